What follows belongs to an exercise in optimizing a design on an open flow for small area; a production flow would make more cautious choices.
In this exercise RTL edits were held to simulation tests only and were not proved equivalent to the original.
Order is by start time. A run may have started before the one above it ended, and the first run may already hold edits.
The series may have gaps, and a smaller design here may also do less where the tests do not look.
No driver is modelled on the clock port, so clocking that relies on it looks cheaper here than on a real chip.

--- design.v ---
module Processing_Element (clk, reset, inA, inB, outA, outB, out);
input [7:0] inA, inB;
input clk, reset;
output reg [7:0]outA, outB;
output reg [15:0] out;
reg [15:0] mulAB;
always @ (posedge clk)
begin
if (reset)
	begin
	out <= 0;
	outA <= 0;
	outB <= 0;
	end
 else
	begin
	outA<= inA;
	outB <= inB;
	mulAB= inA*inB;
	out<= out + mulAB;
	end
end
endmodule
module systolic_array # (parameter N= 8)  (clk, reset, inA, inB, out);
input [N*8-1:0]inA,inB;
input clk, reset;
output [(N**2)*16-1:0]out;
wire [N*8-1:0]stageA[N:0]; 
wire [N*8-1:0]stageB[N:0]; 
wire [N*16-1:0]out_reg[N-1:0]; 
assign stageA[0]=inA;
assign stageB[0]=inB;
genvar i,j;
	generate 
		for (i=0; i<N; i=i+1)
		begin
		for (j=0; j<N; j=j+1)
		begin
			 Processing_Element PE1 (clk, reset, stageA[j][i*8+7:i*8], stageB[i][j*8+7:j*8], stageA[j+1][i*8+7:i*8], stageB[i+1][j*8+7:j*8], out_reg[i][((j+1)*16)-1:j*16]);
		end
		end
		for (i=0;i<N;i=i+1)
		begin
		  assign  out[((i+1)*(N*16)-1): (i*N*16)] = out_reg[i];
		end
	endgenerate
endmodule
--- run.sh ---
#!/bin/bash
# synth_recipe.tcl (not shown) runs the flow's synth.tcl, then flattens the netlist and writes it again
# the make line also repeats each setting of config.mk as NAME=value (left out here)
make -C /OpenROAD-flow-scripts/flow DESIGN_CONFIG=/design/flow/config.mk WORK_HOME=/design/flow/orfs CLKGATE_MAP_FILE= SYNTH_SCRIPT=/design/flow/synth_recipe.tcl finish
--- config.mk ---
export PLATFORM = sky130hd
export DESIGN_NAME = systolic_array
export DESIGN_NICKNAME = systolic_array
export VERILOG_FILES = /design/flow/design.v
export SDC_FILE = /design/flow/constraint.sdc
export NUM_CORES = 4
export LEC_CHECK = 0
export CAP_MARGIN = 20
export CORE_MARGIN = 2
export CORE_UTILIZATION = 40
export SLEW_MARGIN = 20
--- constraint.sdc ---
create_clock -name core_clock -period 6.0 [get_ports {clk}]
set_input_delay 1.2000 -clock core_clock [delete_from_list [all_inputs] [get_ports {clk}]]
set_output_delay 1.2000 -clock core_clock [all_outputs]
set_load 0.01 [all_outputs]
==> flow_metrics.env, run 1 <==
export IMPL_grt_max_degree=180
export IMPL_hold_end="genblk1[4].genblk1[3].PE1.outA[3]$_SDFF_PP0_"
export IMPL_post_cts_setup_buffer_count=0
export IMPL_max_freq_ghz=0.197
export IMPL_vias=151000
export IMPL_post_dp_hpwl_um=506000
export IMPL_start_util_pct=40.1
export IMPL_gp_congestion=0.919
export IMPL_synth_edf_count=0
export IMPL_viasPerCell=4.77
export IMPL_max_slew_margin_pct=31.2
export IMPL_synth_area_top_cells="fa_1, dfxtp_1, ha_1, inv_1, and2_1"
export IMPL_synthMuxAreaShare_pct=0.221
export IMPL_reg2reg_depth=17
export IMPL_fin_skew_ns=0.0638
export IMPL_post_synth_top_area_fraction_pct=30.7
export IMPL_timing_rr_start="genblk1[5].genblk1[1].PE1.outB[0]$_SDFF_PP0_"
export IMPL_ys_top_cells_by_count="inv_1, fa_1, nand2_1"
export IMPL_synthXorXnorAreaFrac_pct=2.48
export IMPL_drv_cap=0
export IMPL_async_reset_ff_share_pct=0
export IMPL_syn_to_final_growth_pct=14.0
export IMPL_hp_class="reg -> reg"
export IMPL_io_buffers=1153
export IMPL_synth_cell_types=71
export IMPL_worstMarginPinSlew_ns=1.03
export IMPL_hold_violations=0
export IMPL_post_route_min_period_ns=5.07
export IMPL_slew_violations=0
export IMPL_placed_area_um2=228000
export IMPL_syn_avg_cell_area_um2=8.92
export IMPL_outcome="no timing/DRC/antenna violations"
export IMPL_yosys_warnings=2
export IMPL_synth_area_um2=209000
export IMPL_synthAdderAreaFrac_pct=44.2
export IMPL_rows=265
export IMPL_drc=0
export IMPL_final_antenna_net_count=0
export IMPL_synth_top_area_cell="fa_1"
export IMPL_grt_pass1_wl_um=952000
export IMPL_synth_compound_area_share_pct=5.44
export IMPL_crit_arrival_ns=5.88
export IMPL_track_usage_pct=23.3
export IMPL_rsz0062_at_grt="no"
export IMPL_cts_repair_resized=0
export IMPL_crit_path_end_kind="register"
export IMPL_wirelength_um=606000
export IMPL_pin_count=1154
export IMPL_synth_simple_area_share_pct=17.3
export IMPL_yosysSeqAreaShare_pct=18.4
export IMPL_die_area_um2=527000
export IMPL_final_area_um2=238000
export IMPL_hold_depth=1
export IMPL_hold_ws_ns=0.585
export IMPL_grt_pass1_vias=160000
export IMPL_synth_most_common_cell="inv_1"
export IMPL_fin_tns_setup_ns=0
export IMPL_r2r_slack_ns=1.00
export IMPL_synth_top_family_by_area="adder cells"
export IMPL_clockBufferDepth=4
export IMPL_cts_hold_buffers=0
export IMPL_cp_max_fo=6
export IMPL_setup_violations=0
export IMPL_first_iter_violations=7081
export IMPL_clock_latency_ns=0.98
export IMPL_worst_setup_path_start_kind="input port"
export IMPL_drive_gt1_share_pct=2.63
export IMPL_cts_buffers=270
export IMPL_holdCritStartpoint="genblk1[4].genblk1[2].PE1.outA[3]$_SDFF_PP0_"
export IMPL_h_tree_depth=5
export IMPL_root_buffer="clkbuf_16"
export IMPL_antenna_found_initial=34
export IMPL_r2r_end="genblk1[6].genblk1[1].PE1.out[13]$_SDFF_PP0_"
export IMPL_clk_pin_slew_worst_paths_ns=0.06
export IMPL_syn_inst=23400
export IMPL_die_x_um=726
export IMPL_grt_remaining_overflow=0
export IMPL_synth_ff_type="dfxtp_1"
export IMPL_cts_sinks=1920
export IMPL_yosys_register_bits=1920
export IMPL_core_area_um2=520000
export IMPL_critPathRequiredTime_ns=6.81
export IMPL_largest_register_ffs=1024
export IMPL_period_share_pct=84.5
export IMPL_fp_dieH_um=726
export IMPL_layout_nets=30100
export IMPL_wl_per_cell_um=19.1
export IMPL_cts_tree="built"
export IMPL_first_pass_iters=6
export IMPL_critical_path_class="in -> reg"
## metrics by stage
stage          std cells  setup slack (ns)  utilization (%)
2_1_floorplan      23400             0.659                -
3_3_place_gp       31200            0.0436             43.9
3_5_place_dp       31200            0.0323             43.9
4_1_cts            31600              1.06             45.7
5_1_grt            31700             0.696             45.7
6_report           31700             0.930             45.7
## cell usage in the layout, fill, tap and decap left out, types with 280 or more instances in the layout
cell             netlist  final
nor2b_1             1332   1332
dfxtp_1             1920   1920
a21oi_1              280    280
fa_1                3200   3200
and2_1              2057   2057
nor2_1               867    867
clkdlybuf4s50_1        0   1152
nand2_1             2282   2282
o21ai_0              394    394
xnor2_1              334    334
inv_1               6165   6165
ha_1                2240   2240
## critical path, stage by stage
cell and delay (ns):
clkdlybuf4s50_1 0.58, buf_4 0.23, and2_1 0.16, fa_1 0.59, fa_1 0.45, fa_1 0.50
inv_1 0.06, fa_1 0.50, inv_1 0.05, ha_1 0.22, or3_1 0.36, o22ai_1 0.27
nor2b_1 0.09, o32ai_1 0.25, mux2_2 0.37
## worst max path at each step
stage                                                       from                                            to  slack, ns  cells past startpoint
floorplan                                                 inB[8]  genblk1[0].genblk1[1].PE1.out[14]$_SDFF_PP0_       0.66                     15
global placement                                         inA[28]  genblk1[3].genblk1[0].PE1.out[14]$_SDFF_PP0_       0.04                     15
detailed placement                                       inA[28]  genblk1[3].genblk1[0].PE1.out[14]$_SDFF_PP0_       0.03                     15
CTS                 genblk1[5].genblk1[1].PE1.outB[0]$_SDFF_PP0_  genblk1[6].genblk1[1].PE1.out[13]$_SDFF_PP0_       1.06                     17
global route        genblk1[5].genblk1[1].PE1.outB[0]$_SDFF_PP0_  genblk1[6].genblk1[1].PE1.out[13]$_SDFF_PP0_       0.70                     17
finish                                                   inA[28]  genblk1[3].genblk1[0].PE1.out[14]$_SDFF_PP0_       0.93                     15
## kinds of logic (layout without fill, tap and decap cells)
| group | after synthesis | after routing |
|---|---|---|
| flip-flops | 1920 | 1920 |
| other | 0 | 24 |
| buffers and inverters | 6604 | 7921 |
| multiplexers | 41 | 41 |
| AO/OA/AOI/OAI | 1714 | 1714 |
| AND/OR/NAND/NOR | 7078 | 7078 |
| adder cells (fa/ha/maj) | 5440 | 5440 |
| XOR/XNOR | 590 | 590 |
## area by class of cell
cell class | instances | area, µm²
Fill cell | 50700 | 282000
Multi-Input combinational cell | 14900 | 145000
Antenna cell | 24 | 60.1
Sequential cell | 1920 | 38400
Timing Repair Buffer | 1268 | 12600
Clock inverter | 128 | 1980
Inverter | 6165 | 23100
Clock buffer | 360 | 7670
Tap cell | 6942 | 8690
## routing by layer
metal	part of all wire [%]	track usage [%]	up-vias	wire length (µm)
met1	43	30.1	75400	262000
met5	0.020	0	-	119
met3	6.0	4.70	869	36600
met4	5.2	9.94	18	31300
li1	-	-	71700	-
met2	45	37.8	3040	276000
Power of run 1 is not shown: the default activity estimate is doubtful for this run.
==> inputs of run 2 (changes only) <==
==> design.v (replaced) <==
module Processing_Element (clk, reset, enn, inA, inB, outA, outB, out);
input [7:0] inA, inB;
input clk, reset, enn;
output reg [7:0] outA, outB;
output reg [15:0] out;
always @(posedge clk) begin
  outA <= inA;
  outB <= inB;
end
wire [7:0] xgn;                           
wire [63:0] p;                            
genvar i, j;
generate for (i = 0; i < 8; i = i + 1) begin : g_i
  OR2 u_g (inA[i], enn, xgn[i]);
  for (j = 0; j < 8; j = j + 1) begin : g_j
    NOR2 u_p (xgn[i], inB[j], p[8*i+j]);
  end
end endgenerate
  wire n1, n2;
  HA u_n1 (out[5], p[5], n1, n2);
  wire n3, n4;
  FA u_n3 (out[6], p[6], p[13], n3, n4);
  wire n5, n6;
  HA u_n5 (p[20], p[27], n5, n6);
  wire n7, n8;
  FA u_n7 (out[7], p[7], p[14], n7, n8);
  wire n9, n10;
  FA u_n9 (p[21], p[28], p[35], n9, n10);
  wire n11, n12;
  HA u_n11 (p[42], p[49], n11, n12);
  wire n13, n14;
  FA u_n13 (out[8], p[15], p[22], n13, n14);
  wire n15, n16;
  FA u_n15 (p[29], p[36], p[43], n15, n16);
  wire n17, n18;
  HA u_n17 (p[50], p[57], n17, n18);
  wire n19, n20;
  FA u_n19 (out[9], p[23], p[30], n19, n20);
  wire n21, n22;
  FA u_n21 (p[37], p[44], p[51], n21, n22);
  wire n23, n24;
  FA u_n23 (out[10], p[31], p[38], n23, n24);
  wire n25, n26;
  HA u_n25 (out[3], p[3], n25, n26);
  wire n27, n28;
  FA u_n27 (out[4], p[4], p[11], n27, n28);
  wire n29, n30;
  HA u_n29 (p[18], p[25], n29, n30);
  wire n31, n32;
  FA u_n31 (p[12], p[19], p[26], n31, n32);
  wire n33, n34;
  FA u_n33 (p[33], p[40], n1, n33, n34);
  wire n35, n36;
  FA u_n35 (p[34], p[41], p[48], n35, n36);
  wire n37, n38;
  FA u_n37 (n2, n5, n3, n37, n38);
  wire n39, n40;
  FA u_n39 (p[56], n6, n11, n39, n40);
  wire n41, n42;
  FA u_n41 (n4, n7, n9, n41, n42);
  wire n43, n44;
  FA u_n43 (n12, n17, n8, n43, n44);
  wire n45, n46;
  FA u_n45 (n10, n13, n15, n45, n46);
  wire n47, n48;
  FA u_n47 (p[58], n18, n14, n47, n48);
  wire n49, n50;
  FA u_n49 (n16, n19, n21, n49, n50);
  wire n51, n52;
  FA u_n51 (p[45], p[52], p[59], n51, n52);
  wire n53, n54;
  FA u_n53 (n20, n22, n23, n53, n54);
  wire n55, n56;
  FA u_n55 (out[11], p[39], p[46], n55, n56);
  wire n57, n58;
  FA u_n57 (p[53], p[60], n24, n57, n58);
  wire n59, n60;
  FA u_n59 (out[12], p[47], p[54], n59, n60);
  wire n61, n62;
  HA u_n61 (out[2], p[2], n61, n62);
  wire n63, n64;
  FA u_n63 (p[10], p[17], p[24], n63, n64);
  wire n65, n66;
  FA u_n65 (p[32], n26, n29, n65, n66);
  wire n67, n68;
  FA u_n67 (n30, n28, n31, n67, n68);
  wire n69, n70;
  FA u_n69 (n32, n35, n34, n69, n70);
  wire n71, n72;
  FA u_n71 (n36, n39, n38, n71, n72);
  wire n73, n74;
  FA u_n73 (n40, n43, n42, n73, n74);
  wire n75, n76;
  FA u_n75 (n44, n47, n46, n75, n76);
  wire n77, n78;
  FA u_n77 (n51, n48, n50, n77, n78);
  wire n79, n80;
  FA u_n79 (n52, n55, n54, n79, n80);
  wire n81, n82;
  FA u_n81 (p[61], n56, n59, n81, n82);
  wire n83, n84;
  FA u_n83 (out[13], p[55], p[62], n83, n84);
  wire n85, n86;
  HA u_n85 (out[1], p[1], n85, n86);
  wire n87, n88;
  FA u_n87 (p[9], p[16], n61, n87, n88);
  wire n89, n90;
  FA u_n89 (n62, n25, n63, n89, n90);
  wire n91, n92;
  FA u_n91 (n64, n27, n65, n91, n92);
  wire n93, n94;
  FA u_n93 (n66, n33, n67, n93, n94);
  wire n95, n96;
  FA u_n95 (n68, n37, n69, n95, n96);
  wire n97, n98;
  FA u_n97 (n41, n70, n71, n97, n98);
  wire n99, n100;
  FA u_n99 (n45, n72, n73, n99, n100);
  wire n101, n102;
  FA u_n101 (n49, n74, n75, n101, n102);
  wire n103, n104;
  FA u_n103 (n53, n76, n77, n103, n104);
  wire n105, n106;
  FA u_n105 (n57, n78, n79, n105, n106);
  wire n107, n108;
  FA u_n107 (n58, n81, n80, n107, n108);
  wire n109, n110;
  FA u_n109 (n60, n83, n82, n109, n110);
  wire n111, n112;
  FA u_n111 (out[14], p[63], n84, n111, n112);
  wire n113, n114;
  HA u_n113 (out[0], p[0], n113, n114);
  wire n115, n116;
  FA u_n115 (p[8], n114, n85, n115, n116);
  wire n117, n118;
  FA u_n117 (n86, n116, n87, n117, n118);
  wire n119, n120;
  FA u_n119 (n88, n89, n118, n119, n120);
  wire n121, n122;
  FA u_n121 (n90, n91, n120, n121, n122);
  wire n123, n124;
  FA u_n123 (n92, n93, n122, n123, n124);
  wire n125, n126;
  FA u_n125 (n94, n95, n124, n125, n126);
  wire n127, n128;
  HA u_n127 (n96, n97, n127, n128);
  wire n129;
  XNOR2 u_n129 (n127, n126, n129);
  wire n130;
  AOI21 u_n130 (n127, n126, n128, n130);
  wire n131;
  XNOR2 u_n131 (n98, n99, n131);
  wire n132;
  NAND2 u_n132 (n98, n99, n132);
  wire n133;
  XNOR2 u_n133 (n131, n130, n133);
  wire n134;
  OAI21 u_n134 (n131, n130, n132, n134);
  wire n135, n136;
  HA u_n135 (n100, n101, n135, n136);
  wire n137;
  XNOR2 u_n137 (n135, n134, n137);
  wire n138;
  AOI21 u_n138 (n135, n134, n136, n138);
  wire n139;
  XNOR2 u_n139 (n102, n103, n139);
  wire n140;
  NAND2 u_n140 (n102, n103, n140);
  wire n141;
  XNOR2 u_n141 (n139, n138, n141);
  wire n142;
  OAI21 u_n142 (n139, n138, n140, n142);
  wire n143, n144;
  HA u_n143 (n104, n105, n143, n144);
  wire n145;
  XNOR2 u_n145 (n143, n142, n145);
  wire n146;
  AOI21 u_n146 (n143, n142, n144, n146);
  wire n147;
  XNOR2 u_n147 (n106, n107, n147);
  wire n148;
  NAND2 u_n148 (n106, n107, n148);
  wire n149;
  XNOR2 u_n149 (n147, n146, n149);
  wire n150;
  OAI21 u_n150 (n147, n146, n148, n150);
  wire n151, n152;
  HA u_n151 (n108, n109, n151, n152);
  wire n153;
  XNOR2 u_n153 (n151, n150, n153);
  wire n154;
  AOI21 u_n154 (n151, n150, n152, n154);
  wire n155;
  XNOR2 u_n155 (n110, n111, n155);
  wire n156;
  NAND2 u_n156 (n110, n111, n156);
  wire n157;
  XNOR2 u_n157 (n155, n154, n157);
  wire n158;
  OAI21 u_n158 (n155, n154, n156, n158);
  wire n159;
  XOR2 u_n159 (out[15], n112, n159);
  wire n160;
  XNOR2 u_n160 (n159, n158, n160);
wire [15:0] d;
  RSTG u_d0 (reset, n113, d[0]);
  RSTG u_d1 (reset, n115, d[1]);
  RSTG u_d2 (reset, n117, d[2]);
  RSTG u_d3 (reset, n119, d[3]);
  RSTG u_d4 (reset, n121, d[4]);
  RSTG u_d5 (reset, n123, d[5]);
  RSTG u_d6 (reset, n125, d[6]);
  NOR2 u_d7 (n129, reset, d[7]);
  NOR2 u_d8 (n133, reset, d[8]);
  NOR2 u_d9 (n137, reset, d[9]);
  NOR2 u_d10 (n141, reset, d[10]);
  NOR2 u_d11 (n145, reset, d[11]);
  NOR2 u_d12 (n149, reset, d[12]);
  NOR2 u_d13 (n153, reset, d[13]);
  NOR2 u_d14 (n157, reset, d[14]);
  NOR2 u_d15 (n160, reset, d[15]);
always @(posedge clk) out <= d;
endmodule
module FA (a, b, c, s, co);
input a, b, c;
output s, co;
assign s = a ^ b ^ c;
assign co = (a & b) | (c & (a ^ b));
endmodule
module HA (a, b, s, co);
input a, b;
output s, co;
assign s = a ^ b;
assign co = a & b;
endmodule
module NOR2 (a, b, y);
input a, b;
output y;
assign y = ~(a | b);
endmodule
module OR2 (a, b, y);
input a, b;
output y;
assign y = a | b;
endmodule
module NAND2 (a, b, y);
input a, b;
output y;
assign y = ~(a & b);
endmodule
module XOR2 (a, b, y);
input a, b;
output y;
assign y = a ^ b;
endmodule
module XNOR2 (a, b, y);
input a, b;
output y;
assign y = ~(a ^ b);
endmodule
module RSTG (r, a, y);
input r, a;
output y;
assign y = ~r & a;
endmodule
module AOI21 (a1, a2, b1, y);
input a1, a2, b1;
output y;
assign y = ~((a1 & a2) | b1);
endmodule
module OAI21 (a1, a2, b1, y);
input a1, a2, b1;
output y;
assign y = ~((a1 | a2) & b1);
endmodule
module systolic_array # (parameter N = 8) (clk, reset, inA, inB, out);
input [N*8-1:0] inA, inB;
input clk, reset;
output [(N**2)*16-1:0] out;
wire [N*8-1:0] stageA [N:0];
wire [N*8-1:0] stageB [N:0];
assign stageA[0] = ~inA;
assign stageB[0] = ~inB;
reg [N-1:1] v;
always @(posedge clk) begin
  if (reset) v <= 0;
  else v <= {v[N-2:1], 1'b1};
end
wire [N-1:0] validn = ~{v, 1'b1};
genvar i, j;
generate
  for (i = 0; i < N; i = i + 1) begin : row
    for (j = 0; j < N; j = j + 1) begin : col
      Processing_Element PE1 (clk, reset, validn[(i > j) ? i : j],
        stageA[j][i*8+7:i*8], stageB[i][j*8+7:j*8],
        stageA[j+1][i*8+7:i*8], stageB[i+1][j*8+7:j*8],
        out[16*(N*i+j)+15 : 16*(N*i+j)]);
    end
  end
endgenerate
endmodule
--- a/config.mk
+++ b/config.mk
@@ -8,4 +8,6 @@
 export CAP_MARGIN = 20
 export CORE_MARGIN = 2
-export CORE_UTILIZATION = 40
+export CORE_UTILIZATION = 50
 export SLEW_MARGIN = 20
+export SYNTH_HIERARCHICAL = 1
+export SYNTH_MINIMUM_KEEP_SIZE = 0
==> run 2 against run 1 <==
Net effect:
- still clean on timing, DRC and antenna
- sequential cell count grew 7
- first-iteration DRC count is 12% lower
- hold slack lost 0.25 ns
- synthesized cell count down 42%
- clock-buffer cell count fell by 52
- sequential share of layout area up 4.6 points
==> flow_metrics.env, run 2 <==
export IMPL_fin_tns_setup_ns=0
export IMPL_outcome="no timing/DRC/antenna violations"
export IMPL_place_inst=19400
export IMPL_final_cell_mix="nor2_1, fa_1, dfxtp_1"
export IMPL_max_slew_margin_pct=30.7
export IMPL_syn_inst=13700
export IMPL_h_tree_depth=4
export IMPL_reg2reg_depth=21
export IMPL_viasPerCell=5.31
export IMPL_grt_pass1_wl_um=730000
export IMPL_wirelength_um=467000
export IMPL_first_pass_iters=5
export IMPL_track_usage_pct=29.8
export IMPL_start_util_pct=50.2
export IMPL_fin_skew_ns=0.0420
export IMPL_hp_class="reg -> reg"
export IMPL_final_antenna_net_count=0
export IMPL_syn_to_final_growth_pct=17.9
export IMPL_clockBufferDepth=4
export IMPL_layout_nets=19900
export IMPL_antenna_found_initial=17
export IMPL_yosys_warnings=8
export IMPL_io_buffers=1153
export IMPL_rows=206
export IMPL_die_x_um=566
export IMPL_synth_area_um2=158000
export IMPL_grt_remaining_overflow=0
export IMPL_pin_count=1154
export IMPL_gp_congestion=0.942
export IMPL_final_common_cell="nor2_1"
export IMPL_top_register="row.col.PE1.out"
export IMPL_setup_violations=0
export IMPL_largestRegisters="row.col.PE1.out (1024), row.col.PE1.outA (448), row.col.PE1.outB (448)"
export IMPL_syn_avg_cell_area_um2=11.6
export IMPL_die_area_um2=320000
export IMPL_cts_tree="built"
export IMPL_fp_dieH_um=566
export IMPL_slew_violations=0
export IMPL_placed_area_um2=178000
export IMPL_period_share_pct=95.9
export IMPL_critPathLaunch="v[1]$_DFF_P_"
export IMPL_grt_pass1_vias=119000
export IMPL_wl_per_cell_um=23.6
export IMPL_cts_buffers=235
export IMPL_grt_max_degree=105
export IMPL_first_iter_violations=6236
export IMPL_post_dp_hpwl_um=388000
export IMPL_multi_input_area_um2=119000
export IMPL_nFillCells=26100
export IMPL_critPathRequiredTime_ns=6.78
export IMPL_clk_pin_slew_worst_paths_ns=0.07
export IMPL_hold_violations=0
export IMPL_vias=105000
export IMPL_post_route_min_period_ns=5.75
export IMPL_core_area_um2=315000
export IMPL_cts_hold_buffers=0
export IMPL_cts_sinks=1927
export IMPL_root_buffer="clkbuf_16"
export IMPL_drive_gt1_share_pct=9.62
export IMPL_clock_latency_ns=0.94
export IMPL_crit_arrival_ns=6.53
export IMPL_final_cells=19800
export IMPL_worstMarginPinSlew_ns=1.04
export IMPL_worst_setup_path_start_kind="register"
export IMPL_r2r_slack_ns=0.25
export IMPL_final_area_um2=186000
export IMPL_holdCritStartpoint="row[1].col[2].PE1.outA[7]$_DFF_P_"
export IMPL_max_freq_ghz=0.174
export IMPL_crit_path_end_kind="register"
export IMPL_timing_rr_start="v[1]$_DFF_P_"
export IMPL_fin_util_pct=59.2
export IMPL_drc=0
export IMPL_drv_cap=0
export IMPL_critical_path_class="reg -> reg"
export IMPL_largest_register_ffs=1024
export IMPL_hold_depth=0
export IMPL_cp_max_fo=16
export IMPL_seq_area_um2=38600
-- run 2: path summary, 6_finish.rpt --
| check | to |
|---|---|
| min reg2reg | row[1].col[3].PE1.outA[7]$_DFF_P_ |
| max | row[0].col[1].PE1.out[15]$_DFF_P_ |
| max reg2reg | row[0].col[1].PE1.out[15]$_DFF_P_ |
| min | row[1].col[3].PE1.outA[7]$_DFF_P_ |
-- run 2: critical path: stages, from the launching register on --
cell and delay (ns):
dfxtp_1 0.33, inv_1 0.44, buf_4 0.28, or2_1 0.34, nor2_1 0.08, ha_1 0.30
fa_1 0.46, fa_1 0.39, fa_1 0.41, fa_1 0.42, fa_1 0.40, fa_1 0.41
a21oi_2 0.16, o21ai_1 0.12, a21oi_2 0.16, o21ai_1 0.12, a21oi_2 0.16, o21ai_1 0.12
a21oi_2 0.17, o21ai_1 0.10, xnor2_1 0.18, nor2_1 0.06
-- run 2: layout make-up --
type | instances | area share [%]
sequential | 1927 | 20.7
inverter | 136 | 0.278
antenna | 4 | 0.00538
clock buffer | 308 | 3.61
tap | 4160 | 2.80
clock inverter | 121 | 0.874
multi-input combinational | 11600 | 63.9
timing repair buffer | 1534 | 7.85
-- run 2: layer usage --
| metal | part of all wire (%) | wire length (µm) | global-route usage, % | vias to the layer above |
|---|---|---|---|---|
| met5 | 0.0045 | 21 | 0 | - |
| met4 | 5.9 | 27700 | 14.7 | 4 |
| met3 | 8.2 | 38100 | 8.32 | 746 |
| met2 | 46 | 215000 | 46.9 | 3364 |
| met1 | 40 | 186000 | 38.0 | 54700 |
| li1 | - | - | - | 46200 |
-- run 2: stage by stage --
step	setup slack (ns)	hold WS [ns]
2_1_floorplan	0.209	0.324
3_3_place_gp	-0.472	0.333
3_5_place_dp	-0.495	0.329
4_1_cts	0.125	0.345
5_1_grt	-0.0000377	0.353
6_report	0.246	0.334
-- run 2: what timing repair did --
item                                    4_1_cts  5_1_grt
endpoints found under the setup margin        0       19
setup buffers                                 0        1
resized for setup                             0        9
Power of run 2 is not shown: the default activity estimate is doubtful for this run.
==> inputs of run 3 (changes only) <==
==> flow/run.sh (new file) <==
#!/bin/bash
set -euo pipefail
bash standard.sh \
  "BUFFER_PORTS_ARGS=-buffer_cell sky130_fd_sc_hd__buf_1" \
  RECOVER_POWER=100 \
  "CTS_ARGS=-sink_clustering_enable -repair_clock_nets -dont_use_dummy_load" \
  finish > make_finish.log 2>&1
==> standard.sh (new file) <==
#!/bin/bash
# synth_recipe.tcl (not shown) runs the flow's synth.tcl, then flattens the netlist and writes it again
# the make line also repeats each setting of config.mk as NAME=value (left out here)
make -C /OpenROAD-flow-scripts/flow DESIGN_CONFIG=/design/flow/config.mk WORK_HOME=/design/flow/orfs CLKGATE_MAP_FILE= SYNTH_SCRIPT=/design/flow/synth_recipe.tcl "${@:-finish}"
removed: run.sh
==> run 3 against run 2 <==
Net effect:
- now fails the layout checks on capacitance limit, slew limit
- hold slack got worse by 0.052 ns
- register-to-register slack improved by 0.02 ns
- clock-buffer cell count decreased by 77
- sequential share of layout area increased by 1.5 points
- critical path depth unchanged
- non-clock buffer count decreased by 147
- global-route usage decreased by 1.2 points
- utilization decreased by 3.9 points
- clock skew increased by 0.084 ns
- design area decreased by 6.7%
- worst setup slack improved by 0.021 ns
==> flow_metrics.env, run 3 <==
export IMPL_outcome="complete, but fails checks"
export IMPL_violations="capacitance limit, slew limit"
export IMPL_critical_path_class="reg -> reg"
export IMPL_core_area_um2=315000
export IMPL_largest_register_ffs=1024
export IMPL_wl_per_cell_um=23.0
export IMPL_max_freq_ghz=0.174
export IMPL_viasPerCell=5.30
export IMPL_clockBufferDepth=4
export IMPL_clock_latency_ns=0.99
export IMPL_syn_inst=13700
export IMPL_syn_avg_cell_area_um2=11.6
export IMPL_layout_nets=19700
export IMPL_syn_to_final_growth_pct=10.0
export IMPL_h_tree_depth=4
export IMPL_grt_pass1_wl_um=699000
export IMPL_rows=206
export IMPL_wirelength_um=448000
export IMPL_drive_gt1_share_pct=6.66
export IMPL_post_dp_hpwl_um=371000
export IMPL_worst_setup_path_start_kind="register"
export IMPL_cp_top_family="adder cells"
export IMPL_final_cell_mix="nor2_1, fa_1, dfxtp_1"
export IMPL_grt_remaining_overflow=0
export IMPL_grt_max_degree=104
export IMPL_cpPeakStageDelay_ns=0.47
export IMPL_first_pass_iters=6
export IMPL_largestRegisters="row.col.PE1.out (1024), row.col.PE1.outA (448), row.col.PE1.outB (448)"
export IMPL_worst_path_max_delay_cell="fa_1"
export IMPL_die_x_um=566
export IMPL_gp_congestion=0.955
export IMPL_nFillCells=27800
export IMPL_clk_pin_slew_worst_paths_ns=0.06
export IMPL_path_cells="inv_2 > buf_12 > or2_0 > nor2_1 > ha_1 > fa_1 > fa_1 > fa_1 > fa_1 > fa_1 > fa_1 > a21oi_2 > o21ai_1 > a21oi_2 > o21ai_1 > a21oi_2 > o21ai_1 > a21oi_2 > o21ai_1 > xnor2_1 > nor2_1"
export IMPL_cts_buffers=231
export IMPL_pre_cts_slack_ns=-0.0969
export IMPL_fin_skew_ns=0.126
export IMPL_final_antenna_net_count=0
export IMPL_post_cts_setup_buffer_count=0
export IMPL_fp_dieH_um=566
export IMPL_top_register="row.col.PE1.out"
export IMPL_start_util_pct=50.2
export IMPL_crit_path_end_kind="register"
export IMPL_worstMarginPinSlew_ns=3.02
export IMPL_track_usage_pct=28.6
export IMPL_cts_tree="built"
export IMPL_drv_cap=9
export IMPL_crit_arrival_ns=6.54
export IMPL_period_share_pct=95.6
export IMPL_yosys_warnings=8
export IMPL_hp_class="reg -> reg"
export IMPL_worst_path_most_repeated_cell="fa_1"
export IMPL_critPathRequiredTime_ns=6.81
export IMPL_max_slew_margin_pct=-101
export IMPL_die_area_um2=320000
export IMPL_grt_pass1_vias=113000
export IMPL_root_buffer="clkbuf_16"
export IMPL_hold_violations=0
export IMPL_drc=0
export IMPL_cp_max_fo=24
export IMPL_slew_violations=358
export IMPL_final_common_cell="nor2_1"
export IMPL_pin_count=1154
export IMPL_first_iter_violations=6235
export IMPL_vias=103000
export IMPL_antenna_found_initial=12
export IMPL_setup_violations=0
export IMPL_path_buf_inv=2
export IMPL_post_route_min_period_ns=5.73
export IMPL_rsz0062_at_grt="no"
export IMPL_fin_ws_ns=0.267
export IMPL_cts_sinks=1927
export IMPL_synth_area_um2=158000
export IMPL_io_buffers=1153
## run 3: cell type report
type	instances	area (µm²)	share of cell area (%)
Multi-Input combinational cell	11600	118000	67.7
Sequential cell	1927	38600	22.2
Timing Repair Buffer	1387	6030	3.47
Clock buffer	231	5780	3.33
Tap cell	4160	5200	3.00
Inverter	136	515	0.297
Antenna cell	15	37.5	0.0216
## run 3: final timing paths
kind | start | slack, ns | end | cells after the start
hold / removal | row[5].col[0].PE1.outA[5]$_DFF_P_ | 0.28 | row[5].col[1].PE1.outA[5]$_DFF_P_ | 0
setup reg to reg | v[3]$_SDFF_PP0_ | 0.27 | row[3].col[1].PE1.out[15]$_DFF_P_ | 21
hold reg to reg | row[5].col[0].PE1.outA[5]$_DFF_P_ | 0.28 | row[5].col[1].PE1.outA[5]$_DFF_P_ | 0
setup / recovery | v[3]$_SDFF_PP0_ | 0.27 | row[3].col[1].PE1.out[15]$_DFF_P_ | 21
## run 3: timing repair
item | in CTS | in global routing
hold buffers | 0 | 0
setup endpoints to repair | 0 | 20
endpoints found under the hold margin | 0 | 0
resized for setup | 0 | 1
## run 3: through the flow
step	util, %	instances	hold WS, ns	setup TNS, ns	instance area, µm²
3_5_place_dp	53.9	19200	0.328	-0.209	170000
5_1_grt	55.2	19400	0.295	0	174000
2_1_floorplan	-	13700	0.324	0	158000
4_1_cts	55.7	19400	0.274	0	175000
6_report	55.2	19500	0.282	0	174000
3_3_place_gp	53.9	19200	0.327	-0.154	170000
## run 3: metal layers
metal  vias to the layer above  global-route usage [%]  wire length (µm)
met5                         -                       0                13
met4                         2                    14.0             27900
met3                       769                    7.53             36300
met2                      3086                    44.2            203000
met1                     53400                    37.6            181000
li1                      45800                       -                 -
Power of run 3 is not shown: the default activity estimate is doubtful for this run.
==> inputs of run 4 (changes only) <==
--- a/design.v
+++ b/design.v
@@ -1,5 +1,5 @@
-module Processing_Element (clk, reset, enn, inA, inB, outA, outB, out);
+module Processing_Element (clk, reset, rn, enn, inA, inB, outA, outB, out);
 input [7:0] inA, inB;
-input clk, reset, enn;
+input clk, reset, rn, enn;    
 output reg [7:0] outA, outB;
 output reg [15:0] out;
@@ -204,11 +204,11 @@
   XNOR2 u_n160 (n159, n158, n160);
 wire [15:0] d;
-  RSTG u_d0 (reset, n113, d[0]);
-  RSTG u_d1 (reset, n115, d[1]);
-  RSTG u_d2 (reset, n117, d[2]);
-  RSTG u_d3 (reset, n119, d[3]);
-  RSTG u_d4 (reset, n121, d[4]);
-  RSTG u_d5 (reset, n123, d[5]);
-  RSTG u_d6 (reset, n125, d[6]);
+  AND2 u_d0 (n113, rn, d[0]);
+  AND2 u_d1 (n115, rn, d[1]);
+  AND2 u_d2 (n117, rn, d[2]);
+  AND2 u_d3 (n119, rn, d[3]);
+  AND2 u_d4 (n121, rn, d[4]);
+  AND2 u_d5 (n123, rn, d[5]);
+  AND2 u_d6 (n125, rn, d[6]);
   NOR2 u_d7 (n129, reset, d[7]);
   NOR2 u_d8 (n133, reset, d[8]);
@@ -259,8 +259,8 @@
 assign y = ~(a ^ b);
 endmodule
-module RSTG (r, a, y);
-input r, a;
+module AND2 (a, b, y);
+input a, b;
 output y;
-assign y = ~r & a;
+assign y = a & b;
 endmodule
 module AOI21 (a1, a2, b1, y);
@@ -288,9 +288,10 @@
 end
 wire [N-1:0] validn = ~{v, 1'b1};
+wire resetn = ~reset;
 genvar i, j;
 generate
   for (i = 0; i < N; i = i + 1) begin : row
     for (j = 0; j < N; j = j + 1) begin : col
-      Processing_Element PE1 (clk, reset, validn[(i > j) ? i : j],
+      Processing_Element PE1 (clk, reset, resetn, validn[(i > j) ? i : j],
         stageA[j][i*8+7:i*8], stageB[i][j*8+7:j*8],
         stageA[j+1][i*8+7:i*8], stageB[i+1][j*8+7:j*8],
==> flow/run.sh (replaced) <==
#!/bin/bash
set -euo pipefail
bash standard.sh \
  "BUFFER_PORTS_ARGS=-buffer_cell sky130_fd_sc_hd__buf_1" \
  "CTS_ARGS=-sink_clustering_enable -repair_clock_nets -dont_use_dummy_load" \
  "POST_CTS_TCL=$PWD/flow/post_cts.tcl" \
  finish > make_finish.log 2>&1
==> flow/post_cts.tcl (new file) <==
# Downsize gates on paths with slack to spare, then repair slew and
# capacitance and legalize again.
estimate_parasitics -placement
repair_timing -recover_power 100 -slack_margin 0.2 -verbose
repair_design -cap_margin 20 -slew_margin 20 -verbose
detailed_placement
check_placement -verbose
==> run 4 against run 3 <==
Net effect:
- now clean on timing, DRC and antenna
- die area down 2.1%
- clock skew down 0.030 ns
- wire length down 1.6%
- register-to-register slack better by 0.02 ns
- global-route usage up 0.17 points
- hold slack better by 0.0022 ns
- sequential share of layout area up 0.33 points
- critical path depth unchanged
- via count down 0.52%
- largest cell class unchanged
- highest routed layer unchanged
==> flow_metrics.env, run 4 <==
export IMPL_first_pass_iters=8
export IMPL_post_dp_hpwl_um=363000
export IMPL_layout_nets=19700
export IMPL_wl_per_cell_um=22.8
export IMPL_crit_path_end_kind="register"
export IMPL_setup_violations=0
export IMPL_top_register="row.col.PE1.out"
export IMPL_syn_to_final_growth_pct=10.8
export IMPL_cp_top_family="adder cells"
export IMPL_largest_register_ffs=1024
export IMPL_cp_max_fo=64
export IMPL_grtUsageMet2_pct=44.0
export IMPL_io_buffers=1153
export IMPL_die_x_um=560
export IMPL_path_buf_inv=2
export IMPL_antenna_found_initial=15
export IMPL_die_area_um2=314000
export IMPL_slew_violations=0
export IMPL_track_usage_pct=28.8
export IMPL_final_area_um2=171000
export IMPL_critical_path_class="reg -> reg"
export IMPL_outcome="no timing/DRC/antenna violations"
export IMPL_fin_skew_ns=0.0960
export IMPL_grt_max_degree=114
export IMPL_grt_pass1_wl_um=689000
export IMPL_critPathRequiredTime_ns=6.77
export IMPL_fp_dieH_um=560
export IMPL_vias=102000
export IMPL_hold_violations=0
export IMPL_yosys_warnings=8
export IMPL_placed_area_um2=166000
export IMPL_core_area_um2=308000
export IMPL_rows=204
export IMPL_period_share_pct=95.3
export IMPL_wirelength_um=441000
export IMPL_worst_path_max_delay_cell="fa_1"
export IMPL_syn_inst=13700
export IMPL_grt_pass1_vias=113000
export IMPL_final_antenna_net_count=0
export IMPL_largestRegisters="row.col.PE1.out (1024), row.col.PE1.outA (448), row.col.PE1.outB (448)"
export IMPL_drc=0
export IMPL_max_freq_ghz=0.175
export IMPL_final_common_cell="nor2_1"
export IMPL_path_cells="clkinv_2 > buf_12 > or2_4 > nor2_1 > ha_1 > fa_1 > fa_1 > fa_1 > fa_1 > fa_1 > fa_1 > a21oi_1 > o21ai_0 > a21oi_2 > o21ai_0 > a21oi_2 > o21ai_1 > a21oi_2 > o21ai_1 > xnor2_1 > nor2_1"
export IMPL_met1_usage_pct=37.7
export IMPL_hp_class="reg -> reg"
export IMPL_crit_arrival_ns=6.49
export IMPL_drive_gt1_share_pct=3.90
export IMPL_viasPerCell=5.29
export IMPL_worst_setup_path_start_kind="register"
export IMPL_synth_area_um2=155000
export IMPL_clock_latency_ns=0.92
export IMPL_final_cell_mix="nor2_1, fa_1, dfxtp_1"
export IMPL_fin_util_pct=55.5
export IMPL_post_route_min_period_ns=5.72
export IMPL_worstMarginPinSlew_ns=0.966
export IMPL_first_iter_violations=5838
export IMPL_fin_tns_setup_ns=0
export IMPL_use_met3_pct=8.88
export IMPL_gp_congestion=0.933
export IMPL_drv_cap=0
export IMPL_worst_path_most_repeated_cell="fa_1"
export IMPL_cpPeakStageDelay_ns=0.46
export IMPL_cts_tree="built"
export IMPL_clk_pin_slew_worst_paths_ns=0.06
export IMPL_hold_ws_ns=0.284
export IMPL_start_util_pct=50.1
export IMPL_cts_sinks=1927
export IMPL_grt_remaining_overflow=0
export IMPL_syn_avg_cell_area_um2=11.3
export IMPL_rsz0062_at_grt="yes"
export IMPL_max_slew_margin_pct=35.6
export IMPL_busiest_layer="met2"
export IMPL_pin_count=1154
[run 4: through the flow]
stage	setup WS, ns	instances
2_1_floorplan	0.209	13700
3_3_place_gp	0.0267	19100
3_5_place_dp	-0.0564	19100
5_1_grt	-0.00868	19400
6_report	0.284	19400
[run 4: per-layer routing]
layer / part of all wire [%] / vias up
met3: 9.1 / 665
li1: - / 45700
met4: 5.4 / 2
met5: 0.0027 / -
met2: 45 / 3130
met1: 41 / 53000
[run 4: final timing paths]
check / startpoint / to / slack, ns / cells past startpoint
worst max-delay path: v[5]$_SDFF_PP0_ / row[1].col[5].PE1.out[15]$_DFF_P_ / 0.28 / 21
worst min-delay path: row[2].col[5].PE1.outA[3]$_DFF_P_ / row[2].col[6].PE1.outA[3]$_DFF_P_ / 0.28 / 0
worst max register to register: v[5]$_SDFF_PP0_ / row[1].col[5].PE1.out[15]$_DFF_P_ / 0.28 / 21
worst min register to register: row[2].col[5].PE1.outA[3]$_DFF_P_ / row[2].col[6].PE1.outA[3]$_DFF_P_ / 0.28 / 0
[run 4: layout make-up]
cell class,instances,area [µm²]
flip-flops and latches,1927,38600
multi-input cells,11600,115000
well taps,4120,5150
fillers,27300,137000
clock buffers,229,5730
diodes,10,25.0
repair buffers,1358,5830
inverters,136,524
Power of run 4 is not shown: the default activity estimate is doubtful for this run.
==> inputs of run 5 (changes only) <==
--- a/design.v
+++ b/design.v
@@ -1,5 +1,5 @@
-module Processing_Element (clk, reset, rn, enn, inA, inB, outA, outB, out);
+module Processing_Element (clk, g, gn, inA, inB, outA, outB, out);
 input [7:0] inA, inB;
-input clk, reset, rn, enn;    
+input clk, g, gn;
 output reg [7:0] outA, outB;
 output reg [15:0] out;
@@ -8,11 +8,9 @@
   outB <= inB;
 end
-wire [7:0] xgn;                           
 wire [63:0] p;                            
 genvar i, j;
 generate for (i = 0; i < 8; i = i + 1) begin : g_i
-  OR2 u_g (inA[i], enn, xgn[i]);
   for (j = 0; j < 8; j = j + 1) begin : g_j
-    NOR2 u_p (xgn[i], inB[j], p[8*i+j]);
+    NOR2 u_p (inA[i], inB[j], p[8*i+j]);
   end
 end endgenerate
@@ -144,19 +142,13 @@
   FA u_n125 (n94, n95, n124, n125, n126);
   wire n127, n128;
-  HA u_n127 (n96, n97, n127, n128);
-  wire n129;
-  XNOR2 u_n129 (n127, n126, n129);
-  wire n130;
-  AOI21 u_n130 (n127, n126, n128, n130);
-  wire n131;
-  XNOR2 u_n131 (n98, n99, n131);
-  wire n132;
-  NAND2 u_n132 (n98, n99, n132);
-  wire n133;
-  XNOR2 u_n133 (n131, n130, n133);
-  wire n134;
-  OAI21 u_n134 (n131, n130, n132, n134);
+  FA u_n127 (n96, n97, n126, n127, n128);
+  wire n129, n130;
+  FA u_n129 (n98, n99, n128, n129, n130);
+  wire n131, n132;
+  FA u_n131 (n100, n101, n130, n131, n132);
+  wire n133, n134;
+  FA u_n133 (n102, n103, n132, n133, n134);
   wire n135, n136;
-  HA u_n135 (n100, n101, n135, n136);
+  HA u_n135 (n104, n105, n135, n136);
   wire n137;
   XNOR2 u_n137 (n135, n134, n137);
@@ -164,7 +156,7 @@
   AOI21 u_n138 (n135, n134, n136, n138);
   wire n139;
-  XNOR2 u_n139 (n102, n103, n139);
+  XNOR2 u_n139 (n106, n107, n139);
   wire n140;
-  NAND2 u_n140 (n102, n103, n140);
+  NAND2 u_n140 (n106, n107, n140);
   wire n141;
   XNOR2 u_n141 (n139, n138, n141);
@@ -172,5 +164,5 @@
   OAI21 u_n142 (n139, n138, n140, n142);
   wire n143, n144;
-  HA u_n143 (n104, n105, n143, n144);
+  HA u_n143 (n108, n109, n143, n144);
   wire n145;
   XNOR2 u_n145 (n143, n142, n145);
@@ -178,46 +170,32 @@
   AOI21 u_n146 (n143, n142, n144, n146);
   wire n147;
-  XNOR2 u_n147 (n106, n107, n147);
+  XNOR2 u_n147 (n110, n111, n147);
   wire n148;
-  NAND2 u_n148 (n106, n107, n148);
+  NAND2 u_n148 (n110, n111, n148);
   wire n149;
   XNOR2 u_n149 (n147, n146, n149);
   wire n150;
   OAI21 u_n150 (n147, n146, n148, n150);
-  wire n151, n152;
-  HA u_n151 (n108, n109, n151, n152);
-  wire n153;
-  XNOR2 u_n153 (n151, n150, n153);
-  wire n154;
-  AOI21 u_n154 (n151, n150, n152, n154);
-  wire n155;
-  XNOR2 u_n155 (n110, n111, n155);
-  wire n156;
-  NAND2 u_n156 (n110, n111, n156);
-  wire n157;
-  XNOR2 u_n157 (n155, n154, n157);
-  wire n158;
-  OAI21 u_n158 (n155, n154, n156, n158);
-  wire n159;
-  XOR2 u_n159 (out[15], n112, n159);
-  wire n160;
-  XNOR2 u_n160 (n159, n158, n160);
+  wire n151;
+  XOR2 u_n151 (out[15], n112, n151);
+  wire n152;
+  XNOR2 u_n152 (n151, n150, n152);
 wire [15:0] d;
-  AND2 u_d0 (n113, rn, d[0]);
-  AND2 u_d1 (n115, rn, d[1]);
-  AND2 u_d2 (n117, rn, d[2]);
-  AND2 u_d3 (n119, rn, d[3]);
-  AND2 u_d4 (n121, rn, d[4]);
-  AND2 u_d5 (n123, rn, d[5]);
-  AND2 u_d6 (n125, rn, d[6]);
-  NOR2 u_d7 (n129, reset, d[7]);
-  NOR2 u_d8 (n133, reset, d[8]);
-  NOR2 u_d9 (n137, reset, d[9]);
-  NOR2 u_d10 (n141, reset, d[10]);
-  NOR2 u_d11 (n145, reset, d[11]);
-  NOR2 u_d12 (n149, reset, d[12]);
-  NOR2 u_d13 (n153, reset, d[13]);
-  NOR2 u_d14 (n157, reset, d[14]);
-  NOR2 u_d15 (n160, reset, d[15]);
+  AND2 u_d0 (n113, g, d[0]);
+  AND2 u_d1 (n115, g, d[1]);
+  AND2 u_d2 (n117, g, d[2]);
+  AND2 u_d3 (n119, g, d[3]);
+  AND2 u_d4 (n121, g, d[4]);
+  AND2 u_d5 (n123, g, d[5]);
+  AND2 u_d6 (n125, g, d[6]);
+  AND2 u_d7 (n127, g, d[7]);
+  AND2 u_d8 (n129, g, d[8]);
+  AND2 u_d9 (n131, g, d[9]);
+  AND2 u_d10 (n133, g, d[10]);
+  NOR2 u_d11 (n137, gn, d[11]);
+  NOR2 u_d12 (n141, gn, d[12]);
+  NOR2 u_d13 (n145, gn, d[13]);
+  NOR2 u_d14 (n149, gn, d[14]);
+  NOR2 u_d15 (n152, gn, d[15]);
 always @(posedge clk) out <= d;
 endmodule
@@ -238,9 +216,4 @@
 output y;
 assign y = ~(a | b);
-endmodule
-module OR2 (a, b, y);
-input a, b;
-output y;
-assign y = a | b;
 endmodule
 module NAND2 (a, b, y);
@@ -287,11 +260,11 @@
   else v <= {v[N-2:1], 1'b1};
 end
-wire [N-1:0] validn = ~{v, 1'b1};
-wire resetn = ~reset;
+wire [N-1:0] g = {v, 1'b1} & {N{~reset}};
+wire [N-1:0] gn = ~g;
 genvar i, j;
 generate
   for (i = 0; i < N; i = i + 1) begin : row
     for (j = 0; j < N; j = j + 1) begin : col
-      Processing_Element PE1 (clk, reset, resetn, validn[(i > j) ? i : j],
+      Processing_Element PE1 (clk, g[(i > j) ? i : j], gn[(i > j) ? i : j],
         stageA[j][i*8+7:i*8], stageB[i][j*8+7:j*8],
         stageA[j+1][i*8+7:i*8], stageB[i+1][j*8+7:j*8],
==> flow/run.sh (replaced) <==
#!/bin/bash
set -euo pipefail
bash standard.sh \
  "BUFFER_PORTS_ARGS=-buffer_cell sky130_fd_sc_hd__buf_1" \
  "CTS_ARGS=-sink_clustering_enable -repair_clock_nets -dont_use_dummy_load -buf_list {sky130_fd_sc_hd__clkbuf_4 sky130_fd_sc_hd__clkbuf_8}" \
  "POST_CTS_TCL=$PWD/flow/post_cts.tcl" \
  finish > make_finish.log 2>&1
--- a/config.mk
+++ b/config.mk
@@ -8,5 +8,5 @@
 export CAP_MARGIN = 20
 export CORE_MARGIN = 2
-export CORE_UTILIZATION = 50
+export CORE_UTILIZATION = 60
 export SLEW_MARGIN = 20
 export SYNTH_HIERARCHICAL = 1
==> run 5 against run 4 <==
Net effect:
- design area is 0.83% lower
- global-route usage is 7.7 points higher
- via count is 0.43% lower
- sequential cell count stayed put
- register-to-register slack worse by 0.12 ns
- synthesized area is 3.0% lower
- final cell count is 5.6% lower
- sequential share of layout area is 0.34 points higher
- clock-buffer cell count is 129 higher
- first-iteration DRC count is 6.3% higher
- utilization is 13 points higher
==> flow_metrics.env, run 5 <==
export IMPL_hp_class="reg -> reg"
export IMPL_met3_length_um=44200
export IMPL_crit_path_end_kind="register"
export IMPL_largest_register_ffs=1024
export IMPL_grt_pass1_vias=117000
export IMPL_pin_count=1154
export IMPL_max_freq_ghz=0.170
export IMPL_cp_max_fo=5
export IMPL_layout_nets=19500
export IMPL_grt_pass1_wl_um=702000
export IMPL_first_pass_iters=6
export IMPL_io_buffers=1153
export IMPL_synth_area_um2=150000
export IMPL_hold_violations=0
export IMPL_outcome="no timing/DRC/antenna violations"
export IMPL_wirelength_um=448000
export IMPL_fin_tns_setup_ns=0
export IMPL_clk_pin_slew_worst_paths_ns=0.07
export IMPL_top_layer_used="met5"
export IMPL_start_util_pct=60.3
export IMPL_holdCritStartpoint="row[4].col[7].PE1.outB[2]$_DFF_P_"
export IMPL_timing_rr_start="row[4].col[6].PE1.outA[0]$_DFF_P_"
export IMPL_nFillCells=19400
export IMPL_final_common_cell="nor2_1"
export IMPL_post_dp_hpwl_um=375000
export IMPL_rows=183
export IMPL_fp_dieH_um=504
export IMPL_worstMarginPinSlew_ns=1.00
export IMPL_critical_path_class="in -> reg"
export IMPL_clock_latency_ns=0.98
export IMPL_post_route_min_period_ns=5.87
export IMPL_syn_to_final_growth_pct=13.2
export IMPL_drv_cap=0
export IMPL_drive_gt1_share_pct=9.22
export IMPL_cts_sinks=1927
export IMPL_met1_length_um=168000
export IMPL_period_share_pct=97.9
export IMPL_wl_per_cell_um=24.5
export IMPL_crit_arrival_ns=6.71
export IMPL_die_area_um2=254000
export IMPL_fin_skew_ns=0.0880
export IMPL_viasPerCell=5.58
export IMPL_worst_setup_path_start_kind="input port"
export IMPL_antenna_found_initial=21
export IMPL_cts_tree="built"
export IMPL_setup_violations=0
export IMPL_critPathLaunch="inB[17]"
export IMPL_grt_max_degree=93
export IMPL_vias=102000
export IMPL_final_cell_mix="nor2_1, fa_1, dfxtp_1"
export IMPL_yosys_warnings=8
export IMPL_hold_ws_ns=0.325
export IMPL_largestRegisters="row.col.PE1.out (1024), row.col.PE1.outA (448), row.col.PE1.outB (448)"
export IMPL_critPathRequiredTime_ns=6.84
export IMPL_core_area_um2=249000
export IMPL_final_area_um2=170000
export IMPL_gp_congestion=0.973
export IMPL_met2_length_um=205000
export IMPL_drc=0
export IMPL_slew_violations=0
export IMPL_first_iter_violations=6203
export IMPL_syn_avg_cell_area_um2=12.0
export IMPL_die_x_um=504
export IMPL_max_slew_margin_pct=33.2
export IMPL_final_antenna_net_count=0
export IMPL_top_register="row.col.PE1.out"
export IMPL_syn_inst=12500
export IMPL_grt_remaining_overflow=0
export IMPL_track_usage_pct=36.5
export IMPL_placed_area_um2=166000
[run 5: cell types whose count changed in the layout (fill, tap and decap cells not counted), moves of 152 or more]
cell / previous run / this run
dfxtp_2: 0 / 152
clkbuf_8: 1 / 358
and2_1: 441 / 660
clkbuf_16: 229 / 0
dfxtp_1: 1927 / 1757
clkbuf_1: 429 / 729
xnor2_1: 832 / 448
fa_1: 3456 / 3624
or2_1: 474 / 0
buf_4: 107 / 422
nor2_1: 4672 / 4414
[run 5: worst max-delay path: stages]
cell and delay, ns:
clkbuf_2 0.13, clkbuf_2 0.14, clkinvlp_4 0.14, buf_4 0.17, nor2_1 0.19, fa_1 0.46
fa_1 0.40, fa_1 0.39, fa_1 0.39, fa_2 0.35, fa_1 0.40, fa_1 0.41
fa_2 0.35, fa_1 0.39, fa_1 0.44, a21oi_2 0.18, o21ai_2 0.09, a21oi_2 0.17
o21ai_1 0.11, xnor2_1 0.15, nor2_1 0.05
[run 5: metrics by stage]
| step | instances | worst slack [ns] | utilization (%) |
|---|---|---|---|
| after floorplan | 12500 | -0.125 | - |
| after global placement | 17900 | -0.545 | 66.7 |
| after detailed placement | 17900 | -0.597 | 66.7 |
| after global routing | 18300 | -0.0166 | 68.3 |
| final | 18300 | 0.128 | 68.3 |
[run 5: metal layers]
metal / vias to the layer above / global-route usage, %
li1: 43500 / -
met1: 53400 / 46.1
met2: 4171 / 56.0
met3: 1035 / 11.8
met4: 12 / 20.5
met5: - / 0
[run 5: area by class of cell]
| type | instances | area [µm²] | area share (%) |
|---|---|---|---|
| inverter | 129 | 556 | 0.327 |
| antenna | 9 | 22.5 | 0.0133 |
| tap | 3330 | 4170 | 2.45 |
| multi-input combinational | 10500 | 111000 | 65.6 |
| timing repair buffer | 2085 | 9980 | 5.88 |
| sequential | 1927 | 38800 | 22.9 |
| clock buffer | 358 | 4930 | 2.90 |
[run 5: final timing paths]
check                                            to  slack, ns  cells past startpoint
hold / removal    row[5].col[7].PE1.outB[2]$_DFF_P_       0.33                      0
hold reg to reg   row[5].col[7].PE1.outB[2]$_DFF_P_       0.33                      0
setup reg to reg  row[4].col[7].PE1.out[15]$_DFF_P_       0.16                     19
setup / recovery  row[0].col[2].PE1.out[15]$_DFF_P_       0.13                     21
Power of run 5 is not shown: the default activity estimate is doubtful for this run.
==> inputs of run 6 (changes only) <==
--- a/design.v
+++ b/design.v
@@ -146,39 +146,49 @@
   FA u_n129 (n98, n99, n128, n129, n130);
   wire n131, n132;
-  FA u_n131 (n100, n101, n130, n131, n132);
-  wire n133, n134;
-  FA u_n133 (n102, n103, n132, n133, n134);
-  wire n135, n136;
-  HA u_n135 (n104, n105, n135, n136);
+  HA u_n131 (n100, n101, n131, n132);
+  wire n133;
+  XNOR2 u_n133 (n131, n130, n133);
+  wire n134;
+  AOI21 u_n134 (n131, n130, n132, n134);
+  wire n135;
+  XNOR2 u_n135 (n102, n103, n135);
+  wire n136;
+  NAND2 u_n136 (n102, n103, n136);
   wire n137;
   XNOR2 u_n137 (n135, n134, n137);
   wire n138;
-  AOI21 u_n138 (n135, n134, n136, n138);
-  wire n139;
-  XNOR2 u_n139 (n106, n107, n139);
-  wire n140;
-  NAND2 u_n140 (n106, n107, n140);
+  OAI21 u_n138 (n135, n134, n136, n138);
+  wire n139, n140;
+  HA u_n139 (n104, n105, n139, n140);
   wire n141;
   XNOR2 u_n141 (n139, n138, n141);
   wire n142;
-  OAI21 u_n142 (n139, n138, n140, n142);
-  wire n143, n144;
-  HA u_n143 (n108, n109, n143, n144);
+  AOI21 u_n142 (n139, n138, n140, n142);
+  wire n143;
+  XNOR2 u_n143 (n106, n107, n143);
+  wire n144;
+  NAND2 u_n144 (n106, n107, n144);
   wire n145;
   XNOR2 u_n145 (n143, n142, n145);
   wire n146;
-  AOI21 u_n146 (n143, n142, n144, n146);
-  wire n147;
-  XNOR2 u_n147 (n110, n111, n147);
-  wire n148;
-  NAND2 u_n148 (n110, n111, n148);
+  OAI21 u_n146 (n143, n142, n144, n146);
+  wire n147, n148;
+  HA u_n147 (n108, n109, n147, n148);
   wire n149;
   XNOR2 u_n149 (n147, n146, n149);
   wire n150;
-  OAI21 u_n150 (n147, n146, n148, n150);
+  AOI21 u_n150 (n147, n146, n148, n150);
   wire n151;
-  XOR2 u_n151 (out[15], n112, n151);
+  XNOR2 u_n151 (n110, n111, n151);
   wire n152;
-  XNOR2 u_n152 (n151, n150, n152);
+  NAND2 u_n152 (n110, n111, n152);
+  wire n153;
+  XNOR2 u_n153 (n151, n150, n153);
+  wire n154;
+  OAI21 u_n154 (n151, n150, n152, n154);
+  wire n155;
+  XOR2 u_n155 (out[15], n112, n155);
+  wire n156;
+  XNOR2 u_n156 (n155, n154, n156);
 wire [15:0] d;
   AND2 u_d0 (n113, g, d[0]);
@@ -191,11 +201,11 @@
   AND2 u_d7 (n127, g, d[7]);
   AND2 u_d8 (n129, g, d[8]);
-  AND2 u_d9 (n131, g, d[9]);
-  AND2 u_d10 (n133, g, d[10]);
-  NOR2 u_d11 (n137, gn, d[11]);
-  NOR2 u_d12 (n141, gn, d[12]);
-  NOR2 u_d13 (n145, gn, d[13]);
-  NOR2 u_d14 (n149, gn, d[14]);
-  NOR2 u_d15 (n152, gn, d[15]);
+  NOR2 u_d9 (n133, gn, d[9]);
+  NOR2 u_d10 (n137, gn, d[10]);
+  NOR2 u_d11 (n141, gn, d[11]);
+  NOR2 u_d12 (n145, gn, d[12]);
+  NOR2 u_d13 (n149, gn, d[13]);
+  NOR2 u_d14 (n153, gn, d[14]);
+  NOR2 u_d15 (n156, gn, d[15]);
 always @(posedge clk) out <= d;
 endmodule
==> flow/run.sh (replaced) <==
#!/bin/bash
set -euo pipefail
bash standard.sh \
  "BUFFER_PORTS_ARGS=-buffer_cell sky130_fd_sc_hd__buf_1" \
  "CTS_ARGS=-sink_clustering_enable -repair_clock_nets -dont_use_dummy_load" \
  "POST_CTS_TCL=$PWD/flow/post_cts.tcl" \
  finish > make_finish.log 2>&1
==> run 6 against run 5 <==
Net effect:
- clock skew fell by 0.026 ns
- sequential cell count did not move
- critical path depth fell by 3
- clock-buffer cell count fell by 138
- global-route usage fell by 1.9 points
- hold slack improved by 0.084 ns
- critical path type is now reg -> reg
- synthesized area rose by 0.48%
- still clean on timing, DRC and antenna
- largest cell class unchanged
- utilization fell by 1.5 points
- sequential share of layout area rose by 0.23 points
- die area rose by 0.48%
==> flow_metrics.env, run 6 <==
export IMPL_outcome="no timing/DRC/antenna violations"
export IMPL_final_cell_mix="nor2_1, fa_1, dfxtp_1"
export IMPL_io_buffers=1153
export IMPL_viasPerCell=5.58
export IMPL_die_area_um2=255000
export IMPL_max_freq_ghz=0.172
export IMPL_core_area_um2=251000
export IMPL_path_cells="clkbuf_2 > nor2_1 > fa_1 > fa_1 > fa_1 > fa_1 > fa_1 > fa_1 > fa_1 > fa_1 > a21oi_1 > o21ai_0 > a21oi_1 > o21ai_0 > a21oi_2 > o21ai_1 > xnor2_1 > nor2_1"
export IMPL_drv_cap=0
export IMPL_critical_path_class="reg -> reg"
export IMPL_syn_to_final_growth_pct=11.0
export IMPL_cpPeakStageDelay_ns=0.57
export IMPL_start_util_pct=60.1
export IMPL_placed_area_um2=163000
export IMPL_rows=184
export IMPL_cp_max_fo=8
export IMPL_max_slew_margin_pct=29.4
export IMPL_syn_inst=12800
export IMPL_first_pass_iters=6
export IMPL_clk_pin_slew_worst_paths_ns=0.06
export IMPL_worst_path_most_repeated_cell="fa_1"
export IMPL_worst_path_max_delay_cell="fa_1"
export IMPL_clock_latency_ns=0.88
export IMPL_critPathRequiredTime_ns=6.76
export IMPL_grt_pass1_vias=115000
export IMPL_grt_remaining_overflow=0
export IMPL_post_dp_hpwl_um=352000
export IMPL_final_common_cell="nor2_1"
export IMPL_drive_gt1_share_pct=4.55
export IMPL_worst_setup_path_start_kind="register"
export IMPL_post_route_min_period_ns=5.82
export IMPL_synth_area_um2=151000
export IMPL_period_share_pct=97.0
export IMPL_fp_dieH_um=505
export IMPL_wl_per_cell_um=23.6
export IMPL_multi_input_area_um2=111000
export IMPL_critPathLaunch="row[0].col[2].PE1.outB[2]$_DFF_P_"
export IMPL_cts_sinks=1927
export IMPL_largestRegisters="row.col.PE1.out (1024), row.col.PE1.outA (448), row.col.PE1.outB (448)"
export IMPL_largest_register_ffs=1024
export IMPL_drc=0
export IMPL_wirelength_um=426000
export IMPL_gp_congestion=0.971
export IMPL_slew_violations=0
export IMPL_hp_class="reg -> reg"
export IMPL_r2r_slack_ns=0.18
export IMPL_seq_area_um2=38700
export IMPL_timing_rr_start="row[0].col[2].PE1.outB[2]$_DFF_P_"
export IMPL_top_register="row.col.PE1.out"
export IMPL_nFillCells=19800
export IMPL_first_iter_violations=6011
export IMPL_vias=101000
export IMPL_track_usage_pct=34.6
export IMPL_cts_tree="built"
export IMPL_setup_violations=0
export IMPL_syn_avg_cell_area_um2=11.8
export IMPL_fin_skew_ns=0.0620
export IMPL_final_antenna_net_count=0
export IMPL_crit_path_end="row[1].col[2].PE1.out[15]$_DFF_P_"
export IMPL_r2r_end="row[1].col[2].PE1.out[15]$_DFF_P_"
export IMPL_pin_count=1154
export IMPL_path_buf_inv=1
export IMPL_cp_top_family="adder cells"
export IMPL_die_x_um=505
export IMPL_layout_nets=19200
export IMPL_worstMarginPinSlew_ns=1.06
export IMPL_crit_path_end_kind="register"
export IMPL_hold_ws_ns=0.410
export IMPL_rsz0062_at_grt="no"
export IMPL_hold_violations=0
export IMPL_yosys_warnings=8
export IMPL_final_area_um2=167000
export IMPL_crit_arrival_ns=6.58
export IMPL_grt_pass1_wl_um=674000
export IMPL_cp_depth=18
export IMPL_grt_max_degree=72
export IMPL_antenna_found_initial=10
export IMPL_fin_util_pct=66.8
export IMPL_reg2reg_depth=18
-- run 6: stage by stage --
step	std cells	setup TNS, ns	setup slack, ns
final	18000	0	0.182
after floorplan	12800	-0.0187	-0.0187
after global placement	17800	-4.85	-0.345
after detailed placement	17800	-9.15	-0.439
after global routing	18000	0	0.000354
-- run 6: worst min-delay path by stage --
stage	startpoint	endpoint	slack, ns	depth (start not counted)
after global routing	row[1].col[5].PE1.outA[3]$_DFF_P_	row[1].col[6].PE1.outA[3]$_DFF_P_	0.41	0
after detailed placement	row[2].col[3].PE1.outB[2]$_DFF_P_	row[3].col[3].PE1.outB[2]$_DFF_P_	0.40	0
final	row[1].col[0].PE1.outA[0]$_DFF_P_	row[1].col[1].PE1.outA[0]$_DFF_P_	0.41	0
after floorplan	row[0].col[0].PE1.outA[0]$_DFF_P_	row[0].col[1].PE1.outA[0]$_DFF_P_	0.42	0
after global placement	row[2].col[3].PE1.outB[2]$_DFF_P_	row[3].col[3].PE1.outB[2]$_DFF_P_	0.41	0
-- run 6: layout make-up --
cell class,instances,share of cell area (%)
Clock buffer,220,3.29
Timing Repair Buffer,1624,4.21
Multi-Input combinational cell,10800,66.6
Tap cell,3348,2.50
Sequential cell,1927,23.1
Inverter,129,0.301
Antenna cell,2,0.00299
-- run 6: layer usage --
layer / GRT usage (%) / vias up / wire length, µm
li1: - / 43400 / -
met4: 21.3 / 2 / 32600
met3: 10.2 / 910 / 36900
met5: 0 / - / 12
met2: 53.7 / 3602 / 196000
met1: 43.0 / 52700 / 160000
Power of run 6 is not shown: the default activity estimate is doubtful for this run.
==> inputs of run 7 (changes only) <==
==> flow/run.sh (replaced) <==
#!/bin/bash
set -euo pipefail
bash standard.sh \
  "BUFFER_PORTS_ARGS=-buffer_cell sky130_fd_sc_hd__buf_1" \
  "CTS_ARGS=-sink_clustering_enable -repair_clock_nets -dont_use_dummy_load -sink_clustering_size 24 -sink_clustering_max_diameter 60" \
  "POST_CTS_TCL=$PWD/flow/post_cts.tcl" \
  finish > make_finish.log 2>&1
==> run 7 against run 6 <==
Net effect:
- non-clock buffer count increased by 1
- clock skew down 0.0020 ns
- utilization down 0.21 points
- via count is 0.21% lower
- first-iteration DRC count is 2.6% higher
- clock-buffer cell count shrank 21
- synthesized area did not move
- highest routed layer unchanged
==> flow_metrics.env, run 7 <==
export IMPL_critPathRequiredTime_ns=6.74
export IMPL_vias=100000
export IMPL_wirelength_um=425000
export IMPL_yosys_warnings=8
export IMPL_worst_path_most_repeated_cell="fa_1"
export IMPL_cp_max_fo=8
export IMPL_cts_tree="built"
export IMPL_gp_congestion=0.971
export IMPL_largest_register_ffs=1024
export IMPL_max_freq_ghz=0.172
export IMPL_hp_class="reg -> reg"
export IMPL_pin_count=1154
export IMPL_period_share_pct=96.8
export IMPL_final_antenna_net_count=0
export IMPL_die_area_um2=255000
export IMPL_fin_util_pct=66.6
export IMPL_nFillCells=19800
export IMPL_grt_pass1_wl_um=673000
export IMPL_wl_per_cell_um=23.6
export IMPL_first_pass_iters=8
export IMPL_fin_skew_ns=0.0599
export IMPL_rows=184
export IMPL_final_cell_mix="nor2_1, fa_1, dfxtp_1"
export IMPL_viasPerCell=5.58
export IMPL_syn_avg_cell_area_um2=11.8
export IMPL_grt_pass1_vias=115000
export IMPL_cpPeakStageDelay_ns=0.57
export IMPL_drc=0
export IMPL_start_util_pct=60.1
export IMPL_track_usage_pct=34.6
export IMPL_syn_inst=12800
export IMPL_largestRegisters="row.col.PE1.out (1024), row.col.PE1.outA (448), row.col.PE1.outB (448)"
export IMPL_clock_latency_ns=0.90
export IMPL_outcome="no timing/DRC/antenna violations"
export IMPL_antenna_found_initial=10
export IMPL_cts_sinks=1927
export IMPL_core_area_um2=251000
export IMPL_setup_violations=0
export IMPL_io_buffers=1153
export IMPL_grt_max_degree=72
export IMPL_rsz0062_at_grt="yes"
export IMPL_drv_cap=0
export IMPL_fin_ws_ns=0.192
export IMPL_path_cells="clkbuf_2 > nor2_1 > fa_1 > fa_1 > fa_1 > fa_1 > fa_1 > fa_1 > fa_1 > fa_1 > a21oi_1 > o21ai_0 > a21oi_1 > o21ai_1 > a21oi_2 > o21ai_0 > xnor2_1 > nor2_1"
export IMPL_synth_area_um2=151000
export IMPL_top_register="row.col.PE1.out"
export IMPL_die_x_um=505
export IMPL_worst_setup_path_start_kind="register"
export IMPL_final_common_cell="nor2_1"
export IMPL_hold_violations=0
export IMPL_pre_cts_slack_ns=-0.439
export IMPL_crit_path_end_kind="register"
export IMPL_clk_pin_slew_worst_paths_ns=0.07
export IMPL_drive_gt1_share_pct=4.42
export IMPL_post_dp_hpwl_um=352000
export IMPL_grt_remaining_overflow=0
export IMPL_hold_ws_ns=0.375
export IMPL_syn_to_final_growth_pct=10.7
export IMPL_r2r_slack_ns=0.19
export IMPL_critical_path_class="reg -> reg"
export IMPL_worstMarginPinSlew_ns=1.03
export IMPL_crit_arrival_ns=6.55
export IMPL_layout_nets=19100
export IMPL_slew_violations=0
export IMPL_first_iter_violations=6169
export IMPL_worst_path_max_delay_cell="fa_1"
export IMPL_post_route_min_period_ns=5.81
export IMPL_max_slew_margin_pct=31.3
export IMPL_fp_dieH_um=505
## run 7: final timing paths
| path | from | to | cells after the start |
|---|---|---|---|
| max reg2reg | row[0].col[2].PE1.outB[2]$_DFF_P_ | row[1].col[2].PE1.out[15]$_DFF_P_ | 18 |
| max | row[0].col[2].PE1.outB[2]$_DFF_P_ | row[1].col[2].PE1.out[15]$_DFF_P_ | 18 |
| min reg2reg | row[2].col[3].PE1.outB[2]$_DFF_P_ | row[3].col[3].PE1.outB[2]$_DFF_P_ | 0 |
| min | row[2].col[3].PE1.outB[2]$_DFF_P_ | row[3].col[3].PE1.outB[2]$_DFF_P_ | 0 |
## run 7: stage by stage
| step | instance area (µm²) | instances | setup TNS (ns) |
|---|---|---|---|
| after floorplan | 151000 | 12800 | -0.0187 |
| after global placement | 163000 | 17800 | -4.85 |
| after detailed placement | 163000 | 17800 | -9.15 |
| after global routing | 167000 | 18000 | -0.0517 |
| final | 167000 | 18000 | 0 |
## run 7: area by class of cell
| type | instances | area, µm² | area share (%) |
|---|---|---|---|
| inverters | 129 | 504 | 0.302 |
| well taps | 3348 | 4190 | 2.51 |
| diodes | 5 | 12.5 | 0.00750 |
| multi-input cells | 10800 | 111000 | 66.8 |
| clock buffers | 199 | 4980 | 2.98 |
| flip-flops and latches | 1927 | 38700 | 23.2 |
| repair buffers | 1625 | 7040 | 4.22 |
## run 7: per-layer routing
metal,vias up,wire (µm),part of all wire [%],track usage [%]
li1,43400,-,-,-
met1,52500,159000,37,42.9
met2,3574,196000,46,53.7
met3,921,37100,8.7,9.93
met4,2,32700,7.7,21.4
met5,-,12,0.0028,0
## run 7: critical path: cells and delay by family (launching register included)
| family | cells | cell delay [ns] |
|---|---|---|
| compound gates | 6 | 1.24 |
| simple gates | 2 | 0.14 |
| flops | 1 | 0.36 |
| xor+xnor | 1 | 0.19 |
| buf+inv | 1 | 0.22 |
| fa+ha+maj | 8 | 3.56 |
Power of run 7 is not shown: the default activity estimate is doubtful for this run.
==> inputs of run 8 (changes only) <==
--- a/design.v
+++ b/design.v
@@ -146,49 +146,260 @@
   FA u_n129 (n98, n99, n128, n129, n130);
   wire n131, n132;
-  HA u_n131 (n100, n101, n131, n132);
+  FA u_n131 (n100, n101, n130, n131, n132);
+  wire n133, n134;
+  FA u_n133 (n102, n103, n132, n133, n134);
+  wire n135, n136;
+  HA u_n135 (n104, n105, n135, n136);
+  wire n137;
+  XNOR2 u_n137 (n135, n134, n137);
+  wire n138;
+  AOI21 u_n138 (n135, n134, n136, n138);
+  wire n139;
+  XNOR2 u_n139 (n106, n107, n139);
+  wire n140;
+  NAND2 u_n140 (n106, n107, n140);
+  wire n141;
+  XNOR2 u_n141 (n139, n138, n141);
+  wire n142;
+  OAI21 u_n142 (n139, n138, n140, n142);
+  wire n143, n144;
+  HA u_n143 (n108, n109, n143, n144);
+  wire n145;
+  XNOR2 u_n145 (n143, n142, n145);
+  wire n146;
+  AOI21 u_n146 (n143, n142, n144, n146);
+  wire n147;
+  XNOR2 u_n147 (n110, n111, n147);
+  wire n148;
+  NAND2 u_n148 (n110, n111, n148);
+  wire n149;
+  XNOR2 u_n149 (n147, n146, n149);
+  wire n150;
+  OAI21 u_n150 (n147, n146, n148, n150);
+  wire n151;
+  XOR2 u_n151 (out[15], n112, n151);
+  wire n152;
+  XNOR2 u_n152 (n151, n150, n152);
+wire [15:0] d;
+  AND2 u_d0 (n113, g, d[0]);
+  AND2 u_d1 (n115, g, d[1]);
+  AND2 u_d2 (n117, g, d[2]);
+  AND2 u_d3 (n119, g, d[3]);
+  AND2 u_d4 (n121, g, d[4]);
+  AND2 u_d5 (n123, g, d[5]);
+  AND2 u_d6 (n125, g, d[6]);
+  AND2 u_d7 (n127, g, d[7]);
+  AND2 u_d8 (n129, g, d[8]);
+  AND2 u_d9 (n131, g, d[9]);
+  AND2 u_d10 (n133, g, d[10]);
+  NOR2 u_d11 (n137, gn, d[11]);
+  NOR2 u_d12 (n141, gn, d[12]);
+  NOR2 u_d13 (n145, gn, d[13]);
+  NOR2 u_d14 (n149, gn, d[14]);
+  NOR2 u_d15 (n152, gn, d[15]);
+always @(posedge clk) out <= d;
+endmodule
+module Processing_Element_Edge (clk, g, gn, inA, inB, outA, outB, out);
+input [7:0] inA, inB;
+input clk, g, gn;
+output reg [7:0] outA, outB;
+output reg [15:0] out;
+always @(posedge clk) begin
+  outA <= inA;
+  outB <= inB;
+end
+wire [63:0] p;                            
+genvar i, j;
+generate for (i = 0; i < 8; i = i + 1) begin : g_i
+  for (j = 0; j < 8; j = j + 1) begin : g_j
+    NOR2 u_p (inA[i], inB[j], p[8*i+j]);
+  end
+end endgenerate
+  wire n1, n2;
+  HA u_n1 (out[5], p[5], n1, n2);
+  wire n3, n4;
+  FA u_n3 (out[6], p[6], p[13], n3, n4);
+  wire n5, n6;
+  HA u_n5 (p[20], p[27], n5, n6);
+  wire n7, n8;
+  FA u_n7 (out[7], p[7], p[14], n7, n8);
+  wire n9, n10;
+  FA u_n9 (p[21], p[28], p[35], n9, n10);
+  wire n11, n12;
+  HA u_n11 (p[42], p[49], n11, n12);
+  wire n13, n14;
+  FA u_n13 (out[8], p[15], p[22], n13, n14);
+  wire n15, n16;
+  FA u_n15 (p[29], p[36], p[43], n15, n16);
+  wire n17, n18;
+  HA u_n17 (p[50], p[57], n17, n18);
+  wire n19, n20;
+  FA u_n19 (out[9], p[23], p[30], n19, n20);
+  wire n21, n22;
+  FA u_n21 (p[37], p[44], p[51], n21, n22);
+  wire n23, n24;
+  FA u_n23 (out[10], p[31], p[38], n23, n24);
+  wire n25, n26;
+  HA u_n25 (out[3], p[3], n25, n26);
+  wire n27, n28;
+  FA u_n27 (out[4], p[4], p[11], n27, n28);
+  wire n29, n30;
+  HA u_n29 (p[18], p[25], n29, n30);
+  wire n31, n32;
+  FA u_n31 (p[12], p[19], p[26], n31, n32);
+  wire n33, n34;
+  FA u_n33 (p[33], p[40], n1, n33, n34);
+  wire n35, n36;
+  FA u_n35 (p[34], p[41], p[48], n35, n36);
+  wire n37, n38;
+  FA u_n37 (n2, n5, n3, n37, n38);
+  wire n39, n40;
+  FA u_n39 (p[56], n6, n11, n39, n40);
+  wire n41, n42;
+  FA u_n41 (n4, n7, n9, n41, n42);
+  wire n43, n44;
+  FA u_n43 (n12, n17, n8, n43, n44);
+  wire n45, n46;
+  FA u_n45 (n10, n13, n15, n45, n46);
+  wire n47, n48;
+  FA u_n47 (p[58], n18, n14, n47, n48);
+  wire n49, n50;
+  FA u_n49 (n16, n19, n21, n49, n50);
+  wire n51, n52;
+  FA u_n51 (p[45], p[52], p[59], n51, n52);
+  wire n53, n54;
+  FA u_n53 (n20, n22, n23, n53, n54);
+  wire n55, n56;
+  FA u_n55 (out[11], p[39], p[46], n55, n56);
+  wire n57, n58;
+  FA u_n57 (p[53], p[60], n24, n57, n58);
+  wire n59, n60;
+  FA u_n59 (out[12], p[47], p[54], n59, n60);
+  wire n61, n62;
+  HA u_n61 (out[2], p[2], n61, n62);
+  wire n63, n64;
+  FA u_n63 (p[10], p[17], p[24], n63, n64);
+  wire n65, n66;
+  FA u_n65 (p[32], n26, n29, n65, n66);
+  wire n67, n68;
+  FA u_n67 (n30, n28, n31, n67, n68);
+  wire n69, n70;
+  FA u_n69 (n32, n35, n34, n69, n70);
+  wire n71, n72;
+  FA u_n71 (n36, n39, n38, n71, n72);
+  wire n73, n74;
+  FA u_n73 (n40, n43, n42, n73, n74);
+  wire n75, n76;
+  FA u_n75 (n44, n47, n46, n75, n76);
+  wire n77, n78;
+  FA u_n77 (n51, n48, n50, n77, n78);
+  wire n79, n80;
+  FA u_n79 (n52, n55, n54, n79, n80);
+  wire n81, n82;
+  FA u_n81 (p[61], n56, n59, n81, n82);
+  wire n83, n84;
+  FA u_n83 (out[13], p[55], p[62], n83, n84);
+  wire n85, n86;
+  HA u_n85 (out[1], p[1], n85, n86);
+  wire n87, n88;
+  FA u_n87 (p[9], p[16], n61, n87, n88);
+  wire n89, n90;
+  FA u_n89 (n62, n25, n63, n89, n90);
+  wire n91, n92;
+  FA u_n91 (n64, n27, n65, n91, n92);
+  wire n93, n94;
+  FA u_n93 (n66, n33, n67, n93, n94);
+  wire n95, n96;
+  FA u_n95 (n68, n37, n69, n95, n96);
+  wire n97, n98;
+  FA u_n97 (n41, n70, n71, n97, n98);
+  wire n99, n100;
+  FA u_n99 (n45, n72, n73, n99, n100);
+  wire n101, n102;
+  FA u_n101 (n49, n74, n75, n101, n102);
+  wire n103, n104;
+  FA u_n103 (n53, n76, n77, n103, n104);
+  wire n105, n106;
+  FA u_n105 (n57, n78, n79, n105, n106);
+  wire n107, n108;
+  FA u_n107 (n58, n81, n80, n107, n108);
+  wire n109, n110;
+  FA u_n109 (n60, n83, n82, n109, n110);
+  wire n111, n112;
+  FA u_n111 (out[14], p[63], n84, n111, n112);
+  wire n113, n114;
+  HA u_n113 (out[0], p[0], n113, n114);
+  wire n115, n116;
+  FA u_n115 (p[8], n114, n85, n115, n116);
+  wire n117, n118;
+  FA u_n117 (n86, n116, n87, n117, n118);
+  wire n119, n120;
+  FA u_n119 (n88, n89, n118, n119, n120);
+  wire n121, n122;
+  FA u_n121 (n90, n91, n120, n121, n122);
+  wire n123, n124;
+  FA u_n123 (n92, n93, n122, n123, n124);
+  wire n125, n126;
+  FA u_n125 (n94, n95, n124, n125, n126);
+  wire n127, n128;
+  HA u_n127 (n96, n97, n127, n128);
+  wire n129;
+  XNOR2 u_n129 (n127, n126, n129);
+  wire n130;
+  AOI21 u_n130 (n127, n126, n128, n130);
+  wire n131;
+  XNOR2 u_n131 (n98, n99, n131);
+  wire n132;
+  NAND2 u_n132 (n98, n99, n132);
   wire n133;
   XNOR2 u_n133 (n131, n130, n133);
   wire n134;
-  AOI21 u_n134 (n131, n130, n132, n134);
-  wire n135;
-  XNOR2 u_n135 (n102, n103, n135);
-  wire n136;
-  NAND2 u_n136 (n102, n103, n136);
+  OAI21 u_n134 (n131, n130, n132, n134);
+  wire n135, n136;
+  HA u_n135 (n100, n101, n135, n136);
   wire n137;
   XNOR2 u_n137 (n135, n134, n137);
   wire n138;
-  OAI21 u_n138 (n135, n134, n136, n138);
-  wire n139, n140;
-  HA u_n139 (n104, n105, n139, n140);
+  AOI21 u_n138 (n135, n134, n136, n138);
+  wire n139;
+  XNOR2 u_n139 (n102, n103, n139);
+  wire n140;
+  NAND2 u_n140 (n102, n103, n140);
   wire n141;
   XNOR2 u_n141 (n139, n138, n141);
   wire n142;
-  AOI21 u_n142 (n139, n138, n140, n142);
-  wire n143;
-  XNOR2 u_n143 (n106, n107, n143);
-  wire n144;
-  NAND2 u_n144 (n106, n107, n144);
+  OAI21 u_n142 (n139, n138, n140, n142);
+  wire n143, n144;
+  HA u_n143 (n104, n105, n143, n144);
   wire n145;
   XNOR2 u_n145 (n143, n142, n145);
   wire n146;
-  OAI21 u_n146 (n143, n142, n144, n146);
-  wire n147, n148;
-  HA u_n147 (n108, n109, n147, n148);
+  AOI21 u_n146 (n143, n142, n144, n146);
+  wire n147;
+  XNOR2 u_n147 (n106, n107, n147);
+  wire n148;
+  NAND2 u_n148 (n106, n107, n148);
   wire n149;
   XNOR2 u_n149 (n147, n146, n149);
   wire n150;
-  AOI21 u_n150 (n147, n146, n148, n150);
-  wire n151;
-  XNOR2 u_n151 (n110, n111, n151);
-  wire n152;
-  NAND2 u_n152 (n110, n111, n152);
+  OAI21 u_n150 (n147, n146, n148, n150);
+  wire n151, n152;
+  HA u_n151 (n108, n109, n151, n152);
   wire n153;
   XNOR2 u_n153 (n151, n150, n153);
   wire n154;
-  OAI21 u_n154 (n151, n150, n152, n154);
+  AOI21 u_n154 (n151, n150, n152, n154);
   wire n155;
-  XOR2 u_n155 (out[15], n112, n155);
+  XNOR2 u_n155 (n110, n111, n155);
   wire n156;
-  XNOR2 u_n156 (n155, n154, n156);
+  NAND2 u_n156 (n110, n111, n156);
+  wire n157;
+  XNOR2 u_n157 (n155, n154, n157);
+  wire n158;
+  OAI21 u_n158 (n155, n154, n156, n158);
+  wire n159;
+  XOR2 u_n159 (out[15], n112, n159);
+  wire n160;
+  XNOR2 u_n160 (n159, n158, n160);
 wire [15:0] d;
   AND2 u_d0 (n113, g, d[0]);
@@ -199,13 +410,13 @@
   AND2 u_d5 (n123, g, d[5]);
   AND2 u_d6 (n125, g, d[6]);
-  AND2 u_d7 (n127, g, d[7]);
-  AND2 u_d8 (n129, g, d[8]);
-  NOR2 u_d9 (n133, gn, d[9]);
-  NOR2 u_d10 (n137, gn, d[10]);
-  NOR2 u_d11 (n141, gn, d[11]);
-  NOR2 u_d12 (n145, gn, d[12]);
-  NOR2 u_d13 (n149, gn, d[13]);
-  NOR2 u_d14 (n153, gn, d[14]);
-  NOR2 u_d15 (n156, gn, d[15]);
+  NOR2 u_d7 (n129, gn, d[7]);
+  NOR2 u_d8 (n133, gn, d[8]);
+  NOR2 u_d9 (n137, gn, d[9]);
+  NOR2 u_d10 (n141, gn, d[10]);
+  NOR2 u_d11 (n145, gn, d[11]);
+  NOR2 u_d12 (n149, gn, d[12]);
+  NOR2 u_d13 (n153, gn, d[13]);
+  NOR2 u_d14 (n157, gn, d[14]);
+  NOR2 u_d15 (n160, gn, d[15]);
 always @(posedge clk) out <= d;
 endmodule
@@ -276,8 +487,15 @@
   for (i = 0; i < N; i = i + 1) begin : row
     for (j = 0; j < N; j = j + 1) begin : col
-      Processing_Element PE1 (clk, g[(i > j) ? i : j], gn[(i > j) ? i : j],
-        stageA[j][i*8+7:i*8], stageB[i][j*8+7:j*8],
-        stageA[j+1][i*8+7:i*8], stageB[i+1][j*8+7:j*8],
-        out[16*(N*i+j)+15 : 16*(N*i+j)]);
+      if (i == 0 || j == 0) begin : e
+        Processing_Element_Edge PE1 (clk, g[(i > j) ? i : j], gn[(i > j) ? i : j],
+          stageA[j][i*8+7:i*8], stageB[i][j*8+7:j*8],
+          stageA[j+1][i*8+7:i*8], stageB[i+1][j*8+7:j*8],
+          out[16*(N*i+j)+15 : 16*(N*i+j)]);
+      end else begin : n
+        Processing_Element PE1 (clk, g[(i > j) ? i : j], gn[(i > j) ? i : j],
+          stageA[j][i*8+7:i*8], stageB[i][j*8+7:j*8],
+          stageA[j+1][i*8+7:i*8], stageB[i+1][j*8+7:j*8],
+          out[16*(N*i+j)+15 : 16*(N*i+j)]);
+      end
     end
   end
==> run 8 against run 7 <==
Net effect:
- global-route usage grew 1.8 points
- critical path type unchanged
- fmax fell by 0.59%
- clock skew up 0.040 ns
- still clean
- critical endpoint is now row[2].col[3].n.PE1.out[14]$_DFF_P_
==> flow_metrics.env, run 8 <==
export IMPL_final_cell_mix="nor2_1, fa_1, dfxtp_1"
export IMPL_rsz0062_at_grt="yes"
export IMPL_drive_gt1_share_pct=6.19
export IMPL_clock_latency_ns=0.89
export IMPL_core_area_um2=249000
export IMPL_largest_register_ffs=784
export IMPL_synth_area_um2=150000
export IMPL_syn_avg_cell_area_um2=11.9
export IMPL_top_register="row.col.n.PE1.out"
export IMPL_hp_class="reg -> reg"
export IMPL_period_share_pct=97.4
export IMPL_holdCritStartpoint="row[1].col[3].n.PE1.outB[0]$_DFF_P_"
export IMPL_setup_violations=0
export IMPL_pin_count=1154
export IMPL_start_util_pct=60.4
export IMPL_grt_remaining_overflow=0
export IMPL_cts_tree="built"
export IMPL_max_slew_margin_pct=22.7
export IMPL_grt_pass1_vias=115000
export IMPL_nFillCells=19600
export IMPL_seq_area_um2=38800
export IMPL_clk_pin_slew_worst_paths_ns=0.09
export IMPL_first_iter_violations=6601
export IMPL_fp_dieH_um=505
export IMPL_die_area_um2=255000
export IMPL_worst_setup_path_start_kind="register"
export IMPL_fin_skew_ns=0.100
export IMPL_track_usage_pct=36.4
export IMPL_cts_sinks=1927
export IMPL_critical_path_class="reg -> reg"
export IMPL_yosys_warnings=9
export IMPL_grt_pass1_wl_um=697000
export IMPL_crit_arrival_ns=6.53
export IMPL_post_route_min_period_ns=5.84
export IMPL_first_pass_iters=9
export IMPL_top_layer_used="met5"
export IMPL_vias=101000
export IMPL_met1_length_um=165000
export IMPL_grt_max_degree=85
export IMPL_critPathRequiredTime_ns=6.69
export IMPL_io_buffers=1153
export IMPL_multi_input_area_um2=111000
export IMPL_fin_util_pct=67.6
export IMPL_final_common_cell="nor2_1"
export IMPL_final_antenna_net_count=0
export IMPL_drv_cap=0
export IMPL_outcome="no timing/DRC/antenna violations"
export IMPL_syn_to_final_growth_pct=11.8
export IMPL_post_dp_hpwl_um=376000
export IMPL_met2_length_um=210000
export IMPL_max_freq_ghz=0.171
export IMPL_timing_rr_start="row[2].col[2].n.PE1.outA[0]$_DFF_P_"
export IMPL_wl_per_cell_um=24.7
export IMPL_layout_nets=19300
export IMPL_antenna_found_initial=17
export IMPL_die_x_um=505
export IMPL_critPathLaunch="row[2].col[2].n.PE1.outA[0]$_DFF_P_"
export IMPL_gp_congestion=0.983
export IMPL_hold_ws_ns=0.360
export IMPL_met3_length_um=43300
export IMPL_slew_violations=0
export IMPL_hold_violations=0
export IMPL_syn_inst=12700
export IMPL_crit_path_end_kind="register"
export IMPL_rows=183
export IMPL_drc=0
export IMPL_viasPerCell=5.60
export IMPL_cp_max_fo=4
export IMPL_wirelength_um=448000
export IMPL_worstMarginPinSlew_ns=1.16
export IMPL_largestRegisters="row.col.n.PE1.out (784), row.col.n.PE1.outA (336), row.col.n.PE1.outB (336)"
run 8: cell type report:
| class | instances | share of cell area, % |
|---|---|---|
| multi-input combinational | 10600 | 66.3 |
| sequential | 1927 | 23.1 |
| timing repair buffer | 1940 | 5.23 |
| clock buffer | 179 | 2.66 |
| tap | 3330 | 2.48 |
| inverter | 129 | 0.288 |
| antenna | 9 | 0.0134 |
run 8: metrics by stage:
stage / instance area [µm²] / instances / worst slack [ns] / TNS, ns
after floorplan: 150000 / 12700 / 0.419 / 0
after global placement: 165000 / 17900 / -0.00721 / -0.0117
after detailed placement: 165000 / 17900 / -0.132 / -0.321
after global routing: 168000 / 18100 / -0.0429 / -0.0919
final: 168000 / 18100 / 0.157 / 0
run 8: path summary, 6_finish.rpt:
check,to,cells after the start,slack (ns)
hold / removal,row[2].col[3].n.PE1.outB[0]$_DFF_P_,0,0.36
setup reg to reg,row[2].col[3].n.PE1.out[14]$_DFF_P_,18,0.16
setup / recovery,row[2].col[3].n.PE1.out[14]$_DFF_P_,18,0.16
hold reg to reg,row[2].col[3].n.PE1.outB[0]$_DFF_P_,0,0.36
run 8: routing by layer:
metal | GRT usage [%] | vias up
met1 | 45.0 | 53200
met2 | 57.4 | 3857
met4 | 19.3 | 14
met5 | 0.432 | -
met3 | 11.4 | 905
li1 | - | 43400
run 8: critical path, stage by stage, from the launching register on:
cell and delay (ns):
dfxtp_2 0.40, nor2_1 0.07, ha_1 0.28, fa_1 0.45, fa_1 0.42, fa_1 0.43
fa_1 0.40, fa_1 0.40, fa_1 0.39, fa_1 0.38, fa_1 0.39, fa_1 0.39
fa_1 0.43, a21oi_2 0.18, o21ai_1 0.14, a21oi_2 0.20, buf_4 0.13, xnor2_1 0.12
nor2_1 0.06
Power of run 8 is not shown: the default activity estimate is doubtful for this run.
==> inputs of run 9 (changes only) <==
==> flow/run.sh (replaced) <==
#!/bin/bash
set -euo pipefail
bash standard.sh \
  "BUFFER_PORTS_ARGS=-buffer_cell sky130_fd_sc_hd__buf_1" \
  "CTS_ARGS=-sink_clustering_enable -repair_clock_nets -dont_use_dummy_load -sink_clustering_size 30 -sink_clustering_max_diameter 70" \
  "POST_CTS_TCL=$PWD/flow/post_cts.tcl" \
  finish > make_finish.log 2>&1
==> run 9 against run 8 <==
Net effect:
- still clean on timing, DRC and antenna
- utilization down 0.30 points
- fmax down 0.12%
- clock-buffer cell count down 30
==> flow_metrics.env, run 9 <==
export IMPL_grt_pass1_wl_um=696000
export IMPL_use_met3_pct=11.5
export IMPL_hp_class="reg -> reg"
export IMPL_hold_violations=0
export IMPL_hold_depth=0
export IMPL_wl_per_cell_um=24.8
export IMPL_clk_pin_slew_worst_paths_ns=0.11
export IMPL_slew_violations=0
export IMPL_final_area_um2=167000
export IMPL_largestRegisters="row.col.n.PE1.out (784), row.col.n.PE1.outA (336), row.col.n.PE1.outB (336)"
export IMPL_busiest_layer="met2"
export IMPL_wirelength_um=448000
export IMPL_cp_top_family="adder cells"
export IMPL_final_antenna_net_count=0
export IMPL_critPathRequiredTime_ns=6.69
export IMPL_final_common_cell="nor2_1"
export IMPL_grt_max_degree=86
export IMPL_max_freq_ghz=0.171
export IMPL_outcome="no timing/DRC/antenna violations"
export IMPL_die_area_um2=255000
export IMPL_start_util_pct=60.4
export IMPL_cp_depth=18
export IMPL_syn_avg_cell_area_um2=11.9
export IMPL_top_register="row.col.n.PE1.out"
export IMPL_track_usage_pct=36.4
export IMPL_pre_cts_slack_ns=-0.132
export IMPL_max_slew_margin_pct=23.5
export IMPL_core_area_um2=249000
export IMPL_drive_gt1_share_pct=5.99
export IMPL_drv_cap=0
export IMPL_layout_nets=19300
export IMPL_placed_area_um2=165000
export IMPL_post_route_min_period_ns=5.85
export IMPL_worst_path_max_delay_cell="fa_1"
export IMPL_cp_max_fo=4
export IMPL_worstMarginPinSlew_ns=1.15
export IMPL_largest_register_ffs=784
export IMPL_vias=101000
export IMPL_antenna_found_initial=17
export IMPL_io_buffers=1153
export IMPL_worst_setup_path_start_kind="register"
export IMPL_first_pass_iters=6
export IMPL_rows=183
export IMPL_path_cells="nor2_1 > ha_1 > fa_1 > fa_1 > fa_1 > fa_1 > fa_1 > fa_1 > fa_1 > fa_1 > fa_1 > fa_1 > a21oi_2 > o21ai_1 > a21oi_2 > buf_4 > xnor2_1 > nor2_1"
export IMPL_synth_area_um2=150000
export IMPL_syn_to_final_growth_pct=11.3
export IMPL_clock_latency_ns=0.87
export IMPL_drc=0
export IMPL_die_x_um=505
export IMPL_period_share_pct=97.5
export IMPL_grtUsageMet2_pct=57.1
export IMPL_path_buf_inv=1
export IMPL_setup_violations=0
export IMPL_fin_util_pct=67.3
export IMPL_grt_remaining_overflow=0
export IMPL_cts_sinks=1927
export IMPL_first_iter_violations=6572
export IMPL_worst_path_most_repeated_cell="fa_1"
export IMPL_crit_path_end_kind="register"
export IMPL_cts_tree="built"
export IMPL_met1_usage_pct=45.1
export IMPL_fp_dieH_um=505
export IMPL_fin_skew_ns=0.0996
export IMPL_grt_pass1_vias=115000
export IMPL_post_dp_hpwl_um=376000
export IMPL_pin_count=1154
export IMPL_syn_inst=12700
export IMPL_final_cell_mix="nor2_1, fa_1, dfxtp_1"
export IMPL_critical_path_class="reg -> reg"
export IMPL_reg2reg_depth=18
export IMPL_yosys_warnings=9
export IMPL_gp_congestion=0.983
export IMPL_crit_arrival_ns=6.54
export IMPL_fin_ws_ns=0.150
export IMPL_cpPeakStageDelay_ns=0.45
export IMPL_viasPerCell=5.60
export IMPL_fin_tns_setup_ns=0
-- run 9: per-stage QoR --
stage / hold WS (ns) / std cells
3_5_place_dp: 0.382 / 17900
5_1_grt: 0.341 / 18100
6_report: 0.340 / 18100
3_3_place_gp: 0.388 / 17900
2_1_floorplan: 0.422 / 12700
-- run 9: worst paths after layout --
path / startpoint / end / slack [ns]
worst min register to register: row[6].col[4].n.PE1.outA[0]$_DFF_P_ / row[6].col[5].n.PE1.outA[0]$_DFF_P_ / 0.34
worst min-delay path: row[6].col[4].n.PE1.outA[0]$_DFF_P_ / row[6].col[5].n.PE1.outA[0]$_DFF_P_ / 0.34
worst max register to register: row[2].col[2].n.PE1.outA[0]$_DFF_P_ / row[2].col[3].n.PE1.out[14]$_DFF_P_ / 0.15
worst max-delay path: row[2].col[2].n.PE1.outA[0]$_DFF_P_ / row[2].col[3].n.PE1.out[14]$_DFF_P_ / 0.15
-- run 9: area by class of cell --
| cell class | instances | area [µm²] |
|---|---|---|
| Timing Repair Buffer | 1944 | 8820 |
| Multi-Input combinational cell | 10600 | 111000 |
| Inverter | 129 | 484 |
| Tap cell | 3330 | 4170 |
| Fill cell | 19700 | 81500 |
| Clock buffer | 149 | 3730 |
| Antenna cell | 7 | 17.5 |
| Sequential cell | 1927 | 38800 |
-- run 9: worst reg2reg max path: stages, from the launching register on --
cell     delay, ns
dfxtp_4       0.40
nor2_1        0.05
ha_1          0.28
fa_1          0.45
fa_1          0.42
fa_1          0.43
fa_1          0.41
fa_1          0.41
fa_1          0.39
fa_1          0.38
fa_1          0.39
fa_1          0.39
fa_1          0.43
a21oi_2       0.18
o21ai_1       0.14
a21oi_2       0.20
buf_4         0.13
xnor2_1       0.12
nor2_1        0.06
-- run 9: routing by layer --
| layer | wire length (µm) | up-vias |
|---|---|---|
| met5 | 208 | - |
| met4 | 29700 | 10 |
| met3 | 42900 | 937 |
| met2 | 209000 | 3850 |
| met1 | 166000 | 53200 |
| li1 | - | 43300 |
Power of run 9 is not shown: the default activity estimate is doubtful for this run.
==> inputs of run 10 (changes only) <==
==> design.v: back to that of run 6 <==
==> run 10 against run 9 <==
Net effect:
- still clean on timing, DRC and antenna
- synthesized cell count increased by 1.3%
- register-to-register slack improved by 0.04 ns
- non-clock buffer count decreased by 320
- first-iteration DRC count shrank 6.2%
- clock skew decreased by 0.014 ns
- hold slack improved by 0.054 ns
- clock-buffer cell count up 7
- global-route usage down 1.9 points
- utilization fell by 1.1 points
- critical endpoint is now row[1].col[6].PE1.out[15]$_DFF_P_
==> flow_metrics.env, run 10 <==
export IMPL_grt_pass1_vias=114000
export IMPL_fin_ws_ns=0.189
export IMPL_worst_setup_path_start_kind="register"
export IMPL_syn_avg_cell_area_um2=11.8
export IMPL_timing_rr_start="row[0].col[6].PE1.outB[1]$_DFF_P_"
export IMPL_hold_violations=0
export IMPL_critPathRequiredTime_ns=6.74
export IMPL_syn_inst=12800
export IMPL_grt_pass1_wl_um=671000
export IMPL_critical_path_class="reg -> reg"
export IMPL_vias=100000
export IMPL_largestRegisters="row.col.PE1.out (1024), row.col.PE1.outA (448), row.col.PE1.outB (448)"
export IMPL_top_register="row.col.PE1.out"
export IMPL_crit_path_end="row[1].col[6].PE1.out[15]$_DFF_P_"
export IMPL_clock_latency_ns=0.86
export IMPL_io_buffers=1153
export IMPL_reg2reg_depth=18
export IMPL_rows=184
export IMPL_cts_sinks=1927
export IMPL_nFillCells=19900
export IMPL_drc=0
export IMPL_slew_violations=0
export IMPL_gp_congestion=0.971
export IMPL_multi_input_area_um2=111000
export IMPL_final_cell_mix="nor2_1, fa_1, dfxtp_1"
export IMPL_pin_count=1154
export IMPL_first_pass_iters=5
export IMPL_setup_violations=0
export IMPL_pre_cts_slack_ns=-0.439
export IMPL_max_slew_margin_pct=28.5
export IMPL_track_usage_pct=34.5
export IMPL_seq_area_um2=38700
export IMPL_antenna_found_initial=10
export IMPL_core_area_um2=251000
export IMPL_final_antenna_net_count=0
export IMPL_crit_path_end_kind="register"
export IMPL_viasPerCell=5.57
export IMPL_wl_per_cell_um=23.6
export IMPL_first_iter_violations=6166
export IMPL_hp_class="reg -> reg"
export IMPL_layout_nets=19100
export IMPL_grt_max_degree=72
export IMPL_cts_tree="built"
export IMPL_drv_cap=0
export IMPL_fin_skew_ns=0.0852
export IMPL_clk_pin_slew_worst_paths_ns=0.10
export IMPL_max_freq_ghz=0.172
export IMPL_yosys_warnings=8
export IMPL_r2r_slack_ns=0.19
export IMPL_drive_gt1_share_pct=4.13
export IMPL_critPathLaunch="row[0].col[6].PE1.outB[1]$_DFF_P_"
export IMPL_cp_max_fo=9
export IMPL_r2r_end="row[1].col[6].PE1.out[15]$_DFF_P_"
export IMPL_outcome="no timing/DRC/antenna violations"
export IMPL_die_area_um2=255000
export IMPL_worstMarginPinSlew_ns=1.07
export IMPL_post_route_min_period_ns=5.81
export IMPL_period_share_pct=96.8
export IMPL_start_util_pct=60.1
export IMPL_fp_dieH_um=505
export IMPL_final_common_cell="nor2_1"
export IMPL_grt_remaining_overflow=0
export IMPL_syn_to_final_growth_pct=9.97
export IMPL_crit_arrival_ns=6.55
export IMPL_synth_area_um2=151000
export IMPL_die_x_um=505
export IMPL_post_dp_hpwl_um=352000
export IMPL_largest_register_ffs=1024
export IMPL_wirelength_um=424000
-- run 10: layout make-up --
cell class / count / area share [%]
Timing Repair Buffer: 1624 / 4.24
Tap cell: 3348 / 2.53
Clock buffer: 156 / 2.35
Inverter: 129 / 0.304
Multi-Input combinational cell: 10800 / 67.2
Sequential cell: 1927 / 23.3
Antenna cell: 3 / 0.00453
-- run 10: worst max-delay path: stages (launching register included) --
cell and delay (ns):
dfxtp_1 0.66, nor2_1 0.11, ha_1 0.30, fa_1 0.39
fa_1 0.42, fa_1 0.39, fa_1 0.38, fa_1 0.39
fa_1 0.41, fa_1 0.40, fa_1 0.42, a21oi_1 0.23
o21ai_0 0.21, a21oi_2 0.21, o21ai_0 0.20, a21oi_2 0.22
o21ai_0 0.13, xnor2_1 0.18, nor2_1 0.05
-- run 10: per-stage QoR --
step | instance area [µm²] | hold WS (ns) | TNS [ns] | utilization (%) | cells
final | 166000 | 0.394 | 0 | 66.1 | 18000
after global routing | 166000 | 0.406 | -0.000663 | 66.1 | 18000
after detailed placement | 163000 | 0.404 | -9.15 | 65.0 | 17800
after floorplan | 151000 | 0.422 | -0.0187 | - | 12800
after global placement | 163000 | 0.411 | -4.85 | 65.0 | 17800
-- run 10: how the worst min path moves through the flow --
stage                                                    to                         startpoint  cells after the start  slack (ns)
after floorplan           row[0].col[1].PE1.outA[0]$_DFF_P_  row[0].col[0].PE1.outA[0]$_DFF_P_                      0        0.42
after global placement    row[3].col[3].PE1.outB[2]$_DFF_P_  row[2].col[3].PE1.outB[2]$_DFF_P_                      0        0.41
after detailed placement  row[3].col[3].PE1.outB[2]$_DFF_P_  row[2].col[3].PE1.outB[2]$_DFF_P_                      0        0.40
after global routing      row[3].col[7].PE1.outB[1]$_DFF_P_  row[2].col[7].PE1.outB[1]$_DFF_P_                      0        0.41
final                     row[6].col[3].PE1.outB[2]$_DFF_P_  row[5].col[3].PE1.outB[2]$_DFF_P_                      0        0.39
-- run 10: per-layer routing --
| layer | wire length [µm] | GRT usage, % | share of wire, % |
|---|---|---|---|
| met5 | 13 | 0 | 0.0031 |
| met3 | 36000 | 9.86 | 8.5 |
| met4 | 32800 | 21.4 | 7.7 |
| met2 | 195000 | 53.4 | 46 |
| met1 | 160000 | 43.0 | 38 |
Power of run 10 is not shown: the default activity estimate is doubtful for this run.
==> inputs of run 11 (changes only) <==
--- a/design.v
+++ b/design.v
@@ -146,49 +146,258 @@
   FA u_n129 (n98, n99, n128, n129, n130);
   wire n131, n132;
-  HA u_n131 (n100, n101, n131, n132);
-  wire n133;
-  XNOR2 u_n133 (n131, n130, n133);
-  wire n134;
-  AOI21 u_n134 (n131, n130, n132, n134);
+  FA u_n131 (n100, n101, n130, n131, n132);
+  wire n133, n134;
+  HA u_n133 (n102, n103, n133, n134);
   wire n135;
-  XNOR2 u_n135 (n102, n103, n135);
+  XNOR2 u_n135 (n133, n132, n135);
   wire n136;
-  NAND2 u_n136 (n102, n103, n136);
+  AOI21 u_n136 (n133, n132, n134, n136);
   wire n137;
-  XNOR2 u_n137 (n135, n134, n137);
+  XNOR2 u_n137 (n104, n105, n137);
   wire n138;
-  OAI21 u_n138 (n135, n134, n136, n138);
-  wire n139, n140;
-  HA u_n139 (n104, n105, n139, n140);
-  wire n141;
-  XNOR2 u_n141 (n139, n138, n141);
-  wire n142;
-  AOI21 u_n142 (n139, n138, n140, n142);
+  NAND2 u_n138 (n104, n105, n138);
+  wire n139;
+  XNOR2 u_n139 (n137, n136, n139);
+  wire n140;
+  OAI21 u_n140 (n137, n136, n138, n140);
+  wire n141, n142;
+  HA u_n141 (n106, n107, n141, n142);
   wire n143;
-  XNOR2 u_n143 (n106, n107, n143);
+  XNOR2 u_n143 (n141, n140, n143);
   wire n144;
-  NAND2 u_n144 (n106, n107, n144);
+  AOI21 u_n144 (n141, n140, n142, n144);
   wire n145;
-  XNOR2 u_n145 (n143, n142, n145);
+  XNOR2 u_n145 (n108, n109, n145);
   wire n146;
-  OAI21 u_n146 (n143, n142, n144, n146);
-  wire n147, n148;
-  HA u_n147 (n108, n109, n147, n148);
-  wire n149;
-  XNOR2 u_n149 (n147, n146, n149);
-  wire n150;
-  AOI21 u_n150 (n147, n146, n148, n150);
+  NAND2 u_n146 (n108, n109, n146);
+  wire n147;
+  XNOR2 u_n147 (n145, n144, n147);
+  wire n148;
+  OAI21 u_n148 (n145, n144, n146, n148);
+  wire n149, n150;
+  HA u_n149 (n110, n111, n149, n150);
   wire n151;
-  XNOR2 u_n151 (n110, n111, n151);
+  XNOR2 u_n151 (n149, n148, n151);
   wire n152;
-  NAND2 u_n152 (n110, n111, n152);
+  AOI21 u_n152 (n149, n148, n150, n152);
   wire n153;
-  XNOR2 u_n153 (n151, n150, n153);
+  XOR2 u_n153 (out[15], n112, n153);
   wire n154;
-  OAI21 u_n154 (n151, n150, n152, n154);
+  XOR2 u_n154 (n153, n152, n154);
+wire [15:0] d;
+  AND2 u_d0 (n113, g, d[0]);
+  AND2 u_d1 (n115, g, d[1]);
+  AND2 u_d2 (n117, g, d[2]);
+  AND2 u_d3 (n119, g, d[3]);
+  AND2 u_d4 (n121, g, d[4]);
+  AND2 u_d5 (n123, g, d[5]);
+  AND2 u_d6 (n125, g, d[6]);
+  AND2 u_d7 (n127, g, d[7]);
+  AND2 u_d8 (n129, g, d[8]);
+  AND2 u_d9 (n131, g, d[9]);
+  NOR2 u_d10 (n135, gn, d[10]);
+  NOR2 u_d11 (n139, gn, d[11]);
+  NOR2 u_d12 (n143, gn, d[12]);
+  NOR2 u_d13 (n147, gn, d[13]);
+  NOR2 u_d14 (n151, gn, d[14]);
+  NOR2 u_d15 (n154, gn, d[15]);
+always @(posedge clk) out <= d;
+endmodule
+module Processing_Element_Edge (clk, g, gn, inA, inB, outA, outB, out);
+input [7:0] inA, inB;
+input clk, g, gn;
+output reg [7:0] outA, outB;
+output reg [15:0] out;
+always @(posedge clk) begin
+  outA <= inA;
+  outB <= inB;
+end
+wire [63:0] p;                            
+genvar i, j;
+generate for (i = 0; i < 8; i = i + 1) begin : g_i
+  for (j = 0; j < 8; j = j + 1) begin : g_j
+    NOR2 u_p (inA[i], inB[j], p[8*i+j]);
+  end
+end endgenerate
+  wire n1, n2;
+  HA u_n1 (out[5], p[5], n1, n2);
+  wire n3, n4;
+  FA u_n3 (out[6], p[6], p[13], n3, n4);
+  wire n5, n6;
+  HA u_n5 (p[20], p[27], n5, n6);
+  wire n7, n8;
+  FA u_n7 (out[7], p[7], p[14], n7, n8);
+  wire n9, n10;
+  FA u_n9 (p[21], p[28], p[35], n9, n10);
+  wire n11, n12;
+  HA u_n11 (p[42], p[49], n11, n12);
+  wire n13, n14;
+  FA u_n13 (out[8], p[15], p[22], n13, n14);
+  wire n15, n16;
+  FA u_n15 (p[29], p[36], p[43], n15, n16);
+  wire n17, n18;
+  HA u_n17 (p[50], p[57], n17, n18);
+  wire n19, n20;
+  FA u_n19 (out[9], p[23], p[30], n19, n20);
+  wire n21, n22;
+  FA u_n21 (p[37], p[44], p[51], n21, n22);
+  wire n23, n24;
+  FA u_n23 (out[10], p[31], p[38], n23, n24);
+  wire n25, n26;
+  HA u_n25 (out[3], p[3], n25, n26);
+  wire n27, n28;
+  FA u_n27 (out[4], p[4], p[11], n27, n28);
+  wire n29, n30;
+  HA u_n29 (p[18], p[25], n29, n30);
+  wire n31, n32;
+  FA u_n31 (p[12], p[19], p[26], n31, n32);
+  wire n33, n34;
+  FA u_n33 (p[33], p[40], n1, n33, n34);
+  wire n35, n36;
+  FA u_n35 (p[34], p[41], p[48], n35, n36);
+  wire n37, n38;
+  FA u_n37 (n2, n5, n3, n37, n38);
+  wire n39, n40;
+  FA u_n39 (p[56], n6, n11, n39, n40);
+  wire n41, n42;
+  FA u_n41 (n4, n7, n9, n41, n42);
+  wire n43, n44;
+  FA u_n43 (n12, n17, n8, n43, n44);
+  wire n45, n46;
+  FA u_n45 (n10, n13, n15, n45, n46);
+  wire n47, n48;
+  FA u_n47 (p[58], n18, n14, n47, n48);
+  wire n49, n50;
+  FA u_n49 (n16, n19, n21, n49, n50);
+  wire n51, n52;
+  FA u_n51 (p[45], p[52], p[59], n51, n52);
+  wire n53, n54;
+  FA u_n53 (n20, n22, n23, n53, n54);
+  wire n55, n56;
+  FA u_n55 (out[11], p[39], p[46], n55, n56);
+  wire n57, n58;
+  FA u_n57 (p[53], p[60], n24, n57, n58);
+  wire n59, n60;
+  FA u_n59 (out[12], p[47], p[54], n59, n60);
+  wire n61, n62;
+  HA u_n61 (out[2], p[2], n61, n62);
+  wire n63, n64;
+  FA u_n63 (p[10], p[17], p[24], n63, n64);
+  wire n65, n66;
+  FA u_n65 (p[32], n26, n29, n65, n66);
+  wire n67, n68;
+  FA u_n67 (n30, n28, n31, n67, n68);
+  wire n69, n70;
+  FA u_n69 (n32, n35, n34, n69, n70);
+  wire n71, n72;
+  FA u_n71 (n36, n39, n38, n71, n72);
+  wire n73, n74;
+  FA u_n73 (n40, n43, n42, n73, n74);
+  wire n75, n76;
+  FA u_n75 (n44, n47, n46, n75, n76);
+  wire n77, n78;
+  FA u_n77 (n51, n48, n50, n77, n78);
+  wire n79, n80;
+  FA u_n79 (n52, n55, n54, n79, n80);
+  wire n81, n82;
+  FA u_n81 (p[61], n56, n59, n81, n82);
+  wire n83, n84;
+  FA u_n83 (out[13], p[55], p[62], n83, n84);
+  wire n85, n86;
+  HA u_n85 (out[1], p[1], n85, n86);
+  wire n87, n88;
+  FA u_n87 (p[9], p[16], n61, n87, n88);
+  wire n89, n90;
+  FA u_n89 (n62, n25, n63, n89, n90);
+  wire n91, n92;
+  FA u_n91 (n64, n27, n65, n91, n92);
+  wire n93, n94;
+  FA u_n93 (n66, n33, n67, n93, n94);
+  wire n95, n96;
+  FA u_n95 (n68, n37, n69, n95, n96);
+  wire n97, n98;
+  FA u_n97 (n41, n70, n71, n97, n98);
+  wire n99, n100;
+  FA u_n99 (n45, n72, n73, n99, n100);
+  wire n101, n102;
+  FA u_n101 (n49, n74, n75, n101, n102);
+  wire n103, n104;
+  FA u_n103 (n53, n76, n77, n103, n104);
+  wire n105, n106;
+  FA u_n105 (n57, n78, n79, n105, n106);
+  wire n107, n108;
+  FA u_n107 (n58, n81, n80, n107, n108);
+  wire n109, n110;
+  FA u_n109 (n60, n83, n82, n109, n110);
+  wire n111, n112;
+  FA u_n111 (out[14], p[63], n84, n111, n112);
+  wire n113, n114;
+  HA u_n113 (out[0], p[0], n113, n114);
+  wire n115, n116;
+  FA u_n115 (p[8], n114, n85, n115, n116);
+  wire n117, n118;
+  FA u_n117 (n86, n116, n87, n117, n118);
+  wire n119, n120;
+  FA u_n119 (n88, n89, n118, n119, n120);
+  wire n121, n122;
+  FA u_n121 (n90, n91, n120, n121, n122);
+  wire n123, n124;
+  FA u_n123 (n92, n93, n122, n123, n124);
+  wire n125, n126;
+  FA u_n125 (n94, n95, n124, n125, n126);
+  wire n127, n128;
+  FA u_n127 (n96, n97, n126, n127, n128);
+  wire n129, n130;
+  HA u_n129 (n98, n99, n129, n130);
+  wire n131;
+  XNOR2 u_n131 (n129, n128, n131);
+  wire n132;
+  AOI21 u_n132 (n129, n128, n130, n132);
+  wire n133;
+  XNOR2 u_n133 (n100, n101, n133);
+  wire n134;
+  NAND2 u_n134 (n100, n101, n134);
+  wire n135;
+  XNOR2 u_n135 (n133, n132, n135);
+  wire n136;
+  OAI21 u_n136 (n133, n132, n134, n136);
+  wire n137, n138;
+  HA u_n137 (n102, n103, n137, n138);
+  wire n139;
+  XNOR2 u_n139 (n137, n136, n139);
+  wire n140;
+  AOI21 u_n140 (n137, n136, n138, n140);
+  wire n141;
+  XNOR2 u_n141 (n104, n105, n141);
+  wire n142;
+  NAND2 u_n142 (n104, n105, n142);
+  wire n143;
+  XNOR2 u_n143 (n141, n140, n143);
+  wire n144;
+  OAI21 u_n144 (n141, n140, n142, n144);
+  wire n145, n146;
+  HA u_n145 (n106, n107, n145, n146);
+  wire n147;
+  XNOR2 u_n147 (n145, n144, n147);
+  wire n148;
+  AOI21 u_n148 (n145, n144, n146, n148);
+  wire n149;
+  XNOR2 u_n149 (n108, n109, n149);
+  wire n150;
+  NAND2 u_n150 (n108, n109, n150);
+  wire n151;
+  XNOR2 u_n151 (n149, n148, n151);
+  wire n152;
+  OAI21 u_n152 (n149, n148, n150, n152);
+  wire n153, n154;
+  HA u_n153 (n110, n111, n153, n154);
   wire n155;
-  XOR2 u_n155 (out[15], n112, n155);
+  XNOR2 u_n155 (n153, n152, n155);
   wire n156;
-  XNOR2 u_n156 (n155, n154, n156);
+  AOI21 u_n156 (n153, n152, n154, n156);
+  wire n157;
+  XOR2 u_n157 (out[15], n112, n157);
+  wire n158;
+  XOR2 u_n158 (n157, n156, n158);
 wire [15:0] d;
   AND2 u_d0 (n113, g, d[0]);
@@ -200,12 +409,12 @@
   AND2 u_d6 (n125, g, d[6]);
   AND2 u_d7 (n127, g, d[7]);
-  AND2 u_d8 (n129, g, d[8]);
-  NOR2 u_d9 (n133, gn, d[9]);
-  NOR2 u_d10 (n137, gn, d[10]);
-  NOR2 u_d11 (n141, gn, d[11]);
-  NOR2 u_d12 (n145, gn, d[12]);
-  NOR2 u_d13 (n149, gn, d[13]);
-  NOR2 u_d14 (n153, gn, d[14]);
-  NOR2 u_d15 (n156, gn, d[15]);
+  NOR2 u_d8 (n131, gn, d[8]);
+  NOR2 u_d9 (n135, gn, d[9]);
+  NOR2 u_d10 (n139, gn, d[10]);
+  NOR2 u_d11 (n143, gn, d[11]);
+  NOR2 u_d12 (n147, gn, d[12]);
+  NOR2 u_d13 (n151, gn, d[13]);
+  NOR2 u_d14 (n155, gn, d[14]);
+  NOR2 u_d15 (n158, gn, d[15]);
 always @(posedge clk) out <= d;
 endmodule
@@ -276,8 +485,15 @@
   for (i = 0; i < N; i = i + 1) begin : row
     for (j = 0; j < N; j = j + 1) begin : col
-      Processing_Element PE1 (clk, g[(i > j) ? i : j], gn[(i > j) ? i : j],
-        stageA[j][i*8+7:i*8], stageB[i][j*8+7:j*8],
-        stageA[j+1][i*8+7:i*8], stageB[i+1][j*8+7:j*8],
-        out[16*(N*i+j)+15 : 16*(N*i+j)]);
+      if (i == 0 || j == 0) begin : e
+        Processing_Element_Edge PE1 (clk, g[(i > j) ? i : j], gn[(i > j) ? i : j],
+          stageA[j][i*8+7:i*8], stageB[i][j*8+7:j*8],
+          stageA[j+1][i*8+7:i*8], stageB[i+1][j*8+7:j*8],
+          out[16*(N*i+j)+15 : 16*(N*i+j)]);
+      end else begin : n
+        Processing_Element PE1 (clk, g[(i > j) ? i : j], gn[(i > j) ? i : j],
+          stageA[j][i*8+7:i*8], stageB[i][j*8+7:j*8],
+          stageA[j+1][i*8+7:i*8], stageB[i+1][j*8+7:j*8],
+          out[16*(N*i+j)+15 : 16*(N*i+j)]);
+      end
     end
   end
--- a/config.mk
+++ b/config.mk
@@ -8,5 +8,5 @@
 export CAP_MARGIN = 20
 export CORE_MARGIN = 2
-export CORE_UTILIZATION = 60
+export CORE_UTILIZATION = 65
 export SLEW_MARGIN = 20
 export SYNTH_HIERARCHICAL = 1
==> run 11 against run 10 <==
Net effect:
- clock skew fell by 0.014 ns
- first-iteration DRC count grew 11%
- highest routed layer unchanged
- critical endpoint is now row[3].col[7].n.PE1.out[15]$_DFF_P_
- largest cell class unchanged
- critical path depth stayed put
- critical path type unchanged
- sequential share of layout area shrank 0.053 points
==> flow_metrics.env, run 11 <==
export IMPL_outcome="no timing/DRC/antenna violations"
export IMPL_wirelength_um=439000
export IMPL_crit_path_end_kind="register"
export IMPL_largestRegisters="row.col.n.PE1.out (784), row.col.n.PE1.outA (336), row.col.n.PE1.outB (336)"
export IMPL_syn_avg_cell_area_um2=11.9
export IMPL_io_buffers=1153
export IMPL_hold_violations=0
export IMPL_clk_pin_slew_worst_paths_ns=0.10
export IMPL_track_usage_pct=38.6
export IMPL_nFillCells=16900
export IMPL_clock_latency_ns=0.83
export IMPL_die_area_um2=236000
export IMPL_fin_skew_ns=0.0711
export IMPL_first_iter_violations=6823
export IMPL_cts_tree="built"
export IMPL_drc=0
export IMPL_hp_class="reg -> reg"
export IMPL_layout_nets=19200
export IMPL_top_register="row.col.n.PE1.out"
export IMPL_yosys_warnings=9
export IMPL_cts_sinks=1927
export IMPL_gp_congestion=0.991
export IMPL_cp_max_fo=6
export IMPL_viasPerCell=5.76
export IMPL_die_x_um=485
export IMPL_antenna_found_initial=16
export IMPL_drv_cap=0
export IMPL_largest_register_ffs=784
export IMPL_setup_violations=0
export IMPL_grt_pass1_wl_um=685000
export IMPL_critical_path_class="reg -> reg"
export IMPL_drive_gt1_share_pct=5.29
export IMPL_grt_remaining_overflow=0
export IMPL_slew_violations=0
export IMPL_grt_pass1_vias=116000
export IMPL_crit_arrival_ns=6.55
export IMPL_final_cell_mix="nor2_1, fa_1, dfxtp_1"
export IMPL_fp_dieH_um=485
export IMPL_first_pass_iters=8
export IMPL_post_dp_hpwl_um=365000
export IMPL_critPathRequiredTime_ns=6.71
export IMPL_seq_area_um2=38700
export IMPL_rows=176
export IMPL_final_antenna_net_count=0
export IMPL_pin_count=1154
export IMPL_grt_max_degree=109
export IMPL_worstMarginPinSlew_ns=1.11
export IMPL_max_freq_ghz=0.171
export IMPL_post_route_min_period_ns=5.84
export IMPL_multi_input_area_um2=112000
export IMPL_hold_ws_ns=0.386
export IMPL_worst_setup_path_start_kind="register"
export IMPL_synth_area_um2=151000
export IMPL_syn_to_final_growth_pct=10.4
export IMPL_start_util_pct=65.4
export IMPL_syn_inst=12700
export IMPL_final_common_cell="nor2_1"
export IMPL_max_slew_margin_pct=26.1
export IMPL_core_area_um2=230000
export IMPL_vias=102000
export IMPL_wl_per_cell_um=24.8
export IMPL_period_share_pct=97.3
[run 11: cell count changes in the layout (fill, tap and decap cells not counted), moves of 27 or more]
cell | before | now
a21oi_1 | 69 | 42
a21oi_2 | 123 | 165
buf_4 | 166 | 230
clkbuf_1 | 617 | 693
clkbuf_2 | 27 | 76
dfxtp_1 | 1860 | 1826
dfxtp_2 | 67 | 97
fa_1 | 3584 | 3617
nand2_1 | 192 | 143
nor2_1 | 4543 | 4509
o21ai_0 | 171 | 75
o21ai_1 | 21 | 68
xnor2_1 | 640 | 493
xor2_1 | 64 | 128
[run 11: area by class of cell]
| class | count | share of cell area, % |
|---|---|---|
| Sequential cell | 1927 | 23.3 |
| Timing Repair Buffer | 1814 | 4.85 |
| Clock buffer | 151 | 2.27 |
| Antenna cell | 16 | 0.0241 |
| Tap cell | 3026 | 2.28 |
| Multi-Input combinational cell | 10700 | 67.0 |
| Inverter | 129 | 0.291 |
[run 11: critical path, stage by stage (launching register included)]
cell	delay, ns
dfxtp_1	0.48
nor2_1	0.09
ha_1	0.29
fa_1	0.45
fa_1	0.40
fa_1	0.40
fa_1	0.39
fa_1	0.38
fa_1	0.41
fa_1	0.39
fa_1	0.39
fa_1	0.43
a21oi_1	0.23
o21ai_0	0.22
a21oi_2	0.21
o21ai_0	0.18
a21oi_2	0.17
xor2_1	0.16
nor2_1	0.05
[run 11: through the flow]
stage	std cells	TNS, ns	setup slack [ns]	area [µm²]	util [%]
after floorplan	12700	0	0.189	151000	-
after global placement	17500	-0.517	-0.267	164000	71.1
after detailed placement	17500	-1.20	-0.246	164000	71.1
after global routing	17700	-0.0159	-0.0102	166000	72.2
final	17700	0	0.163	166000	72.2
[run 11: routing by layer]
metal  GRT usage, %  up-vias  wire (µm)
met2           60.0     4362     203000
met5              0        -         27
met1           46.7    53300     157000
li1               -    43300          -
met3           12.4     1087      43600
met4           25.3        4      35900
[run 11: path summary, 6_finish.rpt]
check,startpoint,to,slack [ns],depth (start not counted)
setup / recovery,row[2].col[7].n.PE1.outB[2]$_DFF_P_,row[3].col[7].n.PE1.out[15]$_DFF_P_,0.16,18
setup reg to reg,row[2].col[7].n.PE1.outB[2]$_DFF_P_,row[3].col[7].n.PE1.out[15]$_DFF_P_,0.16,18
hold / removal,row[7].col[4].n.PE1.outA[2]$_DFF_P_,row[7].col[5].n.PE1.outA[2]$_DFF_P_,0.39,0
hold reg to reg,row[7].col[4].n.PE1.outA[2]$_DFF_P_,row[7].col[5].n.PE1.outA[2]$_DFF_P_,0.39,0
Power of run 11 is not shown: the default activity estimate is doubtful for this run.
==> inputs of run 12 (changes only) <==
==> design.v: back to that of run 6 <==
==> flow/post_cts.tcl (replaced) <==
# Downsize gates on paths with slack to spare, then repair slew and
# capacitance and legalize again.
estimate_parasitics -placement
repair_timing -recover_power 100 -slack_margin 0.2 -verbose
repair_design -cap_margin 10 -slew_margin 10 -verbose
detailed_placement
check_placement -verbose
--- a/config.mk
+++ b/config.mk
@@ -6,8 +6,8 @@
 export NUM_CORES = 4
 export LEC_CHECK = 0
-export CAP_MARGIN = 20
+export CAP_MARGIN = 10
 export CORE_MARGIN = 2
-export CORE_UTILIZATION = 65
-export SLEW_MARGIN = 20
+export CORE_UTILIZATION = 60
+export SLEW_MARGIN = 10
 export SYNTH_HIERARCHICAL = 1
 export SYNTH_MINIMUM_KEEP_SIZE = 0
==> run 12 against run 11 <==
Net effect:
- highest routed layer unchanged
- non-clock buffer count down 190
- clock skew up 0.014 ns
- sequential share of layout area up 0.055 points
==> flow_metrics.env, run 12 <==
export IMPL_outcome="no timing/DRC/antenna violations"
export IMPL_final_cell_mix="nor2_1, fa_1, dfxtp_1"
export IMPL_r2r_end="row[1].col[2].PE1.out[15]$_DFF_P_"
export IMPL_worst_setup_path_start_kind="register"
export IMPL_cpPeakStageDelay_ns=0.58
export IMPL_cts_tree="built"
export IMPL_reg2reg_depth=17
export IMPL_critPathLaunch="row[1].col[1].PE1.outA[2]$_DFF_P_"
export IMPL_place_inst=17800
export IMPL_core_area_um2=251000
export IMPL_top_register="row.col.PE1.out"
export IMPL_antenna_found_initial=7
export IMPL_first_iter_violations=6197
export IMPL_syn_inst=12800
export IMPL_worstMarginPinSlew_ns=1.15
export IMPL_synth_area_um2=151000
export IMPL_timing_rr_start="row[1].col[1].PE1.outA[2]$_DFF_P_"
export IMPL_rows=184
export IMPL_yosys_warnings=8
export IMPL_period_share_pct=96.6
export IMPL_viasPerCell=5.56
export IMPL_wl_per_cell_um=23.6
export IMPL_grt_remaining_overflow=0
export IMPL_drive_gt1_share_pct=4.22
export IMPL_vias=99900
export IMPL_final_antenna_net_count=0
export IMPL_wirelength_um=423000
export IMPL_crit_path_end="row[1].col[2].PE1.out[15]$_DFF_P_"
export IMPL_grt_pass1_vias=114000
export IMPL_critPathRequiredTime_ns=6.71
export IMPL_gp_congestion=0.971
export IMPL_cts_sinks=1927
export IMPL_path_cells="nor2_1 > fa_1 > fa_1 > fa_1 > fa_1 > fa_1 > fa_1 > fa_1 > fa_1 > a21oi_1 > o21ai_0 > a21oi_2 > o21ai_1 > a21oi_1 > o21ai_1 > xnor2_1 > nor2_1"
export IMPL_slew_violations=0
export IMPL_die_x_um=505
export IMPL_clk_pin_slew_worst_paths_ns=0.09
export IMPL_grt_max_degree=84
export IMPL_hp_class="reg -> reg"
export IMPL_fp_dieH_um=505
export IMPL_max_freq_ghz=0.172
export IMPL_die_area_um2=255000
export IMPL_worst_path_most_repeated_cell="fa_1"
export IMPL_drv_cap=0
export IMPL_setup_violations=0
export IMPL_first_pass_iters=6
export IMPL_grt_pass1_wl_um=671000
export IMPL_start_util_pct=60.1
export IMPL_post_route_min_period_ns=5.80
export IMPL_crit_arrival_ns=6.51
export IMPL_clock_latency_ns=0.88
export IMPL_track_usage_pct=34.5
export IMPL_largest_register_ffs=1024
export IMPL_pin_count=1154
export IMPL_fin_skew_ns=0.0849
export IMPL_post_dp_hpwl_um=352000
export IMPL_syn_avg_cell_area_um2=11.8
export IMPL_r2r_slack_ns=0.20
export IMPL_crit_path_end_kind="register"
export IMPL_hold_depth=0
export IMPL_cp_max_fo=9
export IMPL_hold_violations=0
export IMPL_rsz0062_at_grt="no"
export IMPL_max_slew_margin_pct=23.6
export IMPL_final_common_cell="nor2_1"
export IMPL_worst_path_max_delay_cell="dfxtp_1"
export IMPL_final_cells=18000
export IMPL_largestRegisters="row.col.PE1.out (1024), row.col.PE1.outA (448), row.col.PE1.outB (448)"
export IMPL_io_buffers=1153
export IMPL_layout_nets=19100
export IMPL_syn_to_final_growth_pct=9.99
export IMPL_drc=0
export IMPL_critical_path_class="reg -> reg"
run 12: cell type report:
class / instances / area (µm²)
clock buffer: 157 / 3930
sequential: 1927 / 38700
inverter: 129 / 507
multi-input combinational: 10800 / 111000
timing repair buffer: 1624 / 7040
antenna: 4 / 10.0
fill: 19900 / 84900
tap: 3348 / 4190
run 12: worst max-delay path, delay by kind of cell, from the launching register on:
kind / cells / cell delay (ns)
adder cells (fa/ha/maj): 8 / 3.54
AO/OA/AOI/OAI: 6 / 1.20
flip-flops: 1 / 0.58
XOR/XNOR: 1 / 0.19
AND/OR/NAND/NOR: 2 / 0.16
run 12: per-layer routing:
| metal | part of all wire, % | wire [µm] | up-vias | global-route usage [%] |
|---|---|---|---|---|
| li1 | - | - | 43300 | - |
| met1 | 38 | 159000 | 52300 | 43.1 |
| met2 | 46 | 195000 | 3466 | 53.3 |
| met3 | 8.6 | 36200 | 856 | 10.0 |
| met4 | 7.7 | 32700 | 4 | 21.3 |
| met5 | 0.0052 | 22 | - | 0 |
run 12: how the worst min path moves through the flow:
| stage | startpoint | to | slack (ns) |
|---|---|---|---|
| after floorplan | row[0].col[0].PE1.outA[0]$_DFF_P_ | row[0].col[1].PE1.outA[0]$_DFF_P_ | 0.42 |
| after global placement | row[2].col[3].PE1.outB[2]$_DFF_P_ | row[3].col[3].PE1.outB[2]$_DFF_P_ | 0.41 |
| after detailed placement | row[2].col[3].PE1.outB[2]$_DFF_P_ | row[3].col[3].PE1.outB[2]$_DFF_P_ | 0.41 |
| after global routing | row[2].col[7].PE1.outB[2]$_DFF_P_ | row[3].col[7].PE1.outB[2]$_DFF_P_ | 0.39 |
| final | row[2].col[7].PE1.outB[2]$_DFF_P_ | row[3].col[7].PE1.outB[2]$_DFF_P_ | 0.39 |
run 12: stage by stage:
stage	setup TNS [ns]	worst slack, ns	utilization (%)	hold WS, ns	instance area [µm²]
6_report	0	0.202	66.1	0.388	166000
5_1_grt	0	0.000609	66.1	0.391	166000
3_5_place_dp	-9.74	-0.442	65.0	0.407	163000
3_3_place_gp	-4.85	-0.345	65.0	0.411	163000
2_1_floorplan	-0.0187	-0.0187	-	0.422	151000
Power of run 12 is not shown: the default activity estimate is doubtful for this run.
==> inputs of run 13 (changes only) <==
==> flow/post_cts.tcl (replaced) <==
# Downsize gates on paths with slack to spare, then repair slew and
# capacitance and legalize again.
estimate_parasitics -placement
repair_timing -recover_power 100 -slack_margin 0.1 -verbose
repair_design -cap_margin 20 -slew_margin 20 -verbose
detailed_placement
check_placement -verbose
--- a/config.mk
+++ b/config.mk
@@ -6,8 +6,8 @@
 export NUM_CORES = 4
 export LEC_CHECK = 0
-export CAP_MARGIN = 10
+export CAP_MARGIN = 20
 export CORE_MARGIN = 2
 export CORE_UTILIZATION = 60
-export SLEW_MARGIN = 10
+export SLEW_MARGIN = 20
 export SYNTH_HIERARCHICAL = 1
 export SYNTH_MINIMUM_KEEP_SIZE = 0
==> run 13 against run 12 <==
Net effect:
- still clean on timing, DRC and antenna
- register-to-register slack is essentially flat
- wire length is 0.10% higher
- utilization about the same
- design area about the same
- largest cell class unchanged
==> flow_metrics.env, run 13 <==
export IMPL_outcome="no timing/DRC/antenna violations"
export IMPL_synth_area_um2=151000
export IMPL_grt_remaining_overflow=0
export IMPL_path_cells="nor2_1 > ha_1 > fa_1 > fa_1 > fa_1 > fa_1 > fa_1 > fa_1 > fa_1 > fa_1 > a21oi_1 > o21ai_0 > a21oi_2 > o21ai_0 > a21oi_2 > o21ai_0 > xnor2_1 > nor2_1"
export IMPL_hold_ws_ns=0.394
export IMPL_cts_sinks=1927
export IMPL_worst_path_max_delay_cell="dfxtp_1"
export IMPL_grt_max_degree=72
export IMPL_start_util_pct=60.1
export IMPL_worst_path_most_repeated_cell="fa_1"
export IMPL_final_cells=18000
export IMPL_drv_cap=0
export IMPL_timing_rr_start="row[0].col[6].PE1.outB[1]$_DFF_P_"
export IMPL_syn_avg_cell_area_um2=11.8
export IMPL_wirelength_um=424000
export IMPL_yosys_warnings=8
export IMPL_drive_gt1_share_pct=4.13
export IMPL_cp_max_fo=9
export IMPL_final_antenna_net_count=0
export IMPL_hp_class="reg -> reg"
export IMPL_largest_register_ffs=1024
export IMPL_place_inst=17800
export IMPL_post_dp_hpwl_um=352000
export IMPL_nFillCells=19900
export IMPL_worst_setup_path_start_kind="register"
export IMPL_clock_latency_ns=0.86
export IMPL_max_freq_ghz=0.172
export IMPL_layout_nets=19100
export IMPL_syn_to_final_growth_pct=9.97
export IMPL_first_iter_violations=6166
export IMPL_cp_top_family="adder cells"
export IMPL_holdCritStartpoint="row[5].col[3].PE1.outB[2]$_DFF_P_"
export IMPL_cpPeakStageDelay_ns=0.66
export IMPL_crit_path_end_kind="register"
export IMPL_fin_skew_ns=0.0852
export IMPL_grt_pass1_wl_um=671000
export IMPL_setup_violations=0
export IMPL_die_area_um2=255000
export IMPL_top_register="row.col.PE1.out"
export IMPL_crit_arrival_ns=6.55
export IMPL_period_share_pct=96.8
export IMPL_rows=184
export IMPL_critPathRequiredTime_ns=6.74
export IMPL_final_cell_mix="nor2_1, fa_1, dfxtp_1"
export IMPL_drc=0
export IMPL_critical_path_class="reg -> reg"
export IMPL_grt_pass1_vias=114000
export IMPL_first_pass_iters=5
export IMPL_path_buf_inv=0
export IMPL_gp_congestion=0.971
export IMPL_track_usage_pct=34.5
export IMPL_hold_violations=0
export IMPL_die_x_um=505
export IMPL_cts_tree="built"
export IMPL_antenna_found_initial=10
export IMPL_critPathLaunch="row[0].col[6].PE1.outB[1]$_DFF_P_"
export IMPL_syn_inst=12800
export IMPL_slew_violations=0
export IMPL_final_common_cell="nor2_1"
export IMPL_max_slew_margin_pct=28.5
export IMPL_vias=100000
export IMPL_io_buffers=1153
export IMPL_post_route_min_period_ns=5.81
export IMPL_clk_pin_slew_worst_paths_ns=0.10
export IMPL_viasPerCell=5.57
export IMPL_largestRegisters="row.col.PE1.out (1024), row.col.PE1.outA (448), row.col.PE1.outB (448)"
export IMPL_pin_count=1154
export IMPL_fp_dieH_um=505
export IMPL_worstMarginPinSlew_ns=1.07
export IMPL_wl_per_cell_um=23.6
export IMPL_core_area_um2=251000
-- run 13: area by class of cell --
class,count,area [µm²],area share (%)
Sequential cell,1927,38700,23.3
Clock buffer,156,3900,2.35
Timing Repair Buffer,1624,7040,4.24
Antenna cell,3,7.51,0.00453
Inverter,129,504,0.304
Multi-Input combinational cell,10800,111000,67.2
Tap cell,3348,4190,2.53
-- run 13: worst register-to-register path, cell delays in order, from the launching register on --
cell and delay, ns:
dfxtp_1 0.66, nor2_1 0.12, ha_1 0.30, fa_1 0.39
fa_1 0.42, fa_1 0.39, fa_1 0.38, fa_1 0.39
fa_1 0.41, fa_1 0.40, fa_1 0.42, a21oi_1 0.23
o21ai_0 0.21, a21oi_2 0.21, o21ai_0 0.20, a21oi_2 0.22
o21ai_0 0.13, xnor2_1 0.18, nor2_1 0.05
-- run 13: per-layer routing --
layer / up-vias / part of all wire, % / global-route usage (%)
met5: - / 0.0031 / 0
met4: 2 / 7.7 / 21.4
met3: 860 / 8.5 / 9.86
met2: 3426 / 46 / 53.4
met1: 52500 / 38 / 43.0
li1: 43300 / - / -
-- run 13: worst paths after layout --
check | to | depth (start not counted) | slack (ns)
setup / recovery | row[1].col[6].PE1.out[15]$_DFF_P_ | 18 | 0.19
hold / removal | row[6].col[3].PE1.outB[2]$_DFF_P_ | 0 | 0.39
setup reg to reg | row[1].col[6].PE1.out[15]$_DFF_P_ | 18 | 0.19
hold reg to reg | row[6].col[3].PE1.outB[2]$_DFF_P_ | 0 | 0.39
-- run 13: per-stage QoR --
step | TNS (ns) | util, % | area, µm² | setup WS [ns]
after detailed placement | -9.15 | 65.0 | 163000 | -0.439
after global routing | -0.000663 | 66.1 | 166000 | -0.000663
final | 0 | 66.1 | 166000 | 0.189
after global placement | -4.85 | 65.0 | 163000 | -0.345
after floorplan | -0.0187 | - | 151000 | -0.0187
Power of run 13 is not shown: the default activity estimate is doubtful for this run.
==> inputs of run 14 (changes only) <==
==> flow/run.sh (replaced) <==
#!/bin/bash
set -euo pipefail
bash standard.sh \
  "BUFFER_PORTS_ARGS=-buffer_cell sky130_fd_sc_hd__buf_1" \
  "CTS_ARGS=-sink_clustering_enable -repair_clock_nets -dont_use_dummy_load -sink_clustering_size 15 -sink_clustering_max_diameter 50 -buf_list sky130_fd_sc_hd__clkbuf_8" \
  "POST_CTS_TCL=$PWD/flow/post_cts.tcl" \
  finish > make_finish.log 2>&1
==> flow/post_cts.tcl (replaced) <==
# Downsize gates on paths with slack to spare, then repair slew and
# capacitance and legalize again.
estimate_parasitics -placement
repair_timing -recover_power 100 -slack_margin 0.2 -verbose
repair_design -cap_margin 20 -slew_margin 20 -verbose
detailed_placement
check_placement -verbose
==> run 14 against run 13 <==
Net effect:
- clock skew up 0.013 ns
- non-clock buffer count up 2
- final cell count up 0.71%
- utilization about the same
- fmax about the same
- hold slack worse by 0.030 ns
- synthesized cell count unchanged
- synthesized area unchanged
- clock-buffer cell count up 120
- design area about the same
- via count up 0.67%
- sequential share of layout area about the same
==> flow_metrics.env, run 14 <==
export IMPL_critPathRequiredTime_ns=6.81
export IMPL_start_util_pct=60.1
export IMPL_timing_rr_start="row[0].col[1].PE1.outB[1]$_DFF_P_"
export IMPL_cts_sinks=1927
export IMPL_worstMarginPinSlew_ns=1.03
export IMPL_post_dp_hpwl_um=352000
export IMPL_worst_setup_path_start_kind="register"
export IMPL_grt_remaining_overflow=0
export IMPL_seq_area_um2=38700
export IMPL_hold_end="row[7].col[2].PE1.outA[2]$_DFF_P_"
export IMPL_post_route_min_period_ns=5.81
export IMPL_core_area_um2=251000
export IMPL_final_area_um2=166000
export IMPL_final_antenna_net_count=0
export IMPL_path_cells="nor2_1 > ha_1 > fa_1 > fa_1 > fa_1 > fa_1 > fa_1 > fa_1 > fa_1 > fa_1 > a21oi_1 > o21ai_0 > a21oi_2 > o21ai_1 > a21oi_2 > o21ai_1 > xnor2_1 > nor2_1"
export IMPL_first_iter_violations=6232
export IMPL_hold_violations=0
export IMPL_cpPeakStageDelay_ns=0.55
export IMPL_io_buffers=1153
export IMPL_path_buf_inv=0
export IMPL_largestRegisters="row.col.PE1.out (1024), row.col.PE1.outA (448), row.col.PE1.outB (448)"
export IMPL_viasPerCell=5.57
export IMPL_outcome="no timing/DRC/antenna violations"
export IMPL_layout_nets=19200
export IMPL_gp_congestion=0.971
export IMPL_max_slew_margin_pct=31.2
export IMPL_die_area_um2=255000
export IMPL_cp_max_fo=9
export IMPL_grt_max_degree=72
export IMPL_crit_path_end_kind="register"
export IMPL_drv_cap=0
export IMPL_final_cells=18100
export IMPL_final_cell_mix="nor2_1, fa_1, dfxtp_1"
export IMPL_max_freq_ghz=0.172
export IMPL_period_share_pct=96.9
export IMPL_syn_to_final_growth_pct=9.90
export IMPL_critical_path_class="reg -> reg"
export IMPL_crit_arrival_ns=6.63
export IMPL_fin_skew_ns=0.0982
export IMPL_cts_tree="built"
export IMPL_grt_pass1_vias=115000
export IMPL_yosys_warnings=8
export IMPL_pin_count=1154
export IMPL_reg2reg_depth=18
export IMPL_track_usage_pct=34.6
export IMPL_largest_register_ffs=1024
export IMPL_holdCritStartpoint="row[7].col[1].PE1.outA[2]$_DFF_P_"
export IMPL_vias=101000
export IMPL_hp_class="reg -> reg"
export IMPL_r2r_slack_ns=0.19
export IMPL_wl_per_cell_um=23.5
export IMPL_clock_latency_ns=0.99
export IMPL_fp_dieH_um=505
export IMPL_drive_gt1_share_pct=4.81
export IMPL_slew_violations=0
export IMPL_syn_avg_cell_area_um2=11.8
export IMPL_place_inst=17800
export IMPL_clk_pin_slew_worst_paths_ns=0.09
export IMPL_cp_top_family="adder cells"
export IMPL_drc=0
export IMPL_placed_area_um2=163000
export IMPL_die_x_um=505
export IMPL_first_pass_iters=8
export IMPL_top_register="row.col.PE1.out"
export IMPL_syn_inst=12800
export IMPL_final_common_cell="nor2_1"
export IMPL_worst_path_max_delay_cell="dfxtp_1"
export IMPL_worst_path_most_repeated_cell="fa_1"
export IMPL_antenna_found_initial=10
export IMPL_nFillCells=20000
export IMPL_synth_area_um2=151000
export IMPL_wirelength_um=426000
export IMPL_hold_depth=0
export IMPL_fin_util_pct=66.1
export IMPL_r2r_end="row[1].col[1].PE1.out[15]$_DFF_P_"
export IMPL_setup_violations=0
export IMPL_rows=184
export IMPL_grt_pass1_wl_um=673000
export IMPL_multi_input_area_um2=111000
[run 14: worst register-to-register path, delay by kind of cell (launching register included)]
family | cells | cell delay (ns)
AO/OA/AOI/OAI | 6 | 1.15
adder cells (fa/ha/maj) | 9 | 3.64
AND/OR/NAND/NOR | 2 | 0.15
XOR/XNOR | 1 | 0.17
flip-flops | 1 | 0.55
[run 14: final cells by class]
cell class	instances	share of cell area, %
diodes	9	0.0136
clock buffers	276	2.29
inverters	129	0.304
multi-input cells	10800	67.3
flip-flops and latches	1927	23.3
well taps	3348	2.53
repair buffers	1626	4.26
[run 14: layer usage]
layer  wire length (µm)  up-vias  track usage [%]
met5                 13        -                0
met4              31500        2             20.6
met3              37800      905             10.5
met2             196000     3592             53.5
met1             160000    52700             43.0
li1                   -    43500                -
[run 14: worst max-delay path by stage]
stage | cells past startpoint | from | endpoint | slack [ns]
2_1_floorplan | 19 | inB[58] | row[0].col[7].PE1.out[15]$_DFF_P_ | -0.02
3_3_place_gp | 20 | inA[0] | row[0].col[0].PE1.out[15]$_DFF_P_ | -0.34
3_5_place_dp | 20 | inB[50] | row[0].col[6].PE1.out[15]$_DFF_P_ | -0.44
5_1_grt | 17 | row[4].col[2].PE1.outA[2]$_DFF_P_ | row[4].col[3].PE1.out[15]$_DFF_P_ | -0.0001
6_report | 18 | row[0].col[1].PE1.outB[1]$_DFF_P_ | row[1].col[1].PE1.out[15]$_DFF_P_ | 0.19
[run 14: metrics by stage]
stage	setup TNS, ns	setup slack, ns	hold slack (ns)
floorplan	-0.0187	-0.0187	0.422
global placement	-4.85	-0.345	0.411
detailed placement	-9.15	-0.439	0.404
global route	-0.0000973	-0.0000973	0.359
finish	0	0.187	0.364
Power of run 14 is not shown: the default activity estimate is doubtful for this run.
==> inputs of run 15 (changes only) <==
==> flow/run.sh (replaced) <==
#!/bin/bash
set -euo pipefail
bash standard.sh \
  "BUFFER_PORTS_ARGS=-buffer_cell sky130_fd_sc_hd__buf_1" \
  "CTS_ARGS=-sink_clustering_enable -repair_clock_nets -dont_use_dummy_load -sink_clustering_size 30 -sink_clustering_max_diameter 70 -buf_list {sky130_fd_sc_hd__clkbuf_8 sky130_fd_sc_hd__clkbuf_16}" \
  "POST_CTS_TCL=$PWD/flow/post_cts.tcl" \
  finish > make_finish.log 2>&1
==> run 15 against run 14 <==
Net effect:
- wire length fell by 0.51%
- hold slack improved by 0.030 ns
- non-clock buffer count fell by 2
- synthesized cell count did not move
- clock skew fell by 0.013 ns
- via count fell by 0.67%
- still clean
- utilization barely moved
- critical path type unchanged
- largest cell class unchanged
==> flow_metrics.env, run 15 <==
export IMPL_core_area_um2=251000
export IMPL_antenna_found_initial=10
export IMPL_hold_end="row[6].col[3].PE1.outB[2]$_DFF_P_"
export IMPL_gp_congestion=0.971
export IMPL_track_usage_pct=34.5
export IMPL_crit_arrival_ns=6.55
export IMPL_reg2reg_depth=18
export IMPL_worst_path_max_delay_cell="dfxtp_1"
export IMPL_die_area_um2=255000
export IMPL_layout_nets=19100
export IMPL_syn_to_final_growth_pct=9.97
export IMPL_post_dp_hpwl_um=352000
export IMPL_largest_register_ffs=1024
export IMPL_multi_input_area_um2=111000
export IMPL_cp_max_fo=9
export IMPL_grt_pass1_wl_um=671000
export IMPL_hold_ws_ns=0.394
export IMPL_path_cells="nor2_1 > ha_1 > fa_1 > fa_1 > fa_1 > fa_1 > fa_1 > fa_1 > fa_1 > fa_1 > a21oi_1 > o21ai_0 > a21oi_2 > o21ai_0 > a21oi_2 > o21ai_0 > xnor2_1 > nor2_1"
export IMPL_setup_violations=0
export IMPL_worst_setup_path_start_kind="register"
export IMPL_r2r_slack_ns=0.19
export IMPL_cp_top_family="adder cells"
export IMPL_cts_sinks=1927
export IMPL_start_util_pct=60.1
export IMPL_final_cell_mix="nor2_1, fa_1, dfxtp_1"
export IMPL_final_antenna_net_count=0
export IMPL_nFillCells=19900
export IMPL_outcome="no timing/DRC/antenna violations"
export IMPL_die_x_um=505
export IMPL_critPathRequiredTime_ns=6.74
export IMPL_r2r_end="row[1].col[6].PE1.out[15]$_DFF_P_"
export IMPL_drv_cap=0
export IMPL_cpPeakStageDelay_ns=0.66
export IMPL_worst_path_most_repeated_cell="fa_1"
export IMPL_path_buf_inv=0
export IMPL_clock_latency_ns=0.86
export IMPL_hp_class="reg -> reg"
export IMPL_final_common_cell="nor2_1"
export IMPL_slew_violations=0
export IMPL_period_share_pct=96.8
export IMPL_first_iter_violations=6166
export IMPL_timing_rr_start="row[0].col[6].PE1.outB[1]$_DFF_P_"
export IMPL_max_freq_ghz=0.172
export IMPL_top_register="row.col.PE1.out"
export IMPL_critical_path_class="reg -> reg"
export IMPL_post_route_min_period_ns=5.81
export IMPL_clk_pin_slew_worst_paths_ns=0.10
export IMPL_fin_tns_setup_ns=0
export IMPL_drc=0
export IMPL_yosys_warnings=8
export IMPL_cts_tree="built"
export IMPL_syn_inst=12800
export IMPL_max_slew_margin_pct=28.5
export IMPL_fin_skew_ns=0.0852
export IMPL_vias=100000
export IMPL_drive_gt1_share_pct=4.13
export IMPL_grt_max_degree=72
export IMPL_io_buffers=1153
export IMPL_synth_area_um2=151000
export IMPL_fp_dieH_um=505
export IMPL_pin_count=1154
export IMPL_grt_pass1_vias=114000
export IMPL_first_pass_iters=5
export IMPL_hold_violations=0
export IMPL_holdCritStartpoint="row[5].col[3].PE1.outB[2]$_DFF_P_"
export IMPL_viasPerCell=5.57
export IMPL_seq_area_um2=38700
export IMPL_crit_path_end_kind="register"
export IMPL_grt_remaining_overflow=0
export IMPL_rows=184
export IMPL_worstMarginPinSlew_ns=1.07
export IMPL_fin_util_pct=66.1
export IMPL_wirelength_um=424000
export IMPL_syn_avg_cell_area_um2=11.8
export IMPL_wl_per_cell_um=23.6
export IMPL_largestRegisters="row.col.PE1.out (1024), row.col.PE1.outA (448), row.col.PE1.outB (448)"
export IMPL_hold_depth=0
[run 15: layout make-up]
type                            count  area share, %
Multi-Input combinational cell  10800           67.2
Sequential cell                  1927           23.3
Timing Repair Buffer             1624           4.24
Tap cell                         3348           2.53
Clock buffer                      156           2.35
Inverter                          129          0.304
Antenna cell                        3        0.00453
[run 15: worst max path at each step]
| stage | from | end | slack, ns | cells past startpoint |
|---|---|---|---|---|
| 2_1_floorplan | inB[58] | row[0].col[7].PE1.out[15]$_DFF_P_ | -0.02 | 19 |
| 3_3_place_gp | inA[0] | row[0].col[0].PE1.out[15]$_DFF_P_ | -0.34 | 20 |
| 3_5_place_dp | inB[50] | row[0].col[6].PE1.out[15]$_DFF_P_ | -0.44 | 20 |
| 5_1_grt | row[0].col[1].PE1.outB[2]$_DFF_P_ | row[1].col[1].PE1.out[15]$_DFF_P_ | -0.0007 | 18 |
| 6_report | row[0].col[6].PE1.outB[1]$_DFF_P_ | row[1].col[6].PE1.out[15]$_DFF_P_ | 0.19 | 18 |
[run 15: routing by layer]
layer,track usage [%],routed length [µm],vias to the layer above
li1,-,-,43300
met1,43.0,160000,52500
met2,53.4,195000,3426
met3,9.86,36000,860
met4,21.4,32800,2
met5,0,13,-
[run 15: metrics by stage]
step / setup WS (ns) / cell area (µm²) / cells
finish: 0.189 / 166000 / 18000
global route: -0.000663 / 166000 / 18000
detailed placement: -0.439 / 163000 / 17800
global placement: -0.345 / 163000 / 17800
floorplan: -0.0187 / 151000 / 12800
[run 15: worst register-to-register path: cells and delay by family, from the launching register on]
kind	cells	cell delay [ns]
adder cells (fa/ha/maj)	9	3.50
AO/OA/AOI/OAI	6	1.20
flip-flops	1	0.66
XOR/XNOR	1	0.18
AND/OR/NAND/NOR	2	0.17
Power of run 15 is not shown: the default activity estimate is doubtful for this run.

re-timing with driven ports:
Ports are ideal in the flow. The routed layouts listed here were re-timed in OpenROAD.
Step 1: set_driving_cell puts a clkbuf_16 on clk and a buf_2 on each other input, an assumption about the parent block.
Step 2, shift: input delay + t, output delay - t, t = (earliest + latest rising clock arrival at the registers) / 2. This alone moves slack from input paths to output paths.
Three values: ideal ports, drivers, drivers and shift; two values: the first two.
run	shift t [ns]	slack for setup (ns)	slew at the worst register clock pin (ns)
run 1	1.060	0.930 / 0.997 / -0.025	0.07 / 0.07
run 2	1.027	0.246 / 0.246 / -0.603	0.07 / 0.07
run 3	1.045	0.267 / 0.267 / -0.462	0.07 / 0.07
run 4	0.981	0.284 / 0.284 / -0.283	0.07 / 0.07
run 5	1.043	0.128 / 0.159 / -0.850	0.07 / 0.07
run 6	0.957	0.182 / 0.182 / -0.680	0.06 / 0.06
run 7	0.970	0.192 / 0.192 / -0.675	0.09 / 0.09
run 8	0.947	0.157 / 0.157 / -0.459	0.09 / 0.09
run 9	0.931	0.150 / 0.150 / -0.468	0.11 / 0.11
run 10	0.919	0.189 / 0.189 / -0.618	0.10 / 0.10
run 11	0.901	0.163 / 0.163 / -0.587	0.10 / 0.10
run 12	0.938	0.202 / 0.202 / -0.662	0.11 / 0.11
run 13	0.919	0.189 / 0.189 / -0.618	0.10 / 0.10
run 14	1.058	0.187 / 0.187 / -0.757	0.09 / 0.09
run 15	0.919	0.189 / 0.189 / -0.618	0.10 / 0.10
For run 5, which loses most, drivers alone change the setup slack by +0.031 ns; drivers and shift together by -0.978 ns.
